What follows belongs to an exercise in optimizing a design on an open flow for small area and a short achievable clock period; a production flow would make more cautious choices.
At most, simulation tests tie the RTL to the original design; equivalence was not proved.
The runs stand in the order in which they began. Some may have run side by side, so a run need not build on the results above it, and the first need not be the original design.
The series may have gaps, and a smaller design here may also do less where the tests do not look.
No functional check of the RTL was part of runs 8, 9 and 19.

`flow/run.sh`:
```
#!/bin/bash
# synth_recipe.tcl (not shown) runs the flow's synth.tcl, then flattens the netlist and writes it again
# the make line also repeats each setting of config.mk as NAME=value (left out here)
make -C /OpenROAD-flow-scripts/flow DESIGN_CONFIG=/design/flow/config.mk WORK_HOME=/design/flow/orfs CLKGATE_MAP_FILE= SYNTH_SCRIPT=/design/flow/synth_recipe.tcl finish
```
`flow/config.mk`:
```
export PLATFORM = sky130hd
export DESIGN_NAME = top_module_d11
export DESIGN_NICKNAME = top_module_d11
export VERILOG_FILES = /design/flow/design.v
export SDC_FILE = /design/flow/constraint.sdc
export NUM_CORES = 4
export LEC_CHECK = 0
export CAP_MARGIN = 20
export CORE_MARGIN = 2
export CORE_UTILIZATION = 40
export SLEW_MARGIN = 20
```
`flow/constraint.sdc`:
```
create_clock -name core_clock -period 10.0 [get_ports {i_clk}]
set_input_delay 2.0000 -clock core_clock [delete_from_list [all_inputs] [get_ports {i_clk}]]
set_output_delay 2.0000 -clock core_clock [all_outputs]
set_load 0.01 [all_outputs]
```
`flow/design.v`:
```
module M0_Share1(
    i_in1,
    o_out1
);
input wire [0:15] i_in1;
output wire [0:15] o_out1;
assign o_out1[ 0] = i_in1[4] ^ i_in1[ 8] ^ i_in1[12];
assign o_out1[ 1] = i_in1[1] ^ i_in1[ 9] ^ i_in1[13];
assign o_out1[ 2] = i_in1[2] ^ i_in1[ 6] ^ i_in1[14];
assign o_out1[ 3] = i_in1[3] ^ i_in1[ 7] ^ i_in1[11];
assign o_out1[ 4] = i_in1[0] ^ i_in1[ 4] ^ i_in1[ 8];
assign o_out1[ 5] = i_in1[5] ^ i_in1[ 9] ^ i_in1[13];
assign o_out1[ 6] = i_in1[2] ^ i_in1[10] ^ i_in1[14];
assign o_out1[ 7] = i_in1[3] ^ i_in1[ 7] ^ i_in1[15];
assign o_out1[ 8] = i_in1[0] ^ i_in1[ 4] ^ i_in1[12];
assign o_out1[ 9] = i_in1[1] ^ i_in1[ 5] ^ i_in1[ 9];
assign o_out1[10] = i_in1[6] ^ i_in1[10] ^ i_in1[14];
assign o_out1[11] = i_in1[3] ^ i_in1[11] ^ i_in1[15];
assign o_out1[12] = i_in1[0] ^ i_in1[ 8] ^ i_in1[12];
assign o_out1[13] = i_in1[1] ^ i_in1[ 5] ^ i_in1[13];
assign o_out1[14] = i_in1[2] ^ i_in1[ 6] ^ i_in1[10];
assign o_out1[15] = i_in1[7] ^ i_in1[11] ^ i_in1[15];
endmodule
module M1_Share1(
    i_in1,
    o_out1
);
input wire [0:15] i_in1;
output wire [0:15] o_out1;
assign o_out1[ 0] = i_in1[0] ^ i_in1[ 4] ^ i_in1[ 8];
assign o_out1[ 1] = i_in1[5] ^ i_in1[ 9] ^ i_in1[13];
assign o_out1[ 2] = i_in1[2] ^ i_in1[10] ^ i_in1[14];
assign o_out1[ 3] = i_in1[3] ^ i_in1[ 7] ^ i_in1[15];
assign o_out1[ 4] = i_in1[0] ^ i_in1[ 4] ^ i_in1[12];
assign o_out1[ 5] = i_in1[1] ^ i_in1[ 5] ^ i_in1[ 9];
assign o_out1[ 6] = i_in1[6] ^ i_in1[10] ^ i_in1[14];
assign o_out1[ 7] = i_in1[3] ^ i_in1[11] ^ i_in1[15];
assign o_out1[ 8] = i_in1[0] ^ i_in1[ 8] ^ i_in1[12];
assign o_out1[ 9] = i_in1[1] ^ i_in1[ 5] ^ i_in1[13];
assign o_out1[10] = i_in1[2] ^ i_in1[ 6] ^ i_in1[10];
assign o_out1[11] = i_in1[7] ^ i_in1[11] ^ i_in1[15];
assign o_out1[12] = i_in1[4] ^ i_in1[ 8] ^ i_in1[12];
assign o_out1[13] = i_in1[1] ^ i_in1[ 9] ^ i_in1[13];
assign o_out1[14] = i_in1[2] ^ i_in1[ 6] ^ i_in1[14];
assign o_out1[15] = i_in1[3] ^ i_in1[ 7] ^ i_in1[11];
endmodule
module Mprime_cir(
    in,
    out
);
input wire [0:63] in;
output wire [0:63] out;
M0_Share1 m00_Share1(
    .i_in1 (in[0:15]),
    .o_out1 (out[0:15])
);
M1_Share1 m10_Share1(
    .i_in1 (in[16:31]),
    .o_out1 (out[16:31])
);
M1_Share1 m11_Share1(
    .i_in1 (in[32:47]),
    .o_out1 (out[32:47])
);
M0_Share1 m01_Share1(
    .i_in1 (in[48:63]),
    .o_out1 (out[48:63])
);
endmodule
module affine_2sh(
    in1,
    in2,
    out1,
    out2
);
parameter N=64;
input wire [N - 1 : 0] in1;
input wire [N - 1 : 0] in2;
output wire [N - 1 : 0] out1;
output wire [N - 1 : 0] out2;
genvar i;
generate
for (i=0; i<16; i= i + 1) begin : SHARE1
    affine_share1 sh1(
        .i_in1 (in1[3 + i * 4  : i * 4]),
        .o_out1 (out1[3 + i * 4  : i * 4])
    );
end
endgenerate
generate
for (i=0; i<16; i= i + 1) begin : SHARE2
    affine_share2 sh2(
        .i_in2 (in2[3 + i * 4  : i * 4]),
        .o_out2 (out2[3 + i * 4  : i * 4])
    );
end
endgenerate
endmodule
module affine_share1 (
    i_in1,
    o_out1
);        
    input wire [0:3] i_in1;
    output wire [0:3] o_out1;
    wire x1, w1, v1, u1;
    assign x1 = i_in1[0];
    assign w1 = i_in1[1];
    assign v1 = i_in1[2];
    assign u1 = i_in1[3];
    assign o_out1[3] = 1 ^ v1 ;
    assign o_out1[2] = u1 ^ v1 ^ w1 ;
    assign o_out1[1] = 1 ^ x1 ;
    assign o_out1[0] = w1 ;
endmodule
module affine_share2 (
    i_in2,
    o_out2
);         
    input wire [0:3] i_in2;
    output wire [0:3] o_out2;
    wire x2, w2, v2, u2;
    assign x2 = i_in2[0];
    assign w2 = i_in2[1];
    assign v2 = i_in2[2];
    assign u2 = i_in2[3];
    assign o_out2[3] = v2 ;
    assign o_out2[2] = u2 ^ v2 ^ w2 ;
    assign o_out2[1] = x2 ;
    assign o_out2[0] = w2 ;
endmodule
module inv_sr_2sh(
    in1,
    in2,
    out1,
    out2
);
    parameter N = 64;
    input wire [N - 1 : 0] in1;
    input wire [N - 1 : 0] in2;
    output wire [N - 1 : 0] out1;
    output wire [N - 1 : 0] out2;
    inv_sr_cir sh1(
        .in   (in1),
        .out (out1)
    );
    inv_sr_cir sh2(
        .in   (in2),
        .out (out2)
    );
endmodule
module inv_sr_cir(
    in,
    out
);
input wire [0 : 63] in;
output wire [0 : 63] out;
genvar  i;
generate
  for  ( i  =  0 ;  i  <  16 ;  i  =  i + 1 )
    begin  :  mix
       assign  out[((20*i) % 64):((20*i) % 64) + 3] = in[i*4 : i*4 + 3];
    end
endgenerate
endmodule
module mprime_cir_2sh(
    in1,
    in2,
    out1,
    out2
);
    parameter N = 64;
    input wire [N - 1 : 0] in1;
    input wire [N - 1 : 0] in2;
    output wire [N - 1 : 0] out1;
    output wire [N - 1 : 0] out2;
    Mprime_cir sh1(
        .in   (in1),
        .out (out1)
    );
    Mprime_cir sh2(
        .in   (in2),
        .out (out2)
    );
endmodule
module mux_cir(
    sel,
    a,
    b,
    out
);
parameter N = 64;
input wire sel;
input wire [N - 1 : 0] a;
input wire [N - 1 : 0] b;
output wire [N - 1 : 0] out;
assign out = sel? a : b;
endmodule
module mux_cir_2sh(
    sel,
    a1,
    a2,
    b1,
    b2,
    out1,
    out2
);
    parameter N = 64;
    input wire sel;
    input wire [N - 1 : 0] a1;
    input wire [N - 1 : 0] a2;
    input wire [N - 1 : 0] b1;
    input wire [N - 1 : 0] b2;
    output wire [N - 1 : 0] out1;
    output wire [N - 1 : 0] out2;
    mux_cir sh1(
        .sel (sel),
        .a   (a1),
        .b   (b1),
        .out (out1)
    );
    mux_cir sh2(
        .sel (sel),
        .a   (a2),
        .b   (b2),
        .out (out2)
    );
endmodule
module out_key_share_flip(
    in_key,
    out_key
);
input wire [63 : 0] in_key;
output wire [63 : 0] out_key;
assign out_key = {in_key[0], in_key[63 : 2], in_key[1] ^ in_key[63]};
endmodule
module s (
  in1,
  in2,
  out1,
  out2,
  out3,
  out4
);
    input wire [3:0] in1;
    input wire [3:0] in2;
    output wire [7:0] out1;
    output wire [7:0] out2;
    output wire [7:0] out3;
    output wire [7:0] out4;
    s_bit1 sb1_inst (
      .in1 (in1),
      .in2 (in2),
      .out (out1)
    );
    s_bit2 sb2_inst (
      .in1 (in1),
      .in2 (in2),
      .out (out2)
    );
    s_bit3 sb3_inst (
      .in1 (in1),
      .in2 (in2),
      .out (out3)
    );
    s_bit4 sb4_inst (
      .in1 (in1),
      .in2 (in2),
      .out (out4)
    );
endmodule
module s_bit1 (
  in1,
  in2,
  out
);
    input wire [3:0] in1;
    input wire [3:0] in2;
    output wire [7:0] out;
    wire x1, y1, z1, w1;
    wire x2, y2, z2, w2;
    assign x1 = in1[3];
    assign x2 = in2[3];
    assign y1 = in1[2];
    assign y2 = in2[2];
    assign z1 = in1[1];
    assign z2 = in2[1];
    assign w1 = in1[0];
    assign w2 = in2[0];
    s_bit1_sh1 s_bit11_inst (
      .w1 (w1),
      .z1 (z1),
      .y1 (y1),
      .x1 (x1),
      .out1 (out[0])
    );
    s_bit1_sh2 s_bit12_inst (
      .w2 (w2),
      .z2 (z2),
      .y1 (y1),
      .x1 (x1),
      .out2 (out[1])
    );
    s_bit1_sh3 s_bit13_inst (
      .y2 (y2),
      .z1 (z1),
      .w2 (w2),
      .x1 (x1),
      .out3 (out[2])
    );
    s_bit1_sh4 s_bit14_inst (
      .y2 (y2),
      .w1 (w1),
      .z2 (z2),
      .out4 (out[3])
    );
    s_bit1_sh5 s_bit15_inst (
      .x2 (x2),
      .w2 (w2),
      .y1 (y1),
      .z1 (z1),
      .out5 (out[4])
    );
    s_bit1_sh6 s_bit16_inst (
      .x2 (x2),
      .w1 (w1),
      .y1 (y1),
      .z2 (z2),
      .out6 (out[5])
    );
    s_bit1_sh7 s_bit17_inst (
      .x2 (x2),
      .y2 (y2),
      .w1 (w1),
      .z1 (z1),
      .out7 (out[6])
    );
    s_bit1_sh8 s_bit18_inst (
      .y2 (y2),
      .w2 (w2),
      .z2 (z2),
      .out8 (out[7])
    );
endmodule
module s_bit1_sh1 (
  w1,
  z1,
  y1,
  x1,
  out1
);
    input wire w1;
    input wire z1;
    input wire y1;
    input wire x1;
    output wire out1;
    assign out1 = 1'b1 ^ y1 ^ x1 ^ z1 & w1 ^ y1 & z1 ^ x1 & w1 ^ x1 & y1 ^ y1 & z1 & w1 ;
endmodule
module s_bit1_sh2 (
  w2,
  z2,
  y1,
  x1,
  out2
);
    input wire w2;
    input wire z2;
    input wire y1;
    input wire x1;
    output wire out2;
    assign out2 = z2 & w2 ^ y1 & z2 ^ x1 & w2 ^ y1 & z2 & w2 ;
endmodule
module s_bit1_sh3 (
  y2,
  z1,
  w2,
  x1,
  out3
);
    input wire y2;
    input wire z1;
    input wire w2;
    input wire x1;
    output wire out3;
    assign out3 = y2 ^ z1 & w2 ^ y2 & z1 ^ x1 & y2 ^ y2 & z1 & w2 ;
endmodule
module s_bit1_sh4 (
  y2,
  w1,
  z2,
  out4
);
    input wire y2;
    input wire w1;
    input wire z2;
    output wire out4;
    assign out4 = z2 & w1 ^ y2 & z2 ^ y2 & z2 & w1 ;
endmodule
module s_bit1_sh5 (
  x2,
  w2,
  y1,
  z1,
  out5
);
    input wire x2;
    input wire w2;
    input wire y1;
    input wire z1;
    output wire out5;
    assign out5 = x2 ^ x2 & w2 ^ x2 & y1 ^ y1 & z1 & w2 ;
endmodule
module s_bit1_sh6 (
  x2,
  w1,
  y1,
  z2,
  out6
);
    input wire x2;
    input wire w1;
    input wire y1;
    input wire z2;
    output wire out6;
    assign out6 = x2 & w1 ^ y1 & z2 & w1 ;
endmodule
module s_bit1_sh7 (
  x2,
  y2,
  w1,
  z1,
  out7
);
    input wire x2;
    input wire y2;
    input wire w1;
    input wire z1;
    output wire out7;
    assign out7 = x2 & y2 ^ y2 & z1 & w1 ;
endmodule
module s_bit1_sh8 (
  y2,
  w2,
  z2,
  out8
);
    input wire y2;
    input wire w2;
    input wire z2;
    output wire out8;
    assign out8 = y2 & z2 & w2 ;
endmodule
module s_bit2 (
  in1,
  in2,
  out
);
    input wire [3:0] in1;
    input wire [3:0] in2;
    output wire [7:0] out;
    wire x1, y1, z1, w1;
    wire x2, y2, z2, w2;
    assign x1 = in1[3];
    assign x2 = in2[3];
    assign y1 = in1[2];
    assign y2 = in2[2];
    assign z1 = in1[1];
    assign z2 = in2[1];
    assign w1 = in1[0];
    assign w2 = in2[0];
    s_bit2_sh1 s_bit21_inst (
      .w1 (w1),
      .z1 (z1),
      .y1 (y1),
      .x1 (x1),
      .out1 (out[0])
    );
    s_bit2_sh2 s_bit22_inst (
      .w2 (w2),
      .y1 (y1),
      .z2 (z2),
      .x1 (x1),
      .out2 (out[1])
    );
    s_bit2_sh3 s_bit23_inst (
      .y2 (y2),
      .w2 (w2),
      .z1 (z1),
      .x1 (x1),
      .out3 (out[2])
    );
    s_bit2_sh4 s_bit24_inst (
      .y2 (y2),
      .w1 (w1),
      .z2 (z2),
      .x1 (x1),
      .out4 (out[3])
    );
    s_bit2_sh5 s_bit25_inst (
      .x2 (x2),
      .z1 (z1),
      .y1 (y1),
      .w2 (w2),
      .out5 (out[4])
    );
    s_bit2_sh6 s_bit26_inst (
      .x2 (x2),
      .w1 (w1),
      .z2 (z2),
      .y1 (y1),
      .out6 (out[5])
    );
    s_bit2_sh7 s_bit27_inst (
      .x2 (x2),
      .y2 (y2),
      .w1 (w1),
      .z1 (z1),
      .out7 (out[6])
    );
    s_bit2_sh8 s_bit28_inst (
      .x2 (x2),
      .y2 (y2),
      .w2 (w2),
      .z2 (z2),
      .out8 (out[7])
    );
endmodule
module s_bit2_sh1 (
  w1,
  z1,
  y1,
  x1,
  out1
);
    input wire w1;
    input wire z1;
    input wire y1;
    input wire x1;
    output wire out1;
    assign out1 = 1'b1 ^ y1 & w1 ^ y1 & z1 ^ x1 & z1 ^ y1 & z1 & w1 ^ x1 & y1 & z1 ;
endmodule
module s_bit2_sh2 (
  w2,
  y1,
  z2,
  x1,
  out2
);
    input wire w2;
    input wire y1;
    input wire z2;
    input wire x1;
    output wire out2;
    assign out2 = y1 & w2 ^ y1 & z2 ^ x1 & z2 ^ y1 & z2 & w2 ^ x1 & y1 & z2 ;
endmodule
module s_bit2_sh3 (
  y2,
  w2,
  z1,
  x1,
  out3
);
    input wire y2;
    input wire w2;
    input wire z1;
    input wire x1;
    output wire out3;
    assign out3 = y2 & w2 ^ y2 & z1 ^ y2 & z1 & w2 ^ x1 & y2 & z1 ;
endmodule
module s_bit2_sh4 (
  y2,
  w1,
  z2,
  x1,
  out4
);
    input wire y2;
    input wire w1;
    input wire z2;
    input wire x1;
    output wire out4;
    assign out4 = y2 & w1 ^ y2 & z2 ^ y2 & z2 & w1 ^ x1 & y2 & z2 ;
endmodule
module s_bit2_sh5 (
  x2,
  z1,
  y1,
  w2,
  out5
);
    input wire x2;
    input wire z1;
    input wire y1;
    input wire w2;
    output wire out5;
    assign out5 = x2 & z1 ^ y1 & z1 & w2 ^ x2 & y1 & z1 ;
endmodule
module s_bit2_sh6 (
  x2,
  w1,
  z2,
  y1,
  out6
);
    input wire x2;
    input wire w1;
    input wire z2;
    input wire y1;
    output wire out6;
    assign out6 = x2 & z2 ^ y1 & z2 & w1 ^ x2 & y1 & z2 ;
endmodule
module s_bit2_sh7 (
  x2,
  y2,
  w1,
  z1,
  out7
);
    input wire x2;
    input wire y2;
    input wire w1;
    input wire z1;
    output wire out7;
    assign out7 = y2 & z1 & w1 ^ x2 & y2 & z1 ;
endmodule
module s_bit2_sh8 (
  x2,
  y2,
  w2,
  z2,
  out8
);
    input wire x2;
    input wire y2;
    input wire w2;
    input wire z2;
    output wire out8;
    assign out8 = y2 & z2 & w2 ^ x2 & y2 & z2 ;
endmodule
module s_bit3 (
  in1,
  in2,
  out
);
    input wire [3:0] in1;
    input wire [3:0] in2;
    output wire [7:0] out;
    wire x1, y1, z1, w1;
    wire x2, y2, z2, w2;
    assign x1 = in1[3];
    assign x2 = in2[3];
    assign y1 = in1[2];
    assign y2 = in2[2];
    assign z1 = in1[1];
    assign z2 = in2[1];
    assign w1 = in1[0];
    assign w2 = in2[0];
    s_bit3_sh1 s_bit31_inst (
      .w1 (w1),
      .z1 (z1),
      .y1 (y1),
      .x1 (x1),
      .out1 (out[0])
    );
    s_bit3_sh2 s_bit32_inst (
      .w2 (w2),
      .z2 (z2),
      .y1 (y1),
      .x1 (x1),
      .out2 (out[1])
    );
    s_bit3_sh3 s_bit33_inst (
      .y2 (y2),
      .z1 (z1),
      .w2 (w2),
      .x1 (x1),
      .out3 (out[2])
    );
    s_bit3_sh4 s_bit34_inst (
      .y2 (y2),
      .w1 (w1),
      .z2 (z2),
      .x1 (x1),
      .out4 (out[3])
    );
    s_bit3_sh5 s_bit35_inst (
      .x2 (x2),
      .w2 (w2),
      .z1 (z1),
      .y1 (y1),
      .out5 (out[4])
    );
    s_bit3_sh6 s_bit36_inst (
      .x2 (x2),
      .w1 (w1),
      .z2 (z2),
      .y1 (y1),
      .out6 (out[5])
    );
    s_bit3_sh7 s_bit37_inst (
      .x2 (x2),
      .y2 (y2),
      .w1 (w1),
      .z1 (z1),
      .out7 (out[6])
    );
    s_bit3_sh8 s_bit38_inst (
      .x2 (x2),
      .y2 (y2),
      .w2 (w2),
      .z2 (z2),
      .out8 (out[7])
    );
endmodule
module s_bit3_sh1 (
  w1,
  z1,
  y1,
  x1,
  out1
);
    input wire w1;
    input wire z1;
    input wire y1;
    input wire x1;
    output wire out1;
    assign out1 = w1 ^ x1 ^ z1 & w1 ^ x1 & w1 ^ x1 & z1 ^ x1 & z1 & w1 ^ x1 & y1 & z1 ;
endmodule
module s_bit3_sh2 (
  w2,
  z2,
  y1,
  x1,
  out2
);
    input wire w2;
    input wire z2;
    input wire y1;
    input wire x1;
    output wire out2;
    assign out2 = w2 ^ z2 & w2 ^ x1 & w2 ^ x1 & z2 ^ x1 & z2 & w2 ^ x1 & y1 & z2 ;
endmodule
module s_bit3_sh3 (
  y2,
  z1,
  w2,
  x1,
  out3
);
    input wire y2;
    input wire z1;
    input wire w2;
    input wire x1;
    output wire out3;
    assign out3 = z1 & w2 ^ x1 & z1 & w2 ^ x1 & y2 & z1 ;
endmodule
module s_bit3_sh4 (
  y2,
  w1,
  z2,
  x1,
  out4
);
    input wire y2;
    input wire w1;
    input wire z2;
    input wire x1;
    output wire out4;
    assign out4 = z2 & w1 ^ x1 & z2 & w1 ^ x1 & y2 & z2 ;
endmodule
module s_bit3_sh5 (
  x2,
  w2,
  z1,
  y1,
  out5
);
    input wire x2;
    input wire w2;
    input wire z1;
    input wire y1;
    output wire out5;
    assign out5 = x2 ^ x2 & w2 ^ x2 & z1 ^ x2 & z1 & w2 ^ x2 & y1 & z1 ;
endmodule
module s_bit3_sh6 (
  x2,
  w1,
  z2,
  y1,
  out6
);
    input wire x2;
    input wire w1;
    input wire z2;
    input wire y1;
    output wire out6;
    assign out6 = x2 & w1 ^ x2 & z2 ^ x2 & z2 & w1 ^ x2 & y1 & z2 ;
endmodule
module s_bit3_sh7 (
  x2,
  y2,
  w1,
  z1,
  out7
);
    input wire x2;
    input wire y2;
    input wire w1;
    input wire z1;
    output wire out7;
    assign out7 = x2 & z1 & w1 ^ x2 & y2 & z1 ;
endmodule
module s_bit3_sh8 (
  x2,
  y2,
  w2,
  z2,
  out8
);
    input wire x2;
    input wire y2;
    input wire w2;
    input wire z2;
    output wire out8;
    assign out8 = x2 & z2 & w2 ^ x2 & y2 & z2 ;
endmodule
module s_bit4 (
  in1,
  in2,
  out
);
    input wire [3:0] in1;
    input wire [3:0] in2;
    output wire [7:0] out;
    wire x1, y1, z1, w1;
    wire x2, y2, z2, w2;
    assign x1 = in1[3];
    assign x2 = in2[3];
    assign y1 = in1[2];
    assign y2 = in2[2];
    assign z1 = in1[1];
    assign z2 = in2[1];
    assign w1 = in1[0];
    assign w2 = in2[0];
    s_bit4_sh1 s_bit41_inst (
      .w1 (w1),
      .z1 (z1),
      .y1 (y1),
      .x1 (x1),
      .out1 (out[0])
    );
    s_bit4_sh2 s_bit42_inst (
      .w2 (w2),
      .z2 (z2),
      .y1 (y1),
      .x1 (x1),
      .out2 (out[1])
    );
    s_bit4_sh3 s_bit43_inst (
      .y2 (y2),
      .z1 (z1),
      .w2 (w2),
      .x1 (x1),
      .out3 (out[2])
    );
    s_bit4_sh4 s_bit44_inst (
      .y2 (y2),
      .w1 (w1),
      .z2 (z2),
      .x1 (x1),
      .out4 (out[3])
    );
    s_bit4_sh5 s_bit45_inst (
      .x2 (x2),
      .z1 (z1),
      .y1 (y1),
      .w2 (w2),
      .out5 (out[4])
    );
    s_bit4_sh6 s_bit46_inst (
      .x2 (x2),
      .w1 (w1),
      .y1 (y1),
      .z2 (z2),
      .out6 (out[5])
    );
    s_bit4_sh7 s_bit47_inst (
      .x2 (x2),
      .y2 (y2),
      .w1 (w1),
      .z1 (z1),
      .out7 (out[6])
    );
    s_bit4_sh8 s_bit48_inst (
      .x2 (x2),
      .y2 (y2),
      .w2 (w2),
      .z2 (z2),
      .out8 (out[7])
    );
endmodule
module s_bit4_sh1 (
  w1,
  z1,
  y1,
  x1,
  out1
);
    input wire w1;
    input wire z1;
    input wire y1;
    input wire x1;
    output wire out1;
    assign out1 = 1'b1 ^ z1 ^ x1 ^ y1 & z1 ^ x1 & y1 ^ y1 & z1 & w1 ^ x1 & z1 & w1 ^ x1 & y1 & w1 ;
endmodule
module s_bit4_sh2 (
  w2,
  z2,
  y1,
  x1,
  out2
);
    input wire w2;
    input wire z2;
    input wire y1;
    input wire x1;
    output wire out2;
    assign out2 = z2 ^ y1 & z2 ^ y1 & z2 & w2 ^ x1 & z2 & w2 ^ x1 & y1 & w2 ;
endmodule
module s_bit4_sh3 (
  y2,
  z1,
  w2,
  x1,
  out3
);
    input wire y2;
    input wire z1;
    input wire w2;
    input wire x1;
    output wire out3;
    assign out3 = y2 & z1 ^ x1 & y2 ^ y2 & z1 & w2 ^ x1 & z1 & w2 ^ x1 & y2 & w2 ;
endmodule
module s_bit4_sh4 (
  y2,
  w1,
  z2,
  x1,
  out4
);
    input wire y2;
    input wire w1;
    input wire z2;
    input wire x1;
    output wire out4;
    assign out4 = y2 & z2 ^ y2 & z2 & w1 ^ x1 & z2 & w1 ^ x1 & y2 & w1 ;
endmodule
module s_bit4_sh5 (
  x2,
  z1,
  y1,
  w2,
  out5
);
    input wire x2;
    input wire z1;
    input wire y1;
    input wire w2;
    output wire out5;
    assign out5 = x2 ^ x2 & y1 ^ y1 & z1 & w2 ^ x2 & z1 & w2 ^ x2 & y1 & w2 ;
endmodule
module s_bit4_sh6 (
  x2,
  w1,
  y1,
  z2,
  out6
);
    input wire x2;
    input wire w1;
    input wire y1;
    input wire z2;
    output wire out6;
    assign out6 = y1 & z2 & w1 ^ x2 & z2 & w1 ^ x2 & y1 & w1 ;
endmodule
module s_bit4_sh7 (
  x2,
  y2,
  w1,
  z1,
  out7
);
    input wire x2;
    input wire y2;
    input wire w1;
    input wire z1;
    output wire out7;
    assign out7 = x2 & y2 ^ y2 & z1 & w1 ^ x2 & z1 & w1 ^ x2 & y2 & w1 ;
endmodule
module s_bit4_sh8 (
  x2,
  y2,
  w2,
  z2,
  out8
);
    input wire x2;
    input wire y2;
    input wire w2;
    input wire z2;
    output wire out8;
    assign out8 = y2 & z2 & w2 ^ x2 & z2 & w2 ^ x2 & y2 & w2 ;
endmodule
module sbox_rmsk (
    in1,
    in2,
    in3,
    in4,
    in_rand,
    out1,
    out2,
    out3,
    out4
);
input wire [7 : 0] in1;
input wire [7 : 0] in2;
input wire [7 : 0] in3;
input wire [7 : 0] in4;
input wire [11 : 0] in_rand;
output wire [7 : 0] out1;
output wire [7 : 0] out2;
output wire [7 : 0] out3;
output wire [7 : 0] out4;
wire [2 : 0] r1;
wire [2 : 0] r2;
wire [2 : 0] r3;
wire [2 : 0] r4;
wire [2 : 0] r1_inv;
wire [2 : 0] r2_inv;
wire [2 : 0] r3_inv;
wire [2 : 0] r4_inv;
assign r1 = in_rand[2 : 0];
assign r2 = in_rand[5 : 3];
assign r3 = in_rand[8 : 6];
assign r4 = in_rand[11 : 9];
assign r1_inv = {r1[0],r1[1],r1[2]};
assign r2_inv = {r2[0],r2[1],r2[2]};
assign r3_inv = {r3[0],r3[1],r3[2]};
assign r4_inv = {r4[0],r4[1],r4[2]};
  assign out1 = {in1[7], in1[6:4] ^ r1, in1[3:1] ^ r1_inv, in1[0]};
  assign out2 = {in2[7], in2[6:4] ^ r2, in2[3:1] ^ r2_inv, in2[0]};
  assign out3 = {in3[7], in3[6:4] ^ r3, in3[3:1] ^ r3_inv, in3[0]};
  assign out4 = {in4[7], in4[6:4] ^ r4, in4[3:1] ^ r4_inv, in4[0]};
endmodule
module share_reg(
    i_clk,
    i_d,
    o_q
);
input wire i_clk;
input wire i_d;
output wire o_q;
reg state;
always @(posedge i_clk )
begin
        state <= i_d;
end
assign o_q = state;
endmodule
module sr_2sh(
    in1,
    in2,
    out1,
    out2
);
    parameter N = 64;
    input wire [N - 1 : 0] in1;
    input wire [N - 1 : 0] in2;
    output wire [N - 1 : 0] out1;
    output wire [N - 1 : 0] out2;
    sr_cir sh1(
        .in   (in1),
        .out (out1)
    );
    sr_cir sh2(
        .in   (in2),
        .out (out2)
    );
endmodule
module sr_cir(
    in,
    out
);
input wire [0 : 63] in;
output wire [0 : 63] out;
genvar  i;
generate
  for  ( i  =  0 ;  i  <  16 ;  i  =  i + 1 )
    begin  :  mix
       assign  out[((52*i) % 64):((52*i) % 64) + 3] = in[i*4 : i*4 + 3];
    end
endgenerate
endmodule
module xor_cir(
    a,
    b,
    out
);
parameter N = 64;
input wire [N - 1 : 0] a;
input wire [N - 1 : 0] b;
output wire [N - 1 : 0] out;
assign out = a ^ b;
endmodule
module xor_cir4(
    in1,
    in2,
    in3,
    in4,
    out
);
parameter N = 1;
input wire [N - 1 : 0] in1;
input wire [N - 1 : 0] in2;
input wire [N - 1 : 0] in3;
input wire [N - 1 : 0] in4;
output wire [N - 1 : 0] out;
  assign out = in1 ^ in2 ^ in3 ^ in4;
endmodule
module xor_cir_2sh(
    a1,
    a2,
    b1,
    b2,
    out1,
    out2
);
    parameter N = 64;
    input wire [N - 1 : 0] a1;
    input wire [N - 1 : 0] a2;
    input wire [N - 1 : 0] b1;
    input wire [N - 1 : 0] b2;
    output wire [N - 1 : 0] out1;
    output wire [N - 1 : 0] out2;
    xor_cir sh1(
        .a   (a1),
        .b   (b1),
        .out (out1)
    );
    xor_cir sh2(
        .a   (a2),
        .b   (b2),
        .out (out2)
    );
endmodule
module top_module_d11(
    i_clk,
    i_reset,
    i_start,
    i_load,
    i_enc_dec,
    i_pt1,
    i_pt2,
    i_key1,
    i_key2,
    i_r,
    o_ct1,
    o_ct2,
    o_done
);
input  i_start;
input  i_clk;
input  i_reset;
input  i_enc_dec;
input  i_load;
input  [191 : 0] i_r;
input  [63 : 0] i_pt1;
input  [63 : 0] i_pt2;
input  [127 : 0] i_key1;
input  [127 : 0] i_key2;
output wire [63 : 0] o_ct1;
output wire [63 : 0] o_ct2;
output wire o_done;
parameter IDLE = 2'b0, ROUND_FW = 2'b10, ROUND_BW = 2'b11, HALT = 2'b01;
reg [3 : 0] rnd_cnt;
reg [3 : 0] rnd_next;
reg  subrnd_cnt;
reg  subrnd_next;
reg [1 : 0] state;
reg [1 : 0] next_state;
reg done_reg;
reg done_next;
reg sel1, sel2, sel3, sel4;
reg [3 : 0] rc_sel;
wire rk_sel;
wire [3 : 0] rc_in_xor;
reg enc_dec_reg;
reg enc_dec_next;
wire  [63:0] RCarray [15 : 0];
reg [63 : 0] RC_in;
assign  RCarray[0]  =  64'h0;
assign  RCarray[1]  =  64'h0;
assign  RCarray[2]  =  64'h0;
assign  RCarray[3]  =  64'h13198a2e03707344;
assign  RCarray[4]  =  64'ha4093822299f31d0;
assign  RCarray[5]  =  64'h082efa98ec4e6c89;
assign  RCarray[6]  =  64'h452821e638d01377;
assign  RCarray[7]  =  64'hbe5466cf34e90c6c;
assign  RCarray[8]  =  64'h7ef84f78fd955cb1;
assign  RCarray[9]  =  64'h85840851f1ac43aa;
assign  RCarray[10] =  64'hc882d32f25323c54;
assign  RCarray[11] =  64'h64a51195e0e3610d;
assign  RCarray[12] =  64'hd3b5a399ca0c2399;
assign  RCarray[13] =  64'hc0ac29b7c97c50dd;
assign  RCarray[14]  =  64'h0;
assign  RCarray[15]  =  64'h0;
always @(rc_sel or RCarray[12] or RCarray[13] or RCarray[2] or
         RCarray[3] or RCarray[4] or RCarray[5] or RCarray[6] or 
         RCarray[7] or RCarray[8] or RCarray[9] or RCarray[10] or 
         RCarray[11] or RCarray[0] or RCarray[1] or RCarray[14] or 
         RCarray[15])
    RC_in = RCarray[rc_sel];
wire [63 : 0] in_reg_next1;
wire [63 : 0] in_reg_next2;
wire [63 : 0] in_reg_out1;
wire [63 : 0] in_reg_out2;
wire [15 : 0] sbox_out1_b1;
wire [15 : 0] sbox_out2_b1;
wire [15 : 0] sbox_out3_b1;
wire [15 : 0] sbox_out4_b1;
wire [15 : 0] sbox_out5_b1;
wire [15 : 0] sbox_out6_b1;
wire [15 : 0] sbox_out7_b1;
wire [15 : 0] sbox_out8_b1;
wire [15 : 0] sbox_out1_b2;
wire [15 : 0] sbox_out2_b2;
wire [15 : 0] sbox_out3_b2;
wire [15 : 0] sbox_out4_b2;
wire [15 : 0] sbox_out5_b2;
wire [15 : 0] sbox_out6_b2;
wire [15 : 0] sbox_out7_b2;
wire [15 : 0] sbox_out8_b2;
wire [15 : 0] sbox_out1_b3;
wire [15 : 0] sbox_out2_b3;
wire [15 : 0] sbox_out3_b3;
wire [15 : 0] sbox_out4_b3;
wire [15 : 0] sbox_out5_b3;
wire [15 : 0] sbox_out6_b3;
wire [15 : 0] sbox_out7_b3;
wire [15 : 0] sbox_out8_b3;
wire [15 : 0] sbox_out1_b4;
wire [15 : 0] sbox_out2_b4;
wire [15 : 0] sbox_out3_b4;
wire [15 : 0] sbox_out4_b4;
wire [15 : 0] sbox_out5_b4;
wire [15 : 0] sbox_out6_b4;
wire [15 : 0] sbox_out7_b4;
wire [15 : 0] sbox_out8_b4;
wire [15 : 0] out_b1_reg_next1;
wire [15 : 0] out_b1_reg_next2;
wire [15 : 0] out_b1_reg_next3;
wire [15 : 0] out_b1_reg_next4;
wire [15 : 0] out_b1_reg_next5;
wire [15 : 0] out_b1_reg_next6;
wire [15 : 0] out_b1_reg_next7;
wire [15 : 0] out_b1_reg_next8;
wire [15 : 0] out_b2_reg_next1;
wire [15 : 0] out_b2_reg_next2;
wire [15 : 0] out_b2_reg_next3;
wire [15 : 0] out_b2_reg_next4;
wire [15 : 0] out_b2_reg_next5;
wire [15 : 0] out_b2_reg_next6;
wire [15 : 0] out_b2_reg_next7;
wire [15 : 0] out_b2_reg_next8;
wire [15 : 0] out_b3_reg_next1;
wire [15 : 0] out_b3_reg_next2;
wire [15 : 0] out_b3_reg_next3;
wire [15 : 0] out_b3_reg_next4;
wire [15 : 0] out_b3_reg_next5;
wire [15 : 0] out_b3_reg_next6;
wire [15 : 0] out_b3_reg_next7;
wire [15 : 0] out_b3_reg_next8;
wire [15 : 0] out_b4_reg_next1;
wire [15 : 0] out_b4_reg_next2;
wire [15 : 0] out_b4_reg_next3;
wire [15 : 0] out_b4_reg_next4;
wire [15 : 0] out_b4_reg_next5;
wire [15 : 0] out_b4_reg_next6;
wire [15 : 0] out_b4_reg_next7;
wire [15 : 0] out_b4_reg_next8;
wire [15 : 0] out_b1_reg_out1;
wire [15 : 0] out_b1_reg_out2;
wire [15 : 0] out_b1_reg_out3;
wire [15 : 0] out_b1_reg_out4;
wire [15 : 0] out_b1_reg_out5;
wire [15 : 0] out_b1_reg_out6;
wire [15 : 0] out_b1_reg_out7;
wire [15 : 0] out_b1_reg_out8;
wire [15 : 0] out_b2_reg_out1;
wire [15 : 0] out_b2_reg_out2;
wire [15 : 0] out_b2_reg_out3;
wire [15 : 0] out_b2_reg_out4;
wire [15 : 0] out_b2_reg_out5;
wire [15 : 0] out_b2_reg_out6;
wire [15 : 0] out_b2_reg_out7;
wire [15 : 0] out_b2_reg_out8;
wire [15 : 0] out_b3_reg_out1;
wire [15 : 0] out_b3_reg_out2;
wire [15 : 0] out_b3_reg_out3;
wire [15 : 0] out_b3_reg_out4;
wire [15 : 0] out_b3_reg_out5;
wire [15 : 0] out_b3_reg_out6;
wire [15 : 0] out_b3_reg_out7;
wire [15 : 0] out_b3_reg_out8;
wire [15 : 0] out_b4_reg_out1;
wire [15 : 0] out_b4_reg_out2;
wire [15 : 0] out_b4_reg_out3;
wire [15 : 0] out_b4_reg_out4;
wire [15 : 0] out_b4_reg_out5;
wire [15 : 0] out_b4_reg_out6;
wire [15 : 0] out_b4_reg_out7;
wire [15 : 0] out_b4_reg_out8;
reg [63 : 0] key0_next1;
reg [63 : 0] key0_next2;
wire [63 : 0] key0_reg_out1;
wire [63 : 0] key0_reg_out2;
reg [63 : 0] key1_next1;
reg [63 : 0] key1_next2;
wire [63 : 0] key1_reg_out1;
wire [63 : 0] key1_reg_out2;
wire [63 : 0] comp_sh1;
wire [63 : 0] comp_sh2;
wire [63 : 0] fwd_rnd_mux1_in1;
wire [63 : 0] fwd_rnd_mux1_in2;
wire [63 : 0] outaff_out1;
wire [63 : 0] outaff_out2;
wire [63 : 0] rk_out1;
wire [63 : 0] rk_out2;
wire [63 : 0] k1_out1;
wire [63 : 0] k1_out2;
wire [63 : 0] invkeyadd_out1;
wire [63 : 0] invkeyadd_out2;
wire [63 : 0] inv_sr_out1;
wire [63 : 0] inv_sr_out2;
wire [63 : 0] bkwd_rnd_mux1_in1;
wire [63 : 0] bkwd_rnd_mux1_in2;
wire [63 : 0] mux1_out1;
wire [63 : 0] mux1_out2;
wire [63 : 0] mprime_out1;
wire [63 : 0] mprime_out2;
wire [63 : 0] mux2_in1 [1 : 0];
wire [63 : 0] mux2_in2 [1 : 0];
wire [63 : 0] in_key1;
wire [63 : 0] in_key2;
wire [63 : 0] in_wkey1;
wire [63 : 0] in_wkey2;
wire [63 : 0] in_wkey_out1;
wire [63 : 0] in_wkey_out2;
wire [63 : 0] wkey_inv_out1;
wire [63 : 0] wkey_inv_out2;
wire [63 : 0] mux2_out1;
wire [63 : 0] mux2_out2;
wire [63 : 0] srows_out1;
wire [63 : 0] srows_out2;
wire [63 : 0] fwdkey_out1;
wire [63 : 0] fwdkey_out2;
wire [63 : 0] inaff_out1;
wire [63 : 0] inaff_out2;
wire [63 : 0] mux3_in1 [1 : 0];
wire [63 : 0] mux3_in2 [1 : 0];
wire [63 : 0] mux3_out1;
wire [63 : 0] mux3_out2;
wire [63 : 0] mux4_in1 [1 : 0];
wire [63 : 0] mux4_in2 [1 : 0];
wire [63 : 0] mux4_out1;
wire [63 : 0] mux4_out2;
wire [63 : 0] key0_out1;
wire [63 : 0] key0_out2;
wire [63 : 0] out_wkey1;
wire [63 : 0] out_wkey2;
genvar i;
generate
for(i=0; i<64; i = i + 1) begin: KEY0_REG_INST1
    share_reg in_reg1(
        .i_clk (i_clk),
        .i_d   (key0_next1[i]),
        .o_q   (key0_reg_out1[i])
    );
end
endgenerate
generate
for(i=0; i<64; i = i + 1) begin: KEY0_REG_INST2
    share_reg in_reg2(
        .i_clk (i_clk),
        .i_d   (key0_next2[i]),
        .o_q   (key0_reg_out2[i])
    );
end
endgenerate
generate
for(i=0; i<64; i = i + 1) begin: KEY1_REG_INST1
    share_reg in_reg1(
        .i_clk (i_clk),
        .i_d   (key1_next1[i]),
        .o_q   (key1_reg_out1[i])
    );
end
endgenerate
generate
for(i=0; i<64; i = i + 1) begin: KEY1_REG_INST2
    share_reg in_reg2(
        .i_clk (i_clk),
        .i_d   (key1_next2[i]),
        .o_q   (key1_reg_out2[i])
    );
end
endgenerate
generate
for(i=0; i<64; i = i + 1) begin: IN_REG_INST1
    share_reg in_reg1(
        .i_clk (i_clk),
        .i_d   (in_reg_next1[i]),
        .o_q   (in_reg_out1[i])
    );
end
endgenerate
generate
for(i=0; i<64; i = i + 1) begin: IN_REG_INST2
    share_reg in_reg2(
        .i_clk (i_clk),
        .i_d   (in_reg_next2[i]),
        .o_q   (in_reg_out2[i])
    );
end
endgenerate
generate
for(i=0; i<16; i = i + 1) begin: OUT_REG_INST_B1_S1
    share_reg out_reg_b1_s1(
        .i_clk (i_clk),
        .i_d   (out_b1_reg_next1[i]),
        .o_q   (out_b1_reg_out1[i])
    );
end
endgenerate
generate
for(i=0; i<16; i = i + 1) begin: OUT_REG_INST_B1_S2
    share_reg out_reg_b1_s2(
        .i_clk (i_clk),
        .i_d   (out_b1_reg_next2[i]),
        .o_q   (out_b1_reg_out2[i])
    );
end
endgenerate
generate
for(i=0; i<16; i = i + 1) begin: OUT_REG_INST_B1_S3
    share_reg out_reg_b1_s3(
        .i_clk (i_clk),
        .i_d   (out_b1_reg_next3[i]),
        .o_q   (out_b1_reg_out3[i])
    );
end
endgenerate
generate
for(i=0; i<16; i = i + 1) begin: OUT_REG_INST_B1_S4
    share_reg out_reg_b1_s4(
        .i_clk (i_clk),
        .i_d   (out_b1_reg_next4[i]),
        .o_q   (out_b1_reg_out4[i])
    );
end
endgenerate
generate
for(i=0; i<16; i = i + 1) begin: OUT_REG_INST_B1_S5
    share_reg out_reg_b1_s5(
        .i_clk (i_clk),
        .i_d   (out_b1_reg_next5[i]),
        .o_q   (out_b1_reg_out5[i])
    );
end
endgenerate
generate
for(i=0; i<16; i = i + 1) begin: OUT_REG_INST_B1_S6
    share_reg out_reg_b1_s6(
        .i_clk (i_clk),
        .i_d   (out_b1_reg_next6[i]),
        .o_q   (out_b1_reg_out6[i])
    );
end
endgenerate
generate
for(i=0; i<16; i = i + 1) begin: OUT_REG_INST_B1_S7
    share_reg out_reg_b1_s7(
        .i_clk (i_clk),
        .i_d   (out_b1_reg_next7[i]),
        .o_q   (out_b1_reg_out7[i])
    );
end
endgenerate
generate
for(i=0; i<16; i = i + 1) begin: OUT_REG_INST_B1_S8
    share_reg out_reg_b1_s8(
        .i_clk (i_clk),
        .i_d   (out_b1_reg_next8[i]),
        .o_q   (out_b1_reg_out8[i])
    );
end
endgenerate
generate
for(i=0; i<16; i = i + 1) begin: OUT_REG_INST_B2_S1
    share_reg out_reg_b2_s1(
        .i_clk (i_clk),
        .i_d   (out_b2_reg_next1[i]),
        .o_q   (out_b2_reg_out1[i])
    );
end
endgenerate
generate
for(i=0; i<16; i = i + 1) begin: OUT_REG_INST_B2_S2
    share_reg out_reg_b2_s2(
        .i_clk (i_clk),
        .i_d   (out_b2_reg_next2[i]),
        .o_q   (out_b2_reg_out2[i])
    );
end
endgenerate
generate
for(i=0; i<16; i = i + 1) begin: OUT_REG_INST_B2_S3
    share_reg out_reg_b2_s3(
        .i_clk (i_clk),
        .i_d   (out_b2_reg_next3[i]),
        .o_q   (out_b2_reg_out3[i])
    );
end
endgenerate
generate
for(i=0; i<16; i = i + 1) begin: OUT_REG_INST_B2_S4
    share_reg out_reg_b2_s4(
        .i_clk (i_clk),
        .i_d   (out_b2_reg_next4[i]),
        .o_q   (out_b2_reg_out4[i])
    );
end
endgenerate
generate
for(i=0; i<16; i = i + 1) begin: OUT_REG_INST_B2_S5
    share_reg out_reg_b2_s5(
        .i_clk (i_clk),
        .i_d   (out_b2_reg_next5[i]),
        .o_q   (out_b2_reg_out5[i])
    );
end
endgenerate
generate
for(i=0; i<16; i = i + 1) begin: OUT_REG_INST_B2_S6
    share_reg out_reg_b2_s6(
        .i_clk (i_clk),
        .i_d   (out_b2_reg_next6[i]),
        .o_q   (out_b2_reg_out6[i])
    );
end
endgenerate
generate
for(i=0; i<16; i = i + 1) begin: OUT_REG_INST_B2_S7
    share_reg out_reg_b2_s7(
        .i_clk (i_clk),
        .i_d   (out_b2_reg_next7[i]),
        .o_q   (out_b2_reg_out7[i])
    );
end
endgenerate
generate
for(i=0; i<16; i = i + 1) begin: OUT_REG_INST_B2_S8
    share_reg out_reg_b2_s8(
        .i_clk (i_clk),
        .i_d   (out_b2_reg_next8[i]),
        .o_q   (out_b2_reg_out8[i])
    );
end
endgenerate
generate
for(i=0; i<16; i = i + 1) begin: OUT_REG_INST_B3_S1
    share_reg out_reg_b3_s1(
        .i_clk (i_clk),
        .i_d   (out_b3_reg_next1[i]),
        .o_q   (out_b3_reg_out1[i])
    );
end
endgenerate
generate
for(i=0; i<16; i = i + 1) begin: OUT_REG_INST_B3_S2
    share_reg out_reg_b3_s2(
        .i_clk (i_clk),
        .i_d   (out_b3_reg_next2[i]),
        .o_q   (out_b3_reg_out2[i])
    );
end
endgenerate
generate
for(i=0; i<16; i = i + 1) begin: OUT_REG_INST_B3_S3
    share_reg out_reg_b3_s3(
        .i_clk (i_clk),
        .i_d   (out_b3_reg_next3[i]),
        .o_q   (out_b3_reg_out3[i])
    );
end
endgenerate
generate
for(i=0; i<16; i = i + 1) begin: OUT_REG_INST_B3_S4
    share_reg out_reg_b3_s4(
        .i_clk (i_clk),
        .i_d   (out_b3_reg_next4[i]),
        .o_q   (out_b3_reg_out4[i])
    );
end
endgenerate
generate
for(i=0; i<16; i = i + 1) begin: OUT_REG_INST_B3_S5
    share_reg out_reg_b3_s5(
        .i_clk (i_clk),
        .i_d   (out_b3_reg_next5[i]),
        .o_q   (out_b3_reg_out5[i])
    );
end
endgenerate
generate
for(i=0; i<16; i = i + 1) begin: OUT_REG_INST_B3_S6
    share_reg out_reg_b3_s6(
        .i_clk (i_clk),
        .i_d   (out_b3_reg_next6[i]),
        .o_q   (out_b3_reg_out6[i])
    );
end
endgenerate
generate
for(i=0; i<16; i = i + 1) begin: OUT_REG_INST_B3_S7
    share_reg out_reg_b3_s7(
        .i_clk (i_clk),
        .i_d   (out_b3_reg_next7[i]),
        .o_q   (out_b3_reg_out7[i])
    );
end
endgenerate
generate
for(i=0; i<16; i = i + 1) begin: OUT_REG_INST_B3_S8
    share_reg out_reg_b3_s8(
        .i_clk (i_clk),
        .i_d   (out_b3_reg_next8[i]),
        .o_q   (out_b3_reg_out8[i])
    );
end
endgenerate
generate
for(i=0; i<16; i = i + 1) begin: OUT_REG_INST_B4_S1
    share_reg out_reg_b4_s1(
        .i_clk (i_clk),
        .i_d   (out_b4_reg_next1[i]),
        .o_q   (out_b4_reg_out1[i])
    );
end
endgenerate
generate
for(i=0; i<16; i = i + 1) begin: OUT_REG_INST_B4_S2
    share_reg out_reg_b4_s2(
        .i_clk (i_clk),
        .i_d   (out_b4_reg_next2[i]),
        .o_q   (out_b4_reg_out2[i])
    );
end
endgenerate
generate
for(i=0; i<16; i = i + 1) begin: OUT_REG_INST_B4_S3
    share_reg out_reg_b4_s3(
        .i_clk (i_clk),
        .i_d   (out_b4_reg_next3[i]),
        .o_q   (out_b4_reg_out3[i])
    );
end
endgenerate
generate
for(i=0; i<16; i = i + 1) begin: OUT_REG_INST_B4_S4
    share_reg out_reg_b4_s4(
        .i_clk (i_clk),
        .i_d   (out_b4_reg_next4[i]),
        .o_q   (out_b4_reg_out4[i])
    );
end
endgenerate
generate
for(i=0; i<16; i = i + 1) begin: OUT_REG_INST_B4_S5
    share_reg out_reg_b4_s5(
        .i_clk (i_clk),
        .i_d   (out_b4_reg_next5[i]),
        .o_q   (out_b4_reg_out5[i])
    );
end
endgenerate
generate
for(i=0; i<16; i = i + 1) begin: OUT_REG_INST_B4_S6
    share_reg out_reg_b4_s6(
        .i_clk (i_clk),
        .i_d   (out_b4_reg_next6[i]),
        .o_q   (out_b4_reg_out6[i])
    );
end
endgenerate
generate
for(i=0; i<16; i = i + 1) begin: OUT_REG_INST_B4_S7
    share_reg out_reg_b4_s7(
        .i_clk (i_clk),
        .i_d   (out_b4_reg_next7[i]),
        .o_q   (out_b4_reg_out7[i])
    );
end
endgenerate
generate
for(i=0; i<16; i = i + 1) begin: OUT_REG_INST_B4_S8
    share_reg out_reg_b4_s8(
        .i_clk (i_clk),
        .i_d   (out_b4_reg_next8[i]),
        .o_q   (out_b4_reg_out8[i])
    );
end
endgenerate
assign rk_sel = (rnd_cnt == 4'h2)? 1'b1 : 1'b0;
mux_cir_2sh rk_mux(
    .sel (rk_sel),
    .a1  (i_key1[63 : 0]),
    .a2  (i_key2[63 : 0]),
    .b1  (key1_reg_out1),
    .b2  (key1_reg_out2),
    .out1 (k1_out1),
    .out2 (k1_out2)
);
xor_cir rc_add(
    .a (k1_out1),
    .b (RC_in),
    .out (rk_out1)
);
assign rk_out2 = k1_out2;
assign rc_in_xor = (rnd_cnt == 4'h2)? {i_enc_dec, i_enc_dec, i_enc_dec, i_enc_dec} : {enc_dec_reg, enc_dec_reg, enc_dec_reg, enc_dec_reg};
always @(rnd_cnt or rc_in_xor) begin
    rc_sel = rnd_cnt ^ rc_in_xor;
end
generate 
for (i=0; i<16; i = i+1)begin : COMPRESS11
    xor_cir4 #(.N(1)) comp_b1_s1(
        .in1 (out_b1_reg_out1[i]),
        .in2 (out_b1_reg_out2[i]),
        .in3 (out_b1_reg_out3[i]),
        .in4 (out_b1_reg_out4[i]),
        .out (comp_sh1[0 + 4*i])
    );
end
endgenerate
generate 
for (i=0; i<16; i = i+1)begin : COMPRESS12
    xor_cir4 #(.N(1)) comp_b1_s2(
        .in1 (out_b1_reg_out5[i]),
        .in2 (out_b1_reg_out6[i]),
        .in3 (out_b1_reg_out7[i]),
        .in4 (out_b1_reg_out8[i]),
        .out (comp_sh2[0 + 4*i])
    );
end
endgenerate
generate 
for (i=0; i<16; i = i+1)begin : COMPRESS2
    xor_cir4 #(.N(1)) comp_b2_s1(
        .in1 (out_b2_reg_out1[i]),
        .in2 (out_b2_reg_out2[i]),
        .in3 (out_b2_reg_out3[i]),
        .in4 (out_b2_reg_out4[i]),
        .out (comp_sh1[1 + 4*i])
    );
    xor_cir4 #(.N(1)) comp_b2_s2(
        .in1 (out_b2_reg_out5[i]),
        .in2 (out_b2_reg_out6[i]),
        .in3 (out_b2_reg_out7[i]),
        .in4 (out_b2_reg_out8[i]),
        .out (comp_sh2[1 + 4*i])
    );
end
endgenerate
generate 
for (i=0; i<16; i = i+1)begin : COMPRESS3
    xor_cir4 #(.N(1)) comp_b3_s1(
        .in1 (out_b3_reg_out1[i]),
        .in2 (out_b3_reg_out2[i]),
        .in3 (out_b3_reg_out3[i]),
        .in4 (out_b3_reg_out4[i]),
        .out (comp_sh1[2 + 4*i])
    );
    xor_cir4 #(.N(1)) comp_b3_s2(
        .in1 (out_b3_reg_out5[i]),
        .in2 (out_b3_reg_out6[i]),
        .in3 (out_b3_reg_out7[i]),
        .in4 (out_b3_reg_out8[i]),
        .out (comp_sh2[2 + 4*i])
    );
end
endgenerate
generate 
for (i=0; i<16; i = i+1)begin : COMPRESS4
    xor_cir4 #(.N(1)) comp_b4_s1(
        .in1 (out_b4_reg_out1[i]),
        .in2 (out_b4_reg_out2[i]),
        .in3 (out_b4_reg_out3[i]),
        .in4 (out_b4_reg_out4[i]),
        .out (comp_sh1[3 + 4*i])
    );
    xor_cir4 #(.N(1)) comp_b4_s2(
        .in1 (out_b4_reg_out5[i]),
        .in2 (out_b4_reg_out6[i]),
        .in3 (out_b4_reg_out7[i]),
        .in4 (out_b4_reg_out8[i]),
        .out (comp_sh2[3 + 4*i])
    );
end
endgenerate
assign fwd_rnd_mux1_in1 = comp_sh1;
assign fwd_rnd_mux1_in2 = comp_sh2;
affine_2sh outaff(
    .in1  (comp_sh1),
    .in2  (comp_sh2),
    .out1 (outaff_out1),
    .out2 (outaff_out2)
);
xor_cir_2sh inv_keyadd(
    .a1   (outaff_out1),
    .a2   (outaff_out2),
    .b1   (rk_out1),
    .b2   (rk_out2),
    .out1 (invkeyadd_out1),
    .out2 (invkeyadd_out2)
);
inv_sr_2sh invsr(
    .in1  (invkeyadd_out1),
    .in2  (invkeyadd_out2),
    .out1 (inv_sr_out1),
    .out2 (inv_sr_out2)
);
assign bkwd_rnd_mux1_in1 = inv_sr_out1;
assign bkwd_rnd_mux1_in2 = inv_sr_out2;
mux_cir_2sh mux1(
    .sel (sel1),
    .a1 (fwd_rnd_mux1_in1),
    .a2 (fwd_rnd_mux1_in2),
    .b1 (bkwd_rnd_mux1_in1),
    .b2 (bkwd_rnd_mux1_in2),
    .out1 (mux1_out1),
    .out2 (mux1_out2)
);
mprime_cir_2sh mprime(
    .in1 (mux1_out1),
    .in2 (mux1_out2),
    .out1 (mprime_out1),
    .out2 (mprime_out2)
);
assign mux2_in1[1] = mprime_out1;
assign mux2_in2[1] = mprime_out2;
out_key_share_flip in_ok1(
    .in_key (i_key1[127 : 64]),
    .out_key (in_key1)
);
out_key_share_flip in_ok2(
    .in_key (i_key2[127 : 64]),
    .out_key (in_key2)
);
mux_cir_2sh in_key(
    .sel (i_enc_dec),
    .a1  (in_key1),
    .a2  (in_key2),
    .b1  (i_key1[127 : 64]),
    .b2  (i_key2[127 : 64]),
    .out1 (in_wkey1),
    .out2 (in_wkey2)
);
xor_cir_2sh inwkey_add(
    .a1   (i_pt1),
    .a2   (i_pt2),
    .b1   (in_wkey1),
    .b2   (in_wkey2),
    .out1 (in_wkey_out1),
    .out2 (in_wkey_out2)
);
inv_sr_2sh wkey_invsr(
    .in1  (in_wkey_out1),
    .in2  (in_wkey_out2),
    .out1 (wkey_inv_out1),
    .out2 (wkey_inv_out2)
);
assign mux2_in1[0] = wkey_inv_out1;
assign mux2_in2[0] = wkey_inv_out2;
mux_cir_2sh mux2(
    .sel (sel2),
    .a1 (mux2_in1[1]),
    .a2 (mux2_in2[1]),
    .b1 (mux2_in1[0]),
    .b2 (mux2_in2[0]),
    .out1 (mux2_out1),
    .out2 (mux2_out2)
);
sr_2sh srows(
    .in1  (mux2_out1),
    .in2  (mux2_out2),
    .out1 (srows_out1),
    .out2 (srows_out2)
);
xor_cir_2sh fwdkey_add(
    .a1   (srows_out1),
    .a2   (srows_out2),
    .b1   (rk_out1),
    .b2   (rk_out2),
    .out1 (fwdkey_out1),
    .out2 (fwdkey_out2)
);
affine_2sh inaff(
    .in1  (mux2_out1),
    .in2  (mux2_out2),
    .out1 (inaff_out1),
    .out2 (inaff_out2)
);
assign mux3_in1[1] = fwdkey_out1;
assign mux3_in2[1] = fwdkey_out2;
assign mux3_in1[0] = inaff_out1;
assign mux3_in2[0] = inaff_out2;
mux_cir_2sh mux3(
    .sel (sel3),
    .a1 (mux3_in1[1]),
    .a2 (mux3_in2[1]),
    .b1 (mux3_in1[0]),
    .b2 (mux3_in2[0]),
    .out1 (mux3_out1),
    .out2 (mux3_out2)
);
assign mux4_in1[1] = mux3_out1;
assign mux4_in2[1] = mux3_out2;
assign mux4_in1[0] = in_reg_out1;
assign mux4_in2[0] = in_reg_out2;
mux_cir_2sh mux4(
    .sel (sel4),
    .a1 (mux4_in1[1]),
    .a2 (mux4_in2[1]),
    .b1 (mux4_in1[0]),
    .b2 (mux4_in2[0]),
    .out1 (mux4_out1),
    .out2 (mux4_out2)
);
assign in_reg_next1 = mux4_out1;
assign in_reg_next2 = mux4_out2;
generate
for (i=0; i<16; i= i+1) begin: SBOX_INST
    s SBOX_ITK(
        .in1 (in_reg_out1[4*i + 3: 4*i]),
        .in2 (in_reg_out2[4*i + 3: 4*i]),
        .out1({sbox_out8_b1[i],sbox_out7_b1[i],sbox_out6_b1[i],sbox_out5_b1[i],sbox_out4_b1[i],sbox_out3_b1[i],sbox_out2_b1[i],sbox_out1_b1[i]}),
        .out2({sbox_out8_b2[i],sbox_out7_b2[i],sbox_out6_b2[i],sbox_out5_b2[i],sbox_out4_b2[i],sbox_out3_b2[i],sbox_out2_b2[i],sbox_out1_b2[i]}),
        .out3({sbox_out8_b3[i],sbox_out7_b3[i],sbox_out6_b3[i],sbox_out5_b3[i],sbox_out4_b3[i],sbox_out3_b3[i],sbox_out2_b3[i],sbox_out1_b3[i]}),
        .out4({sbox_out8_b4[i],sbox_out7_b4[i],sbox_out6_b4[i],sbox_out5_b4[i],sbox_out4_b4[i],sbox_out3_b4[i],sbox_out2_b4[i],sbox_out1_b4[i]})
    );
end
endgenerate
generate
for (i=0; i<16; i= i+1) begin: REMASKING
    sbox_rmsk srmsk(
        .in1({sbox_out8_b1[i],sbox_out7_b1[i],sbox_out6_b1[i],sbox_out5_b1[i],sbox_out4_b1[i],sbox_out3_b1[i],sbox_out2_b1[i],sbox_out1_b1[i]}),
        .in2({sbox_out8_b2[i],sbox_out7_b2[i],sbox_out6_b2[i],sbox_out5_b2[i],sbox_out4_b2[i],sbox_out3_b2[i],sbox_out2_b2[i],sbox_out1_b2[i]}),
        .in3({sbox_out8_b3[i],sbox_out7_b3[i],sbox_out6_b3[i],sbox_out5_b3[i],sbox_out4_b3[i],sbox_out3_b3[i],sbox_out2_b3[i],sbox_out1_b3[i]}),
        .in4({sbox_out8_b4[i],sbox_out7_b4[i],sbox_out6_b4[i],sbox_out5_b4[i],sbox_out4_b4[i],sbox_out3_b4[i],sbox_out2_b4[i],sbox_out1_b4[i]}),
        .in_rand (i_r[(11 + 12*i): (12*i)]),
        .out1({out_b1_reg_next8[i],out_b1_reg_next7[i],out_b1_reg_next6[i],out_b1_reg_next5[i],out_b1_reg_next4[i],out_b1_reg_next3[i],out_b1_reg_next2[i],out_b1_reg_next1[i]}),
        .out2({out_b2_reg_next8[i],out_b2_reg_next7[i],out_b2_reg_next6[i],out_b2_reg_next5[i],out_b2_reg_next4[i],out_b2_reg_next3[i],out_b2_reg_next2[i],out_b2_reg_next1[i]}),
        .out3({out_b3_reg_next8[i],out_b3_reg_next7[i],out_b3_reg_next6[i],out_b3_reg_next5[i],out_b3_reg_next4[i],out_b3_reg_next3[i],out_b3_reg_next2[i],out_b3_reg_next1[i]}),
        .out4({out_b4_reg_next8[i],out_b4_reg_next7[i],out_b4_reg_next6[i],out_b4_reg_next5[i],out_b4_reg_next4[i],out_b4_reg_next3[i],out_b4_reg_next2[i],out_b4_reg_next1[i]})
    );
end
endgenerate
out_key_share_flip ok1(
    .in_key (key0_reg_out1),
    .out_key (key0_out1)
);
out_key_share_flip ok2(
    .in_key (key0_reg_out2),
    .out_key (key0_out2)
);
mux_cir_2sh mux_out(
    .sel (enc_dec_reg),
    .a1 (key0_reg_out1),
    .a2 (key0_reg_out2),
    .b1 (key0_out1),
    .b2 (key0_out2),
    .out1 (out_wkey1),
    .out2 (out_wkey2)
);
xor_cir_2sh outkey_add(
    .a1 (out_wkey1),
    .a2 (out_wkey2),
    .b1 (invkeyadd_out1),
    .b2 (invkeyadd_out2),
    .out1 (o_ct1),
    .out2 (o_ct2)
);
assign o_done = done_reg;
always @(i_start or i_load or state or i_pt1 or i_pt2 or i_key1 or i_key2 or rnd_cnt or subrnd_cnt or key0_reg_out1 or key0_reg_out2 or key1_reg_out1 or key1_reg_out2 or in_reg_out1 or in_reg_out2 or out_b1_reg_out1 or out_b1_reg_out2 or out_b1_reg_out3 or out_b1_reg_out4 or out_b1_reg_out5 or out_b1_reg_out6 or out_b1_reg_out7 or out_b1_reg_out8 or out_b2_reg_out1 or out_b2_reg_out2 or out_b2_reg_out3 or out_b2_reg_out4 or out_b2_reg_out5 or out_b2_reg_out6 or out_b2_reg_out7 or out_b2_reg_out8 or out_b3_reg_out1 or out_b3_reg_out2 or out_b3_reg_out3 or out_b3_reg_out4 or out_b3_reg_out5 or out_b3_reg_out6 or out_b3_reg_out7 or out_b3_reg_out8 or out_b4_reg_out1 or out_b4_reg_out2 or out_b4_reg_out3 or out_b4_reg_out4 or out_b4_reg_out5 or out_b4_reg_out6 or out_b4_reg_out7 or out_b4_reg_out8)
begin
    next_state = state;
    sel1 = 1'b1;
    sel2 = 2'b1;
    sel3 = 1'b1;
    sel4 = 2'b1;
    key0_next1 = key0_reg_out1;
    key0_next2 = key0_reg_out2;
    key1_next1 = key1_reg_out1;
    key1_next2 = key1_reg_out2;
    rnd_next = rnd_cnt;
    subrnd_next = subrnd_cnt + 1'b1;
    enc_dec_next = enc_dec_reg;
    done_next = 1'b0;
    case(state) 
        IDLE :  begin
        if (i_load == 1'b1) begin
            key0_next1 = i_key1[127 : 64];
            key0_next2 = i_key2[127 : 64];
            key1_next1 = i_key1[63 : 0];
            key1_next2 = i_key2[63 : 0];
            next_state = IDLE;
            enc_dec_next = i_enc_dec;
            sel2  = 1'b0;
            sel3 = 1'b1;
            sel4 = 1'b1;
        end else if (i_start == 1'b1) begin
            next_state = ROUND_FW;
            rnd_next = 4'h2;
            subrnd_next = 1'b1;
            sel4 = 1'b0;
        end else begin
            sel4 = 1'b0;
            next_state = IDLE;
        end
    end
        ROUND_FW: begin
            sel1 = 1'b1;
            sel2 = 1'b1;
            sel3 = 1'b1;
            sel4 = 1'b1;
            next_state = ROUND_FW;
            subrnd_next = subrnd_cnt + 1'b1;
            rnd_next = rnd_cnt;
            if (subrnd_cnt == 1'b1) begin
                sel4 = 1'b0;
                if (rnd_cnt == 4'h7 ) begin
                    rnd_next = rnd_cnt;
                    next_state = ROUND_BW;
                end else begin
                    rnd_next = rnd_cnt + 4'h1;
                    sel3 = 1'b0;
                end
            end else begin
                sel4 = 1'b1;
                if (rnd_cnt == 4'h7) begin
                end
            end
        end
        ROUND_BW: begin
            sel1 = 1'b0;
            sel2 = 1'b1;
            sel3 = 1'b0;
            sel4 = 1'b1;
            subrnd_next = subrnd_cnt + 1'b1;
            rnd_next = rnd_cnt;
            next_state = ROUND_BW;
            if (rnd_cnt == 4'h7) begin
                sel1 = 1'b1;
                sel2 = 1'b1;
                sel3 = 1'b0;
                sel4 = 1'b1;
            end
            if (subrnd_cnt == 1'b1) begin
                sel4 = 1'b0;
                rnd_next = rnd_cnt + 4'h1;
                if (rnd_cnt == 4'hC) begin
                    next_state = HALT;
                    done_next = 1'b1;
                end
            end else begin
                sel4 = 1'b1;
            end
        end
        HALT: begin
            next_state = HALT;
            done_next = 1'b0;
            if (i_start == 0) begin
                next_state = IDLE;
                done_next = 1'b0;
                rnd_next = 4'h2;
                subrnd_next = 2'h0;
            end
        end
        default: begin
            next_state = IDLE;
        end
    endcase
end
always @(posedge i_clk or posedge i_reset)
begin
    if (i_reset == 1'b1) begin
        state <= IDLE;
        rnd_cnt <= 4'h2;
        subrnd_cnt <= 2'h0;
        done_reg <= 1'h0;
        enc_dec_reg <= 1'h0;
    end else begin
        state <= next_state;
        rnd_cnt <= rnd_next;
        subrnd_cnt <= subrnd_next;
        done_reg <= done_next;
        enc_dec_reg <= enc_dec_next;
    end
end
endmodule
```
==> results of run 1 <==
[final timing paths]
kind                                  from                             end  slack (ns)  depth (start not counted)
worst min register to register  subrnd_cnt                      subrnd_cnt        0.55                          1
max in group asynchronous          i_reset                     enc_dec_reg        7.81                          2
worst min-delay path            subrnd_cnt                      subrnd_cnt        0.55                          1
worst max-delay path             i_enc_dec                       o_ct1[53]        1.80                          9
worst max register to register  rnd_cnt[0]  IN_REG_INST2[17].in_reg2.state        3.74                         13
min in group asynchronous          i_reset                        done_reg        1.66                          2
[critical path, delay by kind of cell]
kind	cells	cell delay, ns
AO/OA/AOI/OAI	1	0.21
XOR/XNOR	2	1.21
buffers and inverters	3	1.53
AND/OR/NAND/NOR	3	1.19
[layout make-up]
cell class              instances  area share (%)
diodes                         14          0.0498
clock buffers                 145            4.37
clock inverters                63           0.876
inverters                      60           0.331
multi-input cells            4597            48.8
flip-flops and latches        905            31.3
well taps                    1903            3.39
repair buffers                774            10.9
[metrics by stage]
| stage | hold slack [ns] | area (um^2) | utilization (%) |
|---|---|---|---|
| final | 0.551 | 70300 | 48.8 |
| after global routing | 0.576 | 70300 | 48.8 |
| after CTS | 0.549 | 70200 | 48.7 |
| after detailed placement | 0.539 | 66500 | 46.2 |
| after global placement | 0.523 | 66500 | 46.2 |
| after floorplan | 0.488 | 58100 | - |
[metal layers]
layer,global-route usage [%],wire length (um),up-vias
li1,-,-,21100
met1,43.3,104000,22600
met2,51.7,112000,2350
met3,6.30,21200,497
met4,18.7,16900,14
met5,0,94,-
[kinds of logic (layout without fill, tap and decap cells)]
group,Yosys count,after routing
AO/OA/AOI/OAI,941,941
XOR/XNOR,1907,1907
adder cells (fa/ha/maj),53,53
buffers and inverters,443,1042
flip-flops,905,905
multiplexers,512,512
other,0,14
AND/OR/NAND/NOR,1184,1184
[placed cells by master (no fill, tap or decap), drive strengths merged, types with 14 or more instances in the layout]
master and instances:
nor3 28, clkdlybuf4s50 708, nor2 252, mux2 44
nand2 537, o21a 36, mux2i 468, a21oi 260
ha 38, clkinv 43, dfxtp 512, o211ai 51
clkbuf 146, xor2 587, xnor3 28, buf 65
edfxtp 384, inv 67, and2 28, a21boi 21
nor3b 22, nand2b 43, xnor2 1282, nand3 86
maj3 15, and3 39, o22ai 14, o21ai 449
diode 14, nor2b 99, a211oi 27
==> impl_metrics.py, run 1 <==
metrics = {
    "floorplanning": {
        "design.die.area_um2": 148000,
        "core_um2": 144000,
        "num_rows": 139,
        "die_w_um": 385,
        "io_pins": 710,
        "initial_utilization_pct": 40.4,
        "die_h_um": 385,
    },
    "logic_synthesis": {
        "synth_mux_area_share_pct": 8.95,
        "synth_cell_types": 106,
        "synth_area_um2": 58100,
        "synth_edf_count": 384,
        "yosysMostFrequentCell": "xnor2_1",
        "syn_inst": 5945,
        "synth_common_cells": "xnor2_1 (1277), xor2_1 (587), nand2_1 (534)",
        "yosys.area_share.simple_pct": 9.41,
        "syn_area_per_cell_um2": 9.78,
        "ys_warn_count": 2,
        "synth-compound-area-share_pct": 9.61,
        "async_reset_ff_share_pct": 0.994,
        "synth.area.top_cells": "edfxtp_1 (20%), xnor2_1 (19%), dfxtp_1 (18%), xor2_1 (8.8%), mux2i_1 (8.0%)",
        "synth_top_cell_by_area": "edfxtp_1",
        "synthXorXnorAreaFrac_pct": 29.7,
        "ys_seq_area_share_pct": 37.9,
        "ys_seq_elements": 905,
        "syn_nets": 6564,
        "ys.flop_type": "dfxtp_1",
        "synth_fa_ha_area_share_pct": 1.08,
        "synth_top_family_by_area": "XOR/XNOR gates",
        "synth_top_area_share_pct": 19.8,
    },
    "routing": {
        "postRouteWirelength_um": 255000,
        "drtIter0Drc": 5472,
        "wl_per_cell_um": 30.1,
        "vias": 46500,
        "drc": 0,
        "viasPerCell": 5.50,
        "first_pass_iters": 8,
        "final_antenna_net_count": 0,
    },
    "timing": {
        "hold_viol_final": 0,
        "rsz0062_at_grt": "no",
        "fin_ws_ns": 1.80,
        "finalMaxSlewViolations": 0,
        "finClkSkew_ns": 0.0388,
        "fmax_ghz": 0.122,
        "fin_crit_sh_pct": 82.0,
        "setup-violations-final": 0,
        "slew_headroom_pct": 10.2,
        "fin_crit_ns": 8.20,
        "worst_slew_pin_slew_ns": 1.34,
        "fin_setup_tns_ns": 0,
    },
    "place": {
        "dp.cells": 8238,
        "port_buffers": 709,
        "dp_hpwl_um": 203000,
        "gp_congestion": 1.03,
        "pre_cts_ws_ns": 2.04,
    },
    "global_routing": {
        "antenna_found_initial": 38,
        "grt_usage_pct": 33.2,
        "grt_start_max_net_pins": 112,
        "overflow": 0,
        "first_global_vias": 44000,
        "grt_pass1_wl_um": 344000,
    },
    "clock_network": {
        "clk_latency_ns": 0.75,
        "cts_buffers": 109,
        "cts_resized": 0,
        "cts_tree": "done",
        "cts.sinks": 905,
        "clk_pin_slew_ns": 0.06,
        "h-tree-depth": 3,
        "cts.path.max_buffers": 3,
        "cts_root_buf": "clkbuf_16",
        "postCtsHoldBufs": 0,
        "cts_setup_buffers": 0,
    },
    "setup_path": {
        "cp_common_cell": "nand2_1",
        "crit_type": "primary input to output pin",
        "path_max_fanout": 56,
        "path_cells": "clkbuf_8 > nand3_1 > nand2_1 > buf_4 > a41oi_1 > nand2_1 > xnor3_1 > xnor2_1 > clkdlybuf4s50_1",
        "crit_arrival_ns": 6.20,
        "crit_path_max_incr_delay_ns": 0.72,
        "endpoint_kind": "output pin",
        "startpoint_type": "primary input",
        "crit_slowest_cell": "xnor2_1",
        "cp_data_required_time_ns": 8.00,
    },
    "min_path": {
        "hold_path_class": "flip-flop to flip-flop",
    },
    "layout": {
        "drive_gt1_share_pct": 5.91,
        "nets": 7066,
        "multi_input_area_um2": 34300,
        "area_delta_synth_final_pct": 20.9,
        "fill_cells": 13400,
        "instances_no_fill": 8461,
        "regArea_um2": 22000,
    },
    "flow_run": {
        "cap_violations": 0,
    },
    "run_status": {
        "status": "no timing/DRC/antenna violations",
    },
}
Power of run 1 is left out: the tool's default activity adds up to more than one toggle a clock period on the data nets, which glitch-free logic cannot reach.
==> inputs of run 2 (changes only) <==
==> flow/design.v (replaced) <==
module M0_Share1(
    i_in1,
    o_out1
);
input wire [0:15] i_in1;
output wire [0:15] o_out1;
assign o_out1[ 0] = i_in1[4] ^ i_in1[ 8] ^ i_in1[12];
assign o_out1[ 1] = i_in1[1] ^ i_in1[ 9] ^ i_in1[13];
assign o_out1[ 2] = i_in1[2] ^ i_in1[ 6] ^ i_in1[14];
assign o_out1[ 3] = i_in1[3] ^ i_in1[ 7] ^ i_in1[11];
assign o_out1[ 4] = i_in1[0] ^ i_in1[ 4] ^ i_in1[ 8];
assign o_out1[ 5] = i_in1[5] ^ i_in1[ 9] ^ i_in1[13];
assign o_out1[ 6] = i_in1[2] ^ i_in1[10] ^ i_in1[14];
assign o_out1[ 7] = i_in1[3] ^ i_in1[ 7] ^ i_in1[15];
assign o_out1[ 8] = i_in1[0] ^ i_in1[ 4] ^ i_in1[12];
assign o_out1[ 9] = i_in1[1] ^ i_in1[ 5] ^ i_in1[ 9];
assign o_out1[10] = i_in1[6] ^ i_in1[10] ^ i_in1[14];
assign o_out1[11] = i_in1[3] ^ i_in1[11] ^ i_in1[15];
assign o_out1[12] = i_in1[0] ^ i_in1[ 8] ^ i_in1[12];
assign o_out1[13] = i_in1[1] ^ i_in1[ 5] ^ i_in1[13];
assign o_out1[14] = i_in1[2] ^ i_in1[ 6] ^ i_in1[10];
assign o_out1[15] = i_in1[7] ^ i_in1[11] ^ i_in1[15];
endmodule
module M1_Share1(
    i_in1,
    o_out1
);
input wire [0:15] i_in1;
output wire [0:15] o_out1;
assign o_out1[ 0] = i_in1[0] ^ i_in1[ 4] ^ i_in1[ 8];
assign o_out1[ 1] = i_in1[5] ^ i_in1[ 9] ^ i_in1[13];
assign o_out1[ 2] = i_in1[2] ^ i_in1[10] ^ i_in1[14];
assign o_out1[ 3] = i_in1[3] ^ i_in1[ 7] ^ i_in1[15];
assign o_out1[ 4] = i_in1[0] ^ i_in1[ 4] ^ i_in1[12];
assign o_out1[ 5] = i_in1[1] ^ i_in1[ 5] ^ i_in1[ 9];
assign o_out1[ 6] = i_in1[6] ^ i_in1[10] ^ i_in1[14];
assign o_out1[ 7] = i_in1[3] ^ i_in1[11] ^ i_in1[15];
assign o_out1[ 8] = i_in1[0] ^ i_in1[ 8] ^ i_in1[12];
assign o_out1[ 9] = i_in1[1] ^ i_in1[ 5] ^ i_in1[13];
assign o_out1[10] = i_in1[2] ^ i_in1[ 6] ^ i_in1[10];
assign o_out1[11] = i_in1[7] ^ i_in1[11] ^ i_in1[15];
assign o_out1[12] = i_in1[4] ^ i_in1[ 8] ^ i_in1[12];
assign o_out1[13] = i_in1[1] ^ i_in1[ 9] ^ i_in1[13];
assign o_out1[14] = i_in1[2] ^ i_in1[ 6] ^ i_in1[14];
assign o_out1[15] = i_in1[3] ^ i_in1[ 7] ^ i_in1[11];
endmodule
module Mprime_cir(
    in,
    out
);
input wire [0:63] in;
output wire [0:63] out;
M0_Share1 m00_Share1(
    .i_in1 (in[0:15]),
    .o_out1 (out[0:15])
);
M1_Share1 m10_Share1(
    .i_in1 (in[16:31]),
    .o_out1 (out[16:31])
);
M1_Share1 m11_Share1(
    .i_in1 (in[32:47]),
    .o_out1 (out[32:47])
);
M0_Share1 m01_Share1(
    .i_in1 (in[48:63]),
    .o_out1 (out[48:63])
);
endmodule
module affine_2sh(
    in1,
    in2,
    out1,
    out2
);
parameter N=64;
input wire [N - 1 : 0] in1;
input wire [N - 1 : 0] in2;
output wire [N - 1 : 0] out1;
output wire [N - 1 : 0] out2;
genvar i;
generate
for (i=0; i<16; i= i + 1) begin : SHARE1
    affine_share1 sh1(
        .i_in1 (in1[3 + i * 4  : i * 4]),
        .o_out1 (out1[3 + i * 4  : i * 4])
    );
end
endgenerate
generate
for (i=0; i<16; i= i + 1) begin : SHARE2
    affine_share2 sh2(
        .i_in2 (in2[3 + i * 4  : i * 4]),
        .o_out2 (out2[3 + i * 4  : i * 4])
    );
end
endgenerate
endmodule
module affine_share1 (
    i_in1,
    o_out1
);        
    input wire [0:3] i_in1;
    output wire [0:3] o_out1;
    wire x1, w1, v1, u1;
    assign x1 = i_in1[0];
    assign w1 = i_in1[1];
    assign v1 = i_in1[2];
    assign u1 = i_in1[3];
    assign o_out1[3] = 1 ^ v1 ;
    assign o_out1[2] = u1 ^ v1 ^ w1 ;
    assign o_out1[1] = 1 ^ x1 ;
    assign o_out1[0] = w1 ;
endmodule
module affine_share2 (
    i_in2,
    o_out2
);         
    input wire [0:3] i_in2;
    output wire [0:3] o_out2;
    wire x2, w2, v2, u2;
    assign x2 = i_in2[0];
    assign w2 = i_in2[1];
    assign v2 = i_in2[2];
    assign u2 = i_in2[3];
    assign o_out2[3] = v2 ;
    assign o_out2[2] = u2 ^ v2 ^ w2 ;
    assign o_out2[1] = x2 ;
    assign o_out2[0] = w2 ;
endmodule
module inv_sr_2sh(
    in1,
    in2,
    out1,
    out2
);
    parameter N = 64;
    input wire [N - 1 : 0] in1;
    input wire [N - 1 : 0] in2;
    output wire [N - 1 : 0] out1;
    output wire [N - 1 : 0] out2;
    inv_sr_cir sh1(
        .in   (in1),
        .out (out1)
    );
    inv_sr_cir sh2(
        .in   (in2),
        .out (out2)
    );
endmodule
module inv_sr_cir(
    in,
    out
);
input wire [0 : 63] in;
output wire [0 : 63] out;
genvar  i;
generate
  for  ( i  =  0 ;  i  <  16 ;  i  =  i + 1 )
    begin  :  mix
       assign  out[((20*i) % 64):((20*i) % 64) + 3] = in[i*4 : i*4 + 3];
    end
endgenerate
endmodule
module mprime_cir_2sh(
    in1,
    in2,
    out1,
    out2
);
    parameter N = 64;
    input wire [N - 1 : 0] in1;
    input wire [N - 1 : 0] in2;
    output wire [N - 1 : 0] out1;
    output wire [N - 1 : 0] out2;
    Mprime_cir sh1(
        .in   (in1),
        .out (out1)
    );
    Mprime_cir sh2(
        .in   (in2),
        .out (out2)
    );
endmodule
module mux_cir(
    sel,
    a,
    b,
    out
);
parameter N = 64;
input wire sel;
input wire [N - 1 : 0] a;
input wire [N - 1 : 0] b;
output wire [N - 1 : 0] out;
assign out = sel? a : b;
endmodule
module mux_cir_2sh(
    sel,
    a1,
    a2,
    b1,
    b2,
    out1,
    out2
);
    parameter N = 64;
    input wire sel;
    input wire [N - 1 : 0] a1;
    input wire [N - 1 : 0] a2;
    input wire [N - 1 : 0] b1;
    input wire [N - 1 : 0] b2;
    output wire [N - 1 : 0] out1;
    output wire [N - 1 : 0] out2;
    mux_cir sh1(
        .sel (sel),
        .a   (a1),
        .b   (b1),
        .out (out1)
    );
    mux_cir sh2(
        .sel (sel),
        .a   (a2),
        .b   (b2),
        .out (out2)
    );
endmodule
module out_key_share_flip(
    in_key,
    out_key
);
input wire [63 : 0] in_key;
output wire [63 : 0] out_key;
assign out_key = {in_key[0], in_key[63 : 2], in_key[1] ^ in_key[63]};
endmodule
module s (
  in1,
  in2,
  out1,
  out2,
  out3,
  out4
);
    input wire [3:0] in1;
    input wire [3:0] in2;
    output wire [7:0] out1;
    output wire [7:0] out2;
    output wire [7:0] out3;
    output wire [7:0] out4;
    s_bit1 sb1_inst (
      .in1 (in1),
      .in2 (in2),
      .out (out1)
    );
    s_bit2 sb2_inst (
      .in1 (in1),
      .in2 (in2),
      .out (out2)
    );
    s_bit3 sb3_inst (
      .in1 (in1),
      .in2 (in2),
      .out (out3)
    );
    s_bit4 sb4_inst (
      .in1 (in1),
      .in2 (in2),
      .out (out4)
    );
endmodule
module s_bit1 (
  in1,
  in2,
  out
);
    input wire [3:0] in1;
    input wire [3:0] in2;
    output wire [7:0] out;
    wire x1, y1, z1, w1;
    wire x2, y2, z2, w2;
    assign x1 = in1[3];
    assign x2 = in2[3];
    assign y1 = in1[2];
    assign y2 = in2[2];
    assign z1 = in1[1];
    assign z2 = in2[1];
    assign w1 = in1[0];
    assign w2 = in2[0];
    s_bit1_sh1 s_bit11_inst (
      .w1 (w1),
      .z1 (z1),
      .y1 (y1),
      .x1 (x1),
      .out1 (out[0])
    );
    s_bit1_sh2 s_bit12_inst (
      .w2 (w2),
      .z2 (z2),
      .y1 (y1),
      .x1 (x1),
      .out2 (out[1])
    );
    s_bit1_sh3 s_bit13_inst (
      .y2 (y2),
      .z1 (z1),
      .w2 (w2),
      .x1 (x1),
      .out3 (out[2])
    );
    s_bit1_sh4 s_bit14_inst (
      .y2 (y2),
      .w1 (w1),
      .z2 (z2),
      .out4 (out[3])
    );
    s_bit1_sh5 s_bit15_inst (
      .x2 (x2),
      .w2 (w2),
      .y1 (y1),
      .z1 (z1),
      .out5 (out[4])
    );
    s_bit1_sh6 s_bit16_inst (
      .x2 (x2),
      .w1 (w1),
      .y1 (y1),
      .z2 (z2),
      .out6 (out[5])
    );
    s_bit1_sh7 s_bit17_inst (
      .x2 (x2),
      .y2 (y2),
      .w1 (w1),
      .z1 (z1),
      .out7 (out[6])
    );
    s_bit1_sh8 s_bit18_inst (
      .y2 (y2),
      .w2 (w2),
      .z2 (z2),
      .out8 (out[7])
    );
endmodule
module s_bit1_sh1 (
  w1,
  z1,
  y1,
  x1,
  out1
);
    input wire w1;
    input wire z1;
    input wire y1;
    input wire x1;
    output wire out1;
    assign out1 = 1'b1 ^ y1 ^ x1 ^ z1 & w1 ^ y1 & z1 ^ x1 & w1 ^ x1 & y1 ^ y1 & z1 & w1 ;
endmodule
module s_bit1_sh2 (
  w2,
  z2,
  y1,
  x1,
  out2
);
    input wire w2;
    input wire z2;
    input wire y1;
    input wire x1;
    output wire out2;
    assign out2 = z2 & w2 ^ y1 & z2 ^ x1 & w2 ^ y1 & z2 & w2 ;
endmodule
module s_bit1_sh3 (
  y2,
  z1,
  w2,
  x1,
  out3
);
    input wire y2;
    input wire z1;
    input wire w2;
    input wire x1;
    output wire out3;
    assign out3 = y2 ^ z1 & w2 ^ y2 & z1 ^ x1 & y2 ^ y2 & z1 & w2 ;
endmodule
module s_bit1_sh4 (
  y2,
  w1,
  z2,
  out4
);
    input wire y2;
    input wire w1;
    input wire z2;
    output wire out4;
    assign out4 = z2 & w1 ^ y2 & z2 ^ y2 & z2 & w1 ;
endmodule
module s_bit1_sh5 (
  x2,
  w2,
  y1,
  z1,
  out5
);
    input wire x2;
    input wire w2;
    input wire y1;
    input wire z1;
    output wire out5;
    assign out5 = x2 ^ x2 & w2 ^ x2 & y1 ^ y1 & z1 & w2 ;
endmodule
module s_bit1_sh6 (
  x2,
  w1,
  y1,
  z2,
  out6
);
    input wire x2;
    input wire w1;
    input wire y1;
    input wire z2;
    output wire out6;
    assign out6 = x2 & w1 ^ y1 & z2 & w1 ;
endmodule
module s_bit1_sh7 (
  x2,
  y2,
  w1,
  z1,
  out7
);
    input wire x2;
    input wire y2;
    input wire w1;
    input wire z1;
    output wire out7;
    assign out7 = x2 & y2 ^ y2 & z1 & w1 ;
endmodule
module s_bit1_sh8 (
  y2,
  w2,
  z2,
  out8
);
    input wire y2;
    input wire w2;
    input wire z2;
    output wire out8;
    assign out8 = y2 & z2 & w2 ;
endmodule
module s_bit2 (
  in1,
  in2,
  out
);
    input wire [3:0] in1;
    input wire [3:0] in2;
    output wire [7:0] out;
    wire x1, y1, z1, w1;
    wire x2, y2, z2, w2;
    assign x1 = in1[3];
    assign x2 = in2[3];
    assign y1 = in1[2];
    assign y2 = in2[2];
    assign z1 = in1[1];
    assign z2 = in2[1];
    assign w1 = in1[0];
    assign w2 = in2[0];
    s_bit2_sh1 s_bit21_inst (
      .w1 (w1),
      .z1 (z1),
      .y1 (y1),
      .x1 (x1),
      .out1 (out[0])
    );
    s_bit2_sh2 s_bit22_inst (
      .w2 (w2),
      .y1 (y1),
      .z2 (z2),
      .x1 (x1),
      .out2 (out[1])
    );
    s_bit2_sh3 s_bit23_inst (
      .y2 (y2),
      .w2 (w2),
      .z1 (z1),
      .x1 (x1),
      .out3 (out[2])
    );
    s_bit2_sh4 s_bit24_inst (
      .y2 (y2),
      .w1 (w1),
      .z2 (z2),
      .x1 (x1),
      .out4 (out[3])
    );
    s_bit2_sh5 s_bit25_inst (
      .x2 (x2),
      .z1 (z1),
      .y1 (y1),
      .w2 (w2),
      .out5 (out[4])
    );
    s_bit2_sh6 s_bit26_inst (
      .x2 (x2),
      .w1 (w1),
      .z2 (z2),
      .y1 (y1),
      .out6 (out[5])
    );
    s_bit2_sh7 s_bit27_inst (
      .x2 (x2),
      .y2 (y2),
      .w1 (w1),
      .z1 (z1),
      .out7 (out[6])
    );
    s_bit2_sh8 s_bit28_inst (
      .x2 (x2),
      .y2 (y2),
      .w2 (w2),
      .z2 (z2),
      .out8 (out[7])
    );
endmodule
module s_bit2_sh1 (
  w1,
  z1,
  y1,
  x1,
  out1
);
    input wire w1;
    input wire z1;
    input wire y1;
    input wire x1;
    output wire out1;
    assign out1 = 1'b1 ^ y1 & w1 ^ y1 & z1 ^ x1 & z1 ^ y1 & z1 & w1 ^ x1 & y1 & z1 ;
endmodule
module s_bit2_sh2 (
  w2,
  y1,
  z2,
  x1,
  out2
);
    input wire w2;
    input wire y1;
    input wire z2;
    input wire x1;
    output wire out2;
    assign out2 = y1 & w2 ^ y1 & z2 ^ x1 & z2 ^ y1 & z2 & w2 ^ x1 & y1 & z2 ;
endmodule
module s_bit2_sh3 (
  y2,
  w2,
  z1,
  x1,
  out3
);
    input wire y2;
    input wire w2;
    input wire z1;
    input wire x1;
    output wire out3;
    assign out3 = y2 & w2 ^ y2 & z1 ^ y2 & z1 & w2 ^ x1 & y2 & z1 ;
endmodule
module s_bit2_sh4 (
  y2,
  w1,
  z2,
  x1,
  out4
);
    input wire y2;
    input wire w1;
    input wire z2;
    input wire x1;
    output wire out4;
    assign out4 = y2 & w1 ^ y2 & z2 ^ y2 & z2 & w1 ^ x1 & y2 & z2 ;
endmodule
module s_bit2_sh5 (
  x2,
  z1,
  y1,
  w2,
  out5
);
    input wire x2;
    input wire z1;
    input wire y1;
    input wire w2;
    output wire out5;
    assign out5 = x2 & z1 ^ y1 & z1 & w2 ^ x2 & y1 & z1 ;
endmodule
module s_bit2_sh6 (
  x2,
  w1,
  z2,
  y1,
  out6
);
    input wire x2;
    input wire w1;
    input wire z2;
    input wire y1;
    output wire out6;
    assign out6 = x2 & z2 ^ y1 & z2 & w1 ^ x2 & y1 & z2 ;
endmodule
module s_bit2_sh7 (
  x2,
  y2,
  w1,
  z1,
  out7
);
    input wire x2;
    input wire y2;
    input wire w1;
    input wire z1;
    output wire out7;
    assign out7 = y2 & z1 & w1 ^ x2 & y2 & z1 ;
endmodule
module s_bit2_sh8 (
  x2,
  y2,
  w2,
  z2,
  out8
);
    input wire x2;
    input wire y2;
    input wire w2;
    input wire z2;
    output wire out8;
    assign out8 = y2 & z2 & w2 ^ x2 & y2 & z2 ;
endmodule
module s_bit3 (
  in1,
  in2,
  out
);
    input wire [3:0] in1;
    input wire [3:0] in2;
    output wire [7:0] out;
    wire x1, y1, z1, w1;
    wire x2, y2, z2, w2;
    assign x1 = in1[3];
    assign x2 = in2[3];
    assign y1 = in1[2];
    assign y2 = in2[2];
    assign z1 = in1[1];
    assign z2 = in2[1];
    assign w1 = in1[0];
    assign w2 = in2[0];
    s_bit3_sh1 s_bit31_inst (
      .w1 (w1),
      .z1 (z1),
      .y1 (y1),
      .x1 (x1),
      .out1 (out[0])
    );
    s_bit3_sh2 s_bit32_inst (
      .w2 (w2),
      .z2 (z2),
      .y1 (y1),
      .x1 (x1),
      .out2 (out[1])
    );
    s_bit3_sh3 s_bit33_inst (
      .y2 (y2),
      .z1 (z1),
      .w2 (w2),
      .x1 (x1),
      .out3 (out[2])
    );
    s_bit3_sh4 s_bit34_inst (
      .y2 (y2),
      .w1 (w1),
      .z2 (z2),
      .x1 (x1),
      .out4 (out[3])
    );
    s_bit3_sh5 s_bit35_inst (
      .x2 (x2),
      .w2 (w2),
      .z1 (z1),
      .y1 (y1),
      .out5 (out[4])
    );
    s_bit3_sh6 s_bit36_inst (
      .x2 (x2),
      .w1 (w1),
      .z2 (z2),
      .y1 (y1),
      .out6 (out[5])
    );
    s_bit3_sh7 s_bit37_inst (
      .x2 (x2),
      .y2 (y2),
      .w1 (w1),
      .z1 (z1),
      .out7 (out[6])
    );
    s_bit3_sh8 s_bit38_inst (
      .x2 (x2),
      .y2 (y2),
      .w2 (w2),
      .z2 (z2),
      .out8 (out[7])
    );
endmodule
module s_bit3_sh1 (
  w1,
  z1,
  y1,
  x1,
  out1
);
    input wire w1;
    input wire z1;
    input wire y1;
    input wire x1;
    output wire out1;
    assign out1 = w1 ^ x1 ^ z1 & w1 ^ x1 & w1 ^ x1 & z1 ^ x1 & z1 & w1 ^ x1 & y1 & z1 ;
endmodule
module s_bit3_sh2 (
  w2,
  z2,
  y1,
  x1,
  out2
);
    input wire w2;
    input wire z2;
    input wire y1;
    input wire x1;
    output wire out2;
    assign out2 = w2 ^ z2 & w2 ^ x1 & w2 ^ x1 & z2 ^ x1 & z2 & w2 ^ x1 & y1 & z2 ;
endmodule
module s_bit3_sh3 (
  y2,
  z1,
  w2,
  x1,
  out3
);
    input wire y2;
    input wire z1;
    input wire w2;
    input wire x1;
    output wire out3;
    assign out3 = z1 & w2 ^ x1 & z1 & w2 ^ x1 & y2 & z1 ;
endmodule
module s_bit3_sh4 (
  y2,
  w1,
  z2,
  x1,
  out4
);
    input wire y2;
    input wire w1;
    input wire z2;
    input wire x1;
    output wire out4;
    assign out4 = z2 & w1 ^ x1 & z2 & w1 ^ x1 & y2 & z2 ;
endmodule
module s_bit3_sh5 (
  x2,
  w2,
  z1,
  y1,
  out5
);
    input wire x2;
    input wire w2;
    input wire z1;
    input wire y1;
    output wire out5;
    assign out5 = x2 ^ x2 & w2 ^ x2 & z1 ^ x2 & z1 & w2 ^ x2 & y1 & z1 ;
endmodule
module s_bit3_sh6 (
  x2,
  w1,
  z2,
  y1,
  out6
);
    input wire x2;
    input wire w1;
    input wire z2;
    input wire y1;
    output wire out6;
    assign out6 = x2 & w1 ^ x2 & z2 ^ x2 & z2 & w1 ^ x2 & y1 & z2 ;
endmodule
module s_bit3_sh7 (
  x2,
  y2,
  w1,
  z1,
  out7
);
    input wire x2;
    input wire y2;
    input wire w1;
    input wire z1;
    output wire out7;
    assign out7 = x2 & z1 & w1 ^ x2 & y2 & z1 ;
endmodule
module s_bit3_sh8 (
  x2,
  y2,
  w2,
  z2,
  out8
);
    input wire x2;
    input wire y2;
    input wire w2;
    input wire z2;
    output wire out8;
    assign out8 = x2 & z2 & w2 ^ x2 & y2 & z2 ;
endmodule
module s_bit4 (
  in1,
  in2,
  out
);
    input wire [3:0] in1;
    input wire [3:0] in2;
    output wire [7:0] out;
    wire x1, y1, z1, w1;
    wire x2, y2, z2, w2;
    assign x1 = in1[3];
    assign x2 = in2[3];
    assign y1 = in1[2];
    assign y2 = in2[2];
    assign z1 = in1[1];
    assign z2 = in2[1];
    assign w1 = in1[0];
    assign w2 = in2[0];
    s_bit4_sh1 s_bit41_inst (
      .w1 (w1),
      .z1 (z1),
      .y1 (y1),
      .x1 (x1),
      .out1 (out[0])
    );
    s_bit4_sh2 s_bit42_inst (
      .w2 (w2),
      .z2 (z2),
      .y1 (y1),
      .x1 (x1),
      .out2 (out[1])
    );
    s_bit4_sh3 s_bit43_inst (
      .y2 (y2),
      .z1 (z1),
      .w2 (w2),
      .x1 (x1),
      .out3 (out[2])
    );
    s_bit4_sh4 s_bit44_inst (
      .y2 (y2),
      .w1 (w1),
      .z2 (z2),
      .x1 (x1),
      .out4 (out[3])
    );
    s_bit4_sh5 s_bit45_inst (
      .x2 (x2),
      .z1 (z1),
      .y1 (y1),
      .w2 (w2),
      .out5 (out[4])
    );
    s_bit4_sh6 s_bit46_inst (
      .x2 (x2),
      .w1 (w1),
      .y1 (y1),
      .z2 (z2),
      .out6 (out[5])
    );
    s_bit4_sh7 s_bit47_inst (
      .x2 (x2),
      .y2 (y2),
      .w1 (w1),
      .z1 (z1),
      .out7 (out[6])
    );
    s_bit4_sh8 s_bit48_inst (
      .x2 (x2),
      .y2 (y2),
      .w2 (w2),
      .z2 (z2),
      .out8 (out[7])
    );
endmodule
module s_bit4_sh1 (
  w1,
  z1,
  y1,
  x1,
  out1
);
    input wire w1;
    input wire z1;
    input wire y1;
    input wire x1;
    output wire out1;
    assign out1 = 1'b1 ^ z1 ^ x1 ^ y1 & z1 ^ x1 & y1 ^ y1 & z1 & w1 ^ x1 & z1 & w1 ^ x1 & y1 & w1 ;
endmodule
module s_bit4_sh2 (
  w2,
  z2,
  y1,
  x1,
  out2
);
    input wire w2;
    input wire z2;
    input wire y1;
    input wire x1;
    output wire out2;
    assign out2 = z2 ^ y1 & z2 ^ y1 & z2 & w2 ^ x1 & z2 & w2 ^ x1 & y1 & w2 ;
endmodule
module s_bit4_sh3 (
  y2,
  z1,
  w2,
  x1,
  out3
);
    input wire y2;
    input wire z1;
    input wire w2;
    input wire x1;
    output wire out3;
    assign out3 = y2 & z1 ^ x1 & y2 ^ y2 & z1 & w2 ^ x1 & z1 & w2 ^ x1 & y2 & w2 ;
endmodule
module s_bit4_sh4 (
  y2,
  w1,
  z2,
  x1,
  out4
);
    input wire y2;
    input wire w1;
    input wire z2;
    input wire x1;
    output wire out4;
    assign out4 = y2 & z2 ^ y2 & z2 & w1 ^ x1 & z2 & w1 ^ x1 & y2 & w1 ;
endmodule
module s_bit4_sh5 (
  x2,
  z1,
  y1,
  w2,
  out5
);
    input wire x2;
    input wire z1;
    input wire y1;
    input wire w2;
    output wire out5;
    assign out5 = x2 ^ x2 & y1 ^ y1 & z1 & w2 ^ x2 & z1 & w2 ^ x2 & y1 & w2 ;
endmodule
module s_bit4_sh6 (
  x2,
  w1,
  y1,
  z2,
  out6
);
    input wire x2;
    input wire w1;
    input wire y1;
    input wire z2;
    output wire out6;
    assign out6 = y1 & z2 & w1 ^ x2 & z2 & w1 ^ x2 & y1 & w1 ;
endmodule
module s_bit4_sh7 (
  x2,
  y2,
  w1,
  z1,
  out7
);
    input wire x2;
    input wire y2;
    input wire w1;
    input wire z1;
    output wire out7;
    assign out7 = x2 & y2 ^ y2 & z1 & w1 ^ x2 & z1 & w1 ^ x2 & y2 & w1 ;
endmodule
module s_bit4_sh8 (
  x2,
  y2,
  w2,
  z2,
  out8
);
    input wire x2;
    input wire y2;
    input wire w2;
    input wire z2;
    output wire out8;
    assign out8 = y2 & z2 & w2 ^ x2 & z2 & w2 ^ x2 & y2 & w2 ;
endmodule
module sbox_rmsk (
    in1,
    in2,
    in3,
    in4,
    in_rand,
    out1,
    out2,
    out3,
    out4
);
input wire [7 : 0] in1;
input wire [7 : 0] in2;
input wire [7 : 0] in3;
input wire [7 : 0] in4;
input wire [11 : 0] in_rand;
output wire [7 : 0] out1;
output wire [7 : 0] out2;
output wire [7 : 0] out3;
output wire [7 : 0] out4;
wire [2 : 0] r1;
wire [2 : 0] r2;
wire [2 : 0] r3;
wire [2 : 0] r4;
wire [2 : 0] r1_inv;
wire [2 : 0] r2_inv;
wire [2 : 0] r3_inv;
wire [2 : 0] r4_inv;
assign r1 = in_rand[2 : 0];
assign r2 = in_rand[5 : 3];
assign r3 = in_rand[8 : 6];
assign r4 = in_rand[11 : 9];
assign r1_inv = {r1[0],r1[1],r1[2]};
assign r2_inv = {r2[0],r2[1],r2[2]};
assign r3_inv = {r3[0],r3[1],r3[2]};
assign r4_inv = {r4[0],r4[1],r4[2]};
  assign out1 = {in1[7], in1[6:4] ^ r1, in1[3:1] ^ r1_inv, in1[0]};
  assign out2 = {in2[7], in2[6:4] ^ r2, in2[3:1] ^ r2_inv, in2[0]};
  assign out3 = {in3[7], in3[6:4] ^ r3, in3[3:1] ^ r3_inv, in3[0]};
  assign out4 = {in4[7], in4[6:4] ^ r4, in4[3:1] ^ r4_inv, in4[0]};
endmodule
module share_reg(
    i_clk,
    i_d,
    o_q
);
input wire i_clk;
input wire i_d;
output wire o_q;
reg state;
always @(posedge i_clk )
begin
        state <= i_d;
end
assign o_q = state;
endmodule
module sr_2sh(
    in1,
    in2,
    out1,
    out2
);
    parameter N = 64;
    input wire [N - 1 : 0] in1;
    input wire [N - 1 : 0] in2;
    output wire [N - 1 : 0] out1;
    output wire [N - 1 : 0] out2;
    sr_cir sh1(
        .in   (in1),
        .out (out1)
    );
    sr_cir sh2(
        .in   (in2),
        .out (out2)
    );
endmodule
module sr_cir(
    in,
    out
);
input wire [0 : 63] in;
output wire [0 : 63] out;
genvar  i;
generate
  for  ( i  =  0 ;  i  <  16 ;  i  =  i + 1 )
    begin  :  mix
       assign  out[((52*i) % 64):((52*i) % 64) + 3] = in[i*4 : i*4 + 3];
    end
endgenerate
endmodule
module xor_cir(
    a,
    b,
    out
);
parameter N = 64;
input wire [N - 1 : 0] a;
input wire [N - 1 : 0] b;
output wire [N - 1 : 0] out;
assign out = a ^ b;
endmodule
module xor_cir4(
    in1,
    in2,
    in3,
    in4,
    out
);
parameter N = 1;
input wire [N - 1 : 0] in1;
input wire [N - 1 : 0] in2;
input wire [N - 1 : 0] in3;
input wire [N - 1 : 0] in4;
output wire [N - 1 : 0] out;
  assign out = in1 ^ in2 ^ in3 ^ in4;
endmodule
module xor_cir_2sh(
    a1,
    a2,
    b1,
    b2,
    out1,
    out2
);
    parameter N = 64;
    input wire [N - 1 : 0] a1;
    input wire [N - 1 : 0] a2;
    input wire [N - 1 : 0] b1;
    input wire [N - 1 : 0] b2;
    output wire [N - 1 : 0] out1;
    output wire [N - 1 : 0] out2;
    xor_cir sh1(
        .a   (a1),
        .b   (b1),
        .out (out1)
    );
    xor_cir sh2(
        .a   (a2),
        .b   (b2),
        .out (out2)
    );
endmodule
module top_module_d11(
    i_clk,
    i_reset,
    i_start,
    i_load,
    i_enc_dec,
    i_pt1,
    i_pt2,
    i_key1,
    i_key2,
    i_r,
    o_ct1,
    o_ct2,
    o_done
);
input  i_start;
input  i_clk;
input  i_reset;
input  i_enc_dec;
input  i_load;
input  [191 : 0] i_r;
input  [63 : 0] i_pt1;
input  [63 : 0] i_pt2;
input  [127 : 0] i_key1;
input  [127 : 0] i_key2;
output wire [63 : 0] o_ct1;
output wire [63 : 0] o_ct2;
output wire o_done;
localparam [63:0] ALPHA = 64'hc0ac29b7c97c50dd;
reg        idle;
reg        halt;
reg        done_reg;
reg  [4:0] cnt;
reg        m_fw;     
reg        m_bw;     
reg        enc_dec_reg;
wire load_now = idle & i_load;
always @(posedge i_clk or posedge i_reset)
begin
    if (i_reset == 1'b1) begin
        idle     <= 1'b1;
        halt     <= 1'b0;
        done_reg <= 1'b0;
        cnt      <= 5'd0;
        m_fw     <= 1'b1;
        m_bw     <= 1'b0;
    end else begin
        done_reg <= 1'b0;
        if (idle) begin
            if (!i_load && i_start) begin
                idle <= 1'b0;
                cnt  <= 5'd1;
                m_fw <= 1'b1;
                m_bw <= 1'b0;
            end
        end else if (halt) begin
            if (!i_start) begin
                halt <= 1'b0;
                idle <= 1'b1;
            end
        end else begin
            cnt  <= cnt + 5'd1;
            m_fw <= (cnt < 5'd11);
            m_bw <= (cnt >= 5'd13);
            if (cnt == 5'd23) begin
                halt     <= 1'b1;
                done_reg <= 1'b1;
            end
        end
    end
end
always @(posedge i_clk)
begin
    if (load_now)
        enc_dec_reg <= i_enc_dec;
end
assign o_done = done_reg;
reg [63:0] rc;
always @(*) begin
    case ({enc_dec_reg, cnt[4:1]})
        5'h01: rc = 64'h13198a2e03707344;
        5'h02: rc = 64'ha4093822299f31d0;
        5'h03: rc = 64'h082efa98ec4e6c89;
        5'h04: rc = 64'h452821e638d01377;
        5'h05: rc = 64'hbe5466cf34e90c6c;
        5'h07: rc = 64'h7ef84f78fd955cb1;
        5'h08: rc = 64'h85840851f1ac43aa;
        5'h09: rc = 64'hc882d32f25323c54;
        5'h0a: rc = 64'h64a51195e0e3610d;
        5'h0b: rc = 64'hd3b5a399ca0c2399;
        5'h11: rc = 64'hd3b5a399ca0c2399;
        5'h12: rc = 64'h64a51195e0e3610d;
        5'h13: rc = 64'hc882d32f25323c54;
        5'h14: rc = 64'h85840851f1ac43aa;
        5'h15: rc = 64'h7ef84f78fd955cb1;
        5'h17: rc = 64'hbe5466cf34e90c6c;
        5'h18: rc = 64'h452821e638d01377;
        5'h19: rc = 64'h082efa98ec4e6c89;
        5'h1a: rc = 64'ha4093822299f31d0;
        5'h1b: rc = 64'h13198a2e03707344;
        default: rc = 64'h0;
    endcase
end
reg  [63:0] k1_1, k1_2;
reg  [63:0] kw_1, kw_2;
wire [63:0] ik0f_1, ik0f_2;
out_key_share_flip in_ok1(.in_key(i_key1[127:64]), .out_key(ik0f_1));
out_key_share_flip in_ok2(.in_key(i_key2[127:64]), .out_key(ik0f_2));
wire [63:0] k0in_1  = i_enc_dec ? ik0f_1 : i_key1[127:64];
wire [63:0] k0in_2  = i_enc_dec ? ik0f_2 : i_key2[127:64];
wire [63:0] k0out_1 = i_enc_dec ? i_key1[127:64] : ik0f_1;
wire [63:0] k0out_2 = i_enc_dec ? i_key2[127:64] : ik0f_2;
always @(posedge i_clk)
begin
    if (load_now) begin
        k1_1 <= i_key1[63:0];
        k1_2 <= i_key2[63:0];
        kw_1 <= k0out_1 ^ i_key1[63:0] ^ (i_enc_dec ? 64'h0 : ALPHA);
        kw_2 <= k0out_2 ^ i_key2[63:0];
    end
end
reg  [63:0] st1, st2;
reg  [31:0] sreg [15:0];
wire [63:0] comp1, comp2;
genvar i;
generate
for (i = 0; i < 16; i = i + 1) begin : SB
    wire [7:0] so1, so2, so3, so4;
    wire [7:0] rm1, rm2, rm3, rm4;
    s sbox(
        .in1 (st1[4*i + 3 : 4*i]),
        .in2 (st2[4*i + 3 : 4*i]),
        .out1(so1),
        .out2(so2),
        .out3(so3),
        .out4(so4)
    );
    sbox_rmsk rmsk(
        .in1 (so1),
        .in2 (so2),
        .in3 (so3),
        .in4 (so4),
        .in_rand (i_r[11 + 12*i : 12*i]),
        .out1(rm1),
        .out2(rm2),
        .out3(rm3),
        .out4(rm4)
    );
    always @(posedge i_clk)
        sreg[i] <= {rm4, rm3, rm2, rm1};
    assign comp1[4*i + 0] = ^sreg[i][ 3: 0];
    assign comp2[4*i + 0] = ^sreg[i][ 7: 4];
    assign comp1[4*i + 1] = ^sreg[i][11: 8];
    assign comp2[4*i + 1] = ^sreg[i][15:12];
    assign comp1[4*i + 2] = ^sreg[i][19:16];
    assign comp2[4*i + 2] = ^sreg[i][23:20];
    assign comp1[4*i + 3] = ^sreg[i][27:24];
    assign comp2[4*i + 3] = ^sreg[i][31:28];
end
endgenerate
wire [63:0] rk1 = k1_1 ^ rc;
wire [63:0] rk2 = k1_2;
wire [63:0] oa1, oa2;
affine_2sh outaff(.in1(comp1), .in2(comp2), .out1(oa1), .out2(oa2));
wire [63:0] bk1, bk2;
inv_sr_2sh invsr(.in1(oa1 ^ rk1), .in2(oa2 ^ rk2), .out1(bk1), .out2(bk2));
wire [63:0] z1 = m_bw ? bk1 : comp1;
wire [63:0] z2 = m_bw ? bk2 : comp2;
wire [63:0] w1, w2;
mprime_cir_2sh mprime(.in1(z1), .in2(z2), .out1(w1), .out2(w2));
wire [63:0] ws1, ws2;
sr_2sh srows(.in1(w1), .in2(w2), .out1(ws1), .out2(ws2));
wire [63:0] wa1, wa2;
affine_2sh inaff(.in1(w1), .in2(w2), .out1(wa1), .out2(wa2));
wire [63:0] rv1 = m_fw ? (ws1 ^ rk1) : wa1;
wire [63:0] rv2 = m_fw ? (ws2 ^ rk2) : wa2;
wire [63:0] x0_1 = i_pt1 ^ k0in_1 ^ i_key1[63:0] ^ (i_enc_dec ? ALPHA : 64'h0);
wire [63:0] x0_2 = i_pt2 ^ k0in_2 ^ i_key2[63:0];
always @(posedge i_clk)
begin
    if (idle) begin
        if (i_load) begin
            st1 <= x0_1;
            st2 <= x0_2;
        end
    end else begin
        st1 <= rv1;
        st2 <= rv2;
    end
end
assign o_ct1 = oa1 ^ kw_1;
assign o_ct2 = oa2 ^ kw_2;
endmodule
==> run 2 against run 1 <==
  * Clock-buffer cell count up 17
  * Register-to-register slack better by 1.5 ns
  * Worst hold slack better by 0.0096 ns
  * Cell count up 4.1%
  * Flip-flop and latch count up 2
  * Routed wire length up 0.31%
  * Synthesized cell count up 3.7%
  * Non-clock buffer count up 9
  * Die area up 3.5%
  * Via count up 3.9%
  * Critical endpoint is now o_ct2[37]
==> impl_metrics.py, run 2 <==
metrics = {
    "logic_synthesis": {
        "synth.area.top_cells": "xnor2_1 (21%), edfxtp_1 (19%), dfxtp_1 (17%), xor2_1 (8.0%), xnor3_1 (4.5%)",
        "synth_top_family_by_area": "XOR/XNOR gates",
        "async_reset_ff_share_pct": 1.10,
        "ys.flop_type": "dfxtp_1",
        "synth_mux_area_share_pct": 3.51,
        "syn_inst": 6165,
        "ys_warn_count": 2,
        "synth_top_cell_by_area": "xnor2_1",
        "synthXorXnorAreaFrac_pct": 34.8,
        "yosysMostFrequentCell": "xnor2_1",
        "synth-compound-area-share_pct": 11.2,
        "ys_seq_elements": 907,
        "syn_nets": 6792,
        "synth_area_um2": 60200,
        "synth_fa_ha_area_share_pct": 1.16,
        "yosys.area_share.simple_pct": 9.54,
        "ys_seq_area_share_pct": 36.7,
        "syn_area_per_cell_um2": 9.76,
        "synth_top_area_share_pct": 20.9,
        "synth_common_cells": "xnor2_1 (1436), xor2_1 (553), dfxtp_1 (512)",
        "synth_edf_count": 385,
        "synth_cell_types": 106,
    },
    "setup_path": {
        "worstReg2RegEnd": "st2[49]",
        "critical_path.startpoint": "sreg[9][21]",
        "cp_top_family": "XOR/XNOR gates",
        "cp_num_cells": 5,
        "crit_slowest_cell": "xnor2_1",
        "startpoint_type": "flip-flop",
        "regToRegSetupSlack_ns": 5.24,
        "path_max_fanout": 4,
        "crit_path_end": "o_ct2[37]",
        "crit_path_max_incr_delay_ns": 0.95,
        "crit_type": "flip-flop to output pin",
        "endpoint_kind": "output pin",
        "reg2reg_depth": 9,
        "cp_data_required_time_ns": 8.00,
        "crit_arrival_ns": 3.79,
        "cp_common_cell": "xnor2_1",
        "path_cells": "xnor2_1 > xnor2_1 > xnor3_1 > xor2_1 > clkdlybuf4s50_1",
        "rr_startpoint": "sreg[5][23]",
        "cp_num_buf_inv": 1,
    },
    "floorplanning": {
        "design.die.area_um2": 154000,
        "io_pins": 710,
        "die_w_um": 392,
        "num_rows": 142,
        "die_h_um": 392,
        "initial_utilization_pct": 40.2,
        "core_um2": 150000,
    },
    "timing": {
        "hold_viol_final": 0,
        "finalMaxSlewViolations": 0,
        "worst_slew_pin_slew_ns": 1.25,
        "fin_setup_tns_ns": 0,
        "setup-violations-final": 0,
        "fin_crit_sh_pct": 57.9,
        "rsz0062_at_grt": "no",
        "fmax_ghz": 0.173,
        "fin_crit_ns": 5.79,
        "finClkSkew_ns": 0.0455,
        "slew_headroom_pct": 16.8,
    },
    "place": {
        "dp_hpwl_um": 204000,
        "port_buffers": 709,
        "gp_congestion": 0.993,
    },
    "layout": {
        "regMostFlops": "sreg",
        "area_delta_synth_final_pct": 20.5,
        "drive_gt1_share_pct": 5.49,
        "most-common-layout-cells": "xnor2_1 (1418), clkdlybuf4s50_1 (708), xor2_1 (553)",
        "largest_reg_flops": 512,
        "final_common_cell": "xnor2_1",
        "fill_cells": 14000,
        "nets": 7309,
    },
    "routing": {
        "vias": 48300,
        "drc": 0,
        "drtIter0Drc": 5648,
        "final_antenna_net_count": 0,
        "postRouteWirelength_um": 255000,
        "viasPerCell": 5.48,
        "first_pass_iters": 6,
        "wl_per_cell_um": 29.0,
    },
    "clock_network": {
        "cts_tree": "done",
        "cts.path.max_buffers": 3,
        "cts.sinks": 907,
        "cts_root_buf": "clkbuf_16",
        "clk_latency_ns": 0.78,
        "clk_pin_slew_ns": 0.06,
        "cts_resized": 0,
        "cts_buffers": 106,
        "h-tree-depth": 3,
        "cts_setup_buffers": 0,
        "postCtsHoldBufs": 0,
    },
    "run_status": {
        "status": "no timing/DRC/antenna violations",
    },
    "global_routing": {
        "grt_pass1_wl_um": 347000,
        "overflow": 0,
        "grt_usage_pct": 32.3,
        "grt_start_max_net_pins": 156,
        "first_global_vias": 45500,
        "antenna_found_initial": 36,
    },
    "flow_run": {
        "cap_violations": 0,
    },
    "min_path": {
        "hold_path_class": "flip-flop to flip-flop",
    },
}
-- run 2: metal layers --
layer | track usage [%] | routed length (um) | vias to the layer above
met5 | 0 | 63 | -
met4 | 13.1 | 11400 | 10
met3 | 6.95 | 24500 | 450
met2 | 50.3 | 114000 | 2439
met1 | 43.3 | 105000 | 23600
li1 | - | - | 21800
-- run 2: worst min-delay path by stage --
stage / end / cells past startpoint / start
3_3_place_gp: cnt[1] / 1 / halt
2_1_floorplan: cnt[1] / 1 / halt
4_1_cts: cnt[1] / 1 / halt
5_1_grt: idle / 2 / halt
3_5_place_dp: cnt[1] / 1 / halt
6_report: cnt[1] / 1 / halt
-- run 2: layout make-up --
type	count	area, um^2	share of cell area (%)
antenna	21	52.6	0.0724
multi-input combinational	4792	36400	50.2
clock inverter	39	292	0.402
inverter	92	349	0.481
tap	2016	2520	3.48
clock buffer	162	3180	4.39
timing repair buffer	783	7680	10.6
sequential	907	22100	30.4
-- run 2: through the flow --
| step | utilization (%) | hold WS, ns | cells | worst slack (ns) | area (um^2) |
|---|---|---|---|---|---|
| floorplan | - | 0.486 | 6165 | 1.58 | 60200 |
| global placement | 46.1 | 0.541 | 8590 | 4.94 | 68900 |
| detailed placement | 46.1 | 0.561 | 8590 | 5.04 | 69000 |
| CTS | 48.5 | 0.566 | 8791 | 4.20 | 72500 |
| global route | 48.5 | 0.603 | 8802 | 4.22 | 72500 |
| finish | 48.5 | 0.560 | 8812 | 4.21 | 72500 |
-- run 2: cell families after synthesis --
| family | count (synthesis) |
|---|---|
| muxes | 204 |
| adders and majority gates | 58 |
| xor gates and xnor gates | 2149 |
| AOI/OAI and AO/OA | 1167 |
| buffers and inverters | 466 |
| and+or+nand+nor | 1214 |
| DFF | 907 |
Power of run 2 is left out for the same reason.
==> inputs of run 3 (changes only) <==
--- a/flow/config.mk
+++ b/flow/config.mk
@@ -10,2 +10,3 @@
 export CORE_UTILIZATION = 40
+export SETUP_SLACK_MARGIN = 5
 export SLEW_MARGIN = 20
==> run 3 against run 2 <==
  * Still clean on timing, DRC and antenna
  * Clock-buffer cell count fell by 10
  * First-iteration DRC count is 3.2% higher
  * Synthesized area stayed put
  * Global-route usage fell by 0.11 points
  * Fmax up 14%
  * Die area did not move
  * Critical endpoint unchanged
==> impl_metrics.py, run 3 <==
metrics = {
    "logic_synthesis": {
        "synth_top_area_share_pct": 20.9,
        "synth_cell_types": 106,
        "syn_inst": 6165,
        "ys.flop_type": "dfxtp_1",
        "yosys.area_share.simple_pct": 9.54,
        "synth_top_cell_by_area": "xnor2_1",
        "synth_top_family_by_area": "XOR/XNOR gates",
        "synth-compound-area-share_pct": 11.2,
        "syn_nets": 6792,
        "yosysMostFrequentCell": "xnor2_1",
        "synth.area.top_cells": "xnor2_1 (21%), edfxtp_1 (19%), dfxtp_1 (17%), xor2_1 (8.0%), xnor3_1 (4.5%)",
        "syn_area_per_cell_um2": 9.76,
        "ys_warn_count": 2,
        "ys_seq_elements": 907,
        "synth_edf_count": 385,
        "synth_mux_area_share_pct": 3.51,
        "ys_seq_area_share_pct": 36.7,
        "async_reset_ff_share_pct": 1.10,
        "synth_common_cells": "xnor2_1 (1436), xor2_1 (553), dfxtp_1 (512)",
        "synth_fa_ha_area_share_pct": 1.16,
        "synthXorXnorAreaFrac_pct": 34.8,
        "synth_area_um2": 60200,
    },
    "layout": {
        "regArea_um2": 22100,
        "most-common-layout-cells": "xnor2_1 (1320), clkdlybuf4s50_1 (708), xor2_1 (541)",
        "drive_gt1_share_pct": 8.05,
        "final_common_cell": "xnor2_1",
        "area_delta_synth_final_pct": 23.4,
        "multi_input_area_um2": 37500,
        "regMostFlops": "sreg",
        "fill_cells": 14100,
        "largest_reg_flops": 512,
        "final_area_um2": 74300,
        "nets": 7359,
    },
    "clock_network": {
        "clk_pin_slew_ns": 0.07,
        "postCtsHoldBufs": 0,
        "h-tree-depth": 3,
        "cts_buffers": 106,
        "cts_tree": "done",
        "cts_root_buf": "clkbuf_16",
        "cts.path.max_buffers": 3,
        "cts.sinks": 907,
        "clk_latency_ns": 0.75,
    },
    "floorplanning": {
        "num_rows": 142,
        "initial_utilization_pct": 40.2,
        "die_h_um": 392,
        "die_w_um": 392,
        "core_um2": 150000,
        "design.die.area_um2": 154000,
        "io_pins": 710,
    },
    "timing": {
        "worst_slew_pin_slew_ns": 1.27,
        "slew_headroom_pct": 14.5,
        "finClkSkew_ns": 0.0464,
        "fmax_ghz": 0.196,
        "hold_viol_final": 0,
        "fin_crit_ns": 5.10,
        "finalMaxSlewViolations": 0,
        "whs_ns": 0.567,
        "fin_setup_tns_ns": 0,
        "setup-violations-final": 0,
        "fin_crit_sh_pct": 51.0,
        "rsz0062_at_grt": "yes",
    },
    "routing": {
        "postRouteWirelength_um": 254000,
        "drc": 0,
        "first_pass_iters": 6,
        "vias": 48400,
        "viasPerCell": 5.46,
        "wl_per_cell_um": 28.7,
        "drtIter0Drc": 5826,
        "final_antenna_net_count": 0,
    },
    "place": {
        "placed_area_um2": 69000,
        "port_buffers": 709,
        "dp_hpwl_um": 202000,
        "gp_congestion": 1.01,
    },
    "setup_path": {
        "path_max_fanout": 3,
        "startpoint_type": "flip-flop",
        "cp_data_required_time_ns": 8.00,
        "reg2reg_depth": 10,
        "crit_type": "flip-flop to output pin",
        "endpoint_kind": "output pin",
        "crit_arrival_ns": 3.10,
    },
    "min_path": {
        "hold_path_class": "flip-flop to flip-flop",
        "hold_path_depth": 1,
    },
    "global_routing": {
        "antenna_found_initial": 42,
        "grt_pass1_wl_um": 347000,
        "grt_start_max_net_pins": 140,
        "first_global_vias": 45700,
        "overflow": 0,
        "grt_usage_pct": 32.1,
    },
    "flow_run": {
        "cap_violations": 0,
    },
    "run_status": {
        "status": "no timing/DRC/antenna violations",
    },
}
[run 3: cell counts after synthesis]
No cell type changed its count.
[run 3: kinds of logic (layout without fill, tap and decap cells)]
family                     Yosys count  count (layout)
xor gates and xnor gates          2149            2149
muxes                              204             204
buffers and inverters              466            1125
adders and majority gates           58              58
other                                0              20
DFF                                907             907
and+or+nand+nor                   1214            1214
AOI/OAI and AO/OA                 1167            1167
[run 3: final timing paths]
check / from / end / slack, ns
setup / recovery: sreg[9][7] / o_ct2[37] / 4.90
setup reg to reg: cnt[1] / st1[53] / 5.29
hold reg to reg: halt / cnt[1] / 0.57
hold / removal: halt / cnt[1] / 0.57
min in group asynchronous: i_reset / cnt[4] / 1.59
max in group asynchronous: i_reset / m_bw / 8.06
[run 3: area by class of cell]
class | instances | area share, %
multi-input combinational | 4792 | 50.5
inverter | 92 | 0.470
tap | 2016 | 3.40
sequential | 907 | 29.7
antenna | 20 | 0.0674
clock buffer | 152 | 4.16
timing repair buffer | 833 | 10.9
clock inverter | 48 | 0.723
[run 3: per-layer routing]
layer / vias to the layer above / track usage [%] / wire length [um]
li1: 21900 / - / -
met1: 23600 / 43.2 / 105000
met2: 2353 / 50.7 / 115000
met3: 433 / 6.47 / 23400
met4: 20 / 12.3 / 10800
met5: - / 0 / 135
[run 3: critical path, stage by stage, from the launching register on]
cell and delay (ns):
dfxtp_1 0.31, xnor2_1 0.15, xnor2_2 0.51, xnor3_1 0.36, xor2_1 0.38, clkdlybuf4s50_1 0.64
[run 3: repair_timing]
item | 4_1_cts | 5_1_grt
setup endpoints to repair | 35 | 23
gates resized for setup | 114 | 41
setup buffers | 37 | 14
pin swaps | 34 | 11
[run 3: through the flow]
step | setup slack, ns | std cells | utilization [%]
floorplan | 5.76 | 6165 | -
global placement | 5.03 | 8589 | 46.1
detailed placement | 5.03 | 8589 | 46.1
CTS | 4.66 | 8826 | 49.3
global route | 4.95 | 8855 | 49.7
finish | 4.90 | 8860 | 49.7
Power of run 3 is left out for the same reason.
==> inputs of run 4 (changes only) <==
==> flow/flow/run.sh (new file) <==
#!/bin/bash
set -euo pipefail
export BUFFER_PORTS_ARGS="-buffer_cell sky130_fd_sc_hd__buf_1"
bash standard.sh > standard_flow.log 2>&1
==> flow/standard.sh (new file) <==
#!/bin/bash
# synth_recipe.tcl (not shown) runs the flow's synth.tcl, then flattens the netlist and writes it again
# the make line also repeats each setting of config.mk as NAME=value (left out here)
make -C /OpenROAD-flow-scripts/flow DESIGN_CONFIG=/design/flow/config.mk WORK_HOME=/design/flow/orfs CLKGATE_MAP_FILE= SYNTH_SCRIPT=/design/flow/synth_recipe.tcl "${@:-finish}"
--- a/flow/config.mk
+++ b/flow/config.mk
@@ -10,3 +10,2 @@
 export CORE_UTILIZATION = 40
-export SETUP_SLACK_MARGIN = 5
 export SLEW_MARGIN = 20
removed: flow/run.sh
==> run 4 against run 3 <==
  * Clock skew down 0.0041 ns
  * Fmax down 2.8%
  * Cell count down 0.56%
  * First-iteration DRC count down 4.3%
  * Register-to-register slack worse by 0.17 ns
  * Still clean
  * Routed wire length up 0.26%
==> impl_metrics.py, run 4 <==
metrics = {
    "clock_network": {
        "cts.sinks": 907,
        "cts_buffers": 107,
        "cts.path.max_buffers": 3,
        "cts_root_buf": "clkbuf_16",
        "cts_tree": "done",
        "h-tree-depth": 3,
        "cts_setup_buffers": 0,
        "cts_resized": 0,
        "postCtsHoldBufs": 0,
        "clk_latency_ns": 0.79,
        "clk_pin_slew_ns": 0.07,
    },
    "logic_synthesis": {
        "yosysMostFrequentCell": "xnor2_1",
        "syn_area_per_cell_um2": 9.76,
        "syn_nets": 6792,
        "async_reset_ff_share_pct": 1.10,
        "ys.flop_type": "dfxtp_1",
        "synth_area_um2": 60200,
        "synth_common_cells": "xnor2_1 (1436), xor2_1 (553), dfxtp_1 (512)",
        "ys_seq_elements": 907,
        "synth.area.top_cells": "xnor2_1 (21%), edfxtp_1 (19%), dfxtp_1 (17%), xor2_1 (8.0%), xnor3_1 (4.5%)",
        "ys_seq_area_share_pct": 36.7,
        "synth_edf_count": 385,
        "synth_top_area_share_pct": 20.9,
        "synth_cell_types": 106,
        "syn_inst": 6165,
        "ys_warn_count": 2,
        "synth_top_cell_by_area": "xnor2_1",
    },
    "timing": {
        "finalMaxSlewViolations": 0,
        "worst_slew_pin_slew_ns": 1.21,
        "hold_viol_final": 0,
        "rsz0062_at_grt": "no",
        "setup-violations-final": 0,
        "finClkSkew_ns": 0.0423,
        "slew_headroom_pct": 18.5,
        "fin_setup_tns_ns": 0,
        "fin_crit_sh_pct": 52.4,
        "fmax_ghz": 0.191,
        "whs_ns": 0.580,
        "fin_crit_ns": 5.24,
    },
    "layout": {
        "regMostFlops": "sreg",
        "area_delta_synth_final_pct": 13.9,
        "drive_gt1_share_pct": 5.54,
        "most-common-layout-cells": "xnor2_1 (1417), buf_1 (708), xor2_1 (553)",
        "final_common_cell": "xnor2_1",
        "nets": 7300,
        "largest_reg_flops": 512,
        "instances_no_fill": 8810,
    },
    "setup_path": {
        "crit_slowest_cell": "xnor2_2",
        "crit_arrival_ns": 3.24,
        "startpoint_type": "flip-flop",
        "path_cells": "xnor2_1 > xnor2_2 > xnor3_1 > xnor2_1 > buf_1",
        "endpoint_kind": "output pin",
        "path_max_fanout": 5,
        "crit_type": "flip-flop to output pin",
        "crit_path_max_incr_delay_ns": 0.81,
        "cp_data_required_time_ns": 8.00,
        "cp_common_cell": "xnor2_1",
    },
    "routing": {
        "drc": 0,
        "vias": 48600,
        "viasPerCell": 5.51,
        "wl_per_cell_um": 29.0,
        "final_antenna_net_count": 0,
        "first_pass_iters": 8,
        "postRouteWirelength_um": 255000,
        "drtIter0Drc": 5577,
    },
    "global_routing": {
        "antenna_found_initial": 50,
        "grt_usage_pct": 32.2,
        "grt_start_max_net_pins": 154,
        "first_global_vias": 45400,
        "overflow": 0,
        "grt_pass1_wl_um": 346000,
    },
    "floorplanning": {
        "core_um2": 150000,
        "die_h_um": 392,
        "num_rows": 142,
        "initial_utilization_pct": 40.2,
        "design.die.area_um2": 154000,
        "die_w_um": 392,
        "io_pins": 710,
    },
    "place": {
        "dp.cells": 8580,
        "gp_congestion": 0.994,
        "port_buffers": 709,
        "dp_hpwl_um": 203000,
    },
    "min_path": {
        "hold_path_class": "flip-flop to flip-flop",
    },
    "flow_run": {
        "cap_violations": 0,
    },
    "run_status": {
        "status": "no timing/DRC/antenna violations",
    },
}
[run 4: path summary, 6_finish.rpt]
check / from / endpoint / slack (ns) / cells after the start
min: halt / cnt[1] / 0.58 / 1
max in group asynchronous: i_reset / m_bw / 8.27 / 2
max reg2reg: cnt[2] / st1[53] / 5.12 / 10
min in group asynchronous: i_reset / cnt[2] / 1.26 / 2
max: sreg[4][19] / o_ct1[17] / 4.76 / 5
min reg2reg: halt / cnt[1] / 0.58 / 1
[run 4: routing by layer]
| layer | track usage [%] | wire, um | vias to the layer above |
|---|---|---|---|
| met1 | 42.5 | 103000 | 23800 |
| met5 | 0 | 85 | - |
| met2 | 49.3 | 113000 | 2526 |
| li1 | - | - | 21800 |
| met3 | 7.53 | 25600 | 473 |
| met4 | 16.0 | 13700 | 12 |
[run 4: cell type report]
| type | count | area [um^2] |
|---|---|---|
| repair buffers | 773 | 3200 |
| flip-flops and latches | 907 | 22100 |
| fillers | 14500 | 81100 |
| clock buffers | 147 | 3190 |
| diodes | 26 | 65.1 |
| clock inverters | 57 | 752 |
| inverters | 92 | 349 |
| well taps | 2016 | 2520 |
| multi-input cells | 4792 | 36400 |
[run 4: metrics by stage]
stage	area (um^2)	setup slack [ns]	utilization [%]
6_report	68500	4.76	45.8
2_1_floorplan	60200	1.58	-
5_1_grt	68500	4.66	45.8
4_1_cts	68500	4.68	45.8
3_5_place_dp	64500	4.95	43.1
3_3_place_gp	64500	5.05	43.1
[run 4: critical path, delay by kind of cell (launching register included)]
kind | cells | cell delay (ns)
XOR/XNOR | 4 | 1.98
buffers and inverters | 1 | 0.20
flip-flops | 1 | 0.31
[run 4: kinds of logic (layout without fill, tap and decap cells)]
logic type	Yosys count	count (layout)	share of synthesized area [%]
XOR/XNOR	2149	2149	34.8
AO/OA/AOI/OAI	1167	1167	11.2
other	0	26	0
flip-flops	907	907	36.7
multiplexers	204	204	3.51
buffers and inverters	466	1069	3.14
adder cells (fa/ha/maj)	58	58	1.16
AND/OR/NAND/NOR	1214	1214	9.54
Power of run 4 is left out for the same reason.
==> inputs of run 5 (changes only) <==
--- a/flow/config.mk
+++ b/flow/config.mk
@@ -10,2 +10,3 @@
 export CORE_UTILIZATION = 40
+export SETUP_SLACK_MARGIN = 5
 export SLEW_MARGIN = 20
==> run 5 against run 4 <==
  * Worst hold slack lost 0.0088 ns
  * Non-clock buffer count grew 11
  * Via count grew 0.67%
  * Design area is essentially flat
==> impl_metrics.py, run 5 <==
metrics = {
    "run_status": {
        "status": "no timing/DRC/antenna violations",
    },
    "floorplanning": {
        "io_pins": 710,
        "die_w_um": 392,
        "core_um2": 150000,
        "initial_utilization_pct": 40.2,
        "num_rows": 142,
        "design.die.area_um2": 154000,
        "die_h_um": 392,
    },
    "timing": {
        "finClkSkew_ns": 0.0540,
        "fin_setup_tns_ns": 0,
        "setup-violations-final": 0,
        "fmax_ghz": 0.198,
        "fin_crit_sh_pct": 50.6,
        "fin_crit_ns": 5.06,
        "slew_headroom_pct": 20.4,
        "rsz0062_at_grt": "yes",
        "finalMaxSlewViolations": 0,
        "hold_viol_final": 0,
        "worst_slew_pin_slew_ns": 1.19,
    },
    "setup_path": {
        "crit_type": "flip-flop to output pin",
        "critical_path.startpoint": "sreg[5][13]",
        "cp_data_required_time_ns": 8.00,
        "crit_slowest_cell": "xnor2_1",
        "path_cells": "xnor2_4 > xnor2_1 > xor3_1 > xnor2_1 > buf_1",
        "crit_path_max_incr_delay_ns": 0.50,
        "path_max_fanout": 3,
        "reg2reg_depth": 11,
        "startpoint_type": "flip-flop",
        "endpoint_kind": "output pin",
        "worstReg2RegEnd": "st1[29]",
        "regToRegSetupSlack_ns": 5.08,
        "crit_arrival_ns": 3.06,
        "rr_startpoint": "cnt[2]",
        "cp_common_cell": "xnor2_1",
    },
    "min_path": {
        "worstHoldStart": "halt",
        "hold_path_class": "flip-flop to flip-flop",
        "holdPathEnd": "cnt[1]",
        "hold_path_depth": 1,
    },
    "global_routing": {
        "antenna_found_initial": 37,
        "grt_pass1_wl_um": 345000,
        "grt_usage_pct": 32.1,
        "grt_start_max_net_pins": 112,
        "overflow": 0,
        "first_global_vias": 45000,
    },
    "logic_synthesis": {
        "synth_top_area_share_pct": 20.9,
        "syn_inst": 6165,
        "synth_fa_ha_area_share_pct": 1.16,
        "syn_area_per_cell_um2": 9.76,
        "synth-compound-area-share_pct": 11.2,
        "yosysMostFrequentCell": "xnor2_1",
        "synth_cell_types": 106,
        "ys_seq_elements": 907,
        "synth_edf_count": 385,
        "synth.area.top_cells": "xnor2_1 (21%), edfxtp_1 (19%), dfxtp_1 (17%), xor2_1 (8.0%), xnor3_1 (4.5%)",
        "ys.flop_type": "dfxtp_1",
        "synth_common_cells": "xnor2_1 (1436), xor2_1 (553), dfxtp_1 (512)",
        "ys_seq_area_share_pct": 36.7,
        "ys_warn_count": 2,
        "synthXorXnorAreaFrac_pct": 34.8,
        "synth_area_um2": 60200,
        "synth_top_cell_by_area": "xnor2_1",
        "synth_mux_area_share_pct": 3.51,
        "synth_top_family_by_area": "XOR/XNOR gates",
        "syn_nets": 6792,
        "async_reset_ff_share_pct": 1.10,
        "yosys.area_share.simple_pct": 9.54,
    },
    "clock_network": {
        "cts_root_buf": "clkbuf_16",
        "h-tree-depth": 3,
        "clk_latency_ns": 0.79,
        "cts_tree": "done",
        "cts.path.max_buffers": 3,
        "postCtsHoldBufs": 0,
        "clk_pin_slew_ns": 0.06,
        "cts_buffers": 107,
        "cts.sinks": 907,
    },
    "layout": {
        "regMostFlops": "sreg",
        "multi_input_area_um2": 36600,
        "area_delta_synth_final_pct": 13.8,
        "regArea_um2": 22100,
        "largest_reg_flops": 512,
        "fill_cells": 14600,
        "utilization_pct": 45.8,
        "instances_no_fill": 8811,
        "most-common-layout-cells": "xnor2_1 (1399), buf_1 (708), xor2_1 (551)",
        "nets": 7311,
        "drive_gt1_share_pct": 5.81,
        "final_common_cell": "xnor2_1",
    },
    "place": {
        "gp_congestion": 1.01,
        "dp_hpwl_um": 203000,
        "dp.cells": 8587,
        "port_buffers": 709,
    },
    "routing": {
        "wl_per_cell_um": 28.9,
        "first_pass_iters": 6,
        "drtIter0Drc": 5792,
        "vias": 48900,
        "viasPerCell": 5.55,
        "final_antenna_net_count": 0,
        "drc": 0,
        "postRouteWirelength_um": 255000,
    },
    "flow_run": {
        "cap_violations": 0,
    },
}
## run 5: cell counts after synthesis
No cell type changed its count.
## run 5: what timing repair did
item / 4_1_cts / 5_1_grt
endpoints found under the setup margin: 19 / 8
pin swaps: 1 / 1
buffers inserted: 2 / 2
gates resized for setup: 28 / 7
## run 5: metal layers
layer	GRT usage (%)	routed length [um]	part of all wire [%]	vias up
met3	7.43	27400	11	468
met2	49.8	114000	45	2772
li1	-	-	-	21800
met5	0	152	0.060	-
met4	13.6	12000	4.7	22
met1	42.7	102000	40	23800
## run 5: final cells by class
type / instances / share of cell area (%)
diodes: 16 / 0.0585
clock buffers: 149 / 4.40
clock inverters: 55 / 0.860
inverters: 92 / 0.510
multi-input cells: 4792 / 53.5
flip-flops and latches: 907 / 32.2
well taps: 2016 / 3.68
repair buffers: 784 / 4.75
## run 5: stage by stage
| step | instance area (um^2) | hold WS, ns | setup WS [ns] |
|---|---|---|---|
| after floorplan | 60200 | 0.486 | 5.76 |
| after global placement | 64500 | 0.558 | 4.92 |
| after detailed placement | 64500 | 0.555 | 4.87 |
| after CTS | 68400 | 0.561 | 4.90 |
| after global routing | 68500 | 0.580 | 4.90 |
| final | 68500 | 0.571 | 4.94 |
## run 5: critical path, delay by kind of cell, from the launching register on
family                 cells  cell delay, ns
XOR/XNOR                   4            1.62
flip-flops                 1            0.41
buffers and inverters      1            0.22
## run 5: logic make-up (layout without fill, tap and decap cells)
group | Yosys count | after routing
buf+inv | 466 | 1080
mux | 204 | 204
compound gates | 1167 | 1167
flops | 907 | 907
xor+xnor | 2149 | 2149
simple gates | 1214 | 1214
fa+ha+maj | 58 | 58
other cells | 0 | 16
## run 5: worst max-delay path by stage
stage	to	slack, ns
2_1_floorplan	enc_dec_reg	5.76
3_3_place_gp	st2[28]	4.92
3_5_place_dp	st2[28]	4.87
4_1_cts	o_ct2[21]	4.90
5_1_grt	o_ct2[21]	4.90
6_report	o_ct2[21]	4.94
Power of run 5 is left out for the same reason.
==> inputs of run 6 (changes only) <==
--- a/flow/config.mk
+++ b/flow/config.mk
@@ -10,2 +10,4 @@
 export CORE_UTILIZATION = 40
+export CTS_CLUSTER_DIAMETER = 60
+export CTS_CLUSTER_SIZE = 20
 export SETUP_SLACK_MARGIN = 5
==> run 6 against run 5 <==
  * Die area is the same
  * Fmax shrank 0.38%
  * Critical endpoint unchanged
  * First-iteration DRC count grew 3.0%
  * Still clean on timing, DRC and antenna
  * Sequential share of layout area is essentially flat
  * Flip-flop and latch count is the same
  * Global-route usage shrank 0.068 points
  * Clock skew shrank 0.012 ns
  * Highest routed layer unchanged
  * Cell count shrank 0.11%
  * Critical path type unchanged
==> impl_metrics.py, run 6 <==
metrics = {
    "global_routing": {
        "grt_usage_pct": 32.0,
        "antenna_found_initial": 39,
        "overflow": 0,
        "grt_pass1_wl_um": 345000,
        "first_global_vias": 45000,
        "grt_start_max_net_pins": 112,
    },
    "layout": {
        "nets": 7307,
        "final_area_um2": 68500,
        "final_common_cell": "xnor2_1",
        "most-common-layout-cells": "xnor2_1 (1401), buf_1 (708), xor2_1 (552)",
        "largest_reg_flops": 512,
        "drive_gt1_share_pct": 6.10,
        "regMostFlops": "sreg",
        "utilization_pct": 45.8,
        "area_delta_synth_final_pct": 13.8,
        "fill_cells": 14700,
    },
    "logic_synthesis": {
        "ys_seq_area_share_pct": 36.7,
        "yosysMostFrequentCell": "xnor2_1",
        "ys.flop_type": "dfxtp_1",
        "synth_top_area_share_pct": 20.9,
        "syn_area_per_cell_um2": 9.76,
        "synth_top_cell_by_area": "xnor2_1",
        "synth_cell_types": 106,
        "ys_seq_elements": 907,
        "async_reset_ff_share_pct": 1.10,
        "syn_inst": 6165,
        "synth.area.top_cells": "xnor2_1 (21%), edfxtp_1 (19%), dfxtp_1 (17%), xor2_1 (8.0%), xnor3_1 (4.5%)",
        "synth_edf_count": 385,
        "synth_common_cells": "xnor2_1 (1436), xor2_1 (553), dfxtp_1 (512)",
        "syn_nets": 6792,
        "ys_warn_count": 2,
        "synth_area_um2": 60200,
    },
    "setup_path": {
        "crit_path_end": "o_ct2[21]",
        "worstReg2RegEnd": "st1[13]",
        "reg2reg_depth": 11,
        "rr_startpoint": "cnt[2]",
        "endpoint_kind": "output pin",
        "startpoint_type": "flip-flop",
        "cp_data_required_time_ns": 8.00,
        "crit_type": "flip-flop to output pin",
        "regToRegSetupSlack_ns": 5.14,
        "path_max_fanout": 3,
        "critical_path.startpoint": "sreg[5][13]",
        "crit_arrival_ns": 3.08,
    },
    "clock_network": {
        "cts_buffers": 103,
        "h-tree-depth": 3,
        "clk_pin_slew_ns": 0.07,
        "cts.sinks": 907,
        "cts_tree": "done",
        "cts_root_buf": "clkbuf_16",
        "clk_latency_ns": 0.78,
        "cts.path.max_buffers": 3,
    },
    "place": {
        "port_buffers": 709,
        "dp_hpwl_um": 203000,
        "placed_area_um2": 64500,
        "gp_congestion": 1.01,
        "pre_cts_ws_ns": 4.87,
    },
    "routing": {
        "final_antenna_net_count": 0,
        "viasPerCell": 5.55,
        "wl_per_cell_um": 28.9,
        "postRouteWirelength_um": 254000,
        "vias": 48800,
        "drtIter0Drc": 5968,
        "drc": 0,
        "first_pass_iters": 6,
    },
    "timing": {
        "setup-violations-final": 0,
        "fin_setup_tns_ns": 0,
        "finClkSkew_ns": 0.0417,
        "slew_headroom_pct": 18.4,
        "fin_crit_sh_pct": 50.8,
        "finalMaxSlewViolations": 0,
        "rsz0062_at_grt": "yes",
        "fmax_ghz": 0.197,
        "fin_ws_ns": 4.92,
        "worst_slew_pin_slew_ns": 1.22,
        "fin_crit_ns": 5.08,
        "hold_viol_final": 0,
    },
    "floorplanning": {
        "design.die.area_um2": 154000,
        "initial_utilization_pct": 40.2,
        "io_pins": 710,
        "die_h_um": 392,
        "die_w_um": 392,
        "num_rows": 142,
        "core_um2": 150000,
    },
    "min_path": {
        "hold_path_class": "flip-flop to flip-flop",
    },
    "run_status": {
        "status": "no timing/DRC/antenna violations",
    },
    "flow_run": {
        "cap_violations": 0,
    },
}
## run 6: cell counts after synthesis
Identical to the previous run, type by type.
## run 6: how the worst min path moves through the flow
stage	start	to	depth (start not counted)
final	halt	cnt[1]	1
after global routing	halt	cnt[1]	1
after global placement	halt	cnt[1]	1
after CTS	halt	cnt[1]	1
after detailed placement	halt	cnt[1]	1
after floorplan	halt	cnt[1]	1
## run 6: through the flow
step | instances | hold slack, ns
5_1_grt | 8795 | 0.579
6_report | 8801 | 0.561
4_1_cts | 8784 | 0.560
2_1_floorplan | 6165 | 0.486
3_3_place_gp | 8587 | 0.558
3_5_place_dp | 8587 | 0.555
## run 6: worst max-delay path, stage by stage, from the launching register on
cell and delay, ns:
dfxtp_1 0.41, xnor2_4 0.18, xnor2_1 0.51, xor3_1 0.48, xnor2_1 0.48, buf_1 0.22
## run 6: cells by family after synthesis
group                    after synthesis  synth area share, %
XOR/XNOR                            2149                 34.8
AO/OA/AOI/OAI                       1167                 11.2
AND/OR/NAND/NOR                     1214                 9.54
flip-flops                           907                 36.7
adder cells (fa/ha/maj)               58                 1.16
multiplexers                         204                 3.51
buffers and inverters                466                 3.14
## run 6: cell type report
class	count	area, um^2	area share [%]
clock inverters	77	891	1.30
diodes	15	37.5	0.0548
flip-flops and latches	907	22100	32.2
well taps	2016	2520	3.68
clock buffers	118	2730	3.99
inverters	92	349	0.510
repair buffers	784	3250	4.75
multi-input cells	4792	36600	53.5
## run 6: routing by layer
metal  wire length, um  up-vias  part of all wire, %  global-route usage, %
met4             12600       26                  4.9                   14.4
met3             26700      490                   10                   7.33
met2            113000     2768                   44                   49.4
li1                  -    21800                    -                      -
met5               164        -                0.064                      0
met1            102000    23700                   40                   42.6
## run 6: timing repair
item	4_1_cts	5_1_grt
resized for setup	26	5
pin swaps	1	2
hold buffers	0	0
endpoints found under the setup margin	18	6
buffers inserted	2	2
Power of run 6 is left out for the same reason.
==> inputs of run 7 (changes only) <==
==> flow/flow/run.sh (replaced) <==
#!/bin/bash
set -euo pipefail
export BUFFER_PORTS_ARGS="-buffer_cell sky130_fd_sc_hd__buf_1"
bash standard.sh SETUP_SLACK_MARGIN=6 MATCH_CELL_FOOTPRINT=0 finish > standard_flow.log 2>&1
--- a/flow/config.mk
+++ b/flow/config.mk
@@ -10,5 +10,2 @@
 export CORE_UTILIZATION = 40
-export CTS_CLUSTER_DIAMETER = 60
-export CTS_CLUSTER_SIZE = 20
-export SETUP_SLACK_MARGIN = 5
 export SLEW_MARGIN = 20
==> run 7 against run 6 <==
  * Sequential share of layout area down 3.5 points
  * Die area unchanged
  * Flip-flop and latch count unchanged
  * Setup slack better by 0.46 ns
  * Synthesized area unchanged
  * Fmax up 9.9%
  * Cell count up 4.1%
  * Clock-buffer cell count up 23
  * Core utilization up 6.3 points
  * Highest routed layer unchanged
==> impl_metrics.py, run 7 <==
metrics = {
    "run_status": {
        "status": "no timing/DRC/antenna violations",
    },
    "logic_synthesis": {
        "synth_area_um2": 60200,
        "synth_edf_count": 385,
        "yosysMostFrequentCell": "xnor2_1",
        "ys_seq_area_share_pct": 36.7,
        "synth_top_area_share_pct": 20.9,
        "synth_top_cell_by_area": "xnor2_1",
        "synth.area.top_cells": "xnor2_1 (21%), edfxtp_1 (19%), dfxtp_1 (17%), xor2_1 (8.0%), xnor3_1 (4.5%)",
        "ys.flop_type": "dfxtp_1",
        "async_reset_ff_share_pct": 1.10,
        "syn_inst": 6165,
        "synth_cell_types": 106,
        "ys_warn_count": 2,
        "syn_nets": 6792,
        "ys_seq_elements": 907,
        "syn_area_per_cell_um2": 9.76,
        "synth_common_cells": "xnor2_1 (1436), xor2_1 (553), dfxtp_1 (512)",
    },
    "clock_network": {
        "cts_buffers": 107,
        "postCtsHoldBufs": 0,
        "cts.sinks": 907,
        "clk_pin_slew_ns": 0.06,
        "h-tree-depth": 3,
        "cts_root_buf": "clkbuf_16",
        "cts.path.max_buffers": 3,
        "clk_latency_ns": 0.78,
        "cts_tree": "done",
    },
    "global_routing": {
        "grt_pass1_wl_um": 354000,
        "grt_usage_pct": 32.8,
        "grt_start_max_net_pins": 103,
        "overflow": 0,
        "antenna_found_initial": 32,
        "top_usage_layer": "met2",
        "use_met1_pct": 43.5,
        "first_global_vias": 47300,
        "use_met2_pct": 50.7,
        "met3_usage_pct": 7.00,
    },
    "setup_path": {
        "crit_arrival_ns": 2.62,
        "path_max_fanout": 2,
        "reg2reg_depth": 7,
        "crit_type": "flip-flop to output pin",
        "cp_data_required_time_ns": 8.00,
        "endpoint_kind": "output pin",
        "startpoint_type": "flip-flop",
    },
    "layout": {
        "largest_reg_flops": 512,
        "multi_input_area_um2": 41900,
        "area_delta_synth_final_pct": 29.4,
        "fill_cells": 13500,
        "regArea_um2": 22400,
        "most-common-layout-cells": "xnor2_1 (1067), buf_1 (595), a21oi_1 (504)",
        "regMostFlops": "sreg",
        "nets": 7671,
        "final_common_cell": "xnor2_1",
        "utilization_pct": 52.1,
        "drive_gt1_share_pct": 21.2,
    },
    "timing": {
        "fin_setup_tns_ns": 0,
        "worst_slew_pin_slew_ns": 1.15,
        "fin_crit_ns": 4.62,
        "hold_viol_final": 0,
        "rsz0062_at_grt": "yes",
        "finClkSkew_ns": 0.0468,
        "slew_headroom_pct": 23.0,
        "fin_crit_sh_pct": 46.2,
        "setup-violations-final": 0,
        "finalMaxSlewViolations": 0,
        "fmax_ghz": 0.217,
    },
    "routing": {
        "viasPerCell": 5.50,
        "first_pass_iters": 6,
        "wl_per_cell_um": 28.3,
        "vias": 50400,
        "drc": 0,
        "final_antenna_net_count": 0,
        "postRouteWirelength_um": 260000,
        "drtIter0Drc": 6040,
    },
    "floorplanning": {
        "io_pins": 710,
        "initial_utilization_pct": 40.2,
        "design.die.area_um2": 154000,
        "die_h_um": 392,
        "num_rows": 142,
        "die_w_um": 392,
        "core_um2": 150000,
    },
    "min_path": {
        "hold_path_class": "flip-flop to flip-flop",
        "hold_path_depth": 1,
    },
    "place": {
        "port_buffers": 709,
        "dp_hpwl_um": 201000,
        "gp_congestion": 1.00,
    },
    "flow_run": {
        "cap_violations": 0,
    },
}
[run 7: changes by cell type in the layout (fill, tap and decap cells not counted), sizes merged]
cell / delta
clkinvlp: +4
clkbuf: +36
inv: -34
diode: -3
clkinv: +11
bufinv: +4
buf: +347
[run 7: what timing repair did]
action                     in CTS  in global routing
setup endpoints to repair     200                140
pin swaps                     275                192
cloned                          0                  0
gates resized for setup       987                289
hold endpoints to repair        0                  0
setup buffers                 255                 99
[run 7: path summary, 6_finish.rpt]
| kind | startpoint | endpoint | slack (ns) |
|---|---|---|---|
| max | sreg[5][7] | o_ct2[21] | 5.38 |
| min | halt | cnt[1] | 0.56 |
| max in group asynchronous | i_reset | m_bw | 8.33 |
| max reg2reg | m_bw | st2[41] | 5.95 |
| min in group asynchronous | i_reset | done_reg | 1.26 |
| min reg2reg | halt | cnt[1] | 0.56 |
[run 7: cell families after synthesis]
logic type	after synthesis	synth area share (%)
compound gates	1167	11.2
xor+xnor	2149	34.8
fa+ha+maj	58	1.16
buf+inv	466	3.14
flops	907	36.7
mux	204	3.51
simple gates	1214	9.54
[run 7: final cells by class]
class / instances / area share, %
clock buffer: 141 / 3.86
inverter: 92 / 0.461
sequential: 907 / 28.7
clock inverter: 62 / 0.839
tap: 2016 / 3.24
multi-input combinational: 4792 / 53.8
antenna: 12 / 0.0386
timing repair buffer: 1144 / 9.07
[run 7: layer usage]
metal,vias up,wire [um],share of wire (%)
met2,2821,115000,44
li1,22500,-,-
met1,24600,102000,39
met5,-,215,0.083
met3,524,26800,10
met4,32,15300,5.9
[run 7: through the flow]
step	setup WS [ns]	hold slack, ns	cell area, um^2	instances
2_1_floorplan	5.76	0.486	60200	6165
3_3_place_gp	5.09	0.542	64500	8596
3_5_place_dp	5.10	0.561	64500	8597
4_1_cts	5.33	0.564	75900	9055
5_1_grt	5.35	0.565	77900	9160
6_report	5.38	0.564	77900	9166
[run 7: critical path, cell delays in order (launching register included)]
cell and delay [ns]:
dfxtp_2 0.32, xor2_1 0.19, xnor2_1 0.16, buf_4 0.21, xor3_2 0.55, xnor2_4 0.26, buf_2 0.17
Power of run 7 is left out for the same reason.
==> inputs of run 8 (changes only) <==
--- a/flow/design.v
+++ b/flow/design.v
@@ -1186,3 +1186,3 @@
 reg        done_reg;
-reg  [4:0] cnt;
+reg  [4:0] cnt;      
 reg        m_fw;     
@@ -1190,3 +1190,5 @@
 reg        enc_dec_reg;
-wire load_now = idle & i_load;
+wire load_now  = idle & i_load;
+wire start_now = idle & ~i_load & i_start;
+wire last      = ~idle & ~halt & (cnt == 5'd23);
 always @(posedge i_clk or posedge i_reset)
@@ -1197,28 +1199,24 @@
         done_reg <= 1'b0;
-        cnt      <= 5'd0;
-        m_fw     <= 1'b1;
-        m_bw     <= 1'b0;
     end else begin
-        done_reg <= 1'b0;
-        if (idle) begin
-            if (!i_load && i_start) begin
-                idle <= 1'b0;
-                cnt  <= 5'd1;
-                m_fw <= 1'b1;
-                m_bw <= 1'b0;
-            end
-        end else if (halt) begin
-            if (!i_start) begin
-                halt <= 1'b0;
-                idle <= 1'b1;
-            end
-        end else begin
-            cnt  <= cnt + 5'd1;
-            m_fw <= (cnt < 5'd11);
-            m_bw <= (cnt >= 5'd13);
-            if (cnt == 5'd23) begin
-                halt     <= 1'b1;
-                done_reg <= 1'b1;
-            end
-        end
+        done_reg <= last;
+        if (start_now)
+            idle <= 1'b0;
+        else if (halt && !i_start)
+            idle <= 1'b1;
+        if (last)
+            halt <= 1'b1;
+        else if (!i_start)
+            halt <= 1'b0;
+    end
+end
+always @(posedge i_clk)
+begin
+    if (idle) begin
+        cnt  <= 5'd1;
+        m_fw <= 1'b1;
+        m_bw <= 1'b0;
+    end else begin
+        cnt  <= cnt + 5'd1;
+        m_fw <= (cnt < 5'd11);
+        m_bw <= (cnt >= 5'd13);
     end
@@ -1231,25 +1229,25 @@
 assign o_done = done_reg;
+reg  [3:0] ridx;
+reg  [3:0] ridx_next;
+always @(*) begin
+    if (cnt < 5'd11)
+        ridx_next = {1'b0, cnt[4:1]} + 4'd3;
+    else
+        ridx_next = {1'b0, cnt[4:1]} + 4'd2;
+end
+always @(posedge i_clk)
+    ridx <= ridx_next ^ {4{enc_dec_reg}};
 reg [63:0] rc;
 always @(*) begin
-    case ({enc_dec_reg, cnt[4:1]})
-        5'h01: rc = 64'h13198a2e03707344;
-        5'h02: rc = 64'ha4093822299f31d0;
-        5'h03: rc = 64'h082efa98ec4e6c89;
-        5'h04: rc = 64'h452821e638d01377;
-        5'h05: rc = 64'hbe5466cf34e90c6c;
-        5'h07: rc = 64'h7ef84f78fd955cb1;
-        5'h08: rc = 64'h85840851f1ac43aa;
-        5'h09: rc = 64'hc882d32f25323c54;
-        5'h0a: rc = 64'h64a51195e0e3610d;
-        5'h0b: rc = 64'hd3b5a399ca0c2399;
-        5'h11: rc = 64'hd3b5a399ca0c2399;
-        5'h12: rc = 64'h64a51195e0e3610d;
-        5'h13: rc = 64'hc882d32f25323c54;
-        5'h14: rc = 64'h85840851f1ac43aa;
-        5'h15: rc = 64'h7ef84f78fd955cb1;
-        5'h17: rc = 64'hbe5466cf34e90c6c;
-        5'h18: rc = 64'h452821e638d01377;
-        5'h19: rc = 64'h082efa98ec4e6c89;
-        5'h1a: rc = 64'ha4093822299f31d0;
-        5'h1b: rc = 64'h13198a2e03707344;
+    case (ridx)
+        4'd3:  rc = 64'h13198a2e03707344;
+        4'd4:  rc = 64'ha4093822299f31d0;
+        4'd5:  rc = 64'h082efa98ec4e6c89;
+        4'd6:  rc = 64'h452821e638d01377;
+        4'd7:  rc = 64'hbe5466cf34e90c6c;
+        4'd8:  rc = 64'h7ef84f78fd955cb1;
+        4'd9:  rc = 64'h85840851f1ac43aa;
+        4'd10: rc = 64'hc882d32f25323c54;
+        4'd11: rc = 64'h64a51195e0e3610d;
+        4'd12: rc = 64'hd3b5a399ca0c2399;
         default: rc = 64'h0;
==> flow/flow/run.sh (replaced) <==
#!/bin/bash
set -euo pipefail
export BUFFER_PORTS_ARGS="-buffer_cell sky130_fd_sc_hd__buf_1"
bash standard.sh > standard_flow.log 2>&1
--- a/flow/config.mk
+++ b/flow/config.mk
@@ -9,3 +9,4 @@
 export CORE_MARGIN = 2
-export CORE_UTILIZATION = 40
+export CORE_UTILIZATION = 55
+export SETUP_SLACK_MARGIN = 5
 export SLEW_MARGIN = 20
==> run 8 against run 7 <==
  * Synthesized cell count is essentially flat
  * Core utilization grew 10 points
  * Still clean on timing, DRC and antenna
  * Via count shrank 6.2%
==> impl_metrics.py, run 8 <==
metrics = {
    "run_status": {
        "status": "no timing/DRC/antenna violations",
    },
    "timing": {
        "fin_setup_tns_ns": 0,
        "fin_crit_sh_pct": 50.3,
        "worst_slew_pin_slew_ns": 1.31,
        "setup-violations-final": 0,
        "slew_headroom_pct": 12.3,
        "rsz0062_at_grt": "no",
        "hold_viol_final": 0,
        "fin_crit_ns": 5.03,
        "fmax_ghz": 0.199,
        "finClkSkew_ns": 0.0231,
        "finalMaxSlewViolations": 0,
    },
    "floorplanning": {
        "io_pins": 710,
        "design.die.area_um2": 112000,
        "die_w_um": 335,
        "initial_utilization_pct": 55.5,
        "num_rows": 121,
        "die_h_um": 335,
        "core_um2": 109000,
    },
    "clock_network": {
        "clk_latency_ns": 0.71,
        "postCtsHoldBufs": 0,
        "cts_root_buf": "clkbuf_16",
        "clk_pin_slew_ns": 0.06,
        "h-tree-depth": 3,
        "cts.sinks": 946,
        "cts.path.max_buffers": 3,
        "cts_buffers": 107,
        "cts_tree": "done",
        "cts_setup_buffers": 0,
    },
    "global_routing": {
        "grt_usage_pct": 38.8,
        "first_global_vias": 43700,
        "overflow": 0,
        "antenna_found_initial": 43,
        "grt_start_max_net_pins": 160,
        "grt_pass1_wl_um": 311000,
    },
    "routing": {
        "vias": 47300,
        "first_pass_iters": 6,
        "wl_per_cell_um": 27.4,
        "final_antenna_net_count": 0,
        "drc": 0,
        "postRouteWirelength_um": 225000,
        "drtIter0Drc": 5900,
        "viasPerCell": 5.75,
    },
    "logic_synthesis": {
        "async_reset_ff_share_pct": 0.317,
        "synth_top_area_share_pct": 22.4,
        "synth_cell_types": 67,
        "synth_area_um2": 60400,
        "syn_area_per_cell_um2": 9.79,
        "ys_seq_elements": 946,
        "synth_top_cell_by_area": "xnor2_1",
        "syn_nets": 6802,
        "yosysMostFrequentCell": "xnor2_1",
        "synth_mux_area_share_pct": 3.43,
        "syn_inst": 6171,
        "synth.area.top_cells": "xnor2_1 (22%), edfxtp_1 (19%), dfxtp_1 (18%), xor2_1 (8.5%), a21oi_1 (4.3%)",
        "synth_fa_ha_area_share_pct": 1.28,
        "synth_edf_count": 385,
        "synth_common_cells": "xnor2_1 (1545), xor2_1 (586), dfxtp_1 (558)",
        "synthXorXnorAreaFrac_pct": 36.4,
        "synth_top_family_by_area": "XOR/XNOR gates",
        "ys.flop_type": "dfxtp_1",
        "ys_seq_area_share_pct": 37.8,
        "ys_warn_count": 2,
        "yosys.area_share.simple_pct": 8.41,
        "synth-compound-area-share_pct": 9.87,
    },
    "layout": {
        "nets": 7319,
        "final_area_um2": 67600,
        "area_delta_synth_final_pct": 11.9,
        "largest_reg_flops": 512,
        "final_common_cell": "xnor2_1",
        "most-common-layout-cells": "xnor2_1 (1530), buf_1 (708), xor2_1 (586)",
        "fill_cells": 9435,
        "regMostFlops": "sreg",
        "utilization_pct": 62.1,
        "drive_gt1_share_pct": 4.99,
    },
    "min_path": {
        "hold_path_class": "flip-flop to flip-flop",
        "hold_path_depth": 1,
    },
    "setup_path": {
        "crit_arrival_ns": 3.03,
        "cp_data_required_time_ns": 8.00,
        "endpoint_kind": "output pin",
        "crit_type": "flip-flop to output pin",
        "regToRegSetupSlack_ns": 5.73,
        "reg2reg_depth": 7,
        "path_max_fanout": 4,
        "startpoint_type": "flip-flop",
    },
    "place": {
        "port_buffers": 709,
        "dp_hpwl_um": 177000,
        "placed_area_um2": 64000,
        "gp_congestion": 0.982,
    },
    "flow_run": {
        "cap_violations": 0,
    },
}
-- run 8: cell types whose count changed after synthesis, sizes merged, moves of 13 or more --
| cell | delta |
|---|---|
| nand2b | -19 |
| xor2 | +46 |
| xnor2 | +133 |
| mux2 | -14 |
| a21o | -16 |
| buf | -21 |
| dfxtp | +46 |
| nor2b | -34 |
| and2 | -13 |
| nand2 | +46 |
| xnor3 | -35 |
| nand3 | -17 |
| nor3 | -15 |
| a211oi | +15 |
-- run 8: cell families after synthesis --
logic type | count (synthesis)
simple gates | 1128
fa+ha+maj | 65
flops | 946
buf+inv | 450
xor+xnor | 2290
mux | 198
compound gates | 1094
-- run 8: worst paths after layout --
check | to | startpoint
setup reg to reg | st2[57] | m_bw
min in group asynchronous | done_reg | i_reset
setup / recovery | o_ct1[29] | sreg[7][19]
max in group asynchronous | idle | i_reset
hold reg to reg | cnt[0] | cnt[0]
hold / removal | cnt[0] | cnt[0]
-- run 8: metal layers --
| layer | GRT usage, % | share of wire (%) |
|---|---|---|
| met3 | 7.37 | 10 |
| met2 | 59.7 | 44 |
| met5 | 0 | 0.051 |
| met4 | 18.5 | 5.1 |
| met1 | 52.6 | 40 |
-- run 8: critical path, cell delays in order, from the launching register on --
cell	delay, ns
dfxtp_1	0.31
xnor2_1	0.19
xnor2_2	0.67
xnor2_1	0.25
xnor2_1	0.66
buf_1	0.24
-- run 8: timing repair --
item                                    4_1_cts  5_1_grt
resized for setup                             2        4
endpoints found under the setup margin        2        4
pin swaps                                     0        0
-- run 8: area by class of cell --
class / count / area (um^2) / share of cell area (%)
Timing Repair Buffer: 759 / 3080 / 4.55
Clock buffer: 160 / 3130 / 4.63
Clock inverter: 41 / 368 / 0.544
Antenna cell: 24 / 60.1 / 0.0889
Sequential cell: 946 / 22800 / 33.8
Tap cell: 1414 / 1770 / 2.62
Inverter: 99 / 374 / 0.554
Multi-Input combinational cell: 4775 / 36000 / 53.3
-- run 8: per-stage QoR --
step                std cells  setup slack (ns)  hold slack, ns
floorplan                6171              5.76           0.428
global placement         7993              5.37           0.453
detailed placement       7993              5.36           0.459
CTS                      8194              4.94           0.476
global route             8208              5.00           0.494
finish                   8218              4.97           0.475
Power of run 8 is left out for the same reason.
==> inputs of run 9 (changes only) <==
==> flow/flow/run.sh (replaced) <==
#!/bin/bash
set -euo pipefail
export BUFFER_PORTS_ARGS="-buffer_cell sky130_fd_sc_hd__buf_1"
bash standard.sh SETUP_SLACK_MARGIN=5.5 finish > standard_flow.log 2>&1
--- a/flow/config.mk
+++ b/flow/config.mk
@@ -10,3 +10,2 @@
 export CORE_UTILIZATION = 55
-export SETUP_SLACK_MARGIN = 5
 export SLEW_MARGIN = 20
==> run 9 against run 8 <==
  * Still clean on timing, DRC and antenna
  * Cell count rose by 0.26%
  * Core utilization rose by 1.2 points
  * Design area rose by 2.0%
  * Register-to-register slack got worse by 0.06 ns
  * Synthesized cell count did not move
  * Sequential share of layout area fell by 0.65 points
  * Worst hold slack improved by 0.0075 ns
  * Largest cell class unchanged
==> impl_metrics.py, run 9 <==
metrics = {
    "logic_synthesis": {
        "ys_seq_elements": 946,
        "synth_top_area_share_pct": 22.4,
        "synth_common_cells": "xnor2_1 (1545), xor2_1 (586), dfxtp_1 (558)",
        "synth_top_cell_by_area": "xnor2_1",
        "yosysMostFrequentCell": "xnor2_1",
        "synth_mux_area_share_pct": 3.43,
        "ys_warn_count": 2,
        "synth_fa_ha_area_share_pct": 1.28,
        "synth_area_um2": 60400,
        "ys_seq_area_share_pct": 37.8,
        "ys.flop_type": "dfxtp_1",
        "syn_area_per_cell_um2": 9.79,
        "async_reset_ff_share_pct": 0.317,
        "synth_top_family_by_area": "XOR/XNOR gates",
        "syn_nets": 6802,
        "synth_cell_types": 67,
        "synthXorXnorAreaFrac_pct": 36.4,
        "synth.area.top_cells": "xnor2_1 (22%), edfxtp_1 (19%), dfxtp_1 (18%), xor2_1 (8.5%), a21oi_1 (4.3%)",
        "yosys.area_share.simple_pct": 8.41,
        "synth-compound-area-share_pct": 9.87,
        "syn_inst": 6171,
        "synth_edf_count": 385,
    },
    "global_routing": {
        "first_global_vias": 44100,
        "overflow": 0,
        "grt_start_max_net_pins": 160,
        "grt_usage_pct": 39.1,
        "antenna_found_initial": 39,
        "grt_pass1_wl_um": 313000,
    },
    "setup_path": {
        "crit_arrival_ns": 2.59,
        "cp_data_required_time_ns": 8.00,
        "worstReg2RegEnd": "st2[57]",
        "startpoint_type": "flip-flop",
        "path_cells": "xnor2_1 > xnor2_4 > xor2_1 > xnor2_2 > buf_1",
        "path_max_fanout": 4,
        "crit_slowest_cell": "xnor2_1",
        "rr_startpoint": "m_bw",
        "crit_type": "flip-flop to output pin",
        "critical_path.startpoint": "sreg[7][9]",
        "reg2reg_depth": 7,
        "crit_path_max_incr_delay_ns": 0.48,
        "endpoint_kind": "output pin",
        "regToRegSetupSlack_ns": 5.67,
    },
    "timing": {
        "fin_setup_tns_ns": 0,
        "finClkSkew_ns": 0.0263,
        "fmax_ghz": 0.218,
        "slew_headroom_pct": 21.3,
        "setup-violations-final": 0,
        "finalMaxSlewViolations": 0,
        "fin_crit_sh_pct": 45.9,
        "fin_crit_ns": 4.59,
        "rsz0062_at_grt": "yes",
        "hold_viol_final": 0,
        "fin_ws_ns": 5.41,
        "worst_slew_pin_slew_ns": 1.17,
    },
    "floorplanning": {
        "core_um2": 109000,
        "die_w_um": 335,
        "num_rows": 121,
        "initial_utilization_pct": 55.5,
        "io_pins": 710,
        "die_h_um": 335,
        "design.die.area_um2": 112000,
    },
    "run_status": {
        "status": "no timing/DRC/antenna violations",
    },
    "clock_network": {
        "clk_latency_ns": 0.72,
        "postCtsHoldBufs": 0,
        "cts_tree": "done",
        "h-tree-depth": 3,
        "cts.sinks": 946,
        "clk_pin_slew_ns": 0.06,
        "cts_root_buf": "clkbuf_16",
        "cts_buffers": 107,
        "cts.path.max_buffers": 3,
    },
    "layout": {
        "largest_reg_flops": 512,
        "most-common-layout-cells": "xnor2_1 (1440), buf_1 (706), xor2_1 (566)",
        "final_area_um2": 68900,
        "drive_gt1_share_pct": 7.03,
        "final_common_cell": "xnor2_1",
        "area_delta_synth_final_pct": 14.2,
        "fill_cells": 9317,
        "regMostFlops": "sreg",
        "nets": 7343,
    },
    "place": {
        "pre_cts_ws_ns": 5.36,
        "dp_hpwl_um": 177000,
        "placed_area_um2": 64000,
        "gp_congestion": 0.982,
        "port_buffers": 709,
    },
    "min_path": {
        "holdPathEnd": "cnt[0]",
        "hold_path_depth": 1,
        "hold_path_class": "flip-flop to flip-flop",
        "worstHoldStart": "cnt[0]",
    },
    "routing": {
        "viasPerCell": 5.77,
        "drc": 0,
        "first_pass_iters": 5,
        "wl_per_cell_um": 27.5,
        "drtIter0Drc": 5737,
        "vias": 47500,
        "postRouteWirelength_um": 226000,
        "final_antenna_net_count": 0,
    },
    "flow_run": {
        "cap_violations": 0,
    },
}
## run 9: cell counts after synthesis
Identical to the previous run, type by type.
## run 9: worst max path at each step
stage | to | slack, ns | depth (start not counted)
3_5_place_dp | st2[57] | 5.36 | 8
4_1_cts | o_ct1[29] | 5.33 | 5
6_report | o_ct1[29] | 5.41 | 5
5_1_grt | o_ct1[29] | 5.37 | 5
2_1_floorplan | enc_dec_reg | 5.76 | 1
3_3_place_gp | st2[57] | 5.37 | 8
## run 9: worst max-delay path, delay by kind of cell, from the launching register on
kind	cells	cell delay, ns
xor gates and xnor gates	4	1.33
buffers and inverters	1	0.22
DFF	1	0.31
## run 9: final cells by class
cell class	instances	area, um^2	share of cell area, %
tap	1414	1770	2.57
multi-input combinational	4775	37100	53.9
sequential	946	22800	33.1
clock buffer	160	3130	4.54
inverter	99	374	0.543
antenna	21	52.6	0.0762
timing repair buffer	783	3280	4.76
clock inverter	41	368	0.534
## run 9: kinds of logic after synthesis
logic type | after synthesis
AO/OA/AOI/OAI | 1094
XOR/XNOR | 2290
adder cells (fa/ha/maj) | 65
buffers and inverters | 450
flip-flops | 946
multiplexers | 198
AND/OR/NAND/NOR | 1128
## run 9: what timing repair did
action	4_1_cts	5_1_grt
pin swaps	20	10
gates resized for setup	122	31
setup buffers	18	6
endpoints found under the setup margin	48	20
## run 9: per-layer routing
metal  wire length (um)  part of all wire [%]  global-route usage [%]
met5                107                 0.047                       0
met4              11400                   5.0                    18.6
met3              24300                    11                    8.45
met2             101000                    44                    60.2
met1              89900                    40                    52.3
## run 9: stage by stage
stage,hold WS (ns),instances,util (%)
final,0.483,8239,63.3
after global routing,0.494,8232,63.3
after CTS,0.476,8212,63.0
after floorplan,0.428,6171,-
after detailed placement,0.459,7993,58.8
after global placement,0.453,7993,58.8
Power of run 9 is left out for the same reason.
==> inputs of run 10 (changes only) <==
--- a/flow/design.v
+++ b/flow/design.v
@@ -1229,28 +1229,32 @@
 assign o_done = done_reg;
-reg  [3:0] ridx;
-reg  [3:0] ridx_next;
+reg  [4:0] rsel;
+reg        rflip;
+reg  [4:0] rsel_next;
 always @(*) begin
-    if (cnt < 5'd11)
-        ridx_next = {1'b0, cnt[4:1]} + 4'd3;
-    else
-        ridx_next = {1'b0, cnt[4:1]} + 4'd2;
+    case (cnt[4:1])
+        4'd0:  rsel_next = 5'b00001;    
+        4'd1:  rsel_next = 5'b00010;    
+        4'd2:  rsel_next = 5'b00100;
+        4'd3:  rsel_next = 5'b01000;
+        4'd4:  rsel_next = 5'b10000;    
+        4'd6:  rsel_next = 5'b10000;    
+        4'd7:  rsel_next = 5'b01000;
+        4'd8:  rsel_next = 5'b00100;
+        4'd9:  rsel_next = 5'b00010;
+        default: rsel_next = 5'b00001;  
+    endcase
 end
 always @(posedge i_clk)
-    ridx <= ridx_next ^ {4{enc_dec_reg}};
-reg [63:0] rc;
-always @(*) begin
-    case (ridx)
-        4'd3:  rc = 64'h13198a2e03707344;
-        4'd4:  rc = 64'ha4093822299f31d0;
-        4'd5:  rc = 64'h082efa98ec4e6c89;
-        4'd6:  rc = 64'h452821e638d01377;
-        4'd7:  rc = 64'hbe5466cf34e90c6c;
-        4'd8:  rc = 64'h7ef84f78fd955cb1;
-        4'd9:  rc = 64'h85840851f1ac43aa;
-        4'd10: rc = 64'hc882d32f25323c54;
-        4'd11: rc = 64'h64a51195e0e3610d;
-        4'd12: rc = 64'hd3b5a399ca0c2399;
-        default: rc = 64'h0;
-    endcase
+begin
+    rsel  <= rsel_next;
+    rflip <= (cnt >= 5'd11) ^ enc_dec_reg;
 end
+localparam [63:0] RC1 = 64'h13198a2e03707344;
+localparam [63:0] RC2 = 64'ha4093822299f31d0;
+localparam [63:0] RC3 = 64'h082efa98ec4e6c89;
+localparam [63:0] RC4 = 64'h452821e638d01377;
+localparam [63:0] RC5 = 64'hbe5466cf34e90c6c;
+wire [63:0] rc = (({64{rsel[0]}} & RC1) | ({64{rsel[1]}} & RC2) |
+                  ({64{rsel[2]}} & RC3) | ({64{rsel[3]}} & RC4) |
+                  ({64{rsel[4]}} & RC5)) ^ ({64{rflip}} & ALPHA);
 reg  [63:0] k1_1, k1_2;
--- a/flow/config.mk
+++ b/flow/config.mk
@@ -9,3 +9,3 @@
 export CORE_MARGIN = 2
-export CORE_UTILIZATION = 55
+export CORE_UTILIZATION = 65
 export SLEW_MARGIN = 20
==> run 10 against run 9 <==
  * Still clean on timing, DRC and antenna
  * Critical path depth grew 1
  * Cell count shrank 4.8%
  * Global-route usage grew 4.3 points
  * Clock-buffer cell count shrank 27
  * Via count shrank 1.1%
  * First-iteration DRC count grew 2.2%
  * Setup slack gained 0.077 ns
  * Synthesized cell count shrank 2.1%
==> impl_metrics.py, run 10 <==
metrics = {
    "setup_path": {
        "cp_data_required_time_ns": 8.00,
        "crit_type": "flip-flop to output pin",
        "startpoint_type": "flip-flop",
        "path_max_fanout": 3,
        "crit_arrival_ns": 2.52,
        "endpoint_kind": "output pin",
        "regToRegSetupSlack_ns": 5.55,
    },
    "routing": {
        "first_pass_iters": 5,
        "viasPerCell": 5.99,
        "drtIter0Drc": 5864,
        "postRouteWirelength_um": 208000,
        "vias": 47000,
        "final_antenna_net_count": 0,
        "drc": 0,
        "wl_per_cell_um": 26.5,
    },
    "logic_synthesis": {
        "syn_area_per_cell_um2": 9.76,
        "syn_inst": 6042,
        "ys_seq_area_share_pct": 37.6,
        "synth.area.top_cells": "xnor2_1 (24%), edfxtp_1 (20%), dfxtp_1 (18%), xor2_1 (8.0%), a21oi_1 (4.1%)",
        "yosysMostFrequentCell": "xnor2_1",
        "synth_cell_types": 75,
        "synth_common_cells": "xnor2_1 (1589), xor2_1 (537), dfxtp_1 (525)",
        "ys_warn_count": 2,
        "synth_area_um2": 59000,
        "synth_edf_count": 385,
        "async_reset_ff_share_pct": 0.329,
        "synth_top_area_share_pct": 23.6,
        "syn_nets": 6657,
        "synth_top_cell_by_area": "xnor2_1",
        "ys.flop_type": "dfxtp_1",
        "ys_seq_elements": 913,
    },
    "timing": {
        "fin_crit_ns": 4.52,
        "whs_ns": 0.466,
        "fin_crit_sh_pct": 45.2,
        "fin_setup_tns_ns": 0,
        "rsz0062_at_grt": "yes",
        "hold_viol_final": 0,
        "finalMaxSlewViolations": 0,
        "worst_slew_pin_slew_ns": 1.18,
        "fmax_ghz": 0.221,
        "setup-violations-final": 0,
        "slew_headroom_pct": 21.4,
        "finClkSkew_ns": 0.0266,
    },
    "layout": {
        "multi_input_area_um2": 36000,
        "most-common-layout-cells": "xnor2_1 (1490), buf_1 (707), xor2_1 (523)",
        "regArea_um2": 22200,
        "instances_no_fill": 7847,
        "largest_reg_flops": 512,
        "final_common_cell": "xnor2_1",
        "regMostFlops": "sreg",
        "area_delta_synth_final_pct": 13.2,
        "fill_cells": 6678,
        "nets": 7199,
        "drive_gt1_share_pct": 7.29,
    },
    "clock_network": {
        "h-tree-depth": 3,
        "postCtsHoldBufs": 0,
        "cts.path.max_buffers": 3,
        "cts_buffers": 98,
        "cts_tree": "done",
        "cts.sinks": 913,
        "clk_latency_ns": 0.69,
        "clk_pin_slew_ns": 0.07,
        "cts_root_buf": "clkbuf_16",
    },
    "global_routing": {
        "antenna_found_initial": 15,
        "grt_pass1_wl_um": 294000,
        "first_global_vias": 44300,
        "grt_usage_pct": 43.3,
        "overflow": 0,
        "grt_start_max_net_pins": 163,
    },
    "floorplanning": {
        "design.die.area_um2": 93100,
        "die_w_um": 305,
        "core_um2": 90000,
        "io_pins": 710,
        "num_rows": 110,
        "initial_utilization_pct": 65.5,
        "die_h_um": 305,
    },
    "place": {
        "gp_congestion": 1.03,
        "dp_hpwl_um": 159000,
        "dp.cells": 7614,
        "port_buffers": 709,
    },
    "flow_run": {
        "cap_violations": 0,
    },
    "min_path": {
        "hold_path_class": "flip-flop to flip-flop",
    },
    "run_status": {
        "status": "no timing/DRC/antenna violations",
    },
}
run 10: changes by cell type after synthesis, sizes merged, moves of 24 or more:
cell and delta:
a21oi -24, dfxtp -33, nand2 -26, xnor2 +55
xnor3 -28, xor2 -59
run 10: cell type report:
| class | instances | share of cell area, % |
|---|---|---|
| clock buffer | 133 | 4.15 |
| multi-input combinational | 4680 | 54.0 |
| tap | 1176 | 2.21 |
| timing repair buffer | 800 | 5.17 |
| antenna | 5 | 0.0188 |
| inverter | 91 | 0.512 |
| clock inverter | 49 | 0.754 |
| sequential | 913 | 33.2 |
run 10: metal layers:
layer,part of all wire (%),global-route usage (%),up-vias
met4,7.4,27.1,16
li1,-,-,21100
met3,11,9.66,628
met2,44,67.3,2957
met1,37,55.1,22300
met5,0.050,0,-
run 10: worst paths after layout:
check / startpoint / end / depth (start not counted)
min reg2reg: enc_dec_reg / rflip / 1
max reg2reg: rsel[2] / st1[16] / 9
max in group asynchronous: i_reset / idle / 2
max: sreg[14][12] / o_ct2[57] / 6
min in group asynchronous: i_reset / done_reg / 2
min: enc_dec_reg / rflip / 1
run 10: through the flow:
stage | worst slack [ns] | util (%) | instance area [um^2]
after floorplan | 5.76 | - | 59000
after global placement | 5.70 | 68.9 | 62100
after detailed placement | 5.66 | 69.0 | 62100
after CTS | 5.36 | 73.8 | 66400
after global routing | 5.47 | 74.1 | 66700
final | 5.48 | 74.1 | 66700
run 10: critical path, cell delays in order (launching register included):
cell	delay, ns
dfxtp_1	0.33
xnor2_2	0.13
buf_4	0.16
xnor2_2	0.20
xor3_2	0.52
xnor2_2	0.28
buf_1	0.21
run 10: repair_timing:
action	4_1_cts	5_1_grt
setup endpoints to repair	39	21
pin swaps	36	10
endpoints found under the hold margin	0	0
gates resized for setup	106	27
setup buffers	36	10
run 10: cells by family (layout without fill, tap and decap cells):
logic type,count (synthesis),after routing,synth area share (%)
xor+xnor,2263,2263,36.3
simple gates,1123,1123,8.78
buf+inv,449,1073,3.08
compound gates,1055,1055,9.88
flops,913,913,37.6
mux,191,191,3.40
fa+ha+maj,48,48,0.959
other cells,0,5,0
Power of run 10 is left out for the same reason.
==> inputs of run 11 (changes only) <==
==> flow/flow/run.sh (replaced) <==
#!/bin/bash
set -euo pipefail
export BUFFER_PORTS_ARGS="-buffer_cell sky130_fd_sc_hd__buf_1"
bash standard.sh SETUP_SLACK_MARGIN=6 finish > standard_flow.log 2>&1
==> run 11 against run 10 <==
  * Register-to-register slack improved by 0.27 ns
  * Routed wire length rose by 4.9%
  * Setup slack improved by 0.072 ns
  * Clock-buffer cell count did not move
  * Still clean
  * Critical endpoint is now o_ct1[5]
  * Non-clock buffer count rose by 221
==> impl_metrics.py, run 11 <==
metrics = {
    "routing": {
        "vias": 48700,
        "final_antenna_net_count": 0,
        "drc": 0,
        "drtIter0Drc": 6338,
        "viasPerCell": 6.04,
        "postRouteWirelength_um": 218000,
        "wl_per_cell_um": 27.0,
        "first_pass_iters": 6,
    },
    "min_path": {
        "worstHoldStart": "enc_dec_reg",
        "hold_path_class": "flip-flop to flip-flop",
    },
    "logic_synthesis": {
        "synth_cell_types": 75,
        "syn_area_per_cell_um2": 9.76,
        "synth_edf_count": 385,
        "synthXorXnorAreaFrac_pct": 36.3,
        "yosys.area_share.simple_pct": 8.78,
        "synth_top_family_by_area": "XOR/XNOR gates",
        "synth_top_area_share_pct": 23.6,
        "syn_inst": 6042,
        "ys_seq_elements": 913,
        "ys_seq_area_share_pct": 37.6,
        "synth_common_cells": "xnor2_1 (1589), xor2_1 (537), dfxtp_1 (525)",
        "ys_warn_count": 2,
        "async_reset_ff_share_pct": 0.329,
        "synth_area_um2": 59000,
        "ys.flop_type": "dfxtp_1",
        "syn_nets": 6657,
        "synth_mux_area_share_pct": 3.40,
        "synth_fa_ha_area_share_pct": 0.959,
        "synth.area.top_cells": "xnor2_1 (24%), edfxtp_1 (20%), dfxtp_1 (18%), xor2_1 (8.0%), a21oi_1 (4.1%)",
        "synth_top_cell_by_area": "xnor2_1",
        "synth-compound-area-share_pct": 9.88,
        "yosysMostFrequentCell": "xnor2_1",
    },
    "clock_network": {
        "h-tree-depth": 3,
        "clk_pin_slew_ns": 0.06,
        "cts.sinks": 913,
        "postCtsHoldBufs": 0,
        "cts_tree": "done",
        "cts_root_buf": "clkbuf_16",
        "cts.path.max_buffers": 3,
        "clk_latency_ns": 0.71,
        "cts_buffers": 98,
    },
    "floorplanning": {
        "core_um2": 90000,
        "initial_utilization_pct": 65.5,
        "io_pins": 710,
        "die_w_um": 305,
        "design.die.area_um2": 93100,
        "num_rows": 110,
        "die_h_um": 305,
    },
    "setup_path": {
        "path_max_fanout": 2,
        "crit_slowest_cell": "xnor2_2",
        "cp_common_cell": "xnor2_2",
        "cp_top_family": "XOR/XNOR gates",
        "cp_num_cells": 5,
        "cp_data_required_time_ns": 8.00,
        "cp_num_buf_inv": 1,
        "path_cells": "xnor2_1 > xnor2_2 > xnor3_2 > xnor2_2 > buf_1",
        "startpoint_type": "flip-flop",
        "crit_arrival_ns": 2.44,
        "endpoint_kind": "output pin",
        "crit_path_max_incr_delay_ns": 0.49,
        "worstReg2RegEnd": "st2[41]",
        "reg2reg_depth": 8,
        "crit_type": "flip-flop to output pin",
        "critical_path.startpoint": "sreg[1][1]",
        "rr_startpoint": "m_bw",
        "regToRegSetupSlack_ns": 5.82,
        "crit_path_end": "o_ct1[5]",
    },
    "global_routing": {
        "grt_usage_pct": 45.1,
        "antenna_found_initial": 13,
        "overflow": 0,
        "first_global_vias": 46300,
        "grt_start_max_net_pins": 163,
        "grt_pass1_wl_um": 306000,
    },
    "flow_run": {
        "cap_violations": 0,
    },
    "place": {
        "dp_hpwl_um": 159000,
        "gp_congestion": 1.03,
        "port_buffers": 709,
    },
    "timing": {
        "fin_setup_tns_ns": 0,
        "rsz0062_at_grt": "yes",
        "worst_slew_pin_slew_ns": 1.22,
        "slew_headroom_pct": 18.7,
        "fin_crit_ns": 4.44,
        "finClkSkew_ns": 0.0337,
        "hold_viol_final": 0,
        "fmax_ghz": 0.225,
        "setup-violations-final": 0,
        "fin_crit_sh_pct": 44.4,
        "finalMaxSlewViolations": 0,
    },
    "layout": {
        "regArea_um2": 22300,
        "fill_cells": 5749,
        "largest_reg_flops": 512,
        "nets": 7420,
        "drive_gt1_share_pct": 16.5,
        "most-common-layout-cells": "xnor2_1 (1271), buf_1 (629), xor2_1 (490)",
        "regMostFlops": "sreg",
        "area_delta_synth_final_pct": 22.2,
        "final_common_cell": "xnor2_1",
        "multi_input_area_um2": 38900,
    },
    "run_status": {
        "status": "no timing/DRC/antenna violations",
    },
}
[run 11: metal layers]
layer / vias up / global-route usage [%] / part of all wire, %
met2: 3277 / 69.8 / 45
met4: 14 / 30.5 / 7.9
met1: 23100 / 56.2 / 35
li1: 21500 / - / -
met3: 769 / 10.6 / 12
met5: - / 0.362 / 0.061
[run 11: stage by stage]
step           instances  setup WS, ns  hold slack [ns]  instance area [um^2]  utilization (%)
6_report            8072          5.56            0.458                 72100             80.1
5_1_grt             8066          5.56            0.450                 72000             80.0
4_1_cts             7996          5.58            0.457                 70600             78.4
3_5_place_dp        7614          5.66            0.449                 62100             69.0
3_3_place_gp        7614          5.70            0.429                 62100             68.9
2_1_floorplan       6042          5.76            0.425                 59000                -
[run 11: worst register-to-register path, delay by kind of cell, from the launching register on]
| kind | cells | cell delay, ns |
|---|---|---|
| AOI/OAI and AO/OA | 2 | 0.74 |
| DFF | 1 | 0.65 |
| buffers and inverters | 3 | 1.31 |
| xor gates and xnor gates | 3 | 1.25 |
[run 11: cell families after synthesis]
family                   count (synthesis)
buffers and inverters                  449
AND/OR/NAND/NOR                       1123
adder cells (fa/ha/maj)                 48
XOR/XNOR                              2263
multiplexers                           191
flip-flops                             913
AO/OA/AOI/OAI                         1055
[run 11: layout make-up]
type / instances / share of cell area [%]
Sequential cell: 913 / 30.9
Multi-Input combinational cell: 4680 / 54.0
Tap cell: 1176 / 2.04
Clock buffer: 133 / 3.84
Antenna cell: 9 / 0.0313
Clock inverter: 49 / 0.698
Inverter: 91 / 0.474
Timing Repair Buffer: 1021 / 7.99
[run 11: worst min-delay path by stage]
stage / end / depth (start not counted)
after floorplan: cnt[0] / 1
after global placement: rflip / 1
after detailed placement: rflip / 1
after CTS: rflip / 1
after global routing: rflip / 1
final: rflip / 1
[run 11: repair_timing]
| action | in CTS | in global routing |
|---|---|---|
| pin swaps | 207 | 133 |
| endpoints found under the setup margin | 125 | 106 |
| gates resized for setup | 557 | 202 |
| setup buffers | 200 | 67 |
Power of run 11 is left out for the same reason.
==> inputs of run 12 (changes only) <==
--- a/flow/design.v
+++ b/flow/design.v
@@ -1187,4 +1187,4 @@
 reg  [4:0] cnt;      
-reg        m_fw;     
-reg        m_bw;     
+reg  [3:0] m_fw;     
+reg  [3:0] m_bw;     
 reg        enc_dec_reg;
@@ -1215,8 +1215,8 @@
         cnt  <= 5'd1;
-        m_fw <= 1'b1;
-        m_bw <= 1'b0;
+        m_fw <= 4'b0011;
+        m_bw <= 4'b0101;
     end else begin
         cnt  <= cnt + 5'd1;
-        m_fw <= (cnt < 5'd11);
-        m_bw <= (cnt >= 5'd13);
+        m_fw <= {cnt < 5'd10, cnt < 5'd11, cnt < 5'd10, cnt < 5'd11};
+        m_bw <= {cnt >= 5'd12, cnt >= 5'd12, cnt >= 5'd13, cnt >= 5'd13};
     end
@@ -1322,4 +1322,6 @@
 inv_sr_2sh invsr(.in1(oa1 ^ rk1), .in2(oa2 ^ rk2), .out1(bk1), .out2(bk2));
-wire [63:0] z1 = m_bw ? bk1 : comp1;
-wire [63:0] z2 = m_bw ? bk2 : comp2;
+wire [63:0] sel_bw = {{16{m_bw[3]}}, {16{m_bw[2]}}, {16{m_bw[1]}}, {16{m_bw[0]}}};
+wire [63:0] sel_fw = {{16{m_fw[3]}}, {16{m_fw[2]}}, {16{m_fw[1]}}, {16{m_fw[0]}}};
+wire [63:0] z1 = (sel_bw & bk1) | (~sel_bw & comp1);
+wire [63:0] z2 = (sel_bw & bk2) | (~sel_bw & comp2);
 wire [63:0] w1, w2;
@@ -1330,4 +1332,4 @@
 affine_2sh inaff(.in1(w1), .in2(w2), .out1(wa1), .out2(wa2));
-wire [63:0] rv1 = m_fw ? (ws1 ^ rk1) : wa1;
-wire [63:0] rv2 = m_fw ? (ws2 ^ rk2) : wa2;
+wire [63:0] rv1 = (sel_fw & (ws1 ^ rk1)) | (~sel_fw & wa1);
+wire [63:0] rv2 = (sel_fw & (ws2 ^ rk2)) | (~sel_fw & wa2);
 wire [63:0] x0_1 = i_pt1 ^ k0in_1 ^ i_key1[63:0] ^ (i_enc_dec ? ALPHA : 64'h0);
==> flow/flow/run.sh (replaced) <==
#!/bin/bash
set -euo pipefail
export BUFFER_PORTS_ARGS="-buffer_cell sky130_fd_sc_hd__buf_1"
bash standard.sh SETUP_SLACK_MARGIN=5.5 finish > standard_flow.log 2>&1
==> run 12 against run 11 <==
  * Register-to-register slack lost 0.26 ns
  * Synthesized area decreased by 0.57%
  * Synthesized cell count rose by 0.36%
  * Cell count shrank 2.1%
  * Core utilization shrank 5.9 points
  * Fmax fell by 2.7%
  * Design area shrank 7.6%
  * Routed wire length decreased by 1.9%
  * Clock-buffer cell count increased by 10
  * Worst hold slack lost 0.014 ns
==> impl_metrics.py, run 12 <==
metrics = {
    "run_status": {
        "status": "no timing/DRC/antenna violations",
    },
    "layout": {
        "most-common-layout-cells": "xnor2_1 (1554), buf_1 (704), dfxtp_1 (522)",
        "largest_reg_flops": 512,
        "final_common_cell": "xnor2_1",
        "area_delta_synth_final_pct": 13.5,
        "utilization_pct": 74.2,
        "regMostFlops": "sreg",
        "fill_cells": 6752,
        "drive_gt1_share_pct": 6.81,
        "nets": 7241,
    },
    "clock_network": {
        "clk_pin_slew_ns": 0.07,
        "cts_root_buf": "clkbuf_16",
        "cts.sinks": 919,
        "cts.path.max_buffers": 3,
        "cts_buffers": 98,
        "clk_latency_ns": 0.71,
        "cts_tree": "done",
        "h-tree-depth": 3,
        "postCtsHoldBufs": 0,
    },
    "timing": {
        "hold_viol_final": 0,
        "setup-violations-final": 0,
        "finClkSkew_ns": 0.0374,
        "rsz0062_at_grt": "yes",
        "fin_setup_tns_ns": 0,
        "slew_headroom_pct": 23.3,
        "worst_slew_pin_slew_ns": 1.14,
        "fin_crit_ns": 4.57,
        "fin_crit_sh_pct": 45.7,
        "finalMaxSlewViolations": 0,
        "fmax_ghz": 0.219,
        "whs_ns": 0.444,
    },
    "global_routing": {
        "grt_pass1_wl_um": 301000,
        "antenna_found_initial": 22,
        "first_global_vias": 44800,
        "overflow": 0,
        "use_met2_pct": 68.7,
        "use_met1_pct": 56.2,
        "met3_usage_pct": 11.7,
        "grt_usage_pct": 44.7,
        "grt_start_max_net_pins": 130,
        "top_usage_layer": "met2",
    },
    "logic_synthesis": {
        "synth_area_um2": 58600,
        "syn_area_per_cell_um2": 9.67,
        "yosysMostFrequentCell": "xnor2_1",
        "ys_warn_count": 2,
        "syn_inst": 6064,
        "syn_nets": 6679,
        "synth_edf_count": 385,
        "synth_top_cell_by_area": "xnor2_1",
        "synth_common_cells": "xnor2_1 (1647), dfxtp_1 (531), xor2_1 (524)",
        "ys_seq_elements": 919,
        "async_reset_ff_share_pct": 0.326,
        "ys.flop_type": "dfxtp_1",
        "synth.area.top_cells": "xnor2_1 (25%), edfxtp_1 (20%), dfxtp_1 (18%), xor2_1 (7.8%), a21oi_1 (4.3%)",
        "synth_top_area_share_pct": 24.6,
        "ys_seq_area_share_pct": 38.0,
        "synth_cell_types": 68,
    },
    "setup_path": {
        "cp_data_required_time_ns": 8.00,
        "crit_arrival_ns": 2.57,
        "crit_slowest_cell": "xnor2_1",
        "path_cells": "xnor2_1 > xnor2_4 > xnor2_1 > buf_1",
        "cp_num_buf_inv": 1,
        "cp_common_cell": "xnor2_1",
        "cp_top_family": "XOR/XNOR gates",
        "endpoint_kind": "output pin",
        "crit_path_max_incr_delay_ns": 0.69,
        "crit_type": "flip-flop to output pin",
        "path_max_fanout": 5,
        "startpoint_type": "flip-flop",
    },
    "min_path": {
        "hold_path_class": "flip-flop to flip-flop",
    },
    "routing": {
        "final_antenna_net_count": 0,
        "drtIter0Drc": 6457,
        "postRouteWirelength_um": 214000,
        "drc": 0,
        "viasPerCell": 6.05,
        "vias": 47800,
        "first_pass_iters": 8,
        "wl_per_cell_um": 27.1,
    },
    "place": {
        "port_buffers": 709,
        "gp_congestion": 1.05,
        "dp_hpwl_um": 165000,
    },
    "floorplanning": {
        "initial_utilization_pct": 65.3,
        "core_um2": 89700,
        "num_rows": 110,
        "design.die.area_um2": 92600,
        "die_h_um": 304,
        "io_pins": 710,
        "die_w_um": 304,
    },
    "flow_run": {
        "cap_violations": 0,
    },
}
[run 12: worst paths after layout]
check                        startpoint  depth (start not counted)   endpoint  slack, ns
hold / removal              enc_dec_reg                          1      rflip       0.44
setup reg to reg                rsel[0]                         10    st1[26]       5.56
setup / recovery           sreg[13][15]                          4  o_ct2[52]       5.43
min in group asynchronous       i_reset                          2   done_reg       1.14
hold reg to reg             enc_dec_reg                          1      rflip       0.44
max in group asynchronous       i_reset                          2       idle       8.65
[run 12: cell type report]
cell class / instances / area [um^2] / share of cell area, %
Multi-Input combinational cell: 4694 / 35500 / 53.4
Sequential cell: 919 / 22300 / 33.5
Clock inverter: 42 / 383 / 0.575
Tap cell: 1176 / 1470 / 2.21
Clock buffer: 143 / 2960 / 4.45
Antenna cell: 16 / 40.0 / 0.0602
Inverter: 98 / 380 / 0.572
Timing Repair Buffer: 815 / 3510 / 5.27
[run 12: cells by family (layout without fill, tap and decap cells)]
| family | count (synthesis) | after routing | share of synthesized area [%] |
|---|---|---|---|
| and+or+nand+nor | 1117 | 1117 | 8.66 |
| xor gates and xnor gates | 2275 | 2275 | 36.3 |
| AOI/OAI and AO/OA | 1070 | 1070 | 9.99 |
| muxes | 184 | 184 | 3.18 |
| adders and majority gates | 48 | 48 | 0.965 |
| other | 0 | 16 | 0 |
| DFF | 919 | 919 | 38.0 |
| buffers and inverters | 451 | 1098 | 2.94 |
[run 12: worst register-to-register path, delay by kind of cell (launching register included)]
kind / cells / cell delay [ns]
AO/OA/AOI/OAI: 3 / 1.06
XOR/XNOR: 4 / 1.18
AND/OR/NAND/NOR: 2 / 1.13
flip-flops: 1 / 0.52
buffers and inverters: 1 / 0.27
[run 12: timing repair]
| action | in CTS | in global routing |
|---|---|---|
| gates resized for setup | 99 | 29 |
| setup buffers | 27 | 16 |
| endpoints found under the setup margin | 33 | 20 |
| pin swaps | 27 | 15 |
[run 12: per-layer routing]
metal	part of all wire, %	vias to the layer above
li1	-	21300
met1	36	22700
met2	44	3191
met3	12	667
met4	7.3	14
met5	0.043	-
[run 12: through the flow]
step | std cells | area [um^2] | setup WS (ns)
2_1_floorplan | 6064 | 58600 | 3.77
3_3_place_gp | 7659 | 61900 | 5.63
3_5_place_dp | 7659 | 61900 | 5.55
4_1_cts | 7871 | 66200 | 5.32
5_1_grt | 7899 | 66500 | 5.47
6_report | 7903 | 66500 | 5.43
Power of run 12 is left out for the same reason.
==> inputs of run 13 (changes only) <==
--- a/flow/config.mk
+++ b/flow/config.mk
@@ -10,2 +10,3 @@
 export CORE_UTILIZATION = 65
+export CTS_BUF_LIST = sky130_fd_sc_hd__clkbuf_8
 export SLEW_MARGIN = 20
==> run 13 against run 12 <==
  * Via count grew 1.5%
  * Clock skew is 0.0050 ns lower
  * Non-clock buffer count up 72
  * Critical path type unchanged
  * Setup slack got worse by 0.13 ns
  * Clock-buffer cell count increased by 55
  * Die area stayed put
  * Synthesized area is the same
  * Sequential share of layout area shrank 0.75 points
  * Synthesized cell count unchanged
  * Critical path depth is 2 higher
  * Design area is 2.4% higher
  * Largest cell class unchanged
==> impl_metrics.py, run 13 <==
metrics = {
    "run_status": {
        "status": "no timing/DRC/antenna violations",
    },
    "global_routing": {
        "first_global_vias": 45600,
        "antenna_found_initial": 23,
        "grt_start_max_net_pins": 130,
        "grt_pass1_wl_um": 304000,
        "overflow": 0,
        "grt_usage_pct": 45.4,
    },
    "setup_path": {
        "cp_num_cells": 6,
        "cp_top_family": "XOR/XNOR gates",
        "path_cells": "xnor2_1 > xnor2_2 > xnor2_4 > xnor2_4 > xnor2_4 > buf_2",
        "cp_common_cell": "xnor2_4",
        "critical_path.startpoint": "sreg[5][6]",
        "endpoint_kind": "output pin",
        "path_max_fanout": 3,
        "rr_startpoint": "rflip",
        "crit_arrival_ns": 2.69,
        "cp_data_required_time_ns": 8.00,
        "cp_num_buf_inv": 1,
        "crit_path_max_incr_delay_ns": 0.48,
        "reg2reg_depth": 10,
        "crit_slowest_cell": "xnor2_2",
        "crit_type": "flip-flop to output pin",
        "startpoint_type": "flip-flop",
    },
    "clock_network": {
        "cts_buffers": 158,
        "cts_tree": "done",
        "cts.path.max_buffers": 3,
        "clk_latency_ns": 0.89,
        "clk_pin_slew_ns": 0.06,
        "h-tree-depth": 4,
        "cts_root_buf": "clkbuf_8",
        "postCtsHoldBufs": 0,
        "cts.sinks": 919,
    },
    "floorplanning": {
        "design.die.area_um2": 92600,
        "core_um2": 89700,
        "num_rows": 110,
        "initial_utilization_pct": 65.3,
        "die_h_um": 304,
        "die_w_um": 304,
        "io_pins": 710,
    },
    "logic_synthesis": {
        "yosysMostFrequentCell": "xnor2_1",
        "synth_edf_count": 385,
        "synth_common_cells": "xnor2_1 (1647), dfxtp_1 (531), xor2_1 (524)",
        "synth_area_um2": 58600,
        "syn_area_per_cell_um2": 9.67,
        "syn_inst": 6064,
        "syn_nets": 6679,
        "synth.area.top_cells": "xnor2_1 (25%), edfxtp_1 (20%), dfxtp_1 (18%), xor2_1 (7.8%), a21oi_1 (4.3%)",
        "ys_warn_count": 2,
        "async_reset_ff_share_pct": 0.326,
        "synth_cell_types": 68,
        "ys_seq_elements": 919,
        "synth_top_cell_by_area": "xnor2_1",
        "ys.flop_type": "dfxtp_1",
        "ys_seq_area_share_pct": 38.0,
        "synth_top_area_share_pct": 24.6,
    },
    "timing": {
        "fin_crit_ns": 4.69,
        "hold_viol_final": 0,
        "fin_setup_tns_ns": 0,
        "rsz0062_at_grt": "yes",
        "setup-violations-final": 0,
        "finalMaxSlewViolations": 0,
        "fmax_ghz": 0.213,
        "finClkSkew_ns": 0.0324,
        "worst_slew_pin_slew_ns": 1.12,
        "slew_headroom_pct": 24.6,
        "fin_crit_sh_pct": 46.9,
    },
    "layout": {
        "nets": 7373,
        "largest_reg_flops": 512,
        "area_delta_synth_final_pct": 16.2,
        "final_common_cell": "xnor2_1",
        "drive_gt1_share_pct": 10.6,
        "regMostFlops": "sreg",
        "most-common-layout-cells": "xnor2_1 (1466), buf_1 (687), dfxtp_1 (510)",
    },
    "place": {
        "gp_congestion": 1.05,
        "port_buffers": 709,
        "dp_hpwl_um": 165000,
    },
    "min_path": {
        "hold_path_depth": 1,
        "hold_path_class": "flip-flop to flip-flop",
        "worstHoldStart": "enc_dec_reg",
    },
    "routing": {
        "wl_per_cell_um": 26.8,
        "final_antenna_net_count": 0,
        "drtIter0Drc": 6888,
        "vias": 48500,
        "drc": 0,
        "first_pass_iters": 9,
        "viasPerCell": 6.00,
        "postRouteWirelength_um": 216000,
    },
    "flow_run": {
        "cap_violations": 0,
    },
}
==> run 13: per-layer routing <==
| metal | part of all wire, % | wire length, um | global-route usage (%) | up-vias |
|---|---|---|---|---|
| met5 | 0.053 | 115 | 0 | - |
| met4 | 7.7 | 16800 | 30.8 | 16 |
| met3 | 12 | 27000 | 12.5 | 738 |
| met2 | 44 | 94800 | 68.6 | 3246 |
| met1 | 36 | 77800 | 56.8 | 23000 |
| li1 | - | - | - | 21500 |
==> run 13: path summary, 6_finish.rpt <==
path	to	slack, ns
setup / recovery	o_ct2[21]	5.31
hold / removal	rflip	0.44
setup reg to reg	st1[38]	5.69
hold reg to reg	rflip	0.44
max in group asynchronous	idle	8.83
min in group asynchronous	halt	0.96
==> run 13: final cells by class <==
| class | count | area [um^2] |
|---|---|---|
| diodes | 17 | 42.5 |
| well taps | 1176 | 1470 |
| inverters | 98 | 380 |
| flip-flops and latches | 919 | 22300 |
| repair buffers | 887 | 4100 |
| clock buffers | 198 | 2730 |
| clock inverters | 99 | 612 |
| multi-input cells | 4694 | 36500 |
| fillers | 6589 | 21600 |
==> run 13: what timing repair did <==
item,4_1_cts,5_1_grt
setup endpoints to repair,57,29
gates cloned,0,0
resized for setup,223,65
buffers inserted,89,26
pin swaps,89,55
==> run 13: through the flow <==
stage | cell area, um^2 | cells | setup slack, ns | utilization [%] | hold slack (ns)
detailed placement | 61900 | 7659 | 5.55 | 69.0 | 0.454
global route | 68100 | 8086 | 5.29 | 75.9 | 0.491
global placement | 61900 | 7659 | 5.63 | 69.0 | 0.438
floorplan | 58600 | 6064 | 3.77 | - | 0.421
finish | 68100 | 8088 | 5.31 | 75.9 | 0.444
CTS | 67500 | 8045 | 5.35 | 75.2 | 0.445
==> run 13: worst register-to-register path: cells and delay by family, from the launching register on <==
kind | cells | cell delay, ns
AO/OA/AOI/OAI | 3 | 1.34
XOR/XNOR | 4 | 1.29
buffers and inverters | 2 | 0.66
flip-flops | 1 | 0.62
AND/OR/NAND/NOR | 1 | 0.10
==> run 13: cell families after synthesis <==
| kind of cell | after synthesis | synth area share [%] |
|---|---|---|
| flip-flops | 919 | 38.0 |
| AO/OA/AOI/OAI | 1070 | 9.99 |
| buffers and inverters | 451 | 2.94 |
| adder cells (fa/ha/maj) | 48 | 0.965 |
| XOR/XNOR | 2275 | 36.3 |
| multiplexers | 184 | 3.18 |
| AND/OR/NAND/NOR | 1117 | 8.66 |
Power of run 13 is left out for the same reason.
==> inputs of run 14 (changes only) <==
==> flow/flow/run.sh (replaced) <==
#!/bin/bash
set -euo pipefail
export BUFFER_PORTS_ARGS="-buffer_cell sky130_fd_sc_hd__buf_1"
bash standard.sh SETUP_SLACK_MARGIN=5.5 MATCH_CELL_FOOTPRINT=0 finish > standard_flow.log 2>&1
--- a/flow/config.mk
+++ b/flow/config.mk
@@ -10,3 +10,2 @@
 export CORE_UTILIZATION = 65
-export CTS_BUF_LIST = sky130_fd_sc_hd__clkbuf_8
 export SLEW_MARGIN = 20
==> run 14 against run 13 <==
  * Still clean
  * Worst hold slack improved by 0.012 ns
  * Cell count decreased by 2.3%
  * Clock skew decreased by 0.0028 ns
  * Sequential share of layout area increased by 0.67 points
  * First-iteration DRC count decreased by 11%
  * Synthesized cell count unchanged
  * Core utilization decreased by 1.6 points
  * Critical path type is now flip-flop to flip-flop
  * Largest cell class unchanged
  * Highest routed layer unchanged
==> impl_metrics.py, run 14 <==
metrics = {
    "layout": {
        "drive_gt1_share_pct": 7.05,
        "regArea_um2": 22300,
        "nets": 7242,
        "final_common_cell": "xnor2_1",
        "regMostFlops": "sreg",
        "fill_cells": 6822,
        "most-common-layout-cells": "xnor2_1 (1550), buf_1 (704), dfxtp_1 (518)",
        "area_delta_synth_final_pct": 13.8,
        "multi_input_area_um2": 35600,
        "largest_reg_flops": 512,
    },
    "routing": {
        "final_antenna_net_count": 0,
        "wl_per_cell_um": 26.7,
        "postRouteWirelength_um": 211000,
        "drc": 0,
        "viasPerCell": 6.05,
        "drtIter0Drc": 6161,
        "first_pass_iters": 6,
        "vias": 47800,
    },
    "global_routing": {
        "met3_usage_pct": 10.5,
        "first_global_vias": 44200,
        "grt_usage_pct": 44.2,
        "grt_pass1_wl_um": 297000,
        "use_met2_pct": 67.9,
        "grt_start_max_net_pins": 220,
        "top_usage_layer": "met2",
        "overflow": 0,
        "antenna_found_initial": 24,
        "use_met1_pct": 56.4,
    },
    "timing": {
        "fin_crit_ns": 4.68,
        "worst_slew_pin_slew_ns": 1.23,
        "fmax_ghz": 0.214,
        "slew_headroom_pct": 17.4,
        "fin_ws_ns": 5.32,
        "setup-violations-final": 0,
        "hold_viol_final": 0,
        "rsz0062_at_grt": "yes",
        "fin_crit_sh_pct": 46.8,
        "finClkSkew_ns": 0.0295,
        "finalMaxSlewViolations": 0,
        "fin_setup_tns_ns": 0,
    },
    "min_path": {
        "holdPathEnd": "rflip",
        "hold_path_depth": 1,
        "worstHoldStart": "enc_dec_reg",
        "hold_path_class": "flip-flop to flip-flop",
    },
    "floorplanning": {
        "design.die.area_um2": 92600,
        "io_pins": 710,
        "die_w_um": 304,
        "die_h_um": 304,
        "num_rows": 110,
        "core_um2": 89700,
        "initial_utilization_pct": 65.3,
    },
    "logic_synthesis": {
        "async_reset_ff_share_pct": 0.326,
        "syn_nets": 6679,
        "synth_common_cells": "xnor2_1 (1647), dfxtp_1 (531), xor2_1 (524)",
        "synth_top_area_share_pct": 24.6,
        "synth_area_um2": 58600,
        "syn_inst": 6064,
        "ys_seq_elements": 919,
        "ys_seq_area_share_pct": 38.0,
        "synth.area.top_cells": "xnor2_1 (25%), edfxtp_1 (20%), dfxtp_1 (18%), xor2_1 (7.8%), a21oi_1 (4.3%)",
        "yosysMostFrequentCell": "xnor2_1",
        "ys.flop_type": "dfxtp_1",
        "synth_top_cell_by_area": "xnor2_1",
        "syn_area_per_cell_um2": 9.67,
        "synth_edf_count": 385,
        "synth_cell_types": 68,
        "ys_warn_count": 2,
    },
    "setup_path": {
        "cp_data_required_time_ns": 10.56,
        "crit_slowest_cell": "nor2_1",
        "startpoint_type": "flip-flop",
        "crit_type": "flip-flop to flip-flop",
        "cp_num_buf_inv": 0,
        "crit_arrival_ns": 5.24,
        "reg2reg_depth": 8,
        "worstReg2RegEnd": "st1[36]",
        "regToRegSetupSlack_ns": 5.32,
        "rr_startpoint": "rsel[4]",
        "path_cells": "nor2_1 > xnor2_1 > xor2_1 > a21oi_1 > xnor2_1 > xor2_1 > mux2i_1 > mux2i_1",
        "path_max_fanout": 17,
        "cp_top_family": "XOR/XNOR gates",
        "crit_path_max_incr_delay_ns": 1.10,
        "endpoint_kind": "flip-flop",
    },
    "clock_network": {
        "cts_buffers": 98,
        "cts.path.max_buffers": 3,
        "h-tree-depth": 3,
        "cts_tree": "done",
        "clk_pin_slew_ns": 0.07,
        "cts.sinks": 919,
        "clk_latency_ns": 0.72,
        "cts_root_buf": "clkbuf_16",
    },
    "place": {
        "gp_congestion": 1.04,
        "dp_hpwl_um": 162000,
        "pre_cts_ws_ns": 5.48,
        "port_buffers": 709,
    },
    "run_status": {
        "status": "no timing/DRC/antenna violations",
    },
    "flow_run": {
        "cap_violations": 0,
    },
}
[run 14: repair_timing]
action,4_1_cts,5_1_grt
pin swaps,36,20
resized for setup,99,43
setup endpoints to repair,35,25
hold buffers,0,0
hold endpoints to repair,0,0
setup buffers,34,15
[run 14: through the flow]
step	std cells	utilization (%)	hold slack [ns]	cell area (um^2)
2_1_floorplan	6064	-	0.421	58600
3_3_place_gp	7654	69.0	0.429	61900
3_5_place_dp	7654	69.0	0.436	61900
4_1_cts	7874	73.9	0.452	66300
5_1_grt	7902	74.3	0.480	66700
6_report	7905	74.3	0.456	66700
[run 14: area by class of cell]
class | instances | share of cell area (%)
multi-input cells | 4694 | 53.4
flip-flops and latches | 919 | 33.4
repair buffers | 816 | 5.27
clock buffers | 134 | 4.23
well taps | 1176 | 2.21
clock inverters | 52 | 0.855
inverters | 98 | 0.563
diodes | 16 | 0.0600
[run 14: routing by layer]
| metal | part of all wire (%) | vias to the layer above |
|---|---|---|
| met2 | 44 | 3219 |
| met4 | 7.2 | 12 |
| met5 | 0.038 | - |
| li1 | - | 21300 |
| met3 | 12 | 655 |
| met1 | 36 | 22700 |
[run 14: how the worst max path moves through the flow]
stage                start     endpoint  slack [ns]  cells past startpoint
2_1_floorplan       i_load  enc_dec_reg        3.77                      2
3_3_place_gp     i_enc_dec      st2[16]        5.56                      6
3_5_place_dp     i_enc_dec      st1[35]        5.48                      7
4_1_cts        sreg[9][19]    o_ct1[37]        5.31                      5
5_1_grt        sreg[9][10]    o_ct1[37]        5.42                      6
6_report           rsel[4]      st1[36]        5.32                      8
[run 14: worst register-to-register path, stage by stage, from the launching register on]
cell	delay (ns)
dfxtp_1	0.66
nor2_1	1.12
xnor2_1	0.26
xor2_1	0.47
a21oi_1	0.34
xnor2_1	0.37
xor2_1	0.82
mux2i_1	0.28
mux2i_1	0.21
[run 14: cell families (layout without fill, tap and decap cells)]
kind of cell | count (synthesis) | after routing | synth area share (%)
DFF | 919 | 919 | 38.0
and+or+nand+nor | 1117 | 1117 | 8.66
other | 0 | 16 | 0
adders and majority gates | 48 | 48 | 0.965
muxes | 184 | 184 | 3.18
buffers and inverters | 451 | 1100 | 2.94
AOI/OAI and AO/OA | 1070 | 1070 | 9.99
xor gates and xnor gates | 2275 | 2275 | 36.3
Power of run 14 is left out for the same reason.
==> inputs of run 15 (changes only) <==
==> flow/flow/run.sh (replaced) <==
#!/bin/bash
set -euo pipefail
export BUFFER_PORTS_ARGS="-buffer_cell sky130_fd_sc_hd__buf_1"
bash standard.sh SETUP_SLACK_MARGIN=5.5 finish > standard_flow.log 2>&1
--- a/flow/config.mk
+++ b/flow/config.mk
@@ -9,3 +9,5 @@
 export CORE_MARGIN = 2
-export CORE_UTILIZATION = 65
+export CORE_UTILIZATION = 75
+export CTS_CLUSTER_DIAMETER = 80
+export CTS_CLUSTER_SIZE = 25
 export SLEW_MARGIN = 20
==> run 15 against run 14 <==
  * Still clean
  * Setup slack got worse by 0.0044 ns
  * Critical path depth is 3 lower
  * Core utilization increased by 8.8 points
==> impl_metrics.py, run 15 <==
metrics = {
    "logic_synthesis": {
        "synth_edf_count": 385,
        "ys.flop_type": "dfxtp_1",
        "syn_nets": 6679,
        "yosysMostFrequentCell": "xnor2_1",
        "async_reset_ff_share_pct": 0.326,
        "synth_cell_types": 68,
        "synth_top_cell_by_area": "xnor2_1",
        "synth_top_area_share_pct": 24.6,
        "synth.area.top_cells": "xnor2_1 (25%), edfxtp_1 (20%), dfxtp_1 (18%), xor2_1 (7.8%), a21oi_1 (4.3%)",
        "ys_seq_area_share_pct": 38.0,
        "ys_warn_count": 2,
        "syn_inst": 6064,
        "synth_common_cells": "xnor2_1 (1647), dfxtp_1 (531), xor2_1 (524)",
        "synth_area_um2": 58600,
        "ys_seq_elements": 919,
        "syn_area_per_cell_um2": 9.67,
    },
    "timing": {
        "finalMaxSlewViolations": 0,
        "fmax_ghz": 0.213,
        "setup-violations-final": 0,
        "fin_crit_sh_pct": 46.9,
        "fin_setup_tns_ns": 0,
        "rsz0062_at_grt": "yes",
        "slew_headroom_pct": 10.7,
        "finClkSkew_ns": 0.0447,
        "fin_crit_ns": 4.69,
        "hold_viol_final": 0,
        "worst_slew_pin_slew_ns": 1.33,
    },
    "global_routing": {
        "grt_pass1_wl_um": 305000,
        "overflow": 0,
        "grt_usage_pct": 51.3,
        "grt_start_max_net_pins": 190,
        "antenna_found_initial": 25,
        "first_global_vias": 47300,
    },
    "layout": {
        "nets": 7193,
        "area_delta_synth_final_pct": 9.91,
        "regMostFlops": "sreg",
        "final_common_cell": "xnor2_1",
        "largest_reg_flops": 512,
        "drive_gt1_share_pct": 5.18,
        "most-common-layout-cells": "xnor2_1 (1577), buf_1 (706), dfxtp_1 (523)",
    },
    "setup_path": {
        "path_max_fanout": 3,
        "crit_type": "flip-flop to output pin",
        "cp_data_required_time_ns": 8.00,
        "startpoint_type": "flip-flop",
        "crit_arrival_ns": 2.69,
        "endpoint_kind": "output pin",
    },
    "run_status": {
        "status": "no timing/DRC/antenna violations",
    },
    "routing": {
        "postRouteWirelength_um": 215000,
        "final_antenna_net_count": 0,
        "drc": 0,
        "viasPerCell": 6.49,
        "wl_per_cell_um": 28.0,
        "first_pass_iters": 9,
        "vias": 49800,
        "drtIter0Drc": 7671,
    },
    "clock_network": {
        "cts_tree": "done",
        "cts.path.max_buffers": 3,
        "h-tree-depth": 2,
        "clk_latency_ns": 0.67,
        "cts.sinks": 919,
        "clk_pin_slew_ns": 0.10,
        "cts_buffers": 47,
        "cts_root_buf": "clkbuf_16",
    },
    "floorplanning": {
        "num_rows": 102,
        "core_um2": 77500,
        "io_pins": 710,
        "initial_utilization_pct": 75.7,
        "die_h_um": 284,
        "design.die.area_um2": 80400,
        "die_w_um": 284,
    },
    "place": {
        "dp_hpwl_um": 163000,
        "port_buffers": 709,
        "gp_congestion": 1.08,
    },
    "min_path": {
        "hold_path_class": "flip-flop to flip-flop",
    },
    "flow_run": {
        "cap_violations": 0,
    },
}
## run 15: worst max-delay path, stage by stage (launching register included)
cell and delay [ns]:
dfxtp_1 0.33, xnor2_1 0.16, xnor2_2 0.63, xnor3_1 0.54
xor2_1 0.17, buf_1 0.19
## run 15: worst paths after layout
| path | slack, ns | cells past startpoint | start | endpoint |
|---|---|---|---|---|
| setup / recovery | 5.31 | 5 | sreg[2][9] | o_ct1[9] |
| hold / removal | 0.44 | 1 | enc_dec_reg | rflip |
| setup reg to reg | 5.59 | 10 | rsel[1] | st1[38] |
| hold reg to reg | 0.44 | 1 | enc_dec_reg | rflip |
| max in group asynchronous | 8.61 | 2 | i_reset | idle |
| min in group asynchronous | 1.17 | 2 | i_reset | done_reg |
## run 15: final cells by class
type | instances | area [um^2]
Timing Repair Buffer | 818 | 3520
Sequential cell | 919 | 22300
Multi-Input combinational cell | 4694 | 35300
Fill cell | 4551 | 13000
Clock buffer | 72 | 1400
Clock inverter | 15 | 145
Inverter | 98 | 380
Antenna cell | 24 | 60.1
Tap cell | 1040 | 1300
## run 15: layer usage
metal	vias to the layer above	wire length, um	global-route usage, %
met5	-	91	0
met4	14	20600	38.1
met3	1132	32200	15.5
met2	4310	91600	77.4
met1	23200	70900	62.3
li1	21100	-	-
## run 15: cell families (layout without fill, tap and decap cells)
group	count (synthesis)	in the layout	synth area share (%)
fa+ha+maj	48	48	0.965
buf+inv	451	1003	2.94
flops	919	919	38.0
xor+xnor	2275	2275	36.3
compound gates	1070	1070	9.99
simple gates	1117	1117	8.66
other cells	0	24	0
mux	184	184	3.18
## run 15: timing repair
action / in CTS / in global routing
hold buffers: 0 / 0
pin swaps: 13 / 20
resized for setup: 60 / 33
setup endpoints to repair: 31 / 27
setup buffers: 15 / 35
## run 15: through the flow
| step | util, % | setup slack (ns) | hold WS, ns | std cells | cell area [um^2] |
|---|---|---|---|---|---|
| after floorplan | - | 3.77 | 0.421 | 6064 | 58600 |
| after CTS | 82.4 | 5.26 | 0.442 | 7621 | 63900 |
| final | 83.2 | 5.31 | 0.436 | 7680 | 64400 |
| after global routing | 83.1 | 5.34 | 0.458 | 7669 | 64400 |
| after detailed placement | 79.7 | 5.25 | 0.441 | 7519 | 61700 |
| after global placement | 79.7 | 5.30 | 0.428 | 7518 | 61700 |
Power of run 15 is left out for the same reason.
==> inputs of run 16 (changes only) <==
--- a/flow/config.mk
+++ b/flow/config.mk
@@ -9,3 +9,3 @@
 export CORE_MARGIN = 2
-export CORE_UTILIZATION = 75
+export CORE_UTILIZATION = 65
 export CTS_CLUSTER_DIAMETER = 80
@@ -13 +13,2 @@
 export SLEW_MARGIN = 20
+export TNS_END_PERCENT = 0
==> run 16 against run 15 <==
  * First-iteration DRC count decreased by 19%
  * Worst hold slack improved by 0.026 ns
  * Via count decreased by 5.8%
  * Highest routed layer unchanged
==> impl_metrics.py, run 16 <==
metrics = {
    "logic_synthesis": {
        "synth_top_area_share_pct": 24.6,
        "synth-compound-area-share_pct": 9.99,
        "synth_mux_area_share_pct": 3.18,
        "synthXorXnorAreaFrac_pct": 36.3,
        "async_reset_ff_share_pct": 0.326,
        "synth_cell_types": 68,
        "ys_seq_area_share_pct": 38.0,
        "synth_fa_ha_area_share_pct": 0.965,
        "syn_inst": 6064,
        "ys.flop_type": "dfxtp_1",
        "synth_common_cells": "xnor2_1 (1647), dfxtp_1 (531), xor2_1 (524)",
        "syn_nets": 6679,
        "syn_area_per_cell_um2": 9.67,
        "ys_seq_elements": 919,
        "synth.area.top_cells": "xnor2_1 (25%), edfxtp_1 (20%), dfxtp_1 (18%), xor2_1 (7.8%), a21oi_1 (4.3%)",
        "yosysMostFrequentCell": "xnor2_1",
        "synth_edf_count": 385,
        "yosys.area_share.simple_pct": 8.66,
        "synth_top_cell_by_area": "xnor2_1",
        "synth_top_family_by_area": "XOR/XNOR gates",
        "ys_warn_count": 2,
        "synth_area_um2": 58600,
    },
    "layout": {
        "final_common_cell": "xnor2_1",
        "utilization_pct": 71.2,
        "largest_reg_flops": 512,
        "regMostFlops": "sreg",
        "area_delta_synth_final_pct": 9.01,
        "nets": 7149,
        "drive_gt1_share_pct": 3.83,
        "most-common-layout-cells": "xnor2_1 (1614), buf_1 (708), dfxtp_1 (523)",
    },
    "routing": {
        "postRouteWirelength_um": 209000,
        "viasPerCell": 6.05,
        "wl_per_cell_um": 26.9,
        "final_antenna_net_count": 0,
        "vias": 46900,
        "drc": 0,
        "first_pass_iters": 6,
        "drtIter0Drc": 6228,
    },
    "global_routing": {
        "antenna_found_initial": 20,
        "overflow": 0,
        "grt_pass1_wl_um": 294000,
        "first_global_vias": 43600,
        "grt_usage_pct": 43.7,
        "grt_start_max_net_pins": 130,
    },
    "floorplanning": {
        "initial_utilization_pct": 65.3,
        "core_um2": 89700,
        "die_w_um": 304,
        "die_h_um": 304,
        "num_rows": 110,
        "design.die.area_um2": 92600,
        "io_pins": 710,
    },
    "place": {
        "gp_congestion": 1.05,
        "port_buffers": 709,
        "dp_hpwl_um": 165000,
    },
    "clock_network": {
        "postCtsHoldBufs": 0,
        "cts_tree": "done",
        "cts_buffers": 48,
        "clk_latency_ns": 0.68,
        "cts.path.max_buffers": 3,
        "cts_root_buf": "clkbuf_16",
        "clk_pin_slew_ns": 0.10,
        "cts.sinks": 919,
        "h-tree-depth": 2,
    },
    "setup_path": {
        "crit_arrival_ns": 2.74,
        "path_max_fanout": 2,
        "cp_data_required_time_ns": 8.00,
        "startpoint_type": "flip-flop",
        "crit_type": "flip-flop to output pin",
        "endpoint_kind": "output pin",
    },
    "timing": {
        "slew_headroom_pct": 17.7,
        "finClkSkew_ns": 0.0253,
        "finalMaxSlewViolations": 0,
        "fmax_ghz": 0.211,
        "fin_crit_ns": 4.74,
        "worst_slew_pin_slew_ns": 1.23,
        "fin_setup_tns_ns": 0,
        "hold_viol_final": 0,
        "setup-violations-final": 0,
        "rsz0062_at_grt": "yes",
        "fin_crit_sh_pct": 47.4,
    },
    "min_path": {
        "hold_path_class": "flip-flop to flip-flop",
    },
    "flow_run": {
        "cap_violations": 0,
    },
    "run_status": {
        "status": "no timing/DRC/antenna violations",
    },
}
[run 16: cell count changes in the layout (fill, tap and decap cells not counted), sizes merged]
cell      before  now
inv          104  105
clkinv         9   15
buf          815  772
diode         24   12
bufinv         0    1
clkbuf        75   66
clkinvlp       0    1
[run 16: layer usage]
| metal | wire, um | global-route usage (%) | up-vias |
|---|---|---|---|
| li1 | - | - | 21000 |
| met1 | 77100 | 56.2 | 22300 |
| met2 | 91600 | 66.6 | 2947 |
| met3 | 24900 | 10.3 | 610 |
| met4 | 15300 | 27.2 | 16 |
| met5 | 91 | 0 | - |
[run 16: final timing paths]
path	from	end	slack, ns	depth (start not counted)
hold / removal	enc_dec_reg	rflip	0.46	1
min in group asynchronous	i_reset	done_reg	1.15	2
max in group asynchronous	i_reset	idle	8.64	2
hold reg to reg	enc_dec_reg	rflip	0.46	1
setup reg to reg	rsel[0]	st1[26]	5.53	10
setup / recovery	sreg[1][3]	o_ct1[5]	5.26	5
[run 16: critical path, stage by stage (launching register included)]
cell,delay (ns)
dfxtp_1,0.32
xnor2_1,0.15
xnor2_1,0.53
xnor3_1,0.53
xnor2_1,0.19
buf_1,0.35
[run 16: logic make-up after synthesis]
kind of cell             after synthesis
XOR/XNOR                            2275
AND/OR/NAND/NOR                     1117
buffers and inverters                451
flip-flops                           919
multiplexers                         184
AO/OA/AOI/OAI                       1070
adder cells (fa/ha/maj)               48
[run 16: area by class of cell]
| cell class | instances | area (um^2) |
|---|---|---|
| Multi-Input combinational cell | 4694 | 35000 |
| Tap cell | 1176 | 1470 |
| Sequential cell | 919 | 22300 |
| Antenna cell | 12 | 30.0 |
| Inverter | 98 | 380 |
| Clock buffer | 65 | 1360 |
| Fill cell | 7118 | 25800 |
| Clock inverter | 24 | 225 |
| Timing Repair Buffer | 773 | 3170 |
[run 16: timing repair]
item	4_1_cts	5_1_grt
buffers inserted	1	0
hold endpoints to repair	0	0
gates resized for setup	28	13
endpoints found under the setup margin	31	35
pin swaps	2	1
[run 16: metrics by stage]
stage | instances | hold WS, ns | worst slack [ns] | area [um^2]
floorplan | 6064 | 0.421 | 3.77 | 58600
global placement | 7659 | 0.438 | 5.63 | 61900
detailed placement | 7659 | 0.454 | 5.55 | 61900
CTS | 7749 | 0.464 | 5.31 | 63800
global route | 7760 | 0.500 | 5.28 | 63900
finish | 7761 | 0.463 | 5.26 | 63900
Power of run 16 is left out for the same reason.
==> inputs of run 17 (changes only) <==
--- a/flow/config.mk
+++ b/flow/config.mk
@@ -11,4 +11,3 @@
 export CTS_CLUSTER_DIAMETER = 80
-export CTS_CLUSTER_SIZE = 25
+export CTS_CLUSTER_SIZE = 32
 export SLEW_MARGIN = 20
-export TNS_END_PERCENT = 0
==> run 17 against run 16 <==
  * Non-clock buffer count is 45 higher
  * Setup slack better by 0.20 ns
  * Flip-flop and latch count stayed put
  * Clock-buffer cell count is 9 lower
  * Core utilization increased by 1.2 points
  * First-iteration DRC count rose by 3.8%
==> impl_metrics.py, run 17 <==
metrics = {
    "run_status": {
        "status": "no timing/DRC/antenna violations",
    },
    "clock_network": {
        "clk_pin_slew_ns": 0.12,
        "clk_latency_ns": 0.69,
        "cts.sinks": 919,
        "h-tree-depth": 2,
        "cts_buffers": 46,
        "cts_tree": "done",
        "postCtsHoldBufs": 0,
        "cts.path.max_buffers": 3,
        "cts_root_buf": "clkbuf_16",
    },
    "setup_path": {
        "crit_type": "flip-flop to output pin",
        "startpoint_type": "flip-flop",
        "crit_arrival_ns": 2.54,
        "cp_data_required_time_ns": 8.00,
        "reg2reg_depth": 10,
        "cp_num_buf_inv": 2,
        "cp_top_family": "XOR/XNOR gates",
        "critical_path.startpoint": "sreg[5][13]",
        "rr_startpoint": "rsel[0]",
        "path_cells": "xnor2_1 > xnor2_1 > buf_4 > xnor2_2 > xnor2_2 > buf_1",
        "crit_path_end": "o_ct2[21]",
        "cp_num_cells": 6,
        "path_max_fanout": 5,
        "crit_slowest_cell": "xnor2_1",
        "worstReg2RegEnd": "st1[26]",
        "endpoint_kind": "output pin",
        "regToRegSetupSlack_ns": 5.57,
        "crit_path_max_incr_delay_ns": 0.42,
    },
    "timing": {
        "fin_setup_tns_ns": 0,
        "fin_crit_sh_pct": 45.4,
        "worst_slew_pin_slew_ns": 1.15,
        "finClkSkew_ns": 0.0543,
        "setup-violations-final": 0,
        "fmax_ghz": 0.220,
        "slew_headroom_pct": 22.9,
        "rsz0062_at_grt": "yes",
        "fin_crit_ns": 4.54,
        "hold_viol_final": 0,
        "finalMaxSlewViolations": 0,
    },
    "global_routing": {
        "grt_usage_pct": 44.0,
        "top_usage_layer": "met2",
        "overflow": 0,
        "first_global_vias": 43800,
        "grt_pass1_wl_um": 296000,
        "use_met1_pct": 56.3,
        "use_met2_pct": 68.0,
        "antenna_found_initial": 16,
        "met3_usage_pct": 10.6,
        "grt_start_max_net_pins": 130,
    },
    "routing": {
        "wl_per_cell_um": 27.0,
        "drtIter0Drc": 6467,
        "final_antenna_net_count": 0,
        "drc": 0,
        "vias": 47100,
        "viasPerCell": 6.03,
        "postRouteWirelength_um": 211000,
        "first_pass_iters": 6,
    },
    "logic_synthesis": {
        "synthXorXnorAreaFrac_pct": 36.3,
        "syn_inst": 6064,
        "ys_seq_elements": 919,
        "synth_top_area_share_pct": 24.6,
        "synth_area_um2": 58600,
        "ys.flop_type": "dfxtp_1",
        "yosysMostFrequentCell": "xnor2_1",
        "ys_seq_area_share_pct": 38.0,
        "synth_top_family_by_area": "XOR/XNOR gates",
        "ys_warn_count": 2,
        "synth_mux_area_share_pct": 3.18,
        "synth_top_cell_by_area": "xnor2_1",
        "syn_area_per_cell_um2": 9.67,
        "syn_nets": 6679,
        "synth_fa_ha_area_share_pct": 0.965,
        "synth_cell_types": 68,
        "synth.area.top_cells": "xnor2_1 (25%), edfxtp_1 (20%), dfxtp_1 (18%), xor2_1 (7.8%), a21oi_1 (4.3%)",
        "yosys.area_share.simple_pct": 8.66,
        "synth-compound-area-share_pct": 9.99,
        "async_reset_ff_share_pct": 0.326,
        "synth_common_cells": "xnor2_1 (1647), dfxtp_1 (531), xor2_1 (524)",
        "synth_edf_count": 385,
    },
    "place": {
        "gp_congestion": 1.05,
        "dp_hpwl_um": 165000,
        "placed_area_um2": 61900,
        "dp.cells": 7659,
        "port_buffers": 709,
    },
    "floorplanning": {
        "initial_utilization_pct": 65.3,
        "io_pins": 710,
        "design.die.area_um2": 92600,
        "core_um2": 89700,
        "die_h_um": 304,
        "num_rows": 110,
        "die_w_um": 304,
    },
    "layout": {
        "instances_no_fill": 7802,
        "most-common-layout-cells": "xnor2_1 (1551), buf_1 (704), dfxtp_1 (523)",
        "area_delta_synth_final_pct": 10.9,
        "final_area_um2": 65000,
        "regMostFlops": "sreg",
        "drive_gt1_share_pct": 5.76,
        "fill_cells": 6970,
        "final_common_cell": "xnor2_1",
        "nets": 7192,
        "utilization_pct": 72.4,
        "largest_reg_flops": 512,
    },
    "flow_run": {
        "cap_violations": 0,
    },
    "min_path": {
        "hold_path_class": "flip-flop to flip-flop",
    },
}
-- run 17: layout make-up --
class                           count  area, um^2  share of cell area, %
Multi-Input combinational cell   4694       35500                   54.7
Sequential cell                   919       22300                   34.3
Timing Repair Buffer              818        3520                   5.42
Tap cell                         1176        1470                   2.26
Clock buffer                       56        1330                   2.04
Clock inverter                     30         422                  0.649
Inverter                           98         380                  0.585
Antenna cell                       11        27.5                 0.0424
-- run 17: metal layers --
metal  wire length [um]  up-vias
met5                 94        -
met4              14700       14
met3              24200      604
met2              93600     2855
met1              78500    22500
li1                   -    21100
-- run 17: worst min path at each step --
stage / from / end / slack (ns) / cells after the start
floorplan: cnt[0] / cnt[0] / 0.42 / 1
global placement: enc_dec_reg / rflip / 0.44 / 1
detailed placement: enc_dec_reg / rflip / 0.45 / 1
CTS: enc_dec_reg / rflip / 0.46 / 1
global route: cnt[0] / cnt[0] / 0.50 / 1
finish: enc_dec_reg / rflip / 0.46 / 1
-- run 17: cells by family after synthesis --
kind of cell,count (synthesis)
XOR/XNOR,2275
AND/OR/NAND/NOR,1117
AO/OA/AOI/OAI,1070
flip-flops,919
buffers and inverters,451
multiplexers,184
adder cells (fa/ha/maj),48
-- run 17: repair_timing --
action / CTS / global route
endpoints found under the setup margin: 31 / 25
buffers inserted: 28 / 18
gates resized for setup: 89 / 37
pin swaps: 27 / 16
-- run 17: metrics by stage --
| step | hold WS [ns] | setup slack [ns] |
|---|---|---|
| 2_1_floorplan | 0.421 | 3.77 |
| 6_report | 0.458 | 5.46 |
| 5_1_grt | 0.504 | 5.45 |
| 3_3_place_gp | 0.438 | 5.63 |
| 3_5_place_dp | 0.454 | 5.55 |
| 4_1_cts | 0.461 | 5.34 |
Power of run 17 is left out for the same reason.
==> inputs of run 18 (changes only) <==
==> flow/flow/run.sh (replaced) <==
#!/bin/bash
set -euo pipefail
export BUFFER_PORTS_ARGS="-buffer_cell sky130_fd_sc_hd__buf_1"
bash standard.sh SETUP_SLACK_MARGIN=5.75 finish > standard_flow.log 2>&1
==> run 18 against run 17 <==
  * Still clean
  * Design area rose by 3.3%
  * Flip-flop and latch count is the same
  * Critical path type unchanged
  * Critical path depth shrank 1
  * Via count rose by 1.7%
  * Routed wire length is 1.8% higher
==> impl_metrics.py, run 18 <==
metrics = {
    "layout": {
        "area_delta_synth_final_pct": 14.5,
        "most-common-layout-cells": "xnor2_1 (1435), buf_1 (683), xor2_1 (502)",
        "regArea_um2": 22300,
        "final_common_cell": "xnor2_1",
        "largest_reg_flops": 512,
        "regMostFlops": "sreg",
        "final_area_um2": 67100,
        "nets": 7277,
        "instances_no_fill": 7887,
        "fill_cells": 6662,
        "multi_input_area_um2": 36900,
        "drive_gt1_share_pct": 9.94,
    },
    "logic_synthesis": {
        "ys_seq_elements": 919,
        "yosysMostFrequentCell": "xnor2_1",
        "syn_area_per_cell_um2": 9.67,
        "ys_warn_count": 2,
        "syn_inst": 6064,
        "async_reset_ff_share_pct": 0.326,
        "ys.flop_type": "dfxtp_1",
        "ys_seq_area_share_pct": 38.0,
        "synth_area_um2": 58600,
        "synth.area.top_cells": "xnor2_1 (25%), edfxtp_1 (20%), dfxtp_1 (18%), xor2_1 (7.8%), a21oi_1 (4.3%)",
        "synth_cell_types": 68,
        "synth_edf_count": 385,
        "synth_common_cells": "xnor2_1 (1647), dfxtp_1 (531), xor2_1 (524)",
        "synth_top_area_share_pct": 24.6,
        "syn_nets": 6679,
        "synth_top_cell_by_area": "xnor2_1",
    },
    "global_routing": {
        "use_met2_pct": 68.9,
        "grt_pass1_wl_um": 300000,
        "overflow": 0,
        "top_usage_layer": "met2",
        "first_global_vias": 44500,
        "grt_start_max_net_pins": 130,
        "use_met1_pct": 56.7,
        "antenna_found_initial": 15,
        "met3_usage_pct": 11.1,
        "grt_usage_pct": 44.6,
    },
    "timing": {
        "finalMaxSlewViolations": 0,
        "worst_slew_pin_slew_ns": 1.20,
        "rsz0062_at_grt": "yes",
        "hold_viol_final": 0,
        "fmax_ghz": 0.225,
        "fin_setup_tns_ns": 0,
        "finClkSkew_ns": 0.0506,
        "slew_headroom_pct": 19.6,
        "setup-violations-final": 0,
        "fin_crit_sh_pct": 44.4,
        "fin_crit_ns": 4.44,
    },
    "floorplanning": {
        "num_rows": 110,
        "io_pins": 710,
        "core_um2": 89700,
        "design.die.area_um2": 92600,
        "die_h_um": 304,
        "die_w_um": 304,
        "initial_utilization_pct": 65.3,
    },
    "setup_path": {
        "cp_common_cell": "xnor2_4",
        "endpoint_kind": "output pin",
        "regToRegSetupSlack_ns": 5.67,
        "crit_path_max_incr_delay_ns": 0.47,
        "path_max_fanout": 2,
        "cp_data_required_time_ns": 8.00,
        "crit_arrival_ns": 2.44,
        "cp_top_family": "XOR/XNOR gates",
        "cp_num_buf_inv": 1,
        "crit_type": "flip-flop to output pin",
        "startpoint_type": "flip-flop",
        "critical_path.startpoint": "sreg[9][18]",
        "crit_slowest_cell": "xor3_2",
        "rr_startpoint": "rflip",
        "path_cells": "xor2_2 > xnor2_4 > xor3_2 > xnor2_4 > buf_6",
    },
    "clock_network": {
        "postCtsHoldBufs": 0,
        "clk_pin_slew_ns": 0.12,
        "clk_latency_ns": 0.69,
        "cts.sinks": 919,
        "cts_buffers": 46,
        "h-tree-depth": 2,
        "cts_tree": "done",
        "cts_root_buf": "clkbuf_16",
        "cts.path.max_buffers": 3,
    },
    "routing": {
        "drtIter0Drc": 6468,
        "vias": 47900,
        "postRouteWirelength_um": 215000,
        "wl_per_cell_um": 27.2,
        "drc": 0,
        "viasPerCell": 6.07,
        "first_pass_iters": 6,
        "final_antenna_net_count": 0,
    },
    "place": {
        "dp.cells": 7659,
        "placed_area_um2": 61900,
        "port_buffers": 709,
        "gp_congestion": 1.05,
        "dp_hpwl_um": 165000,
    },
    "flow_run": {
        "cap_violations": 0,
    },
    "min_path": {
        "worstHoldStart": "enc_dec_reg",
        "hold_path_class": "flip-flop to flip-flop",
    },
    "run_status": {
        "status": "no timing/DRC/antenna violations",
    },
}
run 18: stage by stage:
step / setup slack [ns] / hold WS [ns] / utilization (%)
floorplan: 3.77 / 0.421 / -
global placement: 5.63 / 0.438 / 69.0
detailed placement: 5.55 / 0.454 / 69.0
CTS: 5.50 / 0.461 / 73.6
global route: 5.53 / 0.503 / 74.8
finish: 5.56 / 0.461 / 74.8
run 18: logic make-up (layout without fill, tap and decap cells):
family	after synthesis	in the layout	synth area share [%]
XOR/XNOR	2275	2275	36.3
AND/OR/NAND/NOR	1117	1117	8.66
AO/OA/AOI/OAI	1070	1070	9.99
flip-flops	919	919	38.0
buffers and inverters	451	1087	2.94
multiplexers	184	184	3.18
adder cells (fa/ha/maj)	48	48	0.965
other	0	11	0
run 18: worst paths after layout:
path / end / depth (start not counted)
max: o_ct1[37] / 5
min in group asynchronous: done_reg / 2
min reg2reg: rflip / 1
min: rflip / 1
max reg2reg: st1[32] / 9
max in group asynchronous: idle / 2
run 18: timing repair:
action / CTS / global route
resized for setup: 249 / 127
pin swaps: 98 / 89
buffers inserted: 95 / 36
setup endpoints to repair: 62 / 42
run 18: layer usage:
layer	vias to the layer above	share of wire [%]
li1	21300	-
met3	686	12
met5	-	0.033
met4	10	7.4
met1	22700	36
met2	3153	44
run 18: layout make-up:
class	count	area share, %
antenna	11	0.0410
clock buffer	56	1.97
clock inverter	30	0.628
inverter	98	0.567
multi-input combinational	4694	55.0
sequential	919	33.3
tap	1176	2.19
timing repair buffer	903	6.33
run 18: worst reg2reg max path, cell delays in order, from the launching register on:
cell      delay, ns
dfxtp_2        0.66
buf_4          0.46
xnor2_1        0.21
xnor2_1        0.54
mux2i_1        0.47
xnor2_1        0.41
xor2_1         0.53
xor2_1         0.14
a211oi_1       0.52
a21oi_1        0.10
Power of run 18 is left out for the same reason.
==> inputs of run 19 (changes only) <==
--- a/flow/design.v
+++ b/flow/design.v
@@ -1229,4 +1229,4 @@
 assign o_done = done_reg;
-reg  [4:0] rsel;
-reg        rflip;
+reg  [4:0] rsel, rsel_b;
+reg        rflip, rflip_b;
 reg  [4:0] rsel_next;
@@ -1248,4 +1248,6 @@
 begin
-    rsel  <= rsel_next;
-    rflip <= (cnt >= 5'd11) ^ enc_dec_reg;
+    rsel    <= rsel_next;
+    rflip   <= (cnt >= 5'd11) ^ enc_dec_reg;
+    rsel_b  <= cnt[0] ? rsel_next : 5'b0;
+    rflip_b <= cnt[0] & ((cnt >= 5'd11) ^ enc_dec_reg);
 end
@@ -1256,5 +1258,9 @@
 localparam [63:0] RC5 = 64'hbe5466cf34e90c6c;
-wire [63:0] rc = (({64{rsel[0]}} & RC1) | ({64{rsel[1]}} & RC2) |
-                  ({64{rsel[2]}} & RC3) | ({64{rsel[3]}} & RC4) |
-                  ({64{rsel[4]}} & RC5)) ^ ({64{rflip}} & ALPHA);
+wire [63:0] rc_a = (({64{rsel[0]}} & RC1) | ({64{rsel[1]}} & RC2) |
+                    ({64{rsel[2]}} & RC3) | ({64{rsel[3]}} & RC4) |
+                    ({64{rsel[4]}} & RC5)) ^ ({64{rflip}} & ALPHA);
+wire [63:0] rc_b = (({64{rsel_b[0]}} & RC1) | ({64{rsel_b[1]}} & RC2) |
+                    ({64{rsel_b[2]}} & RC3) | ({64{rsel_b[3]}} & RC4) |
+                    ({64{rsel_b[4]}} & RC5)) ^ ({64{rflip_b}} & ALPHA);
+wire [63:0] rc = {rc_b[63:32], rc_a[31:0]};
 reg  [63:0] k1_1, k1_2;
==> flow/flow/run.sh (replaced) <==
#!/bin/bash
set -euo pipefail
export BUFFER_PORTS_ARGS="-buffer_cell sky130_fd_sc_hd__buf_1"
bash standard.sh SETUP_SLACK_MARGIN=5.5 finish > standard_flow.log 2>&1
==> run 19 against run 18 <==
  * Clock-buffer cell count shrank 5
  * Sequential share of layout area grew 0.94 points
  * Cell count shrank 0.94%
  * Critical path type unchanged
  * Highest routed layer unchanged
==> impl_metrics.py, run 19 <==
metrics = {
    "logic_synthesis": {
        "synth.area.top_cells": "xnor2_1 (24%), edfxtp_1 (19%), dfxtp_1 (18%), xor2_1 (7.9%), a21oi_1 (4.2%)",
        "syn_inst": 6090,
        "ys_seq_area_share_pct": 37.8,
        "syn_area_per_cell_um2": 9.77,
        "synth_cell_types": 71,
        "synth_top_area_share_pct": 23.6,
        "ys_warn_count": 2,
        "yosysMostFrequentCell": "xnor2_1",
        "async_reset_ff_share_pct": 0.323,
        "synth_top_cell_by_area": "xnor2_1",
        "ys_seq_elements": 930,
        "synth_common_cells": "xnor2_1 (1601), dfxtp_1 (542), xor2_1 (534)",
        "syn_nets": 6705,
        "ys.flop_type": "dfxtp_1",
        "synth_edf_count": 385,
        "synth_area_um2": 59500,
    },
    "setup_path": {
        "path_max_fanout": 3,
        "startpoint_type": "flip-flop",
        "endpoint_kind": "output pin",
        "cp_data_required_time_ns": 8.00,
        "reg2reg_depth": 7,
        "crit_type": "flip-flop to output pin",
        "crit_arrival_ns": 2.55,
    },
    "flow_run": {
        "cap_violations": 0,
    },
    "floorplanning": {
        "num_rows": 110,
        "design.die.area_um2": 93900,
        "io_pins": 710,
        "core_um2": 90300,
        "die_w_um": 306,
        "die_h_um": 306,
        "initial_utilization_pct": 65.9,
    },
    "place": {
        "dp_hpwl_um": 165000,
        "placed_area_um2": 62700,
        "gp_congestion": 1.05,
        "port_buffers": 709,
    },
    "layout": {
        "largest_reg_flops": 512,
        "final_area_um2": 65800,
        "drive_gt1_share_pct": 5.70,
        "final_common_cell": "xnor2_1",
        "nets": 7209,
        "regMostFlops": "sreg",
        "area_delta_synth_final_pct": 10.6,
        "most-common-layout-cells": "xnor2_1 (1518), buf_1 (707), dfxtp_1 (534)",
    },
    "routing": {
        "postRouteWirelength_um": 210000,
        "drtIter0Drc": 6534,
        "drc": 0,
        "final_antenna_net_count": 0,
        "first_pass_iters": 6,
        "viasPerCell": 6.04,
        "vias": 47200,
        "wl_per_cell_um": 26.9,
    },
    "clock_network": {
        "h-tree-depth": 2,
        "cts.path.max_buffers": 3,
        "cts_tree": "done",
        "cts_buffers": 47,
        "cts.sinks": 930,
        "clk_pin_slew_ns": 0.11,
        "cts_root_buf": "clkbuf_16",
        "clk_latency_ns": 0.69,
    },
    "min_path": {
        "hold_path_class": "flip-flop to flip-flop",
        "hold_path_depth": 0,
    },
    "timing": {
        "slew_headroom_pct": 27.4,
        "hold_viol_final": 0,
        "finClkSkew_ns": 0.0299,
        "fin_crit_ns": 4.55,
        "worst_slew_pin_slew_ns": 1.06,
        "finalMaxSlewViolations": 0,
        "fin_setup_tns_ns": 0,
        "fin_crit_sh_pct": 45.5,
        "setup-violations-final": 0,
        "fmax_ghz": 0.220,
        "rsz0062_at_grt": "yes",
    },
    "run_status": {
        "status": "no timing/DRC/antenna violations",
    },
    "global_routing": {
        "grt_usage_pct": 43.3,
        "overflow": 0,
        "grt_pass1_wl_um": 295000,
        "first_global_vias": 43800,
        "antenna_found_initial": 15,
        "grt_start_max_net_pins": 167,
    },
}
-- run 19: area by class of cell --
type                    instances  area, um^2
well taps                    1176        1470
clock buffers                  51        1210
diodes                          6        15.0
repair buffers                808        3480
fillers                      6837       24500
multi-input cells            4712       36300
inverters                      95         358
flip-flops and latches        930       22500
clock inverters                35         463
-- run 19: worst max-delay path, stage by stage (launching register included) --
cell and delay [ns]:
dfxtp_1 0.33, xnor2_1 0.40, xnor2_2 0.29, xor3_1 0.48, xnor2_1 0.19, buf_1 0.17
-- run 19: timing repair --
action,4_1_cts,5_1_grt
buffers inserted,27,18
resized for setup,99,27
hold buffers,0,0
endpoints found under the setup margin,34,19
gates cloned,0,0
pin swaps,32,15
-- run 19: worst paths after layout --
kind,start,end,slack [ns]
max,sreg[0][12],o_ct2[1],5.45
min,rsel_next[4],rsel[4],0.36
max reg2reg,rsel_b[4],st1[32],5.93
min reg2reg,rsel_next[4],rsel[4],0.36
max in group asynchronous,i_reset,idle,8.65
min in group asynchronous,i_reset,done_reg,1.14
-- run 19: routing by layer --
metal | global-route usage [%] | part of all wire (%)
met1 | 54.8 | 37
met2 | 66.8 | 44
met3 | 11.7 | 12
met4 | 25.7 | 6.7
met5 | 0 | 0.012
-- run 19: cells by family after synthesis --
logic type,share of synthesized area (%)
AO/OA/AOI/OAI,9.65
buffers and inverters,2.88
AND/OR/NAND/NOR,8.84
flip-flops,37.8
multiplexers,3.52
adder cells (fa/ha/maj),0.951
XOR/XNOR,36.3
-- run 19: through the flow --
stage,worst slack [ns],cells,hold slack [ns],util (%)
final,5.45,7813,0.355,72.9
after global routing,5.39,7812,0.362,72.9
after CTS,5.33,7789,0.354,72.4
after detailed placement,5.48,7676,0.330,69.5
after global placement,5.52,7676,0.327,69.5
after floorplan,5.76,6090,0.324,-
Power of run 19 is left out for the same reason.
==> inputs of run 20 (changes only) <==
--- a/flow/design.v
+++ b/flow/design.v
@@ -1229,4 +1229,4 @@
 assign o_done = done_reg;
-reg  [4:0] rsel, rsel_b;
-reg        rflip, rflip_b;
+reg  [4:0] rsel;
+reg        rflip;
 reg  [4:0] rsel_next;
@@ -1248,6 +1248,4 @@
 begin
-    rsel    <= rsel_next;
-    rflip   <= (cnt >= 5'd11) ^ enc_dec_reg;
-    rsel_b  <= cnt[0] ? rsel_next : 5'b0;
-    rflip_b <= cnt[0] & ((cnt >= 5'd11) ^ enc_dec_reg);
+    rsel  <= rsel_next;
+    rflip <= (cnt >= 5'd11) ^ enc_dec_reg;
 end
@@ -1258,9 +1256,5 @@
 localparam [63:0] RC5 = 64'hbe5466cf34e90c6c;
-wire [63:0] rc_a = (({64{rsel[0]}} & RC1) | ({64{rsel[1]}} & RC2) |
-                    ({64{rsel[2]}} & RC3) | ({64{rsel[3]}} & RC4) |
-                    ({64{rsel[4]}} & RC5)) ^ ({64{rflip}} & ALPHA);
-wire [63:0] rc_b = (({64{rsel_b[0]}} & RC1) | ({64{rsel_b[1]}} & RC2) |
-                    ({64{rsel_b[2]}} & RC3) | ({64{rsel_b[3]}} & RC4) |
-                    ({64{rsel_b[4]}} & RC5)) ^ ({64{rflip_b}} & ALPHA);
-wire [63:0] rc = {rc_b[63:32], rc_a[31:0]};
+wire [63:0] rc = (({64{rsel[0]}} & RC1) | ({64{rsel[1]}} & RC2) |
+                  ({64{rsel[2]}} & RC3) | ({64{rsel[3]}} & RC4) |
+                  ({64{rsel[4]}} & RC5)) ^ ({64{rflip}} & ALPHA);
 reg  [63:0] k1_1, k1_2;
--- a/flow/config.mk
+++ b/flow/config.mk
@@ -11,3 +11,3 @@
 export CTS_CLUSTER_DIAMETER = 80
-export CTS_CLUSTER_SIZE = 32
+export CTS_CLUSTER_SIZE = 25
 export SLEW_MARGIN = 20
==> run 20 against run 19 <==
  * Core utilization fell by 0.74 points
  * Cell count fell by 0.22%
  * Routed wire length is 0.34% higher
  * Via count is 0.16% lower
  * Critical path depth increased by 1
==> impl_metrics.py, run 20 <==
metrics = {
    "setup_path": {
        "reg2reg_depth": 10,
        "crit_path_max_incr_delay_ns": 0.43,
        "crit_arrival_ns": 2.60,
        "cp_data_required_time_ns": 8.00,
        "crit_type": "flip-flop to output pin",
        "startpoint_type": "flip-flop",
        "path_cells": "xnor2_2 > xnor2_4 > xnor2_2 > xnor2_2 > xnor2_2 > buf_1",
        "cp_common_cell": "xnor2_2",
        "path_max_fanout": 5,
        "crit_slowest_cell": "xnor2_4",
        "endpoint_kind": "output pin",
    },
    "timing": {
        "fin_crit_sh_pct": 46.0,
        "fin_crit_ns": 4.60,
        "fmax_ghz": 0.218,
        "finClkSkew_ns": 0.0333,
        "hold_viol_final": 0,
        "fin_ws_ns": 5.40,
        "worst_slew_pin_slew_ns": 1.16,
        "finalMaxSlewViolations": 0,
        "fin_setup_tns_ns": 0,
        "slew_headroom_pct": 22.3,
        "rsz0062_at_grt": "yes",
        "setup-violations-final": 0,
    },
    "clock_network": {
        "postCtsHoldBufs": 0,
        "cts_buffers": 48,
        "clk_pin_slew_ns": 0.11,
        "h-tree-depth": 2,
        "cts_root_buf": "clkbuf_16",
        "cts.path.max_buffers": 3,
        "clk_latency_ns": 0.68,
        "cts_tree": "done",
        "cts.sinks": 919,
    },
    "logic_synthesis": {
        "ys_seq_area_share_pct": 38.0,
        "yosys.area_share.simple_pct": 8.66,
        "synth.area.top_cells": "xnor2_1 (25%), edfxtp_1 (20%), dfxtp_1 (18%), xor2_1 (7.8%), a21oi_1 (4.3%)",
        "synth-compound-area-share_pct": 9.99,
        "synth_top_family_by_area": "XOR/XNOR gates",
        "synth_top_cell_by_area": "xnor2_1",
        "syn_area_per_cell_um2": 9.67,
        "ys_warn_count": 2,
        "syn_inst": 6064,
        "synth_area_um2": 58600,
        "synth_cell_types": 68,
        "yosysMostFrequentCell": "xnor2_1",
        "synth_mux_area_share_pct": 3.18,
        "ys.flop_type": "dfxtp_1",
        "ys_seq_elements": 919,
        "syn_nets": 6679,
        "synthXorXnorAreaFrac_pct": 36.3,
        "synth_common_cells": "xnor2_1 (1647), dfxtp_1 (531), xor2_1 (524)",
        "synth_top_area_share_pct": 24.6,
        "synth_fa_ha_area_share_pct": 0.965,
        "synth_edf_count": 385,
        "async_reset_ff_share_pct": 0.326,
    },
    "min_path": {
        "hold_path_class": "flip-flop to flip-flop",
        "hold_path_depth": 1,
    },
    "routing": {
        "viasPerCell": 6.04,
        "final_antenna_net_count": 0,
        "vias": 47100,
        "drc": 0,
        "first_pass_iters": 8,
        "drtIter0Drc": 6570,
        "wl_per_cell_um": 27.1,
        "postRouteWirelength_um": 211000,
    },
    "floorplanning": {
        "core_um2": 89700,
        "die_h_um": 304,
        "design.die.area_um2": 92600,
        "die_w_um": 304,
        "num_rows": 110,
        "initial_utilization_pct": 65.3,
        "io_pins": 710,
    },
    "global_routing": {
        "first_global_vias": 43800,
        "grt_pass1_wl_um": 296000,
        "grt_start_max_net_pins": 130,
        "grt_usage_pct": 44.0,
        "overflow": 0,
        "antenna_found_initial": 17,
    },
    "layout": {
        "nets": 7186,
        "regMostFlops": "sreg",
        "area_delta_synth_final_pct": 10.4,
        "instances_no_fill": 7796,
        "final_area_um2": 64700,
        "fill_cells": 7006,
        "most-common-layout-cells": "xnor2_1 (1556), buf_1 (704), dfxtp_1 (523)",
        "drive_gt1_share_pct": 5.48,
        "largest_reg_flops": 512,
        "final_common_cell": "xnor2_1",
    },
    "place": {
        "pre_cts_ws_ns": 5.55,
        "dp.cells": 7659,
        "dp_hpwl_um": 165000,
        "port_buffers": 709,
        "placed_area_um2": 61900,
        "gp_congestion": 1.05,
    },
    "run_status": {
        "status": "no timing/DRC/antenna violations",
    },
    "flow_run": {
        "cap_violations": 0,
    },
}
-- run 20: changes by cell type after synthesis, moves of 15 or more --
| cell | delta |
|---|---|
| nand2_1 | +31 |
| nor2_1 | -16 |
| nor2b_1 | -15 |
| o21ai_0 | -17 |
| o21ai_1 | +34 |
| xnor2_1 | +46 |
| xnor3_1 | -32 |
-- run 20: cell families after synthesis --
group / count (synthesis)
AO/OA/AOI/OAI: 1070
XOR/XNOR: 2275
adder cells (fa/ha/maj): 48
buffers and inverters: 451
flip-flops: 919
multiplexers: 184
AND/OR/NAND/NOR: 1117
-- run 20: worst max-delay path: cells and delay by family, from the launching register on --
kind | cells | cell delay [ns]
XOR/XNOR | 5 | 1.37
flip-flops | 1 | 0.34
buffers and inverters | 1 | 0.20
-- run 20: path summary, 6_finish.rpt --
kind                        startpoint         to  slack [ns]
max reg2reg                    rsel[0]    st1[26]        5.62
min in group asynchronous      i_reset   done_reg        1.15
min                        enc_dec_reg      rflip        0.47
min reg2reg                enc_dec_reg      rflip        0.47
max                        sreg[5][23]  o_ct2[21]        5.40
max in group asynchronous      i_reset       idle        8.64
-- run 20: layer usage --
layer  track usage, %  vias to the layer above  share of wire (%)  wire length [um]
met5                0                        -              0.047                99
met4             26.7                       14                7.1             15100
met3             10.6                      608                 12             25600
met2             67.5                     3092                 44             92900
met1             56.5                    22300                 37             77200
li1                 -                    21100                  -                 -
-- run 20: timing repair --
item / 4_1_cts / 5_1_grt
setup endpoints to repair: 31 / 22
resized for setup: 85 / 38
pin swaps: 25 / 14
buffers inserted: 27 / 11
-- run 20: metrics by stage --
step | hold slack (ns) | utilization, %
floorplan | 0.421 | -
global placement | 0.438 | 69.0
detailed placement | 0.454 | 69.0
CTS | 0.464 | 71.7
global route | 0.501 | 72.1
finish | 0.474 | 72.1
-- run 20: cell type report --
class                      count  area [um^2]  area share, %
multi-input combinational   4694        35500           54.9
antenna                       10         25.0         0.0387
timing repair buffer         810         3470           5.36
clock inverter                24          225          0.348
clock buffer                  65         1360           2.10
sequential                   919        22300           34.4
inverter                      98          380          0.588
tap                         1176         1470           2.27
Power of run 20 is left out for the same reason.
==> inputs of run 21 (changes only) <==
--- a/flow/config.mk
+++ b/flow/config.mk
@@ -11,3 +11,4 @@
 export CTS_CLUSTER_DIAMETER = 80
-export CTS_CLUSTER_SIZE = 25
+export CTS_CLUSTER_SIZE = 32
+export PLACE_DENSITY = 0.72
 export SLEW_MARGIN = 20
==> run 21 against run 20 <==
  * Cell count increased by 0.26%
  * Non-clock buffer count is 12 higher
  * Flip-flop and latch count unchanged
  * Routed wire length decreased by 1.3%
  * Sequential share of layout area shrank 0.13 points
  * Design area is 0.40% higher
==> impl_metrics.py, run 21 <==
metrics = {
    "floorplanning": {
        "die_w_um": 304,
        "num_rows": 110,
        "initial_utilization_pct": 65.3,
        "die_h_um": 304,
        "io_pins": 710,
        "core_um2": 89700,
        "design.die.area_um2": 92600,
    },
    "setup_path": {
        "cp_num_buf_inv": 2,
        "path_max_fanout": 2,
        "startpoint_type": "flip-flop",
        "endpoint_kind": "output pin",
        "crit_path_max_incr_delay_ns": 0.51,
        "regToRegSetupSlack_ns": 5.54,
        "cp_data_required_time_ns": 8.00,
        "crit_type": "flip-flop to output pin",
        "crit_slowest_cell": "xor3_2",
        "crit_arrival_ns": 2.54,
        "cp_top_family": "XOR/XNOR gates",
        "path_cells": "xnor2_2 > xnor2_2 > buf_6 > xor3_2 > xnor2_4 > buf_6",
    },
    "global_routing": {
        "grt_usage_pct": 43.4,
        "grt_pass1_wl_um": 293000,
        "first_global_vias": 44000,
        "antenna_found_initial": 21,
        "overflow": 0,
        "grt_start_max_net_pins": 181,
    },
    "timing": {
        "fmax_ghz": 0.220,
        "hold_viol_final": 0,
        "fin_crit_ns": 4.54,
        "setup-violations-final": 0,
        "fin_setup_tns_ns": 0,
        "finalMaxSlewViolations": 0,
        "rsz0062_at_grt": "yes",
        "fin_crit_sh_pct": 45.4,
        "slew_headroom_pct": 16.2,
        "worst_slew_pin_slew_ns": 1.25,
        "fin_ws_ns": 5.46,
        "finClkSkew_ns": 0.0615,
    },
    "layout": {
        "drive_gt1_share_pct": 5.72,
        "regMostFlops": "sreg",
        "area_delta_synth_final_pct": 10.9,
        "most-common-layout-cells": "xnor2_1 (1567), buf_1 (701), dfxtp_1 (522)",
        "largest_reg_flops": 512,
        "nets": 7197,
        "final_common_cell": "xnor2_1",
        "final_area_um2": 65000,
    },
    "clock_network": {
        "cts.sinks": 919,
        "clk_pin_slew_ns": 0.12,
        "cts_buffers": 47,
        "cts_root_buf": "clkbuf_16",
        "h-tree-depth": 2,
        "cts_tree": "done",
        "clk_latency_ns": 0.70,
        "cts.path.max_buffers": 3,
    },
    "logic_synthesis": {
        "synth_top_area_share_pct": 24.6,
        "syn_inst": 6064,
        "synth-compound-area-share_pct": 9.99,
        "synth.area.top_cells": "xnor2_1 (25%), edfxtp_1 (20%), dfxtp_1 (18%), xor2_1 (7.8%), a21oi_1 (4.3%)",
        "synth_mux_area_share_pct": 3.18,
        "async_reset_ff_share_pct": 0.326,
        "synth_cell_types": 68,
        "syn_nets": 6679,
        "syn_area_per_cell_um2": 9.67,
        "synth_fa_ha_area_share_pct": 0.965,
        "synth_top_cell_by_area": "xnor2_1",
        "yosysMostFrequentCell": "xnor2_1",
        "synthXorXnorAreaFrac_pct": 36.3,
        "yosys.area_share.simple_pct": 8.66,
        "ys.flop_type": "dfxtp_1",
        "synth_area_um2": 58600,
        "synth_common_cells": "xnor2_1 (1647), dfxtp_1 (531), xor2_1 (524)",
        "synth_edf_count": 385,
        "synth_top_family_by_area": "XOR/XNOR gates",
        "ys_warn_count": 2,
        "ys_seq_elements": 919,
        "ys_seq_area_share_pct": 38.0,
    },
    "routing": {
        "first_pass_iters": 6,
        "drc": 0,
        "viasPerCell": 6.01,
        "final_antenna_net_count": 0,
        "postRouteWirelength_um": 208000,
        "wl_per_cell_um": 26.6,
        "drtIter0Drc": 6153,
        "vias": 47000,
    },
    "place": {
        "gp_congestion": 1.05,
        "dp_hpwl_um": 162000,
        "placed_area_um2": 62000,
        "pre_cts_ws_ns": 5.17,
        "port_buffers": 709,
    },
    "flow_run": {
        "cap_violations": 0,
    },
    "min_path": {
        "hold_path_class": "flip-flop to flip-flop",
    },
    "run_status": {
        "status": "no timing/DRC/antenna violations",
    },
}
## run 21: changes by cell type in the layout (fill, tap and decap cells not counted), moves of 3 or more
cell,before,now
clkbuf_8,3,0
clkinv_2,4,1
inv_4,1,4
clkbuf_1,11,2
buf_1,704,701
xnor2_4,9,15
inv_12,3,7
inv_16,0,4
clkinv_8,1,7
diode_2,10,19
xnor2_1,1556,1567
xnor2_2,105,88
clkinv_4,5,1
buf_4,96,108
## run 21: routing by layer
metal | global-route usage, % | vias up | wire (um)
met4 | 26.2 | 10 | 14900
li1 | - | 21100 | -
met5 | 0 | - | 67
met3 | 9.95 | 613 | 24000
met2 | 67.8 | 2954 | 92900
met1 | 55.0 | 22300 | 76200
## run 21: final cells by class
cell class / instances / area (um^2)
Inverter: 98 / 380
Multi-Input combinational cell: 4694 / 35500
Sequential cell: 919 / 22300
Antenna cell: 19 / 47.5
Clock buffer: 51 / 1230
Fill cell: 6968 / 24800
Clock inverter: 37 / 475
Tap cell: 1176 / 1470
Timing Repair Buffer: 822 / 3570
## run 21: logic make-up after synthesis
| group | count (synthesis) |
|---|---|
| XOR/XNOR | 2275 |
| AND/OR/NAND/NOR | 1117 |
| AO/OA/AOI/OAI | 1070 |
| flip-flops | 919 |
| buffers and inverters | 451 |
| multiplexers | 184 |
| adder cells (fa/ha/maj) | 48 |
## run 21: final timing paths
| check | from | cells past startpoint | end |
|---|---|---|---|
| max | sreg[9][0] | 6 | o_ct1[37] |
| min | enc_dec_reg | 1 | rflip |
| max reg2reg | rsel[2] | 11 | st1[38] |
| min reg2reg | enc_dec_reg | 1 | rflip |
| max in group asynchronous | i_reset | 2 | idle |
| min in group asynchronous | i_reset | 2 | done_reg |
## run 21: repair_timing
item / in CTS / in global routing
pin swaps: 26 / 18
hold buffers: 0 / 0
setup endpoints to repair: 31 / 25
resized for setup: 82 / 41
setup buffers: 30 / 19
## run 21: through the flow
stage	util, %	hold WS (ns)	instances
after detailed placement	69.1	0.435	7660
after global routing	72.4	0.509	7808
after global placement	69.1	0.428	7660
after floorplan	-	0.421	6064
after CTS	71.9	0.450	7778
final	72.4	0.463	7816
## run 21: worst reg2reg max path, stage by stage, from the launching register on
cell,delay (ns)
dfxtp_1,0.71
buf_4,0.32
nor2_1,0.14
xnor2_1,0.17
buf_4,0.21
xor3_1,0.23
a21oi_1,0.60
xnor2_1,0.23
xnor2_1,0.62
nor2_1,0.10
a211oi_1,0.75
a21oi_1,0.10
Power of run 21 is left out for the same reason.

## afterwards: timing with drivers on the ports
The results above use ideal ports. As a check the final layouts listed here were re-extracted and re-timed, cells and wires unchanged. Step 1 sets driving cells, clkbuf_16 on the clock port and buf_2 on the other inputs (assumed; they add their load-dependent delay and slew). Step 2 adds t to the input delays and takes it off the output delays; t is the mean of the earliest and latest rising clock arrival at the registers after step 1. Input paths then give back, and output paths get back, about the clock's delay inside the block. Slacks: ideal / step 1 / step 2; pairs: ideal / step 1.
| run | shift t [ns] | setup WS [ns] | clock arrival spread, ns |
|---|---|---|---|
| run 1 | 0.817 | 1.802 / 1.754 / 1.754 | 0.041 / 0.042 |
| run 2 | 0.839 | 4.208 / 4.123 / 4.962 | 0.046 / 0.046 |
| run 3 | 0.811 | 4.904 / 4.818 / 4.977 | 0.047 / 0.047 |
| run 4 | 0.840 | 4.755 / 4.680 / 4.954 | 0.046 / 0.046 |
| run 5 | 0.853 | 4.942 / 4.856 / 4.755 | 0.056 / 0.055 |
| run 6 | 0.844 | 4.923 / 4.837 / 4.766 | 0.048 / 0.048 |
| run 7 | 0.841 | 5.382 / 5.297 / 5.198 | 0.048 / 0.047 |
| run 8 | 0.786 | 4.969 / 4.885 / 5.342 | 0.025 / 0.025 |
| run 9 | 0.794 | 5.406 / 5.322 / 5.374 | 0.026 / 0.027 |
| run 10 | 0.756 | 5.483 / 5.406 / 5.490 | 0.027 / 0.027 |
| run 11 | 0.766 | 5.555 / 5.478 / 5.477 | 0.034 / 0.034 |
| run 12 | 0.772 | 5.431 / 5.354 / 5.435 | 0.038 / 0.037 |
| run 13 | 0.945 | 5.305 / 5.230 / 5.460 | 0.033 / 0.032 |
| run 14 | 0.784 | 5.319 / 5.319 / 5.283 | 0.031 / 0.030 |
| run 15 | 0.724 | 5.315 / 5.238 / 5.135 | 0.046 / 0.046 |
| run 16 | 0.744 | 5.256 / 5.177 / 5.466 | 0.027 / 0.027 |
| run 17 | 0.748 | 5.456 / 5.374 / 5.440 | 0.056 / 0.055 |
| run 18 | 0.746 | 5.560 / 5.477 / 5.388 | 0.052 / 0.053 |
| run 19 | 0.755 | 5.453 / 5.373 / 5.379 | 0.031 / 0.030 |
| run 20 | 0.742 | 5.403 / 5.325 / 5.487 | 0.034 / 0.033 |
| run 21 | 0.749 | 5.456 / 5.379 / 4.970 | 0.062 / 0.062 |
After both steps setup and hold are still met in every run listed. The setup slack of run 21, which loses most, moves by -0.077 ns with the drivers and by -0.486 ns with both steps.
